Context: an optimization exercise on an open-source flow, tuned for small area. The choices shown serve that exercise and are no tape-out recipe. At most, simulation tests tie the RTL to the original design; equivalence was not proved. Order is by start time. A run may have started before the one above it ended, and the first run may already hold edits. Not every run is shown, and edits may drop behaviour that the tests do not exercise. The RTL of run 7 was laid out without a check of its function. No activity file was given, so power comes from the tool's default toggle rates.

===== design/flow/design.v =====
module sync_debounce #(
	parameter int COUNTER_WIDTH = 15
) (
	input  logic Clk, 
	input  logic d, 
	output logic q
);
	logic ff1, ff2;
	logic [COUNTER_WIDTH : 0] counter;
	always_ff @(posedge Clk) begin
		ff1 <= d;  
		ff2 <= ff1;  
		if (~(ff1 ^ ff2)) begin  
		  if (~counter[COUNTER_WIDTH]) begin
		      counter <= counter + 1'b1;  
		  end else begin
		      q <= ff2;  
		  end
	    end else begin
	       counter <= '0;  
	    end
	end
endmodule
module reg_4 (
	input  logic 		  Clk, 
	input  logic 		  Reset, 
	input  logic 		  Shift_In, 
	input  logic 		  Load, 
	input  logic 		  Shift_En,
	input  logic [7:0]    D,
	output logic 		  Shift_Out,
	output logic [7:0] 	  Data_Out
);
	logic [7:0] Data_Out_d;
	always_comb
	begin
		if (Load) 
		begin
			Data_Out_d = D;
		end
		else if (Shift_En)
		begin
			Data_Out_d = { Shift_In, Data_Out[7:1] };
		end
		else
		begin
			Data_Out_d = Data_Out;  
		end
	end
	always_ff @(posedge Clk)
	begin
	 	 if (Reset)  
		 begin
			Data_Out <= 8'h0;
		 end
		 else 
		 begin
			Data_Out <= Data_Out_d;
		 end
	end
	assign Shift_Out = Data_Out[0];
endmodule
module register_unit (
	input  logic        Clk, 
	input  logic        Reset,
	input  logic        A_In,
	input  logic        B_In,
	input  logic        Ld_A,
	input  logic        Ld_B, 
	input  logic        Shift_En,
	input  logic [7:0]  D, 
	output logic        A_out, 
	output logic        B_out, 
	output logic [7:0]  A,
	output logic [7:0]  B
);
	reg_4 reg_A (
		.Clk            (Clk), 
		.Reset          (Reset),
		.Shift_In       (A_In), 
		.Load           (Ld_A), 
		.Shift_En       (Shift_En),
		.D              (D),
		.Shift_Out      (A_out),
		.Data_Out       (A)
	);
	reg_4 reg_B (
		.Clk            (Clk), 
		.Reset          (Reset),
		.Shift_In       (B_In), 
		.Load           (Ld_B), 
		.Shift_En       (Shift_En),
		.D              (D),
		.Shift_Out      (B_out),
		.Data_Out       (B)
	);
endmodule
module compute (
	input  logic [2:0]  F, 
	input  logic 		A_In, 
	input  logic 		B_In,
	output logic 		A_Out, 
	output logic 		B_Out, 
	output logic 		F_A_B
);
	always_comb
	begin
		case (F)  
			3'b000	: F_A_B = A_In & B_In ;
			3'b001	: F_A_B = A_In | B_In ;
			3'b010	: F_A_B = A_In ^ B_In ;
			3'b011	: F_A_B = 1'b1 ;
			3'b100	: F_A_B = ~(A_In & B_In);
			3'b101	: F_A_B = ~(A_In | B_In);
			3'b110	: F_A_B = ~(A_In ^ B_In);
			3'b111	: F_A_B = 1'b0 ;
		endcase
	end
	assign A_Out = A_In;
	assign B_Out = B_In;
endmodule
module router (
	input  logic [1:0]  R,
	input  logic 		A_In, 
	input  logic 		B_In, 
	input  logic 		F_A_B,
	output logic 		A_Out, 
	output logic 		B_Out
	);
	always_comb
	begin
		case (R)
			2'b00	: A_Out = A_In;
			2'b01	: A_Out = A_In;
			2'b10	: A_Out = F_A_B;
			2'b11	: A_Out = B_In;
		endcase
	end
	always_comb
	begin
		case (R)
			2'b00	: B_Out = B_In;
			2'b01	: B_Out = F_A_B;
			2'b10	: B_Out = B_In;
			2'b11	: B_Out = A_In;
		endcase
	end
endmodule
module control (
	input  logic Clk, 
	input  logic Reset,
	input  logic LoadA,
	input  logic LoadB,
	input  logic Execute,
	output logic Shift_En, 
	output logic Ld_A,
	output logic Ld_B
);
	enum logic [3:0] {
		s_start, 
		s_count0, 
		s_count1, 
		s_count2, 
		s_count3,
		s_count4,
		s_count5,
		s_count6,
		s_count7,
		s_done
	} curr_state, next_state; 
	always_comb
	begin
		case (curr_state) 
			s_start: 
			begin
				Ld_A = LoadA;
				Ld_B = LoadB;
				Shift_En = 1'b0;
			end
			s_done: 
			begin
				Ld_A = 1'b0;
				Ld_B = 1'b0;
				Shift_En = 1'b0;
			end
			default:   
			begin 
				Ld_A = 1'b0;
				Ld_B = 1'b0;
				Shift_En = 1'b1;
			end
		endcase
	end
	always_comb
	begin
		next_state  = curr_state;	 
		case (curr_state) 
			s_start :    
			begin
				if (Execute) 
				begin
					next_state = s_count0;
				end
			end
			s_count0 :    next_state = s_count1;
			s_count1 :    next_state = s_count2;
			s_count2 :    next_state = s_count3;
			s_count3 :    next_state = s_count4;
			s_count4 :    next_state = s_count5;
			s_count5 :    next_state = s_count6;
            s_count6 :    next_state = s_count7;
            s_count7 :    next_state = s_done;
			s_done :    
			begin
				if (~Execute) 
				begin
					next_state = s_start;
				end
			end
		endcase
	end
	always_ff @(posedge Clk)  
	begin
		if (Reset)
		begin
			curr_state <= s_start;
		end
		else 
		begin
			curr_state <= next_state;
		end
	end
endmodule
module HexDriver (
    input   logic           clk,
    input   logic           reset,
    input   logic   [15:0]  in,     
    output  logic   [7:0]   hex_seg,
    output  logic   [3:0]   hex_grid
);
    logic [7:0] hex [4];
    genvar i;
    generate
        for(i = 0; i < 4; i++) begin
            nibble_to_hex nibble_to_hex_(
                .nibble(in[15-4*i -: 4]),
                .hex(hex[i])
            );
        end
    endgenerate
    logic [16:0] counter;
    always_ff @( posedge clk ) begin
        if (reset) begin
            counter <= '0;
        end else begin
            counter <= counter + 1;
        end
    end
    always_comb begin
        if (reset) begin
            hex_grid = '1;
            hex_seg = '1;
        end else begin
            case (counter [16:15])
            2'b00: begin
                hex_seg = ~hex[0];
                hex_grid = 4'b1110;
            end
            2'b01: begin
                hex_seg = ~hex[1];
                hex_grid = 4'b1101;
            end
            2'b10: begin
                hex_seg = ~hex[2];
                hex_grid = 4'b1011;
            end
            2'b11: begin
                hex_seg = ~hex[3];
                hex_grid = 4'b0111;
            end
            endcase
        end
    end
endmodule
module nibble_to_hex(
    input   logic   [3:0]   nibble,
    output  logic   [7:0]   hex
);
    always_comb begin
    case(nibble)
        4'b0000 : hex = 8'b00111111;  
        4'b0001 : hex = 8'b00000110;  
        4'b0010 : hex = 8'b01011011;  
        4'b0011 : hex = 8'b01001111;  
        4'b0100 : hex = 8'b01100110;  
        4'b0101 : hex = 8'b01101101;  
        4'b0110 : hex = 8'b01111101;  
        4'b0111 : hex = 8'b00000111;  
        4'b1000 : hex = 8'b01111111;  
        4'b1001 : hex = 8'b01101111;  
        4'b1010 : hex = 8'b01110111;  
        4'b1011 : hex = 8'b01111100;  
        4'b1100 : hex = 8'b00111001;  
        4'b1101 : hex = 8'b01011110;  
        4'b1110 : hex = 8'b01111001;  
        4'b1111 : hex = 8'b01110001;  
    endcase
    end
endmodule
module Processor (
	input  logic        Clk,      
	input  logic        Reset,    
	input  logic        LoadA,    
	input  logic        LoadB,    
	input  logic        Execute,  
	input  logic [7:0]  Din,       
	input  logic [2:0]  F,        
	input  logic [1:0]  R,        
	output logic [3:0]  LED,      
	output logic [7:0]  Aval,     
	output logic [7:0]  Bval,     
	output logic [7:0]  hex_seg,  
	output logic [3:0]  hex_grid  
); 
	logic Reset_SH;
	logic LoadA_SH;
	logic LoadB_SH;
	logic Execute_SH;
	logic [2:0] F_S;
	logic [1:0] R_S;
	logic       Ld_A;
	logic       Ld_B;
	logic       newA;
	logic       newB;
	logic       bitA;
	logic       bitB;
	logic       Shift_En;
	logic       F_A_B;
	logic       opA;
	logic       opB;
	logic [7:0] A; 
	logic [7:0] B; 
	logic [7:0] Din_S;
	assign Aval = A;
	assign Bval = B;
	assign LED  = {Execute_SH, LoadA_SH, LoadB_SH, Reset_SH};  
	register_unit reg_unit (
		.Clk        (Clk),
		.Reset      (Reset_SH),
		.Ld_A       (Ld_A),
		.Ld_B       (Ld_B),
		.Shift_En   (Shift_En),
		.D          (Din_S),
		.A_In       (newA),
		.B_In       (newB),
		.A_out      (opA),
		.B_out      (opB),
		.A          (A),
		.B          (B) 
	);
	compute compute_unit (
		.F       (F_S),
		.A_In    (opA),
		.B_In    (opB),
		.A_Out   (bitA),
		.B_Out   (bitB),
		.F_A_B   (F_A_B) 
	);
	router router (
		.R       (R_S),
		.A_In    (bitA),
		.B_In    (bitB),
		.F_A_B   (F_A_B),
		.A_Out   (newA),
		.B_Out   (newB)
	);
	control control_unit (
		.Clk        (Clk),
		.Reset      (Reset_SH),
		.LoadA      (LoadA_SH),
		.LoadB      (LoadB_SH),
		.Execute    (Execute_SH),
		.Shift_En   (Shift_En),
		.Ld_A       (Ld_A),
		.Ld_B       (Ld_B) 
	);
	HexDriver HexA (
		.clk        (Clk),
		.reset      (Reset_SH),
		.in         ({B[7:4], B[3:0], A[7:4], A[3:0]}),
		.hex_seg    (hex_seg),
		.hex_grid   (hex_grid)
	);
	sync_debounce button_sync [3:0] (
		.Clk  (Clk),
		.d    ({Reset, LoadA, LoadB, Execute}),
		.q    ({Reset_SH, LoadA_SH, LoadB_SH, Execute_SH})
	);
	sync_debounce Din_sync [7:0] (
		.Clk  (Clk), 
		.d    (Din), 
		.q    (Din_S)
	);
	sync_debounce F_sync [2:0] (
		.Clk  (Clk), 
		.d    (F), 
		.q    (F_S)
	);
	sync_debounce R_sync [1:0] (
		.Clk  (Clk), 
		.d    (R), 
		.q    (R_S)
	);
endmodule

===== design/flow/run.sh =====
#!/bin/bash
# synth_recipe.tcl (not shown) runs the flow's synth.tcl, then flattens the netlist and writes it again
# the make line also repeats each setting of config.mk as NAME=value (left out here)
make -C /OpenROAD-flow-scripts/flow DESIGN_CONFIG=/design/flow/config.mk WORK_HOME=/design/flow/orfs CLKGATE_MAP_FILE= SYNTH_SCRIPT=/design/flow/synth_recipe.tcl finish

===== design/flow/config.mk =====
export PLATFORM = sky130hd
export DESIGN_NAME = Processor
export DESIGN_NICKNAME = Processor
export VERILOG_FILES = /design/flow/design.v
export SDC_FILE = /design/flow/constraint.sdc
export NUM_CORES = 4
export LEC_CHECK = 0
export CAP_MARGIN = 20
export CORE_MARGIN = 2
export CORE_UTILIZATION = 40
export SLEW_MARGIN = 20

===== design/flow/constraint.sdc =====
create_clock -name core_clock -period 5.0 [get_ports {Clk}]
set_input_delay 1.0000 -clock core_clock [delete_from_list [all_inputs] [get_ports {Clk}]]
set_output_delay 1.0000 -clock core_clock [all_outputs]
set_load 0.01 [all_outputs]

==> out/summary.json, run 1 <==
{
  "power": {
    "total_leakage_power_nw": 7.16,
    "power_per_cell_area_nw_per_um2": 351,
    "power_mw": 6.67,
    "max-vdd-ir-drop_mv": 0.244
  },
  "timing": {
    "setup_violations": 0,
    "max-slew-margin-rel_pct": 34.9,
    "clock.fmax_mhz": 262,
    "final.min_clock_period_ns": 3.82,
    "final_max_slew_viol_count": 0,
    "min_period_over_period_pct": 76.4,
    "finalHoldViolations": 0,
    "grt_setup_unrepaired": "false",
    "fin_worst_hold_slack_ns": 0.363,
    "fin_tns_setup_ns": 0,
    "worst-slew-pin-transition_ns": 0.973,
    "finalClockSkew_ns": 0.00890
  },
  "cts": {
    "post_cts_resized": 0,
    "cts-buffers-inserted": 44,
    "tritoncts_num_sinks": 388,
    "post_cts_buffers": 0,
    "ctsHoldBuffers": 0,
    "clock_latency_ns": 0.55,
    "root_buffer": "clkbuf_16",
    "cts.htree.levels": 2,
    "clk_transition_reported_paths_ns": 0.05,
    "clock_tree.buffer_depth": 3,
    "clock_tree_from_tritoncts": "built"
  },
  "setup_path": {
    "timing.setup.critical_path_class": "flop to output port",
    "r2r-start": "control_unit.curr_state[3]",
    "cp-startpoint": "button_sync[3].q",
    "worst-endpoint-arrival_ns": 2.82,
    "crit_path_max_fanout": 55,
    "regToRegSetupSlack_ns": 1.56,
    "timing.rr.end": "HexA.hex[1][1]",
    "ff2ff_path_depth": 9,
    "req_time_crit_path_ns": 4.00,
    "critPathCapture": "hex_seg[1]",
    "start_kind": "flop",
    "endpoint_kind": "output port"
  },
  "synth": {
    "synthesis.instances": 1818,
    "post_syn_area_um2": 16600,
    "netlist_top_cells_count": "371 x dfxtp_1, 306 x nor2_1, 181 x xor2_1",
    "yosys.cell_types.count": 66,
    "synth_nets": 1884,
    "synth.yosys.warnings": 8,
    "edff_count_synth": 17,
    "ys_top_cells_by_area": "dfxtp_1 45%, xor2_1 9.5%, nor2_1 6.9%",
    "synth_seq_area_share_pct": 47.8,
    "synth_flop_cell": "dfxtp_1",
    "yosys.cell_count.top_type": "dfxtp_1",
    "async_flop_share_pct": 0,
    "synth_top_area_share_pct": 44.7,
    "syn_area_per_cell_um2": 9.13,
    "postSynthRegisterBits": 388,
    "synth_top_cell_by_area": "dfxtp_1"
  },
  "global_route": {
    "globalRouteTotalUtil_pct": 14.5,
    "via_count_of_the_first_global_routing_pass": 11300,
    "antenna_found_initial": 0,
    "global_route.overflow_total": 0,
    "grt_pass1_wl_um": 53400,
    "grt_max_degree": 56
  },
  "placement": {
    "gp_congestion": 0.903,
    "dp_hpwl_um": 21600,
    "place.port_buffers": 48
  },
  "drt": {
    "route.detailed.vias_per_inst": 4.94,
    "detail_route.wl_per_cell_um": 12.8,
    "route.final.wire_length_um": 31200,
    "routed-via-count": 12000,
    "drt_iter0_drc": 657,
    "final_antenna_net_count": 0,
    "drc_errors": 0,
    "firstDrtPassIters": 7
  },
  "die": {
    "die_area_um2": 43200,
    "floorplan.core_area_um2": 40900,
    "initial_utilization_pct": 40.6,
    "die_width_um": 208,
    "die_h_um": 208,
    "rows": 74,
    "ios": 50
  },
  "cells_and_area": {
    "antenna-diode-count": 0,
    "num-nets-final": 1929,
    "drive_gt1_share_pct": 6.54,
    "area_delta_synth_final_pct": 14.6
  },
  "flow_run": {
    "maxCapViolCount": 0
  },
  "worst_hold_path": {
    "min_path_type": "flop to flop"
  },
  "outcome": {
    "status": "no timing/DRC/antenna violations"
  }
}
placed cells by master, fill, tap and decap left out, drive strengths merged, types with 46 or more instances in the layout:
cell type,Yosys,final
dfxtp,371,371
nor2,307,307
xor2,181,181
nand2,153,153
nand3,82,82
a21oi,70,70
clkbuf,41,68
inv,58,59
xnor2,56,56
ha,48,48
clkdlybuf4s50,0,48
o21ai,46,46
state kept, by name (all words and copies together) (netlist names), 4 cells and up:
| name | cells |
|---|---|
| Din_sync.counter | 128 |
| Din_sync.ff1 | 8 |
| Din_sync.ff2 | 8 |
| Din_sync.q | 8 |
| F_sync.counter | 48 |
| HexA.counter | 17 |
| HexA.hex | 28 |
| R_sync.counter | 32 |
| button_sync.counter | 64 |
| button_sync.ff1 | 4 |
| button_sync.ff2 | 4 |
| button_sync.q | 4 |
| control_unit.curr_state | 4 |
| reg_unit.reg_A.Data_Out | 8 |
| reg_unit.reg_B.Data_Out | 8 |
report_power, final:
| group | total (mW) | internal (mW) | switching [mW] |
|---|---|---|---|
| sequential | 3.28 | 3.20 | 0.0764 |
| clock | 3.13 | 1.90 | 1.23 |
| combinational | 0.260 | 0.115 | 0.144 |
critical path, cell delays in order (launching register included):
cell and delay [ns]:
edfxtp_1 0.32, buf_4 0.48, clkinv_1 0.68, nand2_1 0.23
clkdlybuf4s50_1 0.56
worst min-delay path by stage:
| stage | start | to | slack, ns | cells past startpoint |
|---|---|---|---|---|
| floorplan | Din_sync[0].ff1 | Din_sync[0].ff2 | 0.35 | 0 |
| global placement | button_sync[2].ff1 | button_sync[2].ff2 | 0.35 | 0 |
| CTS | R_sync[1].ff1 | R_sync[1].ff2 | 0.37 | 0 |
| finish | R_sync[1].ff1 | R_sync[1].ff2 | 0.36 | 0 |
| detailed placement | R_sync[1].ff1 | R_sync[1].ff2 | 0.36 | 0 |
| global route | R_sync[1].ff1 | R_sync[1].ff2 | 0.37 | 0 |
kinds of logic (layout without fill, tap and decap cells):
kind of cell	after synthesis	count (layout)	synth area share, %
XOR/XNOR	237	237	12.5
multiplexers	42	42	3.12
flip-flops	388	388	47.8
other	1	1	0.0226
AO/OA/AOI/OAI	178	178	6.57
adder cells (fa/ha/maj)	48	48	3.62
AND/OR/NAND/NOR	807	807	23.4
buffers and inverters	117	194	2.96
metrics by stage:
step                setup WS, ns  area [um2]  util (%)  std cells
finish                      1.18       19000      46.5       2427
global route               0.969       19000      46.5       2427
CTS                         1.15       19000      46.5       2427
detailed placement          1.63       17600      43.0       2349
global placement            1.80       17500      42.8       2347
floorplan                   2.24       16600         -       1818
final cells by class:
cell class | count | area, um2
clock buffers | 68 | 1310
clock inverters | 10 | 106
fillers | 3889 | 21900
inverters | 59 | 221
multi-input cells | 1313 | 8250
flip-flops and latches | 388 | 7940
well taps | 532 | 666
repair buffers | 57 | 548
per-layer routing:
| metal | track usage (%) | wire, um |
|---|---|---|
| met5 | 0 | 0 |
| met1 | 19.2 | 14900 |
| met4 | 4.70 | 732 |
| met3 | 3.84 | 1860 |
| met2 | 23.1 | 13700 |
==> inputs of run 2 (changes only) <==
--- a/design/flow/design.v
+++ b/design/flow/design.v
@@ -5,20 +5,24 @@
 	input  logic d, 
 	output logic q
 );
+	localparam logic [15:0] SEED = 16'h24bd;
+	localparam logic [15:0] TERM = 16'he485;
+	localparam logic [15:0] MASK = 16'h3d7f;
+	localparam logic [15:0] POL  = 16'haaaa;
 	logic ff1, ff2;
-	logic [COUNTER_WIDTH : 0] counter;
+	logic [15:0] m;         
+	logic [15:0] l, l_next;
+	logic stable, term;
+	assign l      = m ^ POL;
+	assign stable = ~(ff1 ^ ff2);
+	assign l_next = stable ? {l[14:0], l[15] ^ l[6]} : SEED;
+	assign term   = stable & ((l & MASK) == (TERM & MASK));
 	always_ff @(posedge Clk) begin
-		ff1 <= d;  
-		ff2 <= ff1;  
-		if (~(ff1 ^ ff2)) begin  
-		  if (~counter[COUNTER_WIDTH]) begin
-		      counter <= counter + 1'b1;  
-		  end else begin
-		      q <= ff2;  
-		  end
-	    end else begin
-	       counter <= '0;  
-	    end
+		ff1 <= d;
+		ff2 <= ff1;
+		m   <= l_next ^ POL;
+		if (term)
+			q <= ff2;
 	end
 endmodule
 module reg_4 (
@@ -31,32 +35,13 @@
 	output logic 		  Shift_Out,
 	output logic [7:0] 	  Data_Out
 );
-	logic [7:0] Data_Out_d;
-	always_comb
-	begin
-		if (Load) 
-		begin
-			Data_Out_d = D;
-		end
-		else if (Shift_En)
-		begin
-			Data_Out_d = { Shift_In, Data_Out[7:1] };
-		end
-		else
-		begin
-			Data_Out_d = Data_Out;  
-		end
-	end
-	always_ff @(posedge Clk)
-	begin
-	 	 if (Reset)  
-		 begin
+	always_ff @(posedge Clk) begin
+		if (Reset)
 			Data_Out <= 8'h0;
-		 end
-		 else 
-		 begin
-			Data_Out <= Data_Out_d;
-		 end
+		else if (Load)
+			Data_Out <= D;
+		else if (Shift_En)
+			Data_Out <= {Shift_In, Data_Out[7:1]};
 	end
 	assign Shift_Out = Data_Out[0];
 endmodule
@@ -156,78 +141,23 @@
 	output logic Ld_A,
 	output logic Ld_B
 );
-	enum logic [3:0] {
-		s_start, 
-		s_count0, 
-		s_count1, 
-		s_count2, 
-		s_count3,
-		s_count4,
-		s_count5,
-		s_count6,
-		s_count7,
-		s_done
-	} curr_state, next_state; 
-	always_comb
-	begin
-		case (curr_state) 
-			s_start: 
-			begin
-				Ld_A = LoadA;
-				Ld_B = LoadB;
-				Shift_En = 1'b0;
-			end
-			s_done: 
-			begin
-				Ld_A = 1'b0;
-				Ld_B = 1'b0;
-				Shift_En = 1'b0;
-			end
-			default:   
-			begin 
-				Ld_A = 1'b0;
-				Ld_B = 1'b0;
-				Shift_En = 1'b1;
-			end
-		endcase
-	end
-	always_comb
-	begin
-		next_state  = curr_state;	 
-		case (curr_state) 
-			s_start :    
-			begin
-				if (Execute) 
-				begin
-					next_state = s_count0;
-				end
-			end
-			s_count0 :    next_state = s_count1;
-			s_count1 :    next_state = s_count2;
-			s_count2 :    next_state = s_count3;
-			s_count3 :    next_state = s_count4;
-			s_count4 :    next_state = s_count5;
-			s_count5 :    next_state = s_count6;
-            s_count6 :    next_state = s_count7;
-            s_count7 :    next_state = s_done;
-			s_done :    
-			begin
-				if (~Execute) 
-				begin
-					next_state = s_start;
-				end
-			end
-		endcase
-	end
-	always_ff @(posedge Clk)  
-	begin
-		if (Reset)
-		begin
-			curr_state <= s_start;
-		end
-		else 
-		begin
-			curr_state <= next_state;
+	logic       busy;
+	logic [2:0] c;
+	logic       start;
+	assign start    = ~busy & ~c[0];
+	assign Shift_En = busy;
+	assign Ld_A     = start & LoadA;
+	assign Ld_B     = start & LoadB;
+	always_ff @(posedge Clk) begin
+		if (Reset) begin
+			busy <= 1'b0;
+			c    <= 3'b000;
+		end else if (busy) begin
+			busy <= ~&c;
+			c    <= c + {2'b00, ~&c};
+		end else begin
+			busy <= start & Execute;
+			c    <= {3{c[0] & Execute}};
 		end
 	end
 endmodule
@@ -238,47 +168,44 @@
     output  logic   [7:0]   hex_seg,
     output  logic   [3:0]   hex_grid
 );
-    logic [7:0] hex [4];
-    genvar i;
-    generate
-        for(i = 0; i < 4; i++) begin
-            nibble_to_hex nibble_to_hex_(
-                .nibble(in[15-4*i -: 4]),
-                .hex(hex[i])
-            );
-        end
-    endgenerate
-    logic [16:0] counter;
-    always_ff @( posedge clk ) begin
+    localparam logic [14:0] POL = 15'h2aaa;
+    logic [14:0] m;          
+    logic [14:0] p;
+    logic [1:0]  digit;
+    logic        low_zero, wrap;
+    logic [3:0]  nibble;
+    logic [7:0]  hex;
+    assign p        = m ^ POL;
+    assign low_zero = (p[13:0] == 14'd0);
+    assign wrap     = low_zero & ~p[14];
+    always_ff @(posedge clk) begin
         if (reset) begin
-            counter <= '0;
+            m     <= 15'd1 ^ POL;
+            digit <= 2'd0;
         end else begin
-            counter <= counter + 1;
+            m     <= {p[13:0], p[14] ^ p[13] ^ low_zero} ^ POL;
+            digit <= digit + {1'b0, wrap};
         end
     end
     always_comb begin
+        case (digit)
+        2'b00: nibble = in[15:12];
+        2'b01: nibble = in[11:8];
+        2'b10: nibble = in[7:4];
+        2'b11: nibble = in[3:0];
+        endcase
+    end
+    nibble_to_hex nibble_to_hex_ (
+        .nibble(nibble),
+        .hex(hex)
+    );
+    always_comb begin
         if (reset) begin
             hex_grid = '1;
-            hex_seg = '1;
+            hex_seg  = '1;
         end else begin
-            case (counter [16:15])
-            2'b00: begin
-                hex_seg = ~hex[0];
-                hex_grid = 4'b1110;
-            end
-            2'b01: begin
-                hex_seg = ~hex[1];
-                hex_grid = 4'b1101;
-            end
-            2'b10: begin
-                hex_seg = ~hex[2];
-                hex_grid = 4'b1011;
-            end
-            2'b11: begin
-                hex_seg = ~hex[3];
-                hex_grid = 4'b0111;
-            end
-            endcase
+            hex_seg  = ~hex;
+            hex_grid = ~(4'b0001 << digit);
         end
     end
 endmodule
==> run 2 against run 1 <==
Against the previous run: global-route usage fell by 1.7 points; register-to-register slack improved by 1.4 ns; maximum frequency fell by 9.9%; count of clock-buffer cells in the layout fell by 10; critical endpoint is now hex_seg[3].
==> out/summary.json, run 2 <==
{
  "outcome": {
    "status": {"value": "no timing/DRC/antenna violations", "change": "unchanged"}
  },
  "cells_and_area": {
    "top_flop_regs": {"value": "Din_sync.m x128, button_sync.m x64, F_sync.m x48", "change": "was Din_sync.counter x128, button_sync.counter x64, F_sync.counter x48"},
    "mostFrequentLayoutCells": {"value": "343 x dfxtp_1, 174 x nand2_1, 154 x nor2_1", "change": "was 371 x dfxtp_1, 306 x nor2_1, 172 x xor2_1"},
    "antenna-diode-count": {"value": 0, "change": "unchanged"},
    "largest_reg_flops": {"value": 128, "change": "unchanged"},
    "registers.top_by_ff_count": {"value": "Din_sync.m", "change": "was Din_sync.counter"},
    "layout.core_utilization": {"value": 48.9, "unit": "%", "change": "was 46.5%"},
    "layout.filler_cells": {"value": 2385, "change": "was 3889"},
    "most_common_cell_after_layout_fill_and_taps_aside": {"value": "dfxtp_1", "change": "unchanged"},
    "num-nets-final": {"value": 1034, "change": "was 1929"},
    "area_delta_synth_final": {"value": 20.2, "unit": "%", "change": "was 14.6%"},
    "drive_gt1_share": {"value": 7.35, "unit": "%", "change": "was 6.54%"}
  },
  "synth": {
    "edff_count_synth": {"value": 17, "change": "unchanged"},
    "postSynthRegisterBits": {"value": 360, "change": "was 388"},
    "netlist_top_cells_count": {"value": "343 x dfxtp_1, 174 x nand2_1, 154 x nor2_1", "change": "was 371 x dfxtp_1, 306 x nor2_1, 181 x xor2_1"},
    "synth_top_cell_by_area": {"value": "dfxtp_1", "change": "unchanged"},
    "yosys.cell_types.count": {"value": 50, "change": "was 66"},
    "synth_top_area_share": {"value": 65.0, "unit": "%", "change": "was 44.7%"},
    "synth_flop_cell": {"value": "dfxtp_1", "change": "unchanged"},
    "synth_nets": {"value": 964, "change": "was 1884"},
    "post_syn_area": {"value": 10600, "unit": "um2", "change": "was 16600 um2"},
    "ys_top_cells_by_area": {"value": "dfxtp_1 65%, nand2_1 6.2%, nor2_1 5.5%", "change": "was dfxtp_1 45%, xor2_1 9.5%, nor2_1 6.9%"},
    "synth_seq_area_share": {"value": 69.8, "unit": "%", "change": "was 47.8%"},
    "synthesis.instances": {"value": 935, "change": "was 1818"},
    "syn_area_per_cell": {"value": 11.3, "unit": "um2", "change": "was 9.13 um2"},
    "synth.yosys.warnings": {"value": 7, "change": "was 8"},
    "yosys.cell_count.top_type": {"value": "dfxtp_1", "change": "unchanged"},
    "async_flop_share": {"value": 0, "unit": "%", "change": "unchanged"}
  },
  "worst_hold_path": {
    "worstHoldStart": {"value": "Din_sync[4].m[9]", "change": "was R_sync[1].ff1"},
    "min_path_type": {"value": "flop to flop", "change": "unchanged"}
  },
  "power": {
    "power": {"value": 6.47, "unit": "mW", "change": "was 6.67 mW"},
    "p_switching": {"value": 1.34, "unit": "mW", "change": "was 1.45 mW"},
    "share_seq_of_total_power": {"value": 51.1, "unit": "%", "change": "was 49.2%"},
    "max-vdd-ir-drop": {"value": 0.311, "unit": "mV", "change": "was 0.244 mV"},
    "switch_share": {"value": 20.7, "unit": "%", "change": "was 21.8%"},
    "power_per_cell_area": {"value": 510, "unit": "nW/um2", "change": "was 351 nW/um2"},
    "clock_power_share": {"value": 45.1, "unit": "%", "change": "was 47.0%"},
    "total_leakage_power": {"value": 5.05, "unit": "nW", "change": "was 7.16 nW"},
    "pwr-share-comb": {"value": 3.7, "unit": "%", "change": "was 3.9%"},
    "internal_power": {"value": 5.13, "unit": "mW", "change": "was 5.22 mW"}
  },
  "timing": {
    "fin_tns_setup": {"value": 0, "unit": "ns", "change": "unchanged"},
    "finalHoldViolations": {"value": 0, "change": "unchanged"},
    "final.min_clock_period": {"value": 4.24, "unit": "ns", "change": "was 3.82 ns"},
    "setup_violations": {"value": 0, "change": "unchanged"},
    "clock.fmax": {"value": 236, "unit": "MHz", "change": "was 262 MHz"},
    "final_max_slew_viol_count": {"value": 0, "change": "unchanged"},
    "max-slew-margin-rel": {"value": 53.7, "unit": "%", "change": "was 34.9%"},
    "min_period_over_period": {"value": 84.8, "unit": "%", "change": "was 76.4%"},
    "finalClockSkew": {"value": 0.0138, "unit": "ns", "change": "was 0.00890 ns"},
    "layout_setup_ws": {"value": 0.759, "unit": "ns", "change": "was 1.18 ns"},
    "worst-slew-pin-transition": {"value": 0.687, "unit": "ns", "change": "was 0.973 ns"},
    "grt_setup_unrepaired": {"value": "false", "change": "unchanged"}
  },
  "cts": {
    "post_cts_buffers": {"value": 0, "change": "unchanged"},
    "root_buffer": {"value": "clkbuf_16", "change": "unchanged"},
    "clock_tree.buffer_depth": {"value": 3, "change": "unchanged"},
    "clk_transition_reported_paths": {"value": 0.06, "unit": "ns", "change": "was 0.05 ns"},
    "clock_latency": {"value": 0.51, "unit": "ns", "change": "was 0.55 ns"},
    "post_cts_resized": {"value": 0, "change": "unchanged"},
    "clock_tree_from_tritoncts": {"value": "built", "change": "unchanged"},
    "cts-buffers-inserted": {"value": 37, "change": "was 44"},
    "tritoncts_num_sinks": {"value": 360, "change": "was 388"},
    "ctsHoldBuffers": {"value": 0, "change": "unchanged"},
    "cts.htree.levels": {"value": 2, "change": "unchanged"}
  },
  "global_route": {
    "via_count_of_the_first_global_routing_pass": {"value": 6221, "change": "was 11300"},
    "antenna_found_initial": {"value": 0, "change": "unchanged"},
    "grt_pass1_wl": {"value": 30100, "unit": "um", "change": "was 53400 um"},
    "grt_max_degree": {"value": 38, "change": "was 56"},
    "global_route.overflow_total": {"value": 0, "change": "unchanged"},
    "globalRouteTotalUtil": {"value": 12.9, "unit": "%", "change": "was 14.5%"}
  },
  "drt": {
    "drc_errors": {"value": 0, "change": "unchanged"},
    "drt_iter0_drc": {"value": 392, "change": "was 657"},
    "detail_route.wl_per_cell": {"value": 12.8, "unit": "um", "change": "about the same"},
    "firstDrtPassIters": {"value": 4, "change": "was 7"},
    "route.detailed.vias_per_inst": {"value": 4.62, "change": "was 4.94"},
    "final_antenna_net_count": {"value": 0, "change": "unchanged"},
    "routed-via-count": {"value": 6319, "change": "was 12000"},
    "route.final.wire_length": {"value": 17500, "unit": "um", "change": "was 31200 um"}
  },
  "setup_path": {
    "start_kind": {"value": "flop", "change": "unchanged"},
    "crit_path_max_fanout": {"value": 9, "change": "was 55"},
    "cp-startpoint": {"value": "HexA.digit[0]", "change": "was button_sync[3].q"},
    "req_time_crit_path": {"value": 4.00, "unit": "ns", "change": "about the same"},
    "r2r-start": {"value": "control_unit.busy", "change": "was control_unit.curr_state[3]"},
    "max_stage_delay": {"value": 0.75, "unit": "ns", "change": "was 0.68 ns"},
    "timing.setup.critical_path_class": {"value": "flop to output port", "change": "unchanged"},
    "worst-endpoint-arrival": {"value": 3.24, "unit": "ns", "change": "was 2.82 ns"},
    "worst_path_max_delay_cell": {"value": "mux4_1", "change": "was clkinv_1"},
    "critical_path.cell_chain": {"value": "mux4_1, inv_1, ha_1, nor2b_1, a2111oi_4, a41oi_1, clkdlybuf4s50_1", "change": "was buf_4, clkinv_1, nand2_1, clkdlybuf4s50_1"},
    "endpoint_kind": {"value": "output port", "change": "unchanged"}
  },
  "die": {
    "rows": {"value": 59, "change": "was 74"},
    "ios": {"value": 50, "change": "unchanged"},
    "die_width": {"value": 167, "unit": "um", "change": "was 208 um"},
    "floorplan.core_area": {"value": 26000, "unit": "um2", "change": "was 40900 um2"},
    "initial_utilization": {"value": 40.7, "unit": "%", "change": "was 40.6%"},
    "die_h": {"value": 167, "unit": "um", "change": "was 208 um"},
    "die_area": {"value": 27700, "unit": "um2", "change": "was 43200 um2"}
  },
  "placement": {
    "dp_slack": {"value": 1.26, "unit": "ns", "change": "was 1.63 ns"},
    "gp_congestion": {"value": 0.769, "change": "was 0.903"},
    "dp_hpwl": {"value": 11800, "unit": "um", "change": "was 21600 um"},
    "place.port_buffers": {"value": 48, "change": "unchanged"}
  },
  "flow_run": {
    "maxCapViolCount": {"value": 0, "change": "unchanged"}
  }
}
[run 2: final timing paths]
| check | slack, ns | endpoint | cells past startpoint |
|---|---|---|---|
| worst min-delay path | 0.36 | Din_sync[4].m[10] | 1 |
| worst max-delay path | 0.76 | hex_seg[3] | 7 |
| worst min register to register | 0.36 | Din_sync[4].m[10] | 1 |
| worst max register to register | 3.00 | reg_unit.reg_B.Data_Out[7] | 5 |
[run 2: cell families (layout without fill, tap and decap cells)]
family	after synthesis	count (layout)	synth area share [%]
and+or+nand+nor	423	423	18.0
DFF	360	360	69.8
xor gates and xnor gates	54	54	4.48
AOI/OAI and AO/OA	49	49	3.28
buffers and inverters	25	124	1.36
muxes	12	12	1.72
adders and majority gates	11	11	1.30
other	1	1	0.0355
[run 2: per-stage QoR]
step,cells,hold slack (ns),instance area (um2)
6_report,1369,0.358,12700
2_1_floorplan,935,0.343,10600
5_1_grt,1369,0.364,12700
4_1_cts,1369,0.362,12700
3_5_place_dp,1301,0.348,11400
3_3_place_gp,1301,0.344,11400
[run 2: layer usage]
metal  global-route usage [%]  part of all wire (%)  vias to the layer above
li1                         -                     -                     3234
met4                     5.02                   2.3                        0
met3                     2.73                   4.0                       32
met2                     19.6                    44                      103
met5                        0                     0                        -
met1                     18.0                    50                     2950
[run 2: area by class of cell]
| class | instances | area [um2] | area share, % |
|---|---|---|---|
| sequential | 360 | 7380 | 58.1 |
| multi-input combinational | 550 | 3050 | 24.0 |
| clock buffer | 58 | 1160 | 9.12 |
| timing repair buffer | 50 | 495 | 3.90 |
| tap | 335 | 419 | 3.30 |
| clock inverter | 10 | 184 | 1.45 |
| inverter | 6 | 22.5 | 0.177 |
[run 2: power groups by stage]
stage	sequential, mW	clock [mW]	combinational, mW
final	3.31	2.92	0.241
after global routing	3.34	3.13	0.285
after CTS	3.31	3.00	0.247
after detailed placement	3.37	0	0.246
after global placement	3.37	0	0.238
after floorplan	3.33	0	0.187
[run 2: critical path: cells and delay by family (launching register included)]
kind,cells,cell delay (ns)
DFF,1,0.55
and+or+nand+nor,1,0.24
buffers and inverters,2,0.71
adders and majority gates,1,0.24
AOI/OAI and AO/OA,2,0.23
muxes,1,0.75
==> inputs of run 3 (changes only) <==
--- a/design/flow/config.mk
+++ b/design/flow/config.mk
@@ -5,6 +5,7 @@
 export SDC_FILE = /design/flow/constraint.sdc
 export NUM_CORES = 4
 export LEC_CHECK = 0
+export ABC_AREA = 1
 export CAP_MARGIN = 20
 export CORE_MARGIN = 2
 export CORE_UTILIZATION = 40
==> run 3 against run 2 <==
Against the previous run: critical path type unchanged; first-iteration DRC count shrank 12%; count of clock-buffer cells in the layout fell by 4; final area up 0.60%; global-route usage increased by 0.48 points; wire length is 4.2% higher; combinational power up 7%; via count up 6.2%.
==> out/summary.json, run 3 <==
{
  "cts": {
    "clock_latency": {"value": 0.52, "unit": "ns", "change": "was 0.51 ns"},
    "clock_tree.buffer_depth": {"value": 3, "change": "unchanged"},
    "clk_transition_reported_paths": {"value": 0.06, "unit": "ns", "change": "about the same"},
    "clock_tree_from_tritoncts": {"value": "built", "change": "unchanged"},
    "tritoncts_num_sinks": {"value": 360, "change": "unchanged"},
    "post_cts_buffers": {"value": 0, "change": "unchanged"},
    "root_buffer": {"value": "clkbuf_16", "change": "unchanged"},
    "cts-buffers-inserted": {"value": 37, "change": "unchanged"},
    "ctsHoldBuffers": {"value": 0, "change": "unchanged"},
    "post_cts_resized": {"value": 0, "change": "unchanged"},
    "cts.htree.levels": {"value": 2, "change": "unchanged"}
  },
  "die": {
    "rows": {"value": 60, "change": "was 59"},
    "die_width": {"value": 168, "unit": "um", "change": "was 167 um"},
    "initial_utilization": {"value": 40.4, "unit": "%", "change": "was 40.7%"},
    "die_h": {"value": 168, "unit": "um", "change": "was 167 um"},
    "floorplan.core_area": {"value": 26700, "unit": "um2", "change": "was 26000 um2"},
    "die_area": {"value": 28200, "unit": "um2", "change": "was 27700 um2"},
    "ios": {"value": 50, "change": "unchanged"}
  },
  "synth": {
    "yosys.cell_types.count": {"value": 39, "change": "was 50"},
    "edff_count_synth": {"value": 17, "change": "unchanged"},
    "synth_nets": {"value": 1092, "change": "was 964"},
    "async_flop_share": {"value": 0, "unit": "%", "change": "unchanged"},
    "synthesis.instances": {"value": 1063, "change": "was 935"},
    "yosys.cell_count.top_type": {"value": "dfxtp_1", "change": "unchanged"},
    "postSynthRegisterBits": {"value": 360, "change": "unchanged"},
    "synth_seq_area_share": {"value": 68.6, "unit": "%", "change": "was 69.8%"},
    "synth_top_cell_by_area": {"value": "dfxtp_1", "change": "unchanged"},
    "netlist_top_cells_count": {"value": "343 x dfxtp_1, 256 x nand2_1, 174 x nor2_1", "change": "was 343 x dfxtp_1, 174 x nand2_1, 154 x nor2_1"},
    "post_syn_area": {"value": 10800, "unit": "um2", "change": "was 10600 um2"},
    "ys_top_cells_by_area": {"value": "dfxtp_1 64%, nand2_1 8.9%, nor2_1 6.1%", "change": "was dfxtp_1 65%, nand2_1 6.2%, nor2_1 5.5%"},
    "synth.yosys.warnings": {"value": 7, "change": "unchanged"},
    "syn_area_per_cell": {"value": 10.1, "unit": "um2", "change": "was 11.3 um2"},
    "synth_flop_cell": {"value": "dfxtp_1", "change": "unchanged"},
    "synth_top_area_share": {"value": 63.8, "unit": "%", "change": "was 65.0%"}
  },
  "setup_path": {
    "crit_path_max_fanout": {"value": 6, "change": "was 9"},
    "worst-endpoint-arrival": {"value": 2.87, "unit": "ns", "change": "was 3.24 ns"},
    "regToRegSetupSlack": {"value": 3.27, "unit": "ns", "change": "was 3.00 ns"},
    "ff2ff_path_depth": {"value": 3, "change": "was 5"},
    "critPathCapture": {"value": "hex_seg[5]", "change": "was hex_seg[3]"},
    "critical_path_depth": {"value": 11, "change": "was 7"},
    "worst_path_max_delay_cell": {"value": "clkdlybuf4s50_1", "change": "was mux4_1"},
    "cp-startpoint": {"value": "HexA.digit[0]", "change": "unchanged"},
    "timing.setup.critical_path_class": {"value": "flop to output port", "change": "unchanged"},
    "timing.critical_path.max_delay_family": {"value": "buffers and inverters", "change": "was multiplexers"},
    "max_stage_delay": {"value": 0.53, "unit": "ns", "change": "was 0.75 ns"},
    "start_kind": {"value": "flop", "change": "unchanged"},
    "critical_path.cell_chain": {"value": "inv_2, o21ai_0, nand3_1, o21ai_1, inv_1, ha_1, inv_1, nor2_1, o21ai_1, nand3_1, clkdlybuf4s50_1", "change": "was mux4_1, inv_1, ha_1, nor2b_1, a2111oi_4, a41oi_1, clkdlybuf4s50_1"},
    "critical_path_buf_inv_count": {"value": 4, "change": "was 2"},
    "timing.rr.end": {"value": "F_sync[0].q", "change": "was reg_unit.reg_B.Data_Out[7]"},
    "r2r-start": {"value": "F_sync[0].ff2", "change": "was control_unit.busy"},
    "req_time_crit_path": {"value": 4.00, "unit": "ns", "change": "about the same"},
    "endpoint_kind": {"value": "output port", "change": "unchanged"}
  },
  "timing": {
    "grt_setup_unrepaired": {"value": "false", "change": "unchanged"},
    "layout_setup_ws": {"value": 1.13, "unit": "ns", "change": "was 0.759 ns"},
    "final.min_clock_period": {"value": 3.87, "unit": "ns", "change": "was 4.24 ns"},
    "min_period_over_period": {"value": 77.4, "unit": "%", "change": "was 84.8%"},
    "fin_tns_setup": {"value": 0, "unit": "ns", "change": "unchanged"},
    "worst-slew-pin-transition": {"value": 0.706, "unit": "ns", "change": "was 0.687 ns"},
    "max-slew-margin-rel": {"value": 52.6, "unit": "%", "change": "was 53.7%"},
    "finalHoldViolations": {"value": 0, "change": "unchanged"},
    "fin_worst_hold_slack": {"value": 0.343, "unit": "ns", "change": "was 0.358 ns"},
    "setup_violations": {"value": 0, "change": "unchanged"},
    "clock.fmax": {"value": 258, "unit": "MHz", "change": "was 236 MHz"},
    "finalClockSkew": {"value": 0.0292, "unit": "ns", "change": "was 0.0138 ns"},
    "final_max_slew_viol_count": {"value": 0, "change": "unchanged"}
  },
  "cells_and_area": {
    "layout.filler_cells": {"value": 2457, "change": "was 2385"},
    "antenna-diode-count": {"value": 0, "change": "unchanged"},
    "regArea": {"value": 7380, "unit": "um2", "change": "unchanged"},
    "drive_gt1_share": {"value": 7.38, "unit": "%", "change": "was 7.35%"},
    "top_flop_regs": {"value": "Din_sync.m x128, button_sync.m x64, F_sync.m x48", "change": "unchanged"},
    "post-route-cell-area": {"value": 12800, "unit": "um2", "change": "was 12700 um2"},
    "registers.top_by_ff_count": {"value": "Din_sync.m", "change": "unchanged"},
    "largest_reg_flops": {"value": 128, "change": "unchanged"},
    "num-nets-final": {"value": 1167, "change": "was 1034"},
    "mostFrequentLayoutCells": {"value": "343 x dfxtp_1, 256 x nand2_1, 174 x nor2_1", "change": "was 343 x dfxtp_1, 174 x nand2_1, 154 x nor2_1"},
    "most_common_cell_after_layout_fill_and_taps_aside": {"value": "dfxtp_1", "change": "unchanged"},
    "area_delta_synth_final": {"value": 18.8, "unit": "%", "change": "was 20.2%"},
    "area_occupied_by_multi_input_gates": {"value": 3030, "unit": "um2", "change": "was 3050 um2"}
  },
  "global_route": {
    "via_count_of_the_first_global_routing_pass": {"value": 6340, "change": "was 6221"},
    "grt_max_degree": {"value": 32, "change": "was 38"},
    "globalRouteTotalUtil": {"value": 13.3, "unit": "%", "change": "was 12.9%"},
    "global_route.overflow_total": {"value": 0, "change": "unchanged"},
    "antenna_found_initial": {"value": 0, "change": "unchanged"},
    "grt_pass1_wl": {"value": 30900, "unit": "um", "change": "was 30100 um"}
  },
  "drt": {
    "routed-via-count": {"value": 6709, "change": "was 6319"},
    "drt_iter0_drc": {"value": 345, "change": "was 392"},
    "firstDrtPassIters": {"value": 4, "change": "unchanged"},
    "final_antenna_net_count": {"value": 0, "change": "unchanged"},
    "drc_errors": {"value": 0, "change": "unchanged"},
    "detail_route.wl_per_cell": {"value": 12.1, "unit": "um", "change": "was 12.8 um"},
    "route.final.wire_length": {"value": 18300, "unit": "um", "change": "was 17500 um"},
    "route.detailed.vias_per_inst": {"value": 4.45, "change": "was 4.62"}
  },
  "placement": {
    "place.port_buffers": {"value": 48, "change": "unchanged"},
    "gp_congestion": {"value": 0.814, "change": "was 0.769"},
    "dp_hpwl": {"value": 12500, "unit": "um", "change": "was 11800 um"},
    "dpl-instance-area": {"value": 11600, "unit": "um2", "change": "was 11400 um2"},
    "dp_slack": {"value": 1.65, "unit": "ns", "change": "was 1.26 ns"}
  },
  "power": {
    "max-vdd-ir-drop": {"value": 0.273, "unit": "mV", "change": "was 0.311 mV"},
    "power_per_cell_area": {"value": 487, "unit": "nW/um2", "change": "was 510 nW/um2"},
    "total_leakage_power": {"value": 5.36, "unit": "nW", "change": "was 5.05 nW"},
    "power": {"value": 6.22, "unit": "mW", "change": "was 6.47 mW"}
  },
  "worst_hold_path": {
    "min_path_type": {"value": "flop to flop", "change": "unchanged"},
    "timing.hold.worst_path_depth": {"value": 1, "change": "unchanged"}
  },
  "outcome": {
    "status": {"value": "no timing/DRC/antenna violations", "change": "unchanged"}
  },
  "flow_run": {
    "maxCapViolCount": {"value": 0, "change": "unchanged"}
  }
}
==> run 3: cell count changes in the layout (fill, tap and decap cells not counted), sizes merged, moves of 13 or more <==
cell / delta
a31oi: +13
nor2: +24
nand2: +86
inv: +54
xor2: -18
a22oi: -13
nand3: +15
clkinv: +16
==> run 3: worst reg2reg max path: cells and delay by family, from the launching register on <==
kind / cells / cell delay (ns)
xor gates and xnor gates: 1 / 0.57
and+or+nand+nor: 2 / 0.52
DFF: 1 / 0.32
==> run 3: stage by stage <==
step	utilization [%]	instances
3_3_place_gp	43.5	1440
6_report	47.9	1506
4_1_cts	47.9	1506
3_5_place_dp	43.5	1440
2_1_floorplan	-	1063
5_1_grt	47.9	1506
==> run 3: area by class of cell <==
| type | instances | share of cell area (%) |
|---|---|---|
| clock buffers | 54 | 8.30 |
| clock inverters | 12 | 0.960 |
| inverters | 71 | 2.11 |
| multi-input cells | 619 | 23.7 |
| flip-flops and latches | 360 | 57.7 |
| well taps | 341 | 3.34 |
| repair buffers | 49 | 3.82 |
==> run 3: cells by family after synthesis <==
logic type      Yosys count  synth area share (%)
compound gates           40                  2.35
buf+inv                  84                  3.21
simple gates            531                  20.8
flops                   360                  68.6
other cells               1                0.0349
xor+xnor                 36                  3.77
fa+ha+maj                11                  1.28
==> run 3: per-layer routing <==
| layer | track usage (%) | part of all wire [%] |
|---|---|---|
| met5 | 0 | 0 |
| met4 | 4.99 | 2.4 |
| met3 | 3.62 | 5.3 |
| met2 | 20.4 | 43 |
| met1 | 18.1 | 49 |
==> run 3: how the worst min path moves through the flow <==
| stage | from | to | slack [ns] |
|---|---|---|---|
| after floorplan | Din_sync[5].ff1 | Din_sync[5].ff2 | 0.35 |
| after global placement | F_sync[0].m[14] | F_sync[0].m[15] | 0.35 |
| after detailed placement | Din_sync[6].m[9] | Din_sync[6].m[10] | 0.36 |
| after CTS | Din_sync[4].m[14] | Din_sync[4].m[15] | 0.34 |
| after global routing | Din_sync[4].m[14] | Din_sync[4].m[15] | 0.36 |
| final | Din_sync[4].m[14] | Din_sync[4].m[15] | 0.34 |
==> run 3: power breakdown <==
part           switching, mW  total (mW)  leakage [nW]  internal, mW
Sequential             0.141        3.31          3.01          3.17
Clock                   1.07        2.65         0.578          1.58
Combinational          0.146       0.258          1.77         0.112
==> inputs of run 4 (changes only) <==
--- a/design/flow/design.v
+++ b/design/flow/design.v
@@ -5,10 +5,10 @@
 	input  logic d, 
 	output logic q
 );
-	localparam logic [15:0] SEED = 16'h24bd;
-	localparam logic [15:0] TERM = 16'he485;
-	localparam logic [15:0] MASK = 16'h3d7f;
-	localparam logic [15:0] POL  = 16'haaaa;
+	localparam logic [15:0] SEED = 16'h7a64;
+	localparam logic [15:0] TERM = 16'ha8aa;
+	localparam logic [15:0] MASK = 16'hedfa;
+	localparam logic [15:0] POL  = 16'h5555;
 	logic ff1, ff2;
 	logic [15:0] m;         
 	logic [15:0] l, l_next;
@@ -27,22 +27,18 @@
 endmodule
 module reg_4 (
 	input  logic 		  Clk, 
-	input  logic 		  Reset, 
+	input  logic 		  Sel_Load, 
+	input  logic 		  Sel_Shift,
+	input  logic 		  Sel_Hold,
 	input  logic 		  Shift_In, 
-	input  logic 		  Load, 
-	input  logic 		  Shift_En,
 	input  logic [7:0]    D,
 	output logic 		  Shift_Out,
 	output logic [7:0] 	  Data_Out
 );
-	always_ff @(posedge Clk) begin
-		if (Reset)
-			Data_Out <= 8'h0;
-		else if (Load)
-			Data_Out <= D;
-		else if (Shift_En)
-			Data_Out <= {Shift_In, Data_Out[7:1]};
-	end
+	always_ff @(posedge Clk)
+		Data_Out <= ({8{Sel_Load}}  & D)
+		          | ({8{Sel_Shift}} & {Shift_In, Data_Out[7:1]})
+		          | ({8{Sel_Hold}}  & Data_Out);
 	assign Shift_Out = Data_Out[0];
 endmodule
 module register_unit (
@@ -59,22 +55,24 @@
 	output logic [7:0]  A,
 	output logic [7:0]  B
 );
+	logic sel_shift;
+	assign sel_shift = Shift_En & ~Reset;
 	reg_4 reg_A (
 		.Clk            (Clk), 
-		.Reset          (Reset),
+		.Sel_Load       (Ld_A & ~Reset),
+		.Sel_Shift      (sel_shift),
+		.Sel_Hold       (~Ld_A & ~Shift_En & ~Reset),
 		.Shift_In       (A_In), 
-		.Load           (Ld_A), 
-		.Shift_En       (Shift_En),
 		.D              (D),
 		.Shift_Out      (A_out),
 		.Data_Out       (A)
 	);
 	reg_4 reg_B (
 		.Clk            (Clk), 
-		.Reset          (Reset),
+		.Sel_Load       (Ld_B & ~Reset),
+		.Sel_Shift      (sel_shift),
+		.Sel_Hold       (~Ld_B & ~Shift_En & ~Reset),
 		.Shift_In       (B_In), 
-		.Load           (Ld_B), 
-		.Shift_En       (Shift_En),
 		.D              (D),
 		.Shift_Out      (B_out),
 		.Data_Out       (B)
@@ -144,20 +142,20 @@
 	logic       busy;
 	logic [2:0] c;
 	logic       start;
-	assign start    = ~busy & ~c[0];
+	assign start    = ~busy & c[0];
 	assign Shift_En = busy;
 	assign Ld_A     = start & LoadA;
 	assign Ld_B     = start & LoadB;
 	always_ff @(posedge Clk) begin
 		if (Reset) begin
 			busy <= 1'b0;
-			c    <= 3'b000;
+			c    <= 3'b111;
 		end else if (busy) begin
 			busy <= ~&c;
-			c    <= c + {2'b00, ~&c};
+			c    <= c + 3'd1;
 		end else begin
 			busy <= start & Execute;
-			c    <= {3{c[0] & Execute}};
+			c    <= {3{~Execute}};
 		end
 	end
 endmodule
@@ -187,14 +185,10 @@
             digit <= digit + {1'b0, wrap};
         end
     end
-    always_comb begin
-        case (digit)
-        2'b00: nibble = in[15:12];
-        2'b01: nibble = in[11:8];
-        2'b10: nibble = in[7:4];
-        2'b11: nibble = in[3:0];
-        endcase
-    end
+    logic [3:0]  sel;        
+    assign sel    = 4'b0001 << digit;
+    assign nibble = ({4{sel[0]}} & in[15:12]) | ({4{sel[1]}} & in[11:8])
+                  | ({4{sel[2]}} & in[7:4])   | ({4{sel[3]}} & in[3:0]);
     nibble_to_hex nibble_to_hex_ (
         .nibble(nibble),
         .hex(hex)
@@ -205,7 +199,7 @@
             hex_seg  = '1;
         end else begin
             hex_seg  = ~hex;
-            hex_grid = ~(4'b0001 << digit);
+            hex_grid = ~sel;
         end
     end
 endmodule
--- a/design/flow/config.mk
+++ b/design/flow/config.mk
@@ -5,8 +5,10 @@
 export SDC_FILE = /design/flow/constraint.sdc
 export NUM_CORES = 4
 export LEC_CHECK = 0
-export ABC_AREA = 1
 export CAP_MARGIN = 20
 export CORE_MARGIN = 2
-export CORE_UTILIZATION = 40
+export CORE_UTILIZATION = 55
+export CTS_BUF_LIST = sky130_fd_sc_hd__clkbuf_8
+export CTS_CLUSTER_DIAMETER = 45
+export CTS_CLUSTER_SIZE = 18
 export SLEW_MARGIN = 20
==> run 4 against run 3 <==
Against the previous run: still clean on timing, DRC and antenna; maximum frequency fell by 12%; worst setup slack got worse by 0.52 ns; power fell by 13%; area after synthesis fell by 3.8%; synthesized cell count fell by 15%; worst hold slack improved by 0.026 ns; utilization rose by 15 points; via count fell by 8.0%; wire length fell by 8.2%; critical endpoint is now hex_seg[3]; largest power group unchanged.
==> out/summary.json, run 4 <==
{
  "setup_path": {
    "req_time_crit_path": {"value": 4.00, "unit": "ns", "change": "about the same"},
    "regToRegSetupSlack": {"value": 2.78, "unit": "ns", "change": "was 3.27 ns"},
    "start_kind": {"value": "flop", "change": "unchanged"},
    "worst-endpoint-arrival": {"value": 3.39, "unit": "ns", "change": "was 2.87 ns"},
    "crit_path_max_fanout": {"value": 9, "change": "was 6"},
    "timing.setup.critical_path_class": {"value": "flop to output port", "change": "unchanged"},
    "endpoint_kind": {"value": "output port", "change": "unchanged"}
  },
  "global_route": {
    "antenna_found_initial": {"value": 0, "change": "unchanged"},
    "use_met1": {"value": 23.0, "unit": "%", "change": "was 18.1%"},
    "global_route.overflow_total": {"value": 0, "change": "unchanged"},
    "grt_max_degree": {"value": 22, "change": "was 32"},
    "use_met3": {"value": 2.92, "unit": "%", "change": "was 3.62%"},
    "globalRouteTotalUtil": {"value": 17.0, "unit": "%", "change": "was 13.3%"},
    "grt_pass1_wl": {"value": 28400, "unit": "um", "change": "was 30900 um"},
    "via_count_of_the_first_global_routing_pass": {"value": 6065, "change": "was 6340"},
    "globalRouteMet2Util": {"value": 28.2, "unit": "%", "change": "was 20.4%"},
    "global_route.peak_usage_layer": {"value": "met2", "change": "unchanged"}
  },
  "synth": {
    "synth_top_cell_by_area": {"value": "dfxtp_1", "change": "unchanged"},
    "postSynthRegisterBits": {"value": 360, "change": "unchanged"},
    "netlist_top_cells_count": {"value": "343 x dfxtp_1, 157 x nand2_1, 149 x nor2_1", "change": "was 343 x dfxtp_1, 256 x nand2_1, 174 x nor2_1"},
    "yosys.area_share.simple": {"value": 16.3, "unit": "%", "change": "was 20.8%"},
    "synth.yosys.warnings": {"value": 7, "change": "unchanged"},
    "edff_count_synth": {"value": 17, "change": "unchanged"},
    "async_flop_share": {"value": 0, "unit": "%", "change": "unchanged"},
    "synth-xor-area-share": {"value": 4.57, "unit": "%", "change": "was 3.77%"},
    "synth_top_area_share": {"value": 66.3, "unit": "%", "change": "was 63.8%"},
    "synth_seq_area_share": {"value": 71.3, "unit": "%", "change": "was 68.6%"},
    "yosys.cell_count.top_type": {"value": "dfxtp_1", "change": "unchanged"},
    "post_synth_fa_ha_maj_area_fraction": {"value": 1.33, "unit": "%", "change": "was 1.28%"},
    "synth_nets": {"value": 931, "change": "was 1092"},
    "synth_flop_cell": {"value": "dfxtp_1", "change": "unchanged"},
    "muxShareOfSynthArea": {"value": 1.68, "unit": "%", "change": "was 0%"},
    "post_syn_area": {"value": 10300, "unit": "um2", "change": "was 10800 um2"},
    "synthesis.instances": {"value": 902, "change": "was 1063"},
    "syn_area_per_cell": {"value": 11.5, "unit": "um2", "change": "was 10.1 um2"},
    "ys_top_cells_by_area": {"value": "dfxtp_1 66%, nand2_1 5.7%, nor2_1 5.4%", "change": "was dfxtp_1 64%, nand2_1 8.9%, nor2_1 6.1%"},
    "synth_top_family_by_area": {"value": "simple AND/OR/NAND/NOR gates", "change": "unchanged"},
    "yosys.cell_types.count": {"value": 41, "change": "was 39"},
    "post_synthesis_compound_gate_area_fraction": {"value": 3.05, "unit": "%", "change": "was 2.35%"}
  },
  "cts": {
    "clk_transition_reported_paths": {"value": 0.10, "unit": "ns", "change": "was 0.06 ns"},
    "cts-buffers-inserted": {"value": 30, "change": "was 37"},
    "post_cts_buffers": {"value": 0, "change": "unchanged"},
    "clock_latency": {"value": 0.59, "unit": "ns", "change": "was 0.52 ns"},
    "ctsHoldBuffers": {"value": 0, "change": "unchanged"},
    "clock_tree_from_tritoncts": {"value": "built", "change": "unchanged"},
    "clock_tree.buffer_depth": {"value": 3, "change": "unchanged"},
    "root_buffer": {"value": "clkbuf_8", "change": "was clkbuf_16"},
    "tritoncts_num_sinks": {"value": 360, "change": "unchanged"},
    "post_cts_resized": {"value": 0, "change": "unchanged"},
    "cts.htree.levels": {"value": 1, "change": "was 2"}
  },
  "timing": {
    "max-slew-margin-rel": {"value": 29.2, "unit": "%", "change": "was 52.6%"},
    "fin_tns_setup": {"value": 0, "unit": "ns", "change": "unchanged"},
    "min_period_over_period": {"value": 87.7, "unit": "%", "change": "was 77.4%"},
    "worst-slew-pin-transition": {"value": 1.05, "unit": "ns", "change": "was 0.706 ns"},
    "grt_setup_unrepaired": {"value": "false", "change": "unchanged"},
    "final.min_clock_period": {"value": 4.39, "unit": "ns", "change": "was 3.87 ns"},
    "finalClockSkew": {"value": 0.0218, "unit": "ns", "change": "was 0.0292 ns"},
    "final_max_slew_viol_count": {"value": 0, "change": "unchanged"},
    "clock.fmax": {"value": 228, "unit": "MHz", "change": "was 258 MHz"},
    "layout_setup_ws": {"value": 0.614, "unit": "ns", "change": "was 1.13 ns"},
    "finalHoldViolations": {"value": 0, "change": "unchanged"},
    "setup_violations": {"value": 0, "change": "unchanged"}
  },
  "cells_and_area": {
    "registers.top_by_ff_count": {"value": "Din_sync.m", "change": "unchanged"},
    "antenna-diode-count": {"value": 0, "change": "unchanged"},
    "drive_gt1_share": {"value": 6.17, "unit": "%", "change": "was 7.38%"},
    "most_common_cell_after_layout_fill_and_taps_aside": {"value": "dfxtp_1", "change": "unchanged"},
    "area_delta_synth_final": {"value": 13.5, "unit": "%", "change": "was 18.8%"},
    "top_flop_regs": {"value": "Din_sync.m x128, button_sync.m x64, F_sync.m x48", "change": "unchanged"},
    "layout.core_utilization": {"value": 63.2, "unit": "%", "change": "was 47.9%"},
    "largest_reg_flops": {"value": 128, "change": "unchanged"},
    "mostFrequentLayoutCells": {"value": "343 x dfxtp_1, 157 x nand2_1, 149 x nor2_1", "change": "was 343 x dfxtp_1, 256 x nand2_1, 174 x nor2_1"},
    "num-nets-final": {"value": 994, "change": "was 1167"}
  },
  "placement": {
    "gp_congestion": {"value": 0.829, "change": "was 0.814"},
    "dp_slack": {"value": 1.23, "unit": "ns", "change": "was 1.65 ns"},
    "place.port_buffers": {"value": 48, "change": "unchanged"},
    "dp_hpwl": {"value": 11800, "unit": "um", "change": "was 12500 um"}
  },
  "die": {
    "die_width": {"value": 141, "unit": "um", "change": "was 168 um"},
    "floorplan.core_area": {"value": 18600, "unit": "um2", "change": "was 26700 um2"},
    "rows": {"value": 50, "change": "was 60"},
    "initial_utilization": {"value": 55.7, "unit": "%", "change": "was 40.4%"},
    "die_area": {"value": 19900, "unit": "um2", "change": "was 28200 um2"},
    "die_h": {"value": 141, "unit": "um", "change": "was 168 um"},
    "ios": {"value": 50, "change": "unchanged"}
  },
  "drt": {
    "final_antenna_net_count": {"value": 0, "change": "unchanged"},
    "drc_errors": {"value": 0, "change": "unchanged"},
    "route.detailed.vias_per_inst": {"value": 5.05, "change": "was 4.45"},
    "route.final.wire_length": {"value": 16800, "unit": "um", "change": "was 18300 um"},
    "routed-via-count": {"value": 6175, "change": "was 6709"},
    "firstDrtPassIters": {"value": 5, "change": "was 4"},
    "detail_route.wl_per_cell": {"value": 13.7, "unit": "um", "change": "was 12.1 um"},
    "drt_iter0_drc": {"value": 381, "change": "was 345"}
  },
  "worst_hold_path": {
    "min_path_type": {"value": "flop to flop", "change": "unchanged"}
  },
  "flow_run": {
    "maxCapViolCount": {"value": 0, "change": "unchanged"}
  },
  "power": {
    "max-vdd-ir-drop": {"value": 0.302, "unit": "mV", "change": "was 0.273 mV"},
    "total_leakage_power": {"value": 4.77, "unit": "nW", "change": "was 5.36 nW"},
    "power": {"value": 5.42, "unit": "mW", "change": "was 6.22 mW"},
    "power_per_cell_area": {"value": 462, "unit": "nW/um2", "change": "was 487 nW/um2"}
  },
  "outcome": {
    "status": {"value": "no timing/DRC/antenna violations", "change": "unchanged"}
  }
}
[run 4: cell count changes after synthesis, sizes merged, moves of 16 or more]
cell,before,now
nor3,24,2
nor2,178,149
a222oi,0,16
nand2,260,157
xnor2,19,36
inv,59,18
nand4,21,37
[run 4: worst max-delay path, cell delays in order, from the launching register on]
cell and delay, ns:
dfxtp_1 0.56, mux4_1 0.74, inv_1 0.17, ha_1 0.27, nor2b_1 0.25, a2111oi_4 0.07, a41oi_1 0.19, clkdlybuf4s50_1 0.56
[run 4: per-stage QoR]
step,instances,instance area (um2),hold WS [ns]
3_3_place_gp,1167,11000,0.347
3_5_place_dp,1167,11000,0.347
2_1_floorplan,902,10300,0.343
5_1_grt,1222,11700,0.374
4_1_cts,1222,11700,0.371
6_report,1222,11700,0.369
[run 4: cell families after synthesis]
| logic type | Yosys count |
|---|---|
| compound gates | 34 |
| flops | 360 |
| mux | 11 |
| fa+ha+maj | 11 |
| xor+xnor | 54 |
| other cells | 1 |
| buf+inv | 36 |
| simple gates | 395 |
[run 4: final timing paths]
path	startpoint	to	cells after the start
setup / recovery	HexA.digit[0]	hex_seg[3]	7
hold / removal	F_sync[0].m[9]	F_sync[0].m[10]	1
setup reg to reg	button_sync[3].q	reg_unit.reg_A.Data_Out[7]	3
hold reg to reg	F_sync[0].m[9]	F_sync[0].m[10]	1
[run 4: layout make-up]
cell class	count	area, um2
clock buffers	31	427
repair buffers	48	480
clock inverters	24	305
fillers	1533	6840
well taps	234	293
flip-flops and latches	360	7380
multi-input cells	506	2790
inverters	19	71.3
[run 4: report_power, final]
group / switching, mW / leakage (nW) / total, mW / internal, mW
Combinational: 0.135 / 1.37 / 0.243 / 0.107
Clock: 0.979 / 0.388 / 1.87 / 0.888
Sequential: 0.142 / 3.01 / 3.31 / 3.17
[run 4: per-layer routing]
| metal | vias to the layer above | share of wire [%] |
|---|---|---|
| met5 | - | 0 |
| met1 | 2902 | 48 |
| met3 | 36 | 3.6 |
| li1 | 3128 | - |
| met4 | 0 | 2.8 |
| met2 | 109 | 46 |
==> inputs of run 5 (changes only) <==
==> design/flow/config.mk (replaced) <==
export PLATFORM = sky130hd
export DESIGN_NAME = Processor
export DESIGN_NICKNAME = Processor
export VERILOG_FILES = /design/flow/design.v
export SDC_FILE = /design/flow/constraint.sdc
export NUM_CORES = 4
export LEC_CHECK = 0
export CAP_MARGIN = 20
export CORE_MARGIN = 2
export CORE_UTILIZATION = 65
export CTS_BUF_LIST = sky130_fd_sc_hd__clkbuf_4
export CTS_CLUSTER_DIAMETER = 40
export CTS_CLUSTER_SIZE = 10
export SLEW_MARGIN = 20
==> run 5 against run 4 <==
Against the previous run: still clean on timing, DRC and antenna; count of clock-buffer cells in the layout increased by 27; sequential power about the same; clock power decreased by 21%; area after synthesis unchanged; highest routed layer unchanged.
==> out/summary.json, run 5 <==
{
  "synth": {
    "synthesis.instances": {"value": 902, "change": "unchanged"},
    "post_syn_area": {"value": 10300, "unit": "um2", "change": "unchanged"},
    "yosys.cell_types.count": {"value": 41, "change": "unchanged"},
    "edff_count_synth": {"value": 17, "change": "unchanged"},
    "async_flop_share": {"value": 0, "unit": "%", "change": "unchanged"},
    "yosys.cell_count.top_type": {"value": "dfxtp_1", "change": "unchanged"},
    "synth_nets": {"value": 931, "change": "unchanged"},
    "postSynthRegisterBits": {"value": 360, "change": "unchanged"},
    "synth_top_area_share": {"value": 66.3, "unit": "%", "change": "unchanged"},
    "netlist_top_cells_count": {"value": "343 x dfxtp_1, 157 x nand2_1, 149 x nor2_1", "change": "unchanged"},
    "ys_top_cells_by_area": {"value": "dfxtp_1 66%, nand2_1 5.7%, nor2_1 5.4%", "change": "unchanged"},
    "synth_seq_area_share": {"value": 71.3, "unit": "%", "change": "unchanged"},
    "syn_area_per_cell": {"value": 11.5, "unit": "um2", "change": "unchanged"},
    "synth_flop_cell": {"value": "dfxtp_1", "change": "unchanged"},
    "synth_top_cell_by_area": {"value": "dfxtp_1", "change": "unchanged"},
    "synth.yosys.warnings": {"value": 7, "change": "unchanged"}
  },
  "timing": {
    "final.min_clock_period": {"value": 4.51, "unit": "ns", "change": "was 4.39 ns"},
    "finalClockSkew": {"value": 0.0295, "unit": "ns", "change": "was 0.0218 ns"},
    "max-slew-margin-rel": {"value": 32.6, "unit": "%", "change": "was 29.2%"},
    "setup_violations": {"value": 0, "change": "unchanged"},
    "layout_setup_ws": {"value": 0.494, "unit": "ns", "change": "was 0.614 ns"},
    "finalHoldViolations": {"value": 0, "change": "unchanged"},
    "grt_setup_unrepaired": {"value": "false", "change": "unchanged"},
    "clock.fmax": {"value": 222, "unit": "MHz", "change": "was 228 MHz"},
    "min_period_over_period": {"value": 90.1, "unit": "%", "change": "was 87.7%"},
    "worst-slew-pin-transition": {"value": 1.00, "unit": "ns", "change": "was 1.05 ns"},
    "fin_tns_setup": {"value": 0, "unit": "ns", "change": "unchanged"},
    "final_max_slew_viol_count": {"value": 0, "change": "unchanged"}
  },
  "global_route": {
    "use_met1": {"value": 26.9, "unit": "%", "change": "was 23.0%"},
    "via_count_of_the_first_global_routing_pass": {"value": 6297, "change": "was 6065"},
    "global_route.overflow_total": {"value": 0, "change": "unchanged"},
    "grt_pass1_wl": {"value": 28700, "unit": "um", "change": "was 28400 um"},
    "globalRouteMet2Util": {"value": 34.8, "unit": "%", "change": "was 28.2%"},
    "globalRouteTotalUtil": {"value": 21.1, "unit": "%", "change": "was 17.0%"},
    "global_route.peak_usage_layer": {"value": "met2", "change": "unchanged"},
    "antenna_found_initial": {"value": 0, "change": "unchanged"},
    "grt_max_degree": {"value": 22, "change": "unchanged"},
    "use_met3": {"value": 4.92, "unit": "%", "change": "was 2.92%"}
  },
  "setup_path": {
    "timing.rr.end": {"value": "reg_unit.reg_B.Data_Out[7]", "change": "was reg_unit.reg_A.Data_Out[7]"},
    "crit_path_max_fanout": {"value": 9, "change": "unchanged"},
    "worst-endpoint-arrival": {"value": 3.51, "unit": "ns", "change": "was 3.39 ns"},
    "start_kind": {"value": "flop", "change": "unchanged"},
    "worst_path_max_delay_cell": {"value": "mux4_1", "change": "unchanged"},
    "r2r-start": {"value": "button_sync[3].q", "change": "unchanged"},
    "ff2ff_path_depth": {"value": 3, "change": "unchanged"},
    "timing.critical_path.max_delay_family": {"value": "multiplexers", "change": "unchanged"},
    "req_time_crit_path": {"value": 4.00, "unit": "ns", "change": "about the same"},
    "critical_path.cell_chain": {"value": "mux4_1, inv_1, ha_1, nor2b_1, a2111oi_4, a41oi_1, clkdlybuf4s50_1", "change": "unchanged"},
    "critical_path_buf_inv_count": {"value": 2, "change": "unchanged"},
    "regToRegSetupSlack": {"value": 2.85, "unit": "ns", "change": "was 2.78 ns"},
    "max_stage_delay": {"value": 0.73, "unit": "ns", "change": "was 0.74 ns"},
    "endpoint_kind": {"value": "output port", "change": "unchanged"},
    "timing.setup.critical_path_class": {"value": "flop to output port", "change": "unchanged"}
  },
  "cells_and_area": {
    "most_common_cell_after_layout_fill_and_taps_aside": {"value": "dfxtp_1", "change": "unchanged"},
    "largest_reg_flops": {"value": 128, "change": "unchanged"},
    "top_flop_regs": {"value": "Din_sync.m x128, button_sync.m x64, F_sync.m x48", "change": "unchanged"},
    "mostFrequentLayoutCells": {"value": "343 x dfxtp_1, 157 x nand2_1, 149 x nor2_1", "change": "unchanged"},
    "area_delta_synth_final": {"value": 11.0, "unit": "%", "change": "was 13.5%"},
    "stdcell_count": {"value": 1216, "change": "was 1222"},
    "registers.top_by_ff_count": {"value": "Din_sync.m", "change": "unchanged"},
    "num-nets-final": {"value": 1007, "change": "was 994"},
    "drive_gt1_share": {"value": 7.30, "unit": "%", "change": "was 6.17%"},
    "antenna-diode-count": {"value": 0, "change": "unchanged"}
  },
  "cts": {
    "root_buffer": {"value": "clkbuf_4", "change": "was clkbuf_8"},
    "cts.htree.levels": {"value": 2, "change": "was 1"},
    "tritoncts_num_sinks": {"value": 360, "change": "unchanged"},
    "cts-buffers-inserted": {"value": 43, "change": "was 30"},
    "post_cts_resized": {"value": 0, "change": "unchanged"},
    "clock_tree.buffer_depth": {"value": 3, "change": "unchanged"},
    "clk_transition_reported_paths": {"value": 0.11, "unit": "ns", "change": "was 0.10 ns"},
    "clock_tree_from_tritoncts": {"value": "built", "change": "unchanged"},
    "ctsHoldBuffers": {"value": 0, "change": "unchanged"},
    "clock_latency": {"value": 0.67, "unit": "ns", "change": "was 0.59 ns"},
    "post_cts_buffers": {"value": 0, "change": "unchanged"}
  },
  "placement": {
    "place.port_buffers": {"value": 48, "change": "unchanged"},
    "gp_congestion": {"value": 0.931, "change": "was 0.829"},
    "dp_hpwl": {"value": 12000, "unit": "um", "change": "was 11800 um"},
    "dpl.cell_count": {"value": 1149, "change": "was 1167"},
    "dp_slack": {"value": 1.20, "unit": "ns", "change": "was 1.23 ns"}
  },
  "drt": {
    "drt_iter0_drc": {"value": 370, "change": "was 381"},
    "final_antenna_net_count": {"value": 0, "change": "unchanged"},
    "route.final.wire_length": {"value": 17300, "unit": "um", "change": "was 16800 um"},
    "firstDrtPassIters": {"value": 5, "change": "unchanged"},
    "routed-via-count": {"value": 6289, "change": "was 6175"},
    "detail_route.wl_per_cell": {"value": 14.2, "unit": "um", "change": "was 13.7 um"},
    "drc_errors": {"value": 0, "change": "unchanged"},
    "route.detailed.vias_per_inst": {"value": 5.17, "change": "was 5.05"}
  },
  "power": {
    "share_seq_of_total_power": {"value": 66.0, "unit": "%", "change": "was 61.1%"},
    "pwr-share-comb": {"value": 4.8, "unit": "%", "change": "was 4.5%"},
    "internal_power": {"value": 3.87, "unit": "mW", "change": "was 4.17 mW"},
    "power": {"value": 5.03, "unit": "mW", "change": "was 5.42 mW"},
    "max-vdd-ir-drop": {"value": 0.316, "unit": "mV", "change": "was 0.302 mV"},
    "p_switching": {"value": 1.16, "unit": "mW", "change": "was 1.26 mW"},
    "power_per_cell_area": {"value": 438, "unit": "nW/um2", "change": "was 462 nW/um2"},
    "clock_power_share": {"value": 29.2, "unit": "%", "change": "was 34.4%"},
    "switch_share": {"value": 23.1, "unit": "%", "change": "was 23.2%"},
    "total_leakage_power": {"value": 4.69, "unit": "nW", "change": "was 4.77 nW"}
  },
  "worst_hold_path": {
    "timing.hold.worst_path_depth": {"value": 1, "change": "unchanged"},
    "min_path_type": {"value": "flop to flop", "change": "unchanged"},
    "hold_end": {"value": "Din_sync[6].m[13]", "change": "was F_sync[0].m[10]"},
    "worstHoldStart": {"value": "Din_sync[6].m[12]", "change": "was F_sync[0].m[9]"}
  },
  "outcome": {
    "status": {"value": "no timing/DRC/antenna violations", "change": "unchanged"}
  },
  "die": {
    "die_area": {"value": 16900, "unit": "um2", "change": "was 19900 um2"},
    "die_width": {"value": 130, "unit": "um", "change": "was 141 um"},
    "die_h": {"value": 130, "unit": "um", "change": "was 141 um"},
    "floorplan.core_area": {"value": 15700, "unit": "um2", "change": "was 18600 um2"},
    "initial_utilization": {"value": 65.9, "unit": "%", "change": "was 55.7%"},
    "rows": {"value": 46, "change": "was 50"},
    "ios": {"value": 50, "change": "unchanged"}
  },
  "flow_run": {
    "maxCapViolCount": {"value": 0, "change": "unchanged"}
  }
}
run 5: cell counts after synthesis:
Identical to the previous run, type by type.
run 5: logic make-up (layout without fill, tap and decap cells):
logic type / Yosys count / in the layout / synth area share (%)
buffers and inverters: 36 / 134 / 1.80
adders and majority gates: 11 / 11 / 1.33
other: 1 / 1 / 0.0362
xor gates and xnor gates: 54 / 54 / 4.57
AOI/OAI and AO/OA: 34 / 34 / 3.05
and+or+nand+nor: 395 / 395 / 16.3
muxes: 11 / 11 / 1.68
DFF: 360 / 360 / 71.3
run 5: through the flow:
| step | area (um2) | util [%] | hold slack [ns] |
|---|---|---|---|
| detailed placement | 11000 | 69.9 | 0.348 |
| global route | 11500 | 73.1 | 0.376 |
| finish | 11500 | 73.1 | 0.359 |
| global placement | 11000 | 69.9 | 0.346 |
| floorplan | 10300 | - | 0.343 |
| CTS | 11500 | 73.1 | 0.364 |
run 5: worst max-delay path by stage:
stage             startpoint    endpoint  cells after the start
3_5_place_dp   HexA.digit[0]  hex_seg[3]                      7
4_1_cts        HexA.digit[0]  hex_seg[3]                      7
6_report       HexA.digit[0]  hex_seg[3]                      7
5_1_grt        HexA.digit[0]  hex_seg[3]                      7
3_3_place_gp   HexA.digit[0]  hex_seg[3]                      7
2_1_floorplan  HexA.digit[0]  hex_seg[3]                      7
run 5: power groups by stage:
stage	logic (mW)	registers, mW	clock network [mW]
6_report	0.244	3.32	1.47
5_1_grt	0.283	3.35	1.63
4_1_cts	0.249	3.32	1.52
3_5_place_dp	0.248	3.38	0
3_3_place_gp	0.232	3.37	0
2_1_floorplan	0.187	3.34	0
run 5: cell type report:
type	instances	area, um2
clock buffers	58	435
clock inverters	9	65.1
fillers	1112	4220
inverters	19	71.3
multi-input cells	506	2790
flip-flops and latches	360	7380
well taps	216	270
repair buffers	48	480
run 5: layer usage:
| metal | vias to the layer above | wire [um] |
|---|---|---|
| li1 | 3161 | - |
| met1 | 2951 | 7870 |
| met4 | 0 | 470 |
| met2 | 139 | 8120 |
| met3 | 38 | 829 |
| met5 | - | 0 |
==> inputs of run 6 (changes only) <==
==> design/flow/flow/run.sh (new file) <==
#!/bin/bash
export BUFFER_PORTS_ARGS="-buffer_cell sky130_fd_sc_hd__buf_1"
export CTS_ARGS="-sink_clustering_enable -repair_clock_nets -sink_clustering_size 10 -sink_clustering_max_diameter 40 -buf_list sky130_fd_sc_hd__clkbuf_4 -dont_use_dummy_load"
bash standard.sh > standard.log 2>&1
==> design/flow/standard.sh (new file) <==
#!/bin/bash
# synth_recipe.tcl (not shown) runs the flow's synth.tcl, then flattens the netlist and writes it again
# the make line also repeats each setting of config.mk as NAME=value (left out here)
make -C /OpenROAD-flow-scripts/flow DESIGN_CONFIG=/design/flow/config.mk WORK_HOME=/design/flow/orfs CLKGATE_MAP_FILE= SYNTH_SCRIPT=/design/flow/synth_recipe.tcl "${@:-finish}"
--- a/design/flow/config.mk
+++ b/design/flow/config.mk
@@ -8,7 +8,4 @@
 export CAP_MARGIN = 20
 export CORE_MARGIN = 2
 export CORE_UTILIZATION = 65
-export CTS_BUF_LIST = sky130_fd_sc_hd__clkbuf_4
-export CTS_CLUSTER_DIAMETER = 40
-export CTS_CLUSTER_SIZE = 10
 export SLEW_MARGIN = 20
removed: design/flow/run.sh
==> run 6 against run 5 <==
Against the previous run: still clean on timing, DRC and antenna; sequential power about the same; global-route usage decreased by 0.90 points; cell count decreased by 1.9%; synthesized cell count unchanged; sequential share of layout area increased by 2.8 points; clock skew increased by 0.017 ns; count of clock-buffer cells in the layout decreased by 15; via count increased by 0.35%; die area unchanged; combinational power decreased by 5%; critical path type unchanged; critical endpoint unchanged; largest power group unchanged.
==> out/summary.json, run 6 <==
{
  "global_route": {
    "antenna_found_initial": {"value": 1, "change": "was 0"},
    "global_route.overflow_total": {"value": 0, "change": "unchanged"},
    "globalRouteTotalUtil": {"value": 20.2, "unit": "%", "change": "was 21.1%"},
    "grt_pass1_wl": {"value": 27400, "unit": "um", "change": "was 28700 um"},
    "via_count_of_the_first_global_routing_pass": {"value": 6122, "change": "was 6297"},
    "grt_max_degree": {"value": 22, "change": "unchanged"}
  },
  "timing": {
    "final_max_slew_viol_count": {"value": 0, "change": "unchanged"},
    "grt_setup_unrepaired": {"value": "false", "change": "unchanged"},
    "finalHoldViolations": {"value": 0, "change": "unchanged"},
    "fin_worst_hold_slack": {"value": 0.367, "unit": "ns", "change": "was 0.359 ns"},
    "setup_violations": {"value": 0, "change": "unchanged"},
    "max-slew-margin-rel": {"value": 29.9, "unit": "%", "change": "was 32.6%"},
    "clock.fmax": {"value": 250, "unit": "MHz", "change": "was 222 MHz"},
    "final.min_clock_period": {"value": 3.99, "unit": "ns", "change": "was 4.51 ns"},
    "worst-slew-pin-transition": {"value": 1.04, "unit": "ns", "change": "was 1.00 ns"},
    "min_period_over_period": {"value": 79.9, "unit": "%", "change": "was 90.1%"},
    "finalClockSkew": {"value": 0.0466, "unit": "ns", "change": "was 0.0295 ns"},
    "fin_tns_setup": {"value": 0, "unit": "ns", "change": "unchanged"}
  },
  "placement": {
    "dp_hpwl": {"value": 11600, "unit": "um", "change": "was 12000 um"},
    "gp_congestion": {"value": 0.876, "change": "was 0.931"},
    "dpl.cell_count": {"value": 1149, "change": "unchanged"},
    "place.port_buffers": {"value": 48, "change": "unchanged"}
  },
  "power": {
    "share_seq_of_total_power": {"value": 69.7, "unit": "%", "change": "was 66.0%"},
    "clock_power_share": {"value": 25.4, "unit": "%", "change": "was 29.2%"},
    "max-vdd-ir-drop": {"value": 0.366, "unit": "mV", "change": "was 0.316 mV"},
    "p_switching": {"value": 1.09, "unit": "mW", "change": "was 1.16 mW"},
    "power_per_cell_area": {"value": 432, "unit": "nW/um2", "change": "was 438 nW/um2"},
    "total_leakage_power": {"value": 4.45, "unit": "nW", "change": "was 4.69 nW"},
    "switch_share": {"value": 22.9, "unit": "%", "change": "was 23.1%"},
    "pwr-share-comb": {"value": 4.9, "unit": "%", "change": "was 4.8%"},
    "internal_power": {"value": 3.67, "unit": "mW", "change": "was 3.87 mW"}
  },
  "synth": {
    "edff_count_synth": {"value": 17, "change": "unchanged"},
    "synth_top_cell_by_area": {"value": "dfxtp_1", "change": "unchanged"},
    "synth_top_area_share": {"value": 66.3, "unit": "%", "change": "unchanged"},
    "syn_area_per_cell": {"value": 11.5, "unit": "um2", "change": "unchanged"},
    "yosys.cell_types.count": {"value": 41, "change": "unchanged"},
    "post_syn_area": {"value": 10300, "unit": "um2", "change": "unchanged"},
    "synth_nets": {"value": 931, "change": "unchanged"},
    "netlist_top_cells_count": {"value": "343 x dfxtp_1, 157 x nand2_1, 149 x nor2_1", "change": "unchanged"},
    "synth_seq_area_share": {"value": 71.3, "unit": "%", "change": "unchanged"},
    "ys_top_cells_by_area": {"value": "dfxtp_1 66%, nand2_1 5.7%, nor2_1 5.4%", "change": "unchanged"},
    "async_flop_share": {"value": 0, "unit": "%", "change": "unchanged"},
    "yosys.cell_count.top_type": {"value": "dfxtp_1", "change": "unchanged"},
    "synth_flop_cell": {"value": "dfxtp_1", "change": "unchanged"},
    "synthesis.instances": {"value": 902, "change": "unchanged"},
    "synth.yosys.warnings": {"value": 7, "change": "unchanged"},
    "postSynthRegisterBits": {"value": 360, "change": "unchanged"}
  },
  "drt": {
    "drc_errors": {"value": 0, "change": "unchanged"},
    "detail_route.wl_per_cell": {"value": 13.9, "unit": "um", "change": "was 14.2 um"},
    "final_antenna_net_count": {"value": 0, "change": "unchanged"},
    "met3RoutedLength": {"value": 833, "unit": "um", "change": "was 829 um"},
    "routed-via-count": {"value": 6311, "change": "was 6289"},
    "top_layer_used": {"value": "met4", "change": "unchanged"},
    "drt_iter0_drc": {"value": 316, "change": "was 370"},
    "route.detailed.vias_per_inst": {"value": 5.29, "change": "was 5.17"},
    "routed_wire_length_on_met2": {"value": 7750, "unit": "um", "change": "was 8120 um"},
    "route.final.wire_length": {"value": 16600, "unit": "um", "change": "was 17300 um"},
    "firstDrtPassIters": {"value": 8, "change": "was 5"},
    "drt-met1-wl": {"value": 7540, "unit": "um", "change": "was 7870 um"}
  },
  "worst_hold_path": {
    "hold_end": {"value": "Din_sync[5].m[10]", "change": "was Din_sync[6].m[13]"},
    "worstHoldStart": {"value": "Din_sync[5].m[9]", "change": "was Din_sync[6].m[12]"},
    "timing.hold.worst_path_depth": {"value": 1, "change": "unchanged"},
    "min_path_type": {"value": "flop to flop", "change": "unchanged"}
  },
  "setup_path": {
    "timing.setup.critical_path_class": {"value": "flop to output port", "change": "unchanged"},
    "start_kind": {"value": "flop", "change": "unchanged"},
    "timing.critical_path.max_delay_family": {"value": "multiplexers", "change": "unchanged"},
    "endpoint_kind": {"value": "output port", "change": "unchanged"},
    "timing.rr.end": {"value": "reg_unit.reg_B.Data_Out[7]", "change": "unchanged"},
    "ff2ff_path_depth": {"value": 3, "change": "unchanged"},
    "crit_path_max_fanout": {"value": 9, "change": "unchanged"},
    "r2r-start": {"value": "button_sync[3].q", "change": "unchanged"},
    "critical_path_buf_inv_count": {"value": 2, "change": "unchanged"},
    "worst-endpoint-arrival": {"value": 2.99, "unit": "ns", "change": "was 3.51 ns"},
    "max_stage_delay": {"value": 0.71, "unit": "ns", "change": "was 0.73 ns"},
    "worst_path_max_delay_cell": {"value": "mux4_1", "change": "unchanged"},
    "regToRegSetupSlack": {"value": 2.84, "unit": "ns", "change": "was 2.85 ns"},
    "req_time_crit_path": {"value": 4.00, "unit": "ns", "change": "about the same"},
    "critical_path.cell_chain": {"value": "mux4_1, inv_1, ha_1, nor2b_1, a2111oi_4, a41oi_1, buf_1", "change": "was mux4_1, inv_1, ha_1, nor2b_1, a2111oi_4, a41oi_1, clkdlybuf4s50_1"}
  },
  "cells_and_area": {
    "mostFrequentLayoutCells": {"value": "343 x dfxtp_1, 157 x nand2_1, 149 x nor2_1", "change": "unchanged"},
    "stdcell_count": {"value": 1193, "change": "was 1216"},
    "area_occupied_by_multi_input_gates": {"value": 2790, "unit": "um2", "change": "unchanged"},
    "most_common_cell_after_layout_fill_and_taps_aside": {"value": "dfxtp_1", "change": "unchanged"},
    "area_delta_synth_final": {"value": 6.41, "unit": "%", "change": "was 11.0%"},
    "drive_gt1_share": {"value": 5.33, "unit": "%", "change": "was 7.30%"},
    "regArea": {"value": 7380, "unit": "um2", "change": "unchanged"},
    "largest_reg_flops": {"value": 128, "change": "unchanged"},
    "layout.filler_cells": {"value": 1203, "change": "was 1112"},
    "num-nets-final": {"value": 1007, "change": "unchanged"},
    "top_flop_regs": {"value": "Din_sync.m x128, button_sync.m x64, F_sync.m x48", "change": "unchanged"},
    "registers.top_by_ff_count": {"value": "Din_sync.m", "change": "unchanged"}
  },
  "cts": {
    "cts.htree.levels": {"value": 2, "change": "unchanged"},
    "post_cts_resized": {"value": 0, "change": "unchanged"},
    "clk_transition_reported_paths": {"value": 0.10, "unit": "ns", "change": "was 0.11 ns"},
    "tritoncts_num_sinks": {"value": 360, "change": "unchanged"},
    "cts-buffers-inserted": {"value": 43, "change": "unchanged"},
    "post_cts_buffers": {"value": 0, "change": "unchanged"},
    "root_buffer": {"value": "clkbuf_4", "change": "unchanged"},
    "clock_tree.buffer_depth": {"value": 3, "change": "unchanged"},
    "clock_latency": {"value": 0.64, "unit": "ns", "change": "was 0.67 ns"},
    "ctsHoldBuffers": {"value": 0, "change": "unchanged"},
    "clock_tree_from_tritoncts": {"value": "built", "change": "unchanged"}
  },
  "die": {
    "rows": {"value": 46, "change": "unchanged"},
    "floorplan.core_area": {"value": 15700, "unit": "um2", "change": "unchanged"},
    "die_h": {"value": 130, "unit": "um", "change": "unchanged"},
    "die_width": {"value": 130, "unit": "um", "change": "unchanged"},
    "ios": {"value": 50, "change": "unchanged"},
    "initial_utilization": {"value": 65.9, "unit": "%", "change": "unchanged"},
    "die_area": {"value": 16900, "unit": "um2", "change": "unchanged"}
  },
  "flow_run": {
    "maxCapViolCount": {"value": 0, "change": "unchanged"}
  },
  "outcome": {
    "status": {"value": "no timing/DRC/antenna violations", "change": "unchanged"}
  }
}
-- run 6: cell type report --
class                           count  area share, %
Sequential cell                   360           67.0
Clock buffer                       43           2.93
Inverter                           19          0.648
Tap cell                          216           2.45
Multi-Input combinational cell    506           25.3
Timing Repair Buffer               48           1.64
Antenna cell                        1         0.0227
-- run 6: stage by stage --
step / worst slack [ns] / cell area [um2] / util [%] / total power, mW
finish: 1.01 / 11000 / 70.1 / 4.75
floorplan: 2.03 / 10300 / - / 3.52
global route: 0.777 / 11000 / 70.1 / 4.98
detailed placement: 1.66 / 10700 / 68.0 / 3.62
CTS: 0.950 / 11000 / 70.1 / 4.81
global placement: 1.74 / 10700 / 68.0 / 3.59
-- run 6: power by group through the flow --
stage	combinational (mW)	clock (mW)	sequential [mW]
CTS	0.238	1.26	3.32
detailed placement	0.239	0	3.38
floorplan	0.187	0	3.34
finish	0.233	1.21	3.31
global placement	0.223	0	3.37
global route	0.273	1.36	3.35
-- run 6: layer usage --
| metal | up-vias | global-route usage [%] |
|---|---|---|
| met2 | 132 | 33.4 |
| li1 | 3150 | - |
| met4 | 0 | 9.49 |
| met3 | 42 | 4.55 |
| met1 | 2987 | 25.3 |
| met5 | - | 0 |
-- run 6: cells by family (layout without fill, tap and decap cells) --
kind of cell	count (synthesis)	after routing	synth area share [%]
other	1	2	0.0362
buffers and inverters	36	110	1.80
AOI/OAI and AO/OA	34	34	3.05
adders and majority gates	11	11	1.33
DFF	360	360	71.3
muxes	11	11	1.68
and+or+nand+nor	395	395	16.3
xor gates and xnor gates	54	54	4.57
-- run 6: how the worst max path moves through the flow --
stage	startpoint	to	cells past startpoint
final	HexA.digit[0]	hex_seg[3]	7
after global routing	HexA.digit[0]	hex_seg[3]	7
after global placement	HexA.digit[0]	hex_seg[3]	7
after detailed placement	HexA.digit[0]	hex_seg[3]	7
after floorplan	HexA.digit[0]	hex_seg[3]	7
after CTS	HexA.digit[0]	hex_seg[3]	7
-- run 6: worst register-to-register path: stages, from the launching register on --
cell and delay [ns]:
edfxtp_1 0.69, a211oi_1 0.96, a222oi_1 0.27, o311ai_0 0.14
==> inputs of run 7 (changes only) <==
--- a/design/flow/design.v
+++ b/design/flow/design.v
@@ -187,8 +187,13 @@
     end
     logic [3:0]  sel;        
     assign sel    = 4'b0001 << digit;
-    assign nibble = ({4{sel[0]}} & in[15:12]) | ({4{sel[1]}} & in[11:8])
-                  | ({4{sel[2]}} & in[7:4])   | ({4{sel[3]}} & in[3:0]);
+    always_comb
+        case (digit)
+        2'b00: nibble = in[15:12];
+        2'b01: nibble = in[11:8];
+        2'b10: nibble = in[7:4];
+        2'b11: nibble = in[3:0];
+        endcase
     nibble_to_hex nibble_to_hex_ (
         .nibble(nibble),
         .hex(hex)
==> design/flow/flow/run.sh (replaced) <==
#!/bin/bash
# The standard layout with three changes:
#  - synthesis is the standard synthesis script, except that ABC maps the
#    logic with flow/abc_map.script (area-relaxed mapping, no gate sizing or
#    buffering; the resizer later fixes what timing and slew need);
#  - ports are buffered with the smallest buffer;
#  - CTS builds the tree from clkbuf_4 in small clusters, without dummy loads.
# Each tool's full output stays in this folder: standard.log and the ORFS logs
# under orfs/logs.
set -euo pipefail
W=$PWD
sed "s#^\([[:space:]]*\)log_cmd abc {\*}\$abc_args#\1log_cmd abc -script $W/flow/abc_map.script {*}[lrange \$abc_args 2 end]#" \
  "$FLOW_HOME/scripts/synth.tcl" > synth_core.tcl
grep -q "abc_map.script" synth_core.tcl
sed "s#\$::env(SCRIPTS_DIR)/synth.tcl#$W/synth_core.tcl#" synth_recipe.tcl > my_synth.tcl
grep -q "synth_core.tcl" my_synth.tcl
sed "s#SYNTH_SCRIPT=[^ ]*#SYNTH_SCRIPT=$W/my_synth.tcl#" standard.sh > my_standard.sh
grep -q "my_synth.tcl" my_standard.sh
export BUFFER_PORTS_ARGS="-buffer_cell sky130_fd_sc_hd__buf_1"
export CTS_ARGS="-sink_clustering_enable -repair_clock_nets -sink_clustering_size 10 -sink_clustering_max_diameter 40 -buf_list sky130_fd_sc_hd__clkbuf_4 -dont_use_dummy_load"
bash my_standard.sh > standard.log 2>&1
==> design/flow/flow/abc_map.script (new file) <==
&get -n
&st
&dch
&nf -R 1000 -p
&st
&syn2
&if -g -K 6
&synch2
&nf -R 1000 -p
&st
&syn2
&if -g -K 6
&synch2
&nf -R 1000 -p
&st
&syn2
&if -g -K 6
&synch2
&nf -R 1000 -p
&st
&syn2
&if -g -K 6
&synch2
&nf -R 1000 -p
&st
&syn2
&if -g -K 6
&synch2
&nf -R 1000 -p
&put
topo
stime -c
==> run 7 against run 6 <==
Against the previous run: worst setup slack worse by 0.043 ns; critical path depth down 1; largest cell class unchanged; sequential share of layout area about the same; clock power about the same; global-route usage up 0.25 points.
==> out/summary.json, run 7 <==
{
  "outcome": {
    "status": {"value": "no timing/DRC/antenna violations", "change": "unchanged"}
  },
  "setup_path": {
    "r2r-start": {"value": "button_sync[3].q", "change": "unchanged"},
    "timing.setup.critical_path_class": {"value": "flop to output port", "change": "unchanged"},
    "timing.critical_path.max_delay_family": {"value": "multiplexers", "change": "unchanged"},
    "worst-endpoint-arrival": {"value": 3.04, "unit": "ns", "change": "was 2.99 ns"},
    "crit_path_max_fanout": {"value": 9, "change": "unchanged"},
    "critical_path_depth": {"value": 6, "change": "was 7"},
    "endpoint_kind": {"value": "output port", "change": "unchanged"},
    "ff2ff_path_depth": {"value": 3, "change": "unchanged"},
    "req_time_crit_path": {"value": 4.00, "unit": "ns", "change": "about the same"},
    "cp-startpoint": {"value": "HexA.digit[1]", "change": "was HexA.digit[0]"},
    "start_kind": {"value": "flop", "change": "unchanged"},
    "max_stage_delay": {"value": 0.65, "unit": "ns", "change": "was 0.71 ns"},
    "worst_path_max_delay_cell": {"value": "mux4_2", "change": "was mux4_1"},
    "critical_path.cell_chain": {"value": "mux4_2, ha_1, nor2b_1, a2111oi_0, a31oi_1, buf_1", "change": "was mux4_1, inv_1, ha_1, nor2b_1, a2111oi_4, a41oi_1, buf_1"},
    "critical_path_buf_inv_count": {"value": 1, "change": "was 2"}
  },
  "drt": {
    "drt-met1-wl": {"value": 7800, "unit": "um", "change": "was 7540 um"},
    "top_layer_used": {"value": "met4", "change": "unchanged"},
    "firstDrtPassIters": {"value": 5, "change": "was 8"},
    "routed_wire_length_on_met2": {"value": 7600, "unit": "um", "change": "was 7750 um"},
    "met3RoutedLength": {"value": 702, "unit": "um", "change": "was 833 um"},
    "drc_errors": {"value": 0, "change": "unchanged"},
    "route.final.wire_length": {"value": 16400, "unit": "um", "change": "was 16600 um"},
    "routed-via-count": {"value": 6166, "change": "was 6311"},
    "drt_iter0_drc": {"value": 331, "change": "was 316"},
    "detail_route.wl_per_cell": {"value": 13.7, "unit": "um", "change": "was 13.9 um"},
    "route.detailed.vias_per_inst": {"value": 5.17, "change": "was 5.29"},
    "final_antenna_net_count": {"value": 0, "change": "unchanged"}
  },
  "die": {
    "die_width": {"value": 130, "unit": "um", "change": "about the same"},
    "initial_utilization": {"value": 67.2, "unit": "%", "change": "was 65.9%"},
    "ios": {"value": 50, "change": "unchanged"},
    "die_area": {"value": 16900, "unit": "um2", "change": "about the same"},
    "floorplan.core_area": {"value": 15300, "unit": "um2", "change": "was 15700 um2"},
    "die_h": {"value": 130, "unit": "um", "change": "about the same"},
    "rows": {"value": 45, "change": "was 46"}
  },
  "global_route": {
    "via_count_of_the_first_global_routing_pass": {"value": 6180, "change": "was 6122"},
    "antenna_found_initial": {"value": 1, "change": "unchanged"},
    "grt_max_degree": {"value": 37, "change": "was 22"},
    "grt_pass1_wl": {"value": 27900, "unit": "um", "change": "was 27400 um"},
    "global_route.overflow_total": {"value": 0, "change": "unchanged"},
    "globalRouteTotalUtil": {"value": 20.4, "unit": "%", "change": "was 20.2%"}
  },
  "power": {
    "total_leakage_power": {"value": 4.38, "unit": "nW", "change": "was 4.45 nW"},
    "power_per_cell_area": {"value": 430, "unit": "nW/um2", "change": "was 432 nW/um2"},
    "max-vdd-ir-drop": {"value": 0.292, "unit": "mV", "change": "was 0.366 mV"}
  },
  "worst_hold_path": {
    "min_path_type": {"value": "flop to flop", "change": "unchanged"},
    "worstHoldStart": {"value": "Din_sync[2].m[12]", "change": "was Din_sync[5].m[9]"},
    "timing.hold.worst_path_depth": {"value": 1, "change": "unchanged"}
  },
  "synth": {
    "netlist_top_cells_count": {"value": "343 x dfxtp_1, 151 x nand2_1, 151 x nor2_1", "change": "was 343 x dfxtp_1, 157 x nand2_1, 149 x nor2_1"},
    "async_flop_share": {"value": 0, "unit": "%", "change": "unchanged"},
    "syn_area_per_cell": {"value": 11.5, "unit": "um2", "change": "about the same"},
    "ys_top_cells_by_area": {"value": "dfxtp_1 67%, nand2_1 5.5%, nor2_1 5.5%", "change": "was dfxtp_1 66%, nand2_1 5.7%, nor2_1 5.4%"},
    "yosys.cell_types.count": {"value": 36, "change": "was 41"},
    "synth_seq_area_share": {"value": 71.7, "unit": "%", "change": "was 71.3%"},
    "yosys.cell_count.top_type": {"value": "dfxtp_1", "change": "unchanged"},
    "synth_top_cell_by_area": {"value": "dfxtp_1", "change": "unchanged"},
    "postSynthRegisterBits": {"value": 360, "change": "unchanged"},
    "synthesis.instances": {"value": 897, "change": "was 902"},
    "edff_count_synth": {"value": 17, "change": "unchanged"},
    "post_syn_area": {"value": 10300, "unit": "um2", "change": "about the same"},
    "synth_top_area_share": {"value": 66.7, "unit": "%", "change": "was 66.3%"},
    "synth_flop_cell": {"value": "dfxtp_1", "change": "unchanged"},
    "synth_nets": {"value": 926, "change": "was 931"},
    "synth.yosys.warnings": {"value": 7, "change": "unchanged"}
  },
  "cts": {
    "post_cts_buffers": {"value": 0, "change": "unchanged"},
    "clock_latency": {"value": 0.63, "unit": "ns", "change": "was 0.64 ns"},
    "root_buffer": {"value": "clkbuf_4", "change": "unchanged"},
    "cts.htree.levels": {"value": 2, "change": "unchanged"},
    "clock_tree.buffer_depth": {"value": 3, "change": "unchanged"},
    "tritoncts_num_sinks": {"value": 360, "change": "unchanged"},
    "post_cts_resized": {"value": 0, "change": "unchanged"},
    "clk_transition_reported_paths": {"value": 0.10, "unit": "ns", "change": "about the same"},
    "clock_tree_from_tritoncts": {"value": "built", "change": "unchanged"},
    "ctsHoldBuffers": {"value": 0, "change": "unchanged"},
    "cts-buffers-inserted": {"value": 42, "change": "was 43"}
  },
  "timing": {
    "clock.fmax": {"value": 248, "unit": "MHz", "change": "was 250 MHz"},
    "final.min_clock_period": {"value": 4.04, "unit": "ns", "change": "was 3.99 ns"},
    "fin_tns_setup": {"value": 0, "unit": "ns", "change": "unchanged"},
    "final_max_slew_viol_count": {"value": 0, "change": "unchanged"},
    "grt_setup_unrepaired": {"value": "false", "change": "unchanged"},
    "min_period_over_period": {"value": 80.7, "unit": "%", "change": "was 79.9%"},
    "worst-slew-pin-transition": {"value": 1.03, "unit": "ns", "change": "was 1.04 ns"},
    "max-slew-margin-rel": {"value": 30.8, "unit": "%", "change": "was 29.9%"},
    "finalHoldViolations": {"value": 0, "change": "unchanged"},
    "finalClockSkew": {"value": 0.0437, "unit": "ns", "change": "was 0.0466 ns"},
    "setup_violations": {"value": 0, "change": "unchanged"}
  },
  "cells_and_area": {
    "area_occupied_by_multi_input_gates": {"value": 2800, "unit": "um2", "change": "was 2790 um2"},
    "registers.top_by_ff_count": {"value": "Din_sync.m", "change": "unchanged"},
    "largest_reg_flops": {"value": 128, "change": "unchanged"},
    "stdcell_count": {"value": 1192, "change": "was 1193"},
    "drive_gt1_share": {"value": 4.90, "unit": "%", "change": "was 5.33%"},
    "top_flop_regs": {"value": "Din_sync.m x128, button_sync.m x64, F_sync.m x48", "change": "unchanged"},
    "num-nets-final": {"value": 1011, "change": "was 1007"},
    "mostFrequentLayoutCells": {"value": "343 x dfxtp_1, 151 x nor2_1, 151 x nand2_1", "change": "was 343 x dfxtp_1, 157 x nand2_1, 149 x nor2_1"},
    "layout.core_utilization": {"value": 71.9, "unit": "%", "change": "was 70.1%"},
    "layout.filler_cells": {"value": 1127, "change": "was 1203"},
    "regArea": {"value": 7380, "unit": "um2", "change": "unchanged"},
    "area_delta_synth_final": {"value": 6.97, "unit": "%", "change": "was 6.41%"},
    "most_common_cell_after_layout_fill_and_taps_aside": {"value": "dfxtp_1", "change": "unchanged"}
  },
  "placement": {
    "place.port_buffers": {"value": 48, "change": "unchanged"},
    "gp_congestion": {"value": 0.798, "change": "was 0.876"},
    "dp_hpwl": {"value": 11400, "unit": "um", "change": "was 11600 um"},
    "dpl.cell_count": {"value": 1149, "change": "unchanged"}
  },
  "flow_run": {
    "maxCapViolCount": {"value": 0, "change": "unchanged"}
  }
}
[run 7: cell types whose count changed in the layout (fill, tap and decap cells not counted), sizes merged, moves of 3 or more]
cell	before	now
clkinv	1	19
inv	18	0
nand2	157	151
nand2b	2	8
o311ai	3	0
[run 7: path summary, 6_finish.rpt]
kind,end,slack (ns)
max,hex_seg[3],0.96
max reg2reg,reg_unit.reg_B.Data_Out[7],2.86
min,Din_sync[2].m[13],0.36
min reg2reg,Din_sync[2].m[13],0.36
[run 7: layout make-up]
class	instances	area share [%]
antenna	1	0.0227
clock buffer	42	2.86
inverter	19	0.648
multi-input combinational	511	25.4
sequential	360	67.0
tap	211	2.40
timing repair buffer	48	1.64
[run 7: cells by family after synthesis]
family,synth area share [%]
xor+xnor,4.60
mux,1.70
fa+ha+maj,1.34
other cells,0.0364
buf+inv,1.20
simple gates,16.7
compound gates,2.74
flops,71.7
[run 7: power breakdown]
group          leakage (nW)  internal (mW)  switching, mW  total (mW)
sequential             3.01           3.17          0.142        3.31
combinational          1.17         0.0988          0.135       0.234
clock                 0.193          0.389          0.800        1.19
total                  4.38           3.66           1.08        4.74
[run 7: metal layers]
metal,track usage (%),up-vias
li1,-,3144
met1,26.7,2897
met2,33.3,104
met3,5.00,21
met4,7.59,0
met5,0,-
[run 7: stage by stage]
step / setup slack [ns] / hold slack, ns / total power, mW / area, um2
2_1_floorplan: 2.03 / 0.343 / 3.52 / 10300
3_3_place_gp: 1.87 / 0.344 / 3.59 / 10700
3_5_place_dp: 1.60 / 0.348 / 3.62 / 10700
4_1_cts: 0.920 / 0.370 / 4.80 / 11000
5_1_grt: 0.533 / 0.380 / 4.98 / 11000
6_report: 0.963 / 0.364 / 4.74 / 11000
==> inputs of run 8 (changes only) <==
==> design/flow/design.v (replaced) <==
module sync_debounce #(
	parameter int COUNTER_WIDTH = 15,
	parameter int N = 1
) (
	input  logic         Clk, 
	input  logic [N-1:0] d, 
	output logic [N-1:0] q
);
	genvar i;
	generate
	for (i = 0; i < N; i++) begin : bit_
	localparam logic [15:0] SEED = 16'h7a64;
	localparam logic [15:0] TERM = 16'ha8aa;
	localparam logic [15:0] MASK = 16'hedfa;
	localparam logic [15:0] POL  = 16'h5555;
	logic ff1, ff2;
	logic [15:0] m;         
	logic [15:0] l, l_next;
	logic stable, term;
	assign l      = m ^ POL;
	assign stable = ~(ff1 ^ ff2);
	assign l_next = stable ? {l[14:0], l[15] ^ l[6]} : SEED;
	assign term   = stable & ((l & MASK) == (TERM & MASK));
	always_ff @(posedge Clk) begin
		ff1 <= d[i];
		ff2 <= ff1;
		m   <= l_next ^ POL;
		if (term)
			q[i] <= ff2;
	end
	end
	endgenerate
endmodule
module reg_4 (
	input  logic 		  Clk, 
	input  logic 		  Sel_Load, 
	input  logic 		  Sel_Shift,
	input  logic 		  Sel_Hold,
	input  logic 		  Shift_In, 
	input  logic [7:0]    D,
	output logic [7:0] 	  Data_Out
);
	always_ff @(posedge Clk)
		Data_Out <= ({8{Sel_Load}}  & D)
		          | ({8{Sel_Shift}} & {Shift_In, Data_Out[7:1]})
		          | ({8{Sel_Hold}}  & Data_Out);
endmodule
module register_unit (
	input  logic        Clk, 
	input  logic [3:0]  Buttons,    
	input  logic        A_In,
	input  logic        B_In,
	input  logic        Ld_A,
	input  logic        Ld_B, 
	input  logic        Shift_En,
	input  logic [7:0]  D, 
	output logic [7:0]  A,
	output logic [7:0]  B
);
	logic sel_shift;
	assign sel_shift = Shift_En & ~Buttons[0];
	reg_4 reg_A (
		.Clk            (Clk), 
		.Sel_Load       (Ld_A & ~Buttons[0]),
		.Sel_Shift      (sel_shift),
		.Sel_Hold       (~Ld_A & ~Shift_En & ~Buttons[0]),
		.Shift_In       (A_In), 
		.D              (D),
		.Data_Out       (A)
	);
	reg_4 reg_B (
		.Clk            (Clk), 
		.Sel_Load       (Ld_B & ~Buttons[0]),
		.Sel_Shift      (sel_shift),
		.Sel_Hold       (~Ld_B & ~Shift_En & ~Buttons[0]),
		.Shift_In       (B_In), 
		.D              (D),
		.Data_Out       (B)
	);
endmodule
module compute (
	input  logic [2:0]  F, 
	input  logic [7:0]  A,      
	input  logic [7:0]  B,
	output logic 		F_A_B
);
	logic [3:0] tt;    
	always_comb
	begin
		case (F)
			3'b000	: tt = 4'b1000;    
			3'b001	: tt = 4'b1110;    
			3'b010	: tt = 4'b0110;    
			3'b011	: tt = 4'b1111;    
			3'b100	: tt = 4'b0111;    
			3'b101	: tt = 4'b0001;    
			3'b110	: tt = 4'b1001;    
			3'b111	: tt = 4'b0000;    
		endcase
	end
	assign F_A_B = tt[{A[0], B[0]}];
endmodule
module router (
	input  logic [1:0]  R,
	input  logic [7:0]  A,      
	input  logic [7:0]  B,
	input  logic 		F_A_B,
	output logic 		A_Out, 
	output logic 		B_Out
	);
	always_comb
	begin
		case (R)
			2'b00	: A_Out = A[0];
			2'b01	: A_Out = A[0];
			2'b10	: A_Out = F_A_B;
			2'b11	: A_Out = B[0];
		endcase
	end
	always_comb
	begin
		case (R)
			2'b00	: B_Out = B[0];
			2'b01	: B_Out = F_A_B;
			2'b10	: B_Out = B[0];
			2'b11	: B_Out = A[0];
		endcase
	end
endmodule
module control (
	input  logic       Clk, 
	input  logic [3:0] Buttons,    
	output logic Shift_En, 
	output logic Ld_A,
	output logic Ld_B
);
	logic       busy;
	logic [2:0] c;
	logic       start;
	assign start    = ~busy & c[0];
	assign Shift_En = busy;
	assign Ld_A     = start & Buttons[2];
	assign Ld_B     = start & Buttons[1];
	always_ff @(posedge Clk) begin
		if (Buttons[0]) begin
			busy <= 1'b0;
			c    <= 3'b111;
		end else if (busy) begin
			busy <= ~&c;
			c    <= c + 3'd1;
		end else begin
			busy <= start & Buttons[3];
			c    <= {3{~Buttons[3]}};
		end
	end
endmodule
module HexDriver (
    input   logic           clk,
    input   logic   [3:0]   buttons,    
    input   logic   [15:0]  in,     
    output  logic   [7:0]   hex_seg,
    output  logic   [3:0]   hex_grid
);
    localparam logic [14:0] POL = 15'h2aaa;
    logic [14:0] m;          
    logic [14:0] p;
    logic [1:0]  digit;
    logic        low_zero, wrap;
    logic [3:0]  nibble;
    logic [7:0]  hex;
    assign p        = m ^ POL;
    assign low_zero = (p[13:0] == 14'd0);
    assign wrap     = low_zero & ~p[14];
    always_ff @(posedge clk) begin
        if (buttons[0]) begin
            m     <= 15'd1 ^ POL;
            digit <= 2'd0;
        end else begin
            m     <= {p[13:0], p[14] ^ p[13] ^ low_zero} ^ POL;
            digit <= digit + {1'b0, wrap};
        end
    end
    logic [3:0]  sel;        
    assign sel    = 4'b0001 << digit;
    always_comb
        case (digit)
        2'b00: nibble = in[15:12];
        2'b01: nibble = in[11:8];
        2'b10: nibble = in[7:4];
        2'b11: nibble = in[3:0];
        endcase
    nibble_to_hex nibble_to_hex_ (
        .nibble(nibble),
        .hex(hex)
    );
    always_comb begin
        if (buttons[0]) begin
            hex_grid = '1;
            hex_seg  = '1;
        end else begin
            hex_seg  = ~hex;
            hex_grid = ~sel;
        end
    end
endmodule
module nibble_to_hex(
    input   logic   [3:0]   nibble,
    output  logic   [7:0]   hex
);
    always_comb begin
    case(nibble)
        4'b0000 : hex = 8'b00111111;  
        4'b0001 : hex = 8'b00000110;  
        4'b0010 : hex = 8'b01011011;  
        4'b0011 : hex = 8'b01001111;  
        4'b0100 : hex = 8'b01100110;  
        4'b0101 : hex = 8'b01101101;  
        4'b0110 : hex = 8'b01111101;  
        4'b0111 : hex = 8'b00000111;  
        4'b1000 : hex = 8'b01111111;  
        4'b1001 : hex = 8'b01101111;  
        4'b1010 : hex = 8'b01110111;  
        4'b1011 : hex = 8'b01111100;  
        4'b1100 : hex = 8'b00111001;  
        4'b1101 : hex = 8'b01011110;  
        4'b1110 : hex = 8'b01111001;  
        4'b1111 : hex = 8'b01110001;  
    endcase
    end
endmodule
module Processor (
	input  logic        Clk,      
	input  logic        Reset,    
	input  logic        LoadA,    
	input  logic        LoadB,    
	input  logic        Execute,  
	input  logic [7:0]  Din,       
	input  logic [2:0]  F,        
	input  logic [1:0]  R,        
	output logic [3:0]  LED,      
	output logic [7:0]  Aval,     
	output logic [7:0]  Bval,     
	output logic [7:0]  hex_seg,  
	output logic [3:0]  hex_grid  
); 
	logic [2:0] F_S;
	logic [1:0] R_S;
	logic [7:0] Din_S;
	logic       Ld_A;
	logic       Ld_B;
	logic       Shift_En;
	logic       newA;
	logic       newB;
	logic       F_A_B;
	register_unit reg_unit (
		.Clk        (Clk),
		.Buttons    (LED),
		.Ld_A       (Ld_A),
		.Ld_B       (Ld_B),
		.Shift_En   (Shift_En),
		.D          (Din_S),
		.A_In       (newA),
		.B_In       (newB),
		.A          (Aval),
		.B          (Bval) 
	);
	compute compute_unit (
		.F       (F_S),
		.A       (Aval),
		.B       (Bval),
		.F_A_B   (F_A_B) 
	);
	router router (
		.R       (R_S),
		.A       (Aval),
		.B       (Bval),
		.F_A_B   (F_A_B),
		.A_Out   (newA),
		.B_Out   (newB)
	);
	control control_unit (
		.Clk        (Clk),
		.Buttons    (LED),
		.Shift_En   (Shift_En),
		.Ld_A       (Ld_A),
		.Ld_B       (Ld_B) 
	);
	HexDriver HexA (
		.clk        (Clk),
		.buttons    (LED),
		.in         ({Bval[7:4], Bval[3:0], Aval[7:4], Aval[3:0]}),
		.hex_seg    (hex_seg),
		.hex_grid   (hex_grid)
	);
	sync_debounce #(.N(4)) button_sync (
		.Clk  (Clk),
		.d    ({Execute, LoadA, LoadB, Reset}),
		.q    (LED)
	);
	sync_debounce #(.N(8)) Din_sync (
		.Clk  (Clk), 
		.d    (Din), 
		.q    (Din_S)
	);
	sync_debounce #(.N(3)) F_sync (
		.Clk  (Clk), 
		.d    (F), 
		.q    (F_S)
	);
	sync_debounce #(.N(2)) R_sync (
		.Clk  (Clk), 
		.d    (R), 
		.q    (R_S)
	);
endmodule
==> design/flow/flow/run.sh (replaced) <==
#!/bin/bash
# The standard layout with these changes:
#  - synthesis is the standard synthesis script, except that ABC maps the
#    logic with flow/abc_map.script (area-relaxed mapping, no gate sizing or
#    buffering; the resizer later fixes what timing and slew need) and that
#    Yosys does not pre-extract half/full adders (ADDER_MAP_FILE empty), so
#    ABC maps all combinational logic. Registers are mapped exactly as in the
#    standard synthesis (dfflibmap before ABC; ABC does not touch them);
#  - ports are buffered with the smallest buffer;
#  - CTS builds the tree from clkbuf_4 in small clusters, without dummy loads.
# Each tool's full output stays in this folder: standard.log and the ORFS logs
# under orfs/logs.
set -euo pipefail
W=$PWD
sed "s#^\([[:space:]]*\)log_cmd abc {\*}\$abc_args#\1log_cmd abc -script $W/flow/abc_map.script {*}[lrange \$abc_args 2 end]#" \
  "$FLOW_HOME/scripts/synth.tcl" > synth_core.tcl
grep -q "abc_map.script" synth_core.tcl
sed "s#\$::env(SCRIPTS_DIR)/synth.tcl#$W/synth_core.tcl#" synth_recipe.tcl > my_synth.tcl
grep -q "synth_core.tcl" my_synth.tcl
sed "s#SYNTH_SCRIPT=[^ ]*#SYNTH_SCRIPT=$W/my_synth.tcl ADDER_MAP_FILE=#" standard.sh > my_standard.sh
grep -q "my_synth.tcl" my_standard.sh
export BUFFER_PORTS_ARGS="-buffer_cell sky130_fd_sc_hd__buf_1"
export CTS_ARGS="-sink_clustering_enable -repair_clock_nets -sink_clustering_size 10 -sink_clustering_max_diameter 40 -buf_list sky130_fd_sc_hd__clkbuf_4 -dont_use_dummy_load"
bash my_standard.sh > standard.log 2>&1
==> run 8 against run 7 <==
Against the previous run: register-to-register slack gained 0.09 ns; utilization decreased by 0.13 points; worst hold slack worse by 0.029 ns; non-clock buffer count grew 1; critical path depth did not move; worst setup slack better by 0.34 ns; clock power is essentially flat; count of clock-buffer cells in the layout up 1; cell count down 2.1%; sequential power is essentially flat; critical path type unchanged; critical endpoint unchanged.
==> out/summary.json, run 8 <==
{
  "die": {
    "die_h": {"value": 129, "unit": "um", "change": "was 130 um"},
    "die_width": {"value": 129, "unit": "um", "change": "was 130 um"},
    "floorplan.core_area": {"value": 15200, "unit": "um2", "change": "was 15300 um2"},
    "ios": {"value": 50, "change": "unchanged"},
    "die_area": {"value": 16600, "unit": "um2", "change": "was 16900 um2"},
    "rows": {"value": 45, "change": "unchanged"},
    "initial_utilization": {"value": 66.7, "unit": "%", "change": "was 67.2%"}
  },
  "power": {
    "max-vdd-ir-drop": {"value": 0.334, "unit": "mV", "change": "was 0.292 mV"},
    "pwr-share-comb": {"value": 4.9, "unit": "%", "change": "about the same"},
    "power_per_cell_area": {"value": 436, "unit": "nW/um2", "change": "was 430 nW/um2"},
    "clock_power_share": {"value": 25.5, "unit": "%", "change": "was 25.1%"},
    "share_seq_of_total_power": {"value": 69.6, "unit": "%", "change": "was 69.9%"},
    "internal_power": {"value": 3.67, "unit": "mW", "change": "was 3.66 mW"},
    "power": {"value": 4.76, "unit": "mW", "change": "was 4.74 mW"},
    "total_leakage_power": {"value": 4.32, "unit": "nW", "change": "was 4.38 nW"},
    "p_switching": {"value": 1.09, "unit": "mW", "change": "was 1.08 mW"},
    "switch_share": {"value": 22.9, "unit": "%", "change": "was 22.8%"}
  },
  "timing": {
    "fin_tns_setup": {"value": 0, "unit": "ns", "change": "unchanged"},
    "min_period_over_period": {"value": 74.0, "unit": "%", "change": "was 80.7%"},
    "finalClockSkew": {"value": 0.0603, "unit": "ns", "change": "was 0.0437 ns"},
    "setup_violations": {"value": 0, "change": "unchanged"},
    "final.min_clock_period": {"value": 3.70, "unit": "ns", "change": "was 4.04 ns"},
    "clock.fmax": {"value": 270, "unit": "MHz", "change": "was 248 MHz"},
    "worst-slew-pin-transition": {"value": 0.987, "unit": "ns", "change": "was 1.03 ns"},
    "grt_setup_unrepaired": {"value": "false", "change": "unchanged"},
    "max-slew-margin-rel": {"value": 33.8, "unit": "%", "change": "was 30.8%"},
    "final_max_slew_viol_count": {"value": 0, "change": "unchanged"},
    "finalHoldViolations": {"value": 0, "change": "unchanged"}
  },
  "cts": {
    "tritoncts_num_sinks": {"value": 360, "change": "unchanged"},
    "cts.htree.levels": {"value": 2, "change": "unchanged"},
    "clk_transition_reported_paths": {"value": 0.10, "unit": "ns", "change": "about the same"},
    "clock_tree.buffer_depth": {"value": 3, "change": "unchanged"},
    "post_cts_buffers": {"value": 0, "change": "unchanged"},
    "root_buffer": {"value": "clkbuf_4", "change": "unchanged"},
    "ctsHoldBuffers": {"value": 0, "change": "unchanged"},
    "cts-buffers-inserted": {"value": 43, "change": "was 42"},
    "clock_tree_from_tritoncts": {"value": "built", "change": "unchanged"},
    "clock_latency": {"value": 0.65, "unit": "ns", "change": "was 0.63 ns"},
    "post_cts_resized": {"value": 0, "change": "unchanged"}
  },
  "global_route": {
    "grt_max_degree": {"value": 39, "change": "was 37"},
    "antenna_found_initial": {"value": 1, "change": "unchanged"},
    "globalRouteTotalUtil": {"value": 19.7, "unit": "%", "change": "was 20.4%"},
    "global_route.overflow_total": {"value": 0, "change": "unchanged"},
    "grt_pass1_wl": {"value": 26800, "unit": "um", "change": "was 27900 um"},
    "via_count_of_the_first_global_routing_pass": {"value": 6035, "change": "was 6180"}
  },
  "placement": {
    "dpl-instance-area": {"value": 10600, "unit": "um2", "change": "was 10700 um2"},
    "gp_congestion": {"value": 0.824, "change": "was 0.798"},
    "dp_hpwl": {"value": 11000, "unit": "um", "change": "was 11400 um"},
    "place.port_buffers": {"value": 48, "change": "unchanged"}
  },
  "synth": {
    "synth_top_cell_by_area": {"value": "dfxtp_1", "change": "unchanged"},
    "ys_top_cells_by_area": {"value": "dfxtp_1 68%, nor2_1 5.7%, nand2_1 5.6%", "change": "was dfxtp_1 67%, nand2_1 5.5%, nor2_1 5.5%"},
    "postSynthRegisterBits": {"value": 360, "change": "unchanged"},
    "synth_seq_area_share": {"value": 72.7, "unit": "%", "change": "was 71.7%"},
    "synth.yosys.warnings": {"value": 10, "change": "was 7"},
    "yosys.cell_count.top_type": {"value": "dfxtp_1", "change": "unchanged"},
    "synthesis.instances": {"value": 887, "change": "was 897"},
    "yosys.cell_types.count": {"value": 40, "change": "was 36"},
    "synth_nets": {"value": 905, "change": "was 926"},
    "edff_count_synth": {"value": 17, "change": "unchanged"},
    "async_flop_share": {"value": 0, "unit": "%", "change": "unchanged"},
    "post_syn_area": {"value": 10100, "unit": "um2", "change": "was 10300 um2"},
    "netlist_top_cells_count": {"value": "343 x dfxtp_1, 153 x nor2_1, 150 x nand2_1", "change": "was 343 x dfxtp_1, 151 x nand2_1, 151 x nor2_1"},
    "synth_flop_cell": {"value": "dfxtp_1", "change": "unchanged"},
    "syn_area_per_cell": {"value": 11.4, "unit": "um2", "change": "was 11.5 um2"},
    "synth_top_area_share": {"value": 67.7, "unit": "%", "change": "was 66.7%"}
  },
  "setup_path": {
    "worst-endpoint-arrival": {"value": 2.70, "unit": "ns", "change": "was 3.04 ns"},
    "endpoint_kind": {"value": "output port", "change": "unchanged"},
    "r2r-start": {"value": "button_sync.q[0]", "change": "was button_sync[3].q"},
    "crit_path_max_fanout": {"value": 10, "change": "was 9"},
    "cp-startpoint": {"value": "HexA.digit[1]", "change": "unchanged"},
    "start_kind": {"value": "flop", "change": "unchanged"},
    "timing.setup.critical_path_class": {"value": "flop to output port", "change": "unchanged"},
    "req_time_crit_path": {"value": 4.00, "unit": "ns", "change": "about the same"}
  },
  "drt": {
    "final_antenna_net_count": {"value": 0, "change": "unchanged"},
    "route.final.wire_length": {"value": 15900, "unit": "um", "change": "was 16400 um"},
    "route.detailed.vias_per_inst": {"value": 5.28, "change": "was 5.17"},
    "drc_errors": {"value": 0, "change": "unchanged"},
    "firstDrtPassIters": {"value": 9, "change": "was 5"},
    "drt_iter0_drc": {"value": 331, "change": "unchanged"},
    "detail_route.wl_per_cell": {"value": 13.6, "unit": "um", "change": "was 13.7 um"},
    "routed-via-count": {"value": 6164, "change": "was 6166"}
  },
  "cells_and_area": {
    "top_flop_regs": {"value": "Din_sync.bit_.m x128, button_sync.bit_.m x64, F_sync.bit_.m x48", "change": "was Din_sync.m x128, button_sync.m x64, F_sync.m x48"},
    "largest_reg_flops": {"value": 128, "change": "unchanged"},
    "area_delta_synth_final": {"value": 7.52, "unit": "%", "change": "was 6.97%"},
    "most_common_cell_after_layout_fill_and_taps_aside": {"value": "dfxtp_1", "change": "unchanged"},
    "num-nets-final": {"value": 998, "change": "was 1011"},
    "regArea": {"value": 7380, "unit": "um2", "change": "unchanged"},
    "drive_gt1_share": {"value": 5.01, "unit": "%", "change": "was 4.90%"},
    "area_occupied_by_multi_input_gates": {"value": 2710, "unit": "um2", "change": "was 2800 um2"},
    "registers.top_by_ff_count": {"value": "Din_sync.bit_.m", "change": "was Din_sync.m"},
    "post-route-cell-area": {"value": 10900, "unit": "um2", "change": "was 11000 um2"},
    "layout.filler_cells": {"value": 1123, "change": "was 1127"},
    "mostFrequentLayoutCells": {"value": "343 x dfxtp_1, 153 x nor2_1, 150 x nand2_1", "change": "was 343 x dfxtp_1, 151 x nor2_1, 151 x nand2_1"}
  },
  "flow_run": {
    "maxCapViolCount": {"value": 0, "change": "unchanged"}
  },
  "worst_hold_path": {
    "worstHoldStart": {"value": "Din_sync.bit_[4].m[12]", "change": "was Din_sync[2].m[12]"},
    "min_path_type": {"value": "flop to flop", "change": "unchanged"}
  },
  "outcome": {
    "status": {"value": "no timing/DRC/antenna violations", "change": "unchanged"}
  }
}
[run 8: power groups by stage]
stage | clock, mW | combinational [mW] | sequential (mW)
6_report | 1.21 | 0.233 | 3.31
5_1_grt | 1.37 | 0.275 | 3.35
4_1_cts | 1.25 | 0.237 | 3.31
3_5_place_dp | 0 | 0.237 | 3.38
3_3_place_gp | 0 | 0.224 | 3.37
2_1_floorplan | 0 | 0.187 | 3.34
[run 8: worst max-delay path, cell delays in order (launching register included)]
cell and delay, ns:
dfxtp_1 0.55, mux4_2 0.66, nor2b_1 0.20, nand3b_1 0.11, o21ai_0 0.08, a2111o_1 0.37
buf_1 0.14
[run 8: area by class of cell]
| cell class | instances | area share (%) |
|---|---|---|
| diodes | 1 | 0.0229 |
| well taps | 188 | 2.16 |
| repair buffers | 49 | 1.90 |
| flip-flops and latches | 360 | 67.6 |
| multi-input cells | 512 | 24.8 |
| inverters | 14 | 0.482 |
| clock buffers | 43 | 2.96 |
[run 8: metrics by stage]
| step | std cells | setup slack, ns | util (%) | hold slack (ns) |
|---|---|---|---|---|
| detailed placement | 1122 | 1.95 | 69.4 | 0.347 |
| finish | 1167 | 1.30 | 71.8 | 0.335 |
| global route | 1167 | 1.15 | 71.8 | 0.352 |
| global placement | 1122 | 2.05 | 69.4 | 0.346 |
| CTS | 1165 | 1.26 | 71.5 | 0.327 |
| floorplan | 887 | 2.19 | - | 0.343 |
[run 8: worst paths after layout]
| check | to | slack [ns] | cells past startpoint |
|---|---|---|---|
| worst min-delay path | Din_sync.bit_[4].m[13] | 0.34 | 1 |
| worst max-delay path | hex_seg[3] | 1.30 | 6 |
| worst min register to register | Din_sync.bit_[4].m[13] | 0.34 | 1 |
| worst max register to register | reg_unit.reg_B.Data_Out[7] | 2.95 | 4 |
[run 8: metal layers]
layer	track usage, %	up-vias	wire, um
met5	0	-	0
li1	-	3138	-
met3	5.82	29	1000
met2	30.7	129	7150
met4	8.12	0	303
met1	26.1	2868	7470
[run 8: kinds of logic after synthesis]
| group | share of synthesized area (%) |
|---|---|
| and+or+nand+nor | 17.5 |
| DFF | 72.7 |
| xor gates and xnor gates | 4.83 |
| AOI/OAI and AO/OA | 3.16 |
| buffers and inverters | 0.592 |
| muxes | 1.09 |
| adders and majority gates | 0.0987 |
| other | 0.0370 |
==> inputs of run 9 (changes only) <==
--- a/design/flow/flow/run.sh
+++ b/design/flow/flow/run.sh
@@ -20,5 +20,5 @@
 sed "s#SYNTH_SCRIPT=[^ ]*#SYNTH_SCRIPT=$W/my_synth.tcl ADDER_MAP_FILE=#" standard.sh > my_standard.sh
 grep -q "my_synth.tcl" my_standard.sh
 export BUFFER_PORTS_ARGS="-buffer_cell sky130_fd_sc_hd__buf_1"
-export CTS_ARGS="-sink_clustering_enable -repair_clock_nets -sink_clustering_size 10 -sink_clustering_max_diameter 40 -buf_list sky130_fd_sc_hd__clkbuf_4 -dont_use_dummy_load"
+export CTS_ARGS="-sink_clustering_enable -repair_clock_nets -sink_clustering_size 22 -sink_clustering_max_diameter 50 -buf_list sky130_fd_sc_hd__clkbuf_8 -dont_use_dummy_load"
 bash my_standard.sh > standard.log 2>&1
==> design/flow/flow/abc_map.script (replaced) <==
strash
&get -n
&st
&dch -f
&nf -R 1000 -p
&put
topo
stime -c
==> run 9 against run 8 <==
Against the previous run: worst setup slack lost 0.20 ns; combinational power is essentially flat; first-iteration DRC count grew 35%; power is essentially flat; wire length grew 1.6%; register-to-register slack lost 0.28 ns; clock skew shrank 0.0057 ns; worst hold slack gained 0.011 ns; still clean; via count grew 0.28%.
==> out/summary.json, run 9 <==
{
  "outcome": {
    "status": {"value": "no timing/DRC/antenna violations", "change": "unchanged"}
  },
  "global_route": {
    "antenna_found_initial": {"value": 0, "change": "was 1"},
    "grt_max_degree": {"value": 23, "change": "was 39"},
    "globalRouteTotalUtil": {"value": 20.2, "unit": "%", "change": "was 19.7%"},
    "global_route.overflow_total": {"value": 0, "change": "unchanged"},
    "via_count_of_the_first_global_routing_pass": {"value": 6029, "change": "was 6035"},
    "grt_pass1_wl": {"value": 27500, "unit": "um", "change": "was 26800 um"}
  },
  "flow_run": {
    "maxCapViolCount": {"value": 0, "change": "unchanged"}
  },
  "drt": {
    "route.detailed.vias_per_inst": {"value": 5.37, "change": "was 5.28"},
    "firstDrtPassIters": {"value": 5, "change": "was 9"},
    "detail_route.wl_per_cell": {"value": 14.0, "unit": "um", "change": "was 13.6 um"},
    "route.final.wire_length": {"value": 16200, "unit": "um", "change": "was 15900 um"},
    "final_antenna_net_count": {"value": 0, "change": "unchanged"},
    "drc_errors": {"value": 0, "change": "unchanged"},
    "drt_iter0_drc": {"value": 447, "change": "was 331"},
    "routed-via-count": {"value": 6181, "change": "was 6164"}
  },
  "timing": {
    "clock.fmax": {"value": 257, "unit": "MHz", "change": "was 270 MHz"},
    "worst-slew-pin-transition": {"value": 1.03, "unit": "ns", "change": "was 0.987 ns"},
    "max-slew-margin-rel": {"value": 31.0, "unit": "%", "change": "was 33.8%"},
    "fin_tns_setup": {"value": 0, "unit": "ns", "change": "unchanged"},
    "finalHoldViolations": {"value": 0, "change": "unchanged"},
    "layout_setup_ws": {"value": 1.10, "unit": "ns", "change": "was 1.30 ns"},
    "min_period_over_period": {"value": 78.0, "unit": "%", "change": "was 74.0%"},
    "grt_setup_unrepaired": {"value": "false", "change": "unchanged"},
    "finalClockSkew": {"value": 0.0546, "unit": "ns", "change": "was 0.0603 ns"},
    "final_max_slew_viol_count": {"value": 0, "change": "unchanged"},
    "setup_violations": {"value": 0, "change": "unchanged"},
    "final.min_clock_period": {"value": 3.90, "unit": "ns", "change": "was 3.70 ns"}
  },
  "cts": {
    "ctsHoldBuffers": {"value": 0, "change": "unchanged"},
    "cts.htree.levels": {"value": 1, "change": "was 2"},
    "tritoncts_num_sinks": {"value": 360, "change": "unchanged"},
    "post_cts_resized": {"value": 0, "change": "unchanged"},
    "clock_latency": {"value": 0.55, "unit": "ns", "change": "was 0.65 ns"},
    "root_buffer": {"value": "clkbuf_8", "change": "was clkbuf_4"},
    "clk_transition_reported_paths": {"value": 0.12, "unit": "ns", "change": "was 0.10 ns"},
    "clock_tree.buffer_depth": {"value": 3, "change": "unchanged"},
    "post_cts_buffers": {"value": 0, "change": "unchanged"},
    "clock_tree_from_tritoncts": {"value": "built", "change": "unchanged"},
    "cts-buffers-inserted": {"value": 24, "change": "was 43"}
  },
  "die": {
    "rows": {"value": 45, "change": "unchanged"},
    "initial_utilization": {"value": 66.5, "unit": "%", "change": "was 66.7%"},
    "floorplan.core_area": {"value": 15100, "unit": "um2", "change": "was 15200 um2"},
    "die_width": {"value": 128, "unit": "um", "change": "was 129 um"},
    "die_h": {"value": 128, "unit": "um", "change": "was 129 um"},
    "ios": {"value": 50, "change": "unchanged"},
    "die_area": {"value": 16500, "unit": "um2", "change": "was 16600 um2"}
  },
  "synth": {
    "synth_flop_cell": {"value": "dfxtp_1", "change": "unchanged"},
    "ys_top_cells_by_area": {"value": "dfxtp_1 68%, nand2_1 5.9%, nor2_1 5.6%", "change": "was dfxtp_1 68%, nor2_1 5.7%, nand2_1 5.6%"},
    "synth.yosys.warnings": {"value": 10, "change": "unchanged"},
    "netlist_top_cells_count": {"value": "343 x dfxtp_1, 159 x nand2_1, 151 x nor2_1", "change": "was 343 x dfxtp_1, 153 x nor2_1, 150 x nand2_1"},
    "syn_area_per_cell": {"value": 11.3, "unit": "um2", "change": "was 11.4 um2"},
    "yosys.cell_types.count": {"value": 38, "change": "was 40"},
    "synth_top_area_share": {"value": 68.2, "unit": "%", "change": "was 67.7%"},
    "synth_nets": {"value": 911, "change": "was 905"},
    "edff_count_synth": {"value": 17, "change": "unchanged"},
    "synth_top_cell_by_area": {"value": "dfxtp_1", "change": "unchanged"},
    "post_syn_area": {"value": 10100, "unit": "um2", "change": "about the same"},
    "synthesis.instances": {"value": 893, "change": "was 887"},
    "async_flop_share": {"value": 0, "unit": "%", "change": "unchanged"},
    "postSynthRegisterBits": {"value": 360, "change": "unchanged"},
    "yosys.cell_count.top_type": {"value": "dfxtp_1", "change": "unchanged"},
    "synth_seq_area_share": {"value": 73.2, "unit": "%", "change": "was 72.7%"}
  },
  "setup_path": {
    "critical_path_buf_inv_count": {"value": 2, "change": "was 1"},
    "start_kind": {"value": "flop", "change": "unchanged"},
    "critical_path.cell_chain": {"value": "nor2b_1, a222oi_1, mux2i_1, clkinv_1, nor2_1, o21ai_0, a21oi_1, a311o_1, buf_1", "change": "was mux4_2, nor2b_1, nand3b_1, o21ai_0, a2111o_1, buf_1"},
    "timing.critical_path.max_delay_family": {"value": "compound AO/OA/AOI/OAI gates", "change": "was multiplexers"},
    "req_time_crit_path": {"value": 4.00, "unit": "ns", "change": "about the same"},
    "max_stage_delay": {"value": 0.55, "unit": "ns", "change": "was 0.66 ns"},
    "timing.setup.critical_path_class": {"value": "flop to output port", "change": "unchanged"},
    "endpoint_kind": {"value": "output port", "change": "unchanged"},
    "worst-endpoint-arrival": {"value": 2.90, "unit": "ns", "change": "was 2.70 ns"},
    "crit_path_max_fanout": {"value": 9, "change": "was 10"},
    "worst_path_max_delay_cell": {"value": "mux2i_1", "change": "was mux4_2"}
  },
  "placement": {
    "dp_slack": {"value": 1.69, "unit": "ns", "change": "was 1.95 ns"},
    "dpl-instance-area": {"value": 10500, "unit": "um2", "change": "was 10600 um2"},
    "place.port_buffers": {"value": 48, "change": "unchanged"},
    "dp_hpwl": {"value": 11500, "unit": "um", "change": "was 11000 um"},
    "gp_congestion": {"value": 0.824, "change": "about the same"}
  },
  "power": {
    "internal_power": {"value": 3.70, "unit": "mW", "change": "was 3.67 mW"},
    "share_seq_of_total_power": {"value": 69.7, "unit": "%", "change": "was 69.6%"},
    "total_leakage_power": {"value": 4.28, "unit": "nW", "change": "was 4.32 nW"},
    "clock_power_share": {"value": 25.4, "unit": "%", "change": "was 25.5%"},
    "power_per_cell_area": {"value": 440, "unit": "nW/um2", "change": "was 436 nW/um2"},
    "switch_share": {"value": 22.2, "unit": "%", "change": "was 22.9%"},
    "power": {"value": 4.76, "unit": "mW", "change": "about the same"},
    "max-vdd-ir-drop": {"value": 0.333, "unit": "mV", "change": "was 0.334 mV"},
    "pwr-share-comb": {"value": 4.9, "unit": "%", "change": "about the same"},
    "p_switching": {"value": 1.05, "unit": "mW", "change": "was 1.09 mW"}
  },
  "cells_and_area": {
    "area_occupied_by_multi_input_gates": {"value": 2620, "unit": "um2", "change": "was 2710 um2"},
    "mostFrequentLayoutCells": {"value": "343 x dfxtp_1, 159 x nand2_1, 151 x nor2_1", "change": "was 343 x dfxtp_1, 153 x nor2_1, 150 x nand2_1"},
    "regArea": {"value": 7380, "unit": "um2", "change": "unchanged"},
    "top_flop_regs": {"value": "Din_sync.bit_.m x128, button_sync.bit_.m x64, F_sync.bit_.m x48", "change": "unchanged"},
    "area_delta_synth_final": {"value": 7.33, "unit": "%", "change": "was 7.52%"},
    "layout.filler_cells": {"value": 1098, "change": "was 1123"},
    "most_common_cell_after_layout_fill_and_taps_aside": {"value": "dfxtp_1", "change": "unchanged"},
    "layout.core_utilization": {"value": 71.4, "unit": "%", "change": "was 71.8%"},
    "drive_gt1_share": {"value": 2.49, "unit": "%", "change": "was 5.01%"},
    "post-route-cell-area": {"value": 10800, "unit": "um2", "change": "was 10900 um2"},
    "antenna-diode-count": {"value": 0, "change": "was 1"},
    "num-nets-final": {"value": 984, "change": "was 998"},
    "largest_reg_flops": {"value": 128, "change": "unchanged"},
    "registers.top_by_ff_count": {"value": "Din_sync.bit_.m", "change": "unchanged"}
  },
  "worst_hold_path": {
    "min_path_type": {"value": "flop to flop", "change": "unchanged"}
  }
}
-- run 9: changes by cell type after synthesis, moves of 3 or more --
cell | previous run | this run
a21oi_1 | 3 | 8
and3_1 | 1 | 4
clkinv_1 | 14 | 19
mux4_2 | 4 | 0
nand2_1 | 150 | 159
nand2b_1 | 11 | 0
o211ai_1 | 1 | 5
xnor2_1 | 37 | 34
-- run 9: path summary, 6_finish.rpt --
| kind | slack, ns | to | from | cells past startpoint |
|---|---|---|---|---|
| setup / recovery | 1.10 | hex_seg[0] | HexA.digit[0] | 9 |
| hold / removal | 0.35 | Din_sync.bit_[6].m[11] | Din_sync.bit_[6].m[10] | 1 |
| setup reg to reg | 2.67 | reg_unit.reg_B.Data_Out[0] | button_sync.q[0] | 4 |
| hold reg to reg | 0.35 | Din_sync.bit_[6].m[11] | Din_sync.bit_[6].m[10] | 1 |
-- run 9: metrics by stage --
stage          instances  hold WS [ns]
6_report            1152         0.347
3_5_place_dp        1128         0.347
3_3_place_gp        1128         0.345
2_1_floorplan        893         0.343
4_1_cts             1152         0.350
5_1_grt             1152         0.358
-- run 9: area by class of cell --
class | count | area share (%)
multi-input combinational | 513 | 24.2
clock buffer | 24 | 3.05
inverter | 19 | 0.660
tap | 188 | 2.18
timing repair buffer | 48 | 1.67
sequential | 360 | 68.2
-- run 9: logic make-up (layout without fill, tap and decap cells) --
group	Yosys count	in the layout	synth area share, %
buf+inv	20	91	0.782
simple gates	400	400	16.9
fa+ha+maj	1	1	0.0994
xor+xnor	54	54	4.69
other cells	1	1	0.0372
flops	360	360	73.2
compound gates	56	56	4.19
mux	1	1	0.0994
-- run 9: power by group through the flow --
stage | Combinational [mW] | Sequential [mW] | Clock, mW
2_1_floorplan | 0.186 | 3.34 | 0
3_3_place_gp | 0.224 | 3.37 | 0
3_5_place_dp | 0.238 | 3.38 | 0
4_1_cts | 0.239 | 3.31 | 1.25
5_1_grt | 0.276 | 3.34 | 1.36
6_report | 0.235 | 3.31 | 1.21
-- run 9: routing by layer --
layer / up-vias / routed length (um) / part of all wire [%] / track usage (%)
met2: 151 / 7380 / 46 / 33.1
met3: 33 / 782 / 4.8 / 3.95
met5: - / 0 / 0 / 0
met1: 2886 / 7620 / 47 / 27.6
li1: 3111 / - / - / -
met4: 0 / 396 / 2.4 / 6.07
-- run 9: worst register-to-register path: cells and delay by family (launching register included) --
family                 cells  cell delay [ns]
AND/OR/NAND/NOR            1             0.43
AO/OA/AOI/OAI              1             0.35
buffers and inverters      2             0.68
flip-flops                 1             0.75
==> inputs of run 10 (changes only) <==
--- a/design/flow/flow/run.sh
+++ b/design/flow/flow/run.sh
@@ -20,5 +20,5 @@
 sed "s#SYNTH_SCRIPT=[^ ]*#SYNTH_SCRIPT=$W/my_synth.tcl ADDER_MAP_FILE=#" standard.sh > my_standard.sh
 grep -q "my_synth.tcl" my_standard.sh
 export BUFFER_PORTS_ARGS="-buffer_cell sky130_fd_sc_hd__buf_1"
-export CTS_ARGS="-sink_clustering_enable -repair_clock_nets -sink_clustering_size 22 -sink_clustering_max_diameter 50 -buf_list sky130_fd_sc_hd__clkbuf_8 -dont_use_dummy_load"
+export CTS_ARGS="-sink_clustering_enable -repair_clock_nets -sink_clustering_size 12 -sink_clustering_max_diameter 45 -buf_list sky130_fd_sc_hd__clkbuf_4 -dont_use_dummy_load"
 bash my_standard.sh > standard.log 2>&1
==> run 10 against run 9 <==
Against the previous run: still clean; utilization fell by 0.38 points; wire length barely moved; die area did not move; synthesized cell count did not move; register-to-register slack barely moved; first-iteration DRC count rose by 0.22%.
==> out/summary.json, run 10 <==
{
  "setup_path": {
    "critPathCapture": {"value": "hex_seg[0]", "change": "unchanged"},
    "critical_path_depth": {"value": 9, "change": "unchanged"},
    "timing.rr.end": {"value": "reg_unit.reg_B.Data_Out[0]", "change": "unchanged"},
    "timing.setup.critical_path_class": {"value": "flop to output port", "change": "unchanged"},
    "critical_path.cell_chain": {"value": "nor2b_1, a222oi_1, mux2i_1, clkinv_1, nor2_1, o21ai_0, a21oi_1, a311o_1, buf_1", "change": "unchanged"},
    "critical_path_buf_inv_count": {"value": 2, "change": "unchanged"},
    "worst-endpoint-arrival": {"value": 2.97, "unit": "ns", "change": "was 2.90 ns"},
    "r2r-start": {"value": "button_sync.q[0]", "change": "unchanged"},
    "cp-startpoint": {"value": "HexA.digit[1]", "change": "was HexA.digit[0]"},
    "crit_path_max_fanout": {"value": 9, "change": "unchanged"},
    "worst_path_max_delay_cell": {"value": "mux2i_1", "change": "unchanged"},
    "start_kind": {"value": "flop", "change": "unchanged"},
    "regToRegSetupSlack": {"value": 2.67, "unit": "ns", "change": "about the same"},
    "timing.critical_path.max_delay_family": {"value": "compound AO/OA/AOI/OAI gates", "change": "unchanged"},
    "endpoint_kind": {"value": "output port", "change": "unchanged"},
    "max_stage_delay": {"value": 0.55, "unit": "ns", "change": "about the same"},
    "ff2ff_path_depth": {"value": 4, "change": "unchanged"},
    "req_time_crit_path": {"value": 4.00, "unit": "ns", "change": "about the same"}
  },
  "global_route": {
    "grt_max_degree": {"value": 21, "change": "was 23"},
    "grt_pass1_wl": {"value": 27400, "unit": "um", "change": "was 27500 um"},
    "via_count_of_the_first_global_routing_pass": {"value": 6119, "change": "was 6029"},
    "global_route.overflow_total": {"value": 0, "change": "unchanged"},
    "globalRouteTotalUtil": {"value": 20.5, "unit": "%", "change": "was 20.2%"},
    "antenna_found_initial": {"value": 1, "change": "was 0"}
  },
  "placement": {
    "dpl-instance-area": {"value": 10500, "unit": "um2", "change": "unchanged"},
    "dp_hpwl": {"value": 11500, "unit": "um", "change": "unchanged"},
    "place.port_buffers": {"value": 48, "change": "unchanged"},
    "gp_congestion": {"value": 0.824, "change": "unchanged"}
  },
  "synth": {
    "netlist_top_cells_count": {"value": "343 x dfxtp_1, 159 x nand2_1, 151 x nor2_1", "change": "unchanged"},
    "async_flop_share": {"value": 0, "unit": "%", "change": "unchanged"},
    "synth_top_cell_by_area": {"value": "dfxtp_1", "change": "unchanged"},
    "post_synthesis_compound_gate_area_fraction": {"value": 4.19, "unit": "%", "change": "unchanged"},
    "synth.yosys.warnings": {"value": 10, "change": "unchanged"},
    "synth-xor-area-share": {"value": 4.69, "unit": "%", "change": "unchanged"},
    "postSynthRegisterBits": {"value": 360, "change": "unchanged"},
    "yosys.cell_count.top_type": {"value": "dfxtp_1", "change": "unchanged"},
    "yosys.cell_types.count": {"value": 38, "change": "unchanged"},
    "muxShareOfSynthArea": {"value": 0.0994, "unit": "%", "change": "unchanged"},
    "ys_top_cells_by_area": {"value": "dfxtp_1 68%, nand2_1 5.9%, nor2_1 5.6%", "change": "unchanged"},
    "synth_nets": {"value": 911, "change": "unchanged"},
    "yosys.area_share.simple": {"value": 16.9, "unit": "%", "change": "unchanged"},
    "edff_count_synth": {"value": 17, "change": "unchanged"},
    "syn_area_per_cell": {"value": 11.3, "unit": "um2", "change": "unchanged"},
    "post_syn_area": {"value": 10100, "unit": "um2", "change": "unchanged"},
    "post_synth_fa_ha_maj_area_fraction": {"value": 0.0994, "unit": "%", "change": "unchanged"},
    "synth_flop_cell": {"value": "dfxtp_1", "change": "unchanged"},
    "synth_top_area_share": {"value": 68.2, "unit": "%", "change": "unchanged"},
    "synth_seq_area_share": {"value": 73.2, "unit": "%", "change": "unchanged"},
    "synthesis.instances": {"value": 893, "change": "unchanged"},
    "synth_top_family_by_area": {"value": "simple AND/OR/NAND/NOR gates", "change": "unchanged"}
  },
  "cells_and_area": {
    "mostFrequentLayoutCells": {"value": "343 x dfxtp_1, 159 x nand2_1, 151 x nor2_1", "change": "unchanged"},
    "area_delta_synth_final": {"value": 6.76, "unit": "%", "change": "was 7.33%"},
    "drive_gt1_share": {"value": 3.69, "unit": "%", "change": "was 2.49%"},
    "top_flop_regs": {"value": "Din_sync.bit_.m x128, button_sync.bit_.m x64, F_sync.bit_.m x48", "change": "unchanged"},
    "post-route-cell-area": {"value": 10800, "unit": "um2", "change": "about the same"},
    "largest_reg_flops": {"value": 128, "change": "unchanged"},
    "layout.filler_cells": {"value": 1111, "change": "was 1098"},
    "most_common_cell_after_layout_fill_and_taps_aside": {"value": "dfxtp_1", "change": "unchanged"},
    "num-nets-final": {"value": 996, "change": "was 984"},
    "registers.top_by_ff_count": {"value": "Din_sync.bit_.m", "change": "unchanged"}
  },
  "cts": {
    "cts-buffers-inserted": {"value": 36, "change": "was 24"},
    "clock_tree.buffer_depth": {"value": 3, "change": "unchanged"},
    "ctsHoldBuffers": {"value": 0, "change": "unchanged"},
    "clk_transition_reported_paths": {"value": 0.11, "unit": "ns", "change": "was 0.12 ns"},
    "cts.htree.levels": {"value": 2, "change": "was 1"},
    "root_buffer": {"value": "clkbuf_4", "change": "was clkbuf_8"},
    "post_cts_resized": {"value": 0, "change": "unchanged"},
    "tritoncts_num_sinks": {"value": 360, "change": "unchanged"},
    "clock_tree_from_tritoncts": {"value": "built", "change": "unchanged"},
    "clock_latency": {"value": 0.62, "unit": "ns", "change": "was 0.55 ns"},
    "post_cts_buffers": {"value": 0, "change": "unchanged"}
  },
  "timing": {
    "fin_tns_setup": {"value": 0, "unit": "ns", "change": "unchanged"},
    "fin_worst_hold_slack": {"value": 0.333, "unit": "ns", "change": "was 0.347 ns"},
    "final_max_slew_viol_count": {"value": 0, "change": "unchanged"},
    "grt_setup_unrepaired": {"value": "false", "change": "unchanged"},
    "setup_violations": {"value": 0, "change": "unchanged"},
    "min_period_over_period": {"value": 79.4, "unit": "%", "change": "was 78.0%"},
    "max-slew-margin-rel": {"value": 28.6, "unit": "%", "change": "was 31.0%"},
    "final.min_clock_period": {"value": 3.97, "unit": "ns", "change": "was 3.90 ns"},
    "finalHoldViolations": {"value": 0, "change": "unchanged"},
    "finalClockSkew": {"value": 0.0398, "unit": "ns", "change": "was 0.0546 ns"},
    "clock.fmax": {"value": 252, "unit": "MHz", "change": "was 257 MHz"},
    "worst-slew-pin-transition": {"value": 1.06, "unit": "ns", "change": "was 1.03 ns"}
  },
  "worst_hold_path": {
    "min_path_type": {"value": "flop to flop", "change": "unchanged"},
    "timing.hold.worst_path_depth": {"value": 1, "change": "unchanged"},
    "worstHoldStart": {"value": "button_sync.bit_[1].m[12]", "change": "was Din_sync.bit_[6].m[10]"}
  },
  "drt": {
    "drc_errors": {"value": 0, "change": "unchanged"},
    "detail_route.wl_per_cell": {"value": 13.9, "unit": "um", "change": "was 14.0 um"},
    "routed-via-count": {"value": 6248, "change": "was 6181"},
    "drt_iter0_drc": {"value": 448, "change": "was 447"},
    "firstDrtPassIters": {"value": 6, "change": "was 5"},
    "route.final.wire_length": {"value": 16200, "unit": "um", "change": "about the same"},
    "route.detailed.vias_per_inst": {"value": 5.36, "change": "was 5.37"},
    "final_antenna_net_count": {"value": 0, "change": "unchanged"}
  },
  "die": {
    "ios": {"value": 50, "change": "unchanged"},
    "initial_utilization": {"value": 66.5, "unit": "%", "change": "unchanged"},
    "rows": {"value": 45, "change": "unchanged"},
    "die_area": {"value": 16500, "unit": "um2", "change": "unchanged"},
    "floorplan.core_area": {"value": 15100, "unit": "um2", "change": "unchanged"},
    "die_h": {"value": 128, "unit": "um", "change": "unchanged"},
    "die_width": {"value": 128, "unit": "um", "change": "unchanged"}
  },
  "power": {
    "total_leakage_power": {"value": 4.27, "unit": "nW", "change": "was 4.28 nW"},
    "power_per_cell_area": {"value": 433, "unit": "nW/um2", "change": "was 440 nW/um2"},
    "max-vdd-ir-drop": {"value": 0.300, "unit": "mV", "change": "was 0.333 mV"}
  },
  "outcome": {
    "status": {"value": "no timing/DRC/antenna violations", "change": "unchanged"}
  },
  "flow_run": {
    "maxCapViolCount": {"value": 0, "change": "unchanged"}
  }
}
==> run 10: layer usage <==
layer	vias to the layer above	GRT usage [%]	routed length [um]
met5	-	0	0
met4	0	8.50	389
met3	31	4.86	795
met2	125	33.0	7410
met1	2942	26.8	7590
li1	3150	-	-
==> run 10: layout make-up <==
type                       instances  area (um2)  area share, %
sequential                       360        7380           68.6
multi-input combinational        513        2620           24.3
clock buffer                      36         270           2.51
tap                              188         235           2.19
timing repair buffer              48         180           1.68
inverter                          19        71.3          0.663
antenna                            1        2.50         0.0233
==> run 10: worst min-delay path by stage <==
stage | end | slack (ns)
after floorplan | Din_sync.bit_[0].m[10] | 0.34
after global placement | F_sync.bit_[2].m[13] | 0.34
after CTS | button_sync.bit_[1].m[13] | 0.32
after detailed placement | F_sync.bit_[2].m[13] | 0.35
final | button_sync.bit_[1].m[13] | 0.33
after global routing | button_sync.bit_[1].m[13] | 0.34
==> run 10: cell families (layout without fill, tap and decap cells) <==
kind of cell | count (synthesis) | count (layout)
compound gates | 56 | 56
xor+xnor | 54 | 54
fa+ha+maj | 1 | 1
buf+inv | 20 | 103
flops | 360 | 360
mux | 1 | 1
other cells | 1 | 2
simple gates | 400 | 400
==> run 10: stage by stage <==
stage          power, mW  cells  utilization [%]  setup WS, ns
2_1_floorplan       3.52    893                -          2.12
3_3_place_gp        3.59   1128             69.2          1.89
3_5_place_dp        3.61   1128             69.2          1.69
4_1_cts             4.71   1164             71.0          1.02
5_1_grt             4.89   1165             71.0         0.739
6_report            4.66   1165             71.0          1.03
==> run 10: where the power goes <==
part	switching (mW)	internal, mW
registers	0.140	3.17
clock network	0.779	0.335
logic	0.136	0.0981
==> inputs of run 11 (changes only) <==
--- a/design/flow/flow/run.sh
+++ b/design/flow/flow/run.sh
@@ -20,5 +20,5 @@
 sed "s#SYNTH_SCRIPT=[^ ]*#SYNTH_SCRIPT=$W/my_synth.tcl ADDER_MAP_FILE=#" standard.sh > my_standard.sh
 grep -q "my_synth.tcl" my_standard.sh
 export BUFFER_PORTS_ARGS="-buffer_cell sky130_fd_sc_hd__buf_1"
-export CTS_ARGS="-sink_clustering_enable -repair_clock_nets -sink_clustering_size 12 -sink_clustering_max_diameter 45 -buf_list sky130_fd_sc_hd__clkbuf_4 -dont_use_dummy_load"
+export CTS_ARGS="-sink_clustering_enable -repair_clock_nets -sink_clustering_size 13 -sink_clustering_max_diameter 35 -buf_list sky130_fd_sc_hd__clkbuf_4 -dont_use_dummy_load"
 bash my_standard.sh > standard.log 2>&1
--- a/design/flow/config.mk
+++ b/design/flow/config.mk
@@ -7,5 +7,5 @@
 export LEC_CHECK = 0
 export CAP_MARGIN = 20
 export CORE_MARGIN = 2
-export CORE_UTILIZATION = 65
+export CORE_UTILIZATION = 75
 export SLEW_MARGIN = 20
==> run 11 against run 10 <==
Against the previous run: cell count fell by 0.77%; sequential share of layout area is essentially flat; worst setup slack lost 0.019 ns; synthesized cell count is the same; global-route usage is 4.2 points higher; worst hold slack gained 0.014 ns; flip-flop and latch count is the same; first-iteration DRC count decreased by 4.9%; area after synthesis did not move; utilization increased by 11 points; final area hardly changed; register-to-register slack lost 0.05 ns; critical endpoint is now hex_seg[3]; largest cell class unchanged; largest power group unchanged.
==> out/summary.json, run 11 <==
{
  "synth": {
    "synth_top_cell_by_area": {"value": "dfxtp_1", "change": "unchanged"},
    "synth_seq_area_share": {"value": 73.2, "unit": "%", "change": "unchanged"},
    "synthesis.instances": {"value": 893, "change": "unchanged"},
    "async_flop_share": {"value": 0, "unit": "%", "change": "unchanged"},
    "post_syn_area": {"value": 10100, "unit": "um2", "change": "unchanged"},
    "yosys.cell_count.top_type": {"value": "dfxtp_1", "change": "unchanged"},
    "synth_flop_cell": {"value": "dfxtp_1", "change": "unchanged"},
    "yosys.cell_types.count": {"value": 38, "change": "unchanged"},
    "ys_top_cells_by_area": {"value": "dfxtp_1 68%, nand2_1 5.9%, nor2_1 5.6%", "change": "unchanged"},
    "netlist_top_cells_count": {"value": "343 x dfxtp_1, 159 x nand2_1, 151 x nor2_1", "change": "unchanged"},
    "edff_count_synth": {"value": 17, "change": "unchanged"},
    "synth_nets": {"value": 911, "change": "unchanged"},
    "syn_area_per_cell": {"value": 11.3, "unit": "um2", "change": "unchanged"},
    "synth.yosys.warnings": {"value": 10, "change": "unchanged"},
    "postSynthRegisterBits": {"value": 360, "change": "unchanged"},
    "synth_top_area_share": {"value": 68.2, "unit": "%", "change": "unchanged"}
  },
  "setup_path": {
    "r2r-start": {"value": "button_sync.q[0]", "change": "unchanged"},
    "start_kind": {"value": "flop", "change": "unchanged"},
    "timing.setup.critical_path_class": {"value": "flop to output port", "change": "unchanged"},
    "worst-endpoint-arrival": {"value": 2.99, "unit": "ns", "change": "was 2.97 ns"},
    "cp-startpoint": {"value": "HexA.digit[0]", "change": "was HexA.digit[1]"},
    "req_time_crit_path": {"value": 4.00, "unit": "ns", "change": "about the same"},
    "endpoint_kind": {"value": "output port", "change": "unchanged"},
    "crit_path_max_fanout": {"value": 9, "change": "unchanged"}
  },
  "cts": {
    "tritoncts_num_sinks": {"value": 360, "change": "unchanged"},
    "post_cts_buffers": {"value": 0, "change": "unchanged"},
    "cts-buffers-inserted": {"value": 39, "change": "was 36"},
    "clock_tree.buffer_depth": {"value": 3, "change": "unchanged"},
    "ctsHoldBuffers": {"value": 0, "change": "unchanged"},
    "root_buffer": {"value": "clkbuf_4", "change": "unchanged"},
    "clock_latency": {"value": 0.65, "unit": "ns", "change": "was 0.62 ns"},
    "clock_tree_from_tritoncts": {"value": "built", "change": "unchanged"},
    "post_cts_resized": {"value": 0, "change": "unchanged"},
    "clk_transition_reported_paths": {"value": 0.12, "unit": "ns", "change": "was 0.11 ns"},
    "cts.htree.levels": {"value": 2, "change": "unchanged"}
  },
  "flow_run": {
    "maxCapViolCount": {"value": 0, "change": "unchanged"}
  },
  "timing": {
    "final.min_clock_period": {"value": 3.99, "unit": "ns", "change": "was 3.97 ns"},
    "finalClockSkew": {"value": 0.0564, "unit": "ns", "change": "was 0.0398 ns"},
    "min_period_over_period": {"value": 79.8, "unit": "%", "change": "was 79.4%"},
    "finalHoldViolations": {"value": 0, "change": "unchanged"},
    "fin_worst_hold_slack": {"value": 0.347, "unit": "ns", "change": "was 0.333 ns"},
    "max-slew-margin-rel": {"value": 32.6, "unit": "%", "change": "was 28.6%"},
    "grt_setup_unrepaired": {"value": "false", "change": "unchanged"},
    "final_max_slew_viol_count": {"value": 0, "change": "unchanged"},
    "worst-slew-pin-transition": {"value": 1.01, "unit": "ns", "change": "was 1.06 ns"},
    "fin_tns_setup": {"value": 0, "unit": "ns", "change": "unchanged"},
    "clock.fmax": {"value": 251, "unit": "MHz", "change": "was 252 MHz"},
    "setup_violations": {"value": 0, "change": "unchanged"}
  },
  "die": {
    "ios": {"value": 50, "change": "unchanged"},
    "initial_utilization": {"value": 76.4, "unit": "%", "change": "was 66.5%"},
    "die_area": {"value": 14400, "unit": "um2", "change": "was 16500 um2"},
    "rows": {"value": 42, "change": "was 45"},
    "die_width": {"value": 120, "unit": "um", "change": "was 128 um"},
    "die_h": {"value": 120, "unit": "um", "change": "was 128 um"},
    "floorplan.core_area": {"value": 13200, "unit": "um2", "change": "was 15100 um2"}
  },
  "drt": {
    "final_antenna_net_count": {"value": 0, "change": "unchanged"},
    "drt_iter0_drc": {"value": 426, "change": "was 448"},
    "detail_route.wl_per_cell": {"value": 14.7, "unit": "um", "change": "was 13.9 um"},
    "route.final.wire_length": {"value": 17000, "unit": "um", "change": "was 16200 um"},
    "route.detailed.vias_per_inst": {"value": 5.52, "change": "was 5.36"},
    "routed-via-count": {"value": 6384, "change": "was 6248"},
    "drc_errors": {"value": 0, "change": "unchanged"},
    "firstDrtPassIters": {"value": 6, "change": "unchanged"}
  },
  "power": {
    "max-vdd-ir-drop": {"value": 0.285, "unit": "mV", "change": "was 0.300 mV"},
    "p_switching": {"value": 1.07, "unit": "mW", "change": "was 1.06 mW"},
    "share_seq_of_total_power": {"value": 70.5, "unit": "%", "change": "was 71.1%"},
    "total_leakage_power": {"value": 4.28, "unit": "nW", "change": "was 4.27 nW"},
    "clock_power_share": {"value": 24.4, "unit": "%", "change": "was 23.9%"},
    "power": {"value": 4.70, "unit": "mW", "change": "was 4.66 mW"},
    "power_per_cell_area": {"value": 437, "unit": "nW/um2", "change": "was 433 nW/um2"},
    "internal_power": {"value": 3.63, "unit": "mW", "change": "was 3.61 mW"},
    "pwr-share-comb": {"value": 5.1, "unit": "%", "change": "was 5.0%"},
    "switch_share": {"value": 22.8, "unit": "%", "change": "was 22.6%"}
  },
  "worst_hold_path": {
    "worstHoldStart": {"value": "button_sync.bit_[1].m[12]", "change": "unchanged"},
    "min_path_type": {"value": "flop to flop", "change": "unchanged"}
  },
  "placement": {
    "dpl.cell_count": {"value": 1116, "change": "was 1128"},
    "gp_congestion": {"value": 0.877, "change": "was 0.824"},
    "place.port_buffers": {"value": 48, "change": "unchanged"},
    "dp_hpwl": {"value": 12100, "unit": "um", "change": "was 11500 um"}
  },
  "cells_and_area": {
    "top_flop_regs": {"value": "Din_sync.bit_.m x128, button_sync.bit_.m x64, F_sync.bit_.m x48", "change": "unchanged"},
    "area_occupied_by_multi_input_gates": {"value": 2620, "unit": "um2", "change": "unchanged"},
    "mostFrequentLayoutCells": {"value": "343 x dfxtp_1, 159 x nand2_1, 151 x nor2_1", "change": "unchanged"},
    "layout.filler_cells": {"value": 818, "change": "was 1111"},
    "drive_gt1_share": {"value": 3.98, "unit": "%", "change": "was 3.69%"},
    "stdcell_count": {"value": 1156, "change": "was 1165"},
    "registers.top_by_ff_count": {"value": "Din_sync.bit_.m", "change": "unchanged"},
    "num-nets-final": {"value": 999, "change": "was 996"},
    "most_common_cell_after_layout_fill_and_taps_aside": {"value": "dfxtp_1", "change": "unchanged"},
    "largest_reg_flops": {"value": 128, "change": "unchanged"},
    "area_delta_synth_final": {"value": 6.83, "unit": "%", "change": "was 6.76%"},
    "regArea": {"value": 7380, "unit": "um2", "change": "unchanged"}
  },
  "outcome": {
    "status": {"value": "no timing/DRC/antenna violations", "change": "unchanged"}
  },
  "global_route": {
    "grt_max_degree": {"value": 21, "change": "unchanged"},
    "antenna_found_initial": {"value": 1, "change": "unchanged"},
    "grt_pass1_wl": {"value": 28600, "unit": "um", "change": "was 27400 um"},
    "globalRouteTotalUtil": {"value": 24.6, "unit": "%", "change": "was 20.5%"},
    "via_count_of_the_first_global_routing_pass": {"value": 6275, "change": "was 6119"},
    "global_route.overflow_total": {"value": 0, "change": "unchanged"}
  }
}
==> run 11: layout make-up <==
type / instances / share of cell area [%]
diodes: 1 / 0.0233
clock buffers: 39 / 2.72
inverters: 19 / 0.663
multi-input cells: 513 / 24.3
flip-flops and latches: 360 / 68.5
well taps: 176 / 2.05
repair buffers: 48 / 1.67
==> run 11: metal layers <==
layer / routed length, um / track usage [%] / vias to the layer above
met5: 0 / 0 / -
met4: 397 / 8.75 / 0
met3: 961 / 6.08 / 41
met2: 8250 / 41.1 / 181
met1: 7400 / 31.4 / 2999
li1: - / - / 3163
==> run 11: power groups by stage <==
stage	Sequential (mW)	Clock, mW	Combinational, mW
floorplan	3.34	0	0.186
global placement	3.37	0	0.222
detailed placement	3.38	0	0.242
CTS	3.32	1.19	0.243
global route	3.35	1.30	0.279
finish	3.32	1.15	0.239
==> run 11: logic make-up (layout without fill, tap and decap cells) <==
family	Yosys count	in the layout	synth area share, %
flops	360	360	73.2
fa+ha+maj	1	1	0.0994
buf+inv	20	106	0.782
xor+xnor	54	54	4.69
compound gates	56	56	4.19
mux	1	1	0.0994
simple gates	400	400	16.9
other cells	1	2	0.0372
==> run 11: critical path: stages, from the launching register on <==
cell,delay [ns]
dfxtp_1,0.45
nor2b_1,0.32
a222oi_1,0.14
mux2i_1,0.53
nor2_1,0.19
nand2_1,0.13
a21oi_1,0.09
or3_1,0.37
buf_1,0.14
==> run 11: through the flow <==
step / cell area (um2) / setup slack [ns] / utilization [%]
3_5_place_dp: 10500 / 1.70 / 79.4
5_1_grt: 10800 / 0.716 / 81.6
4_1_cts: 10800 / 1.03 / 81.6
3_3_place_gp: 10500 / 1.90 / 79.4
2_1_floorplan: 10100 / 2.12 / -
6_report: 10800 / 1.01 / 81.6
==> run 11: worst paths after layout <==
kind | slack (ns) | cells past startpoint | to
worst max-delay path | 1.01 | 8 | hex_seg[3]
worst max register to register | 2.62 | 4 | reg_unit.reg_B.Data_Out[2]
worst min-delay path | 0.35 | 1 | button_sync.bit_[1].m[13]
worst min register to register | 0.35 | 1 | button_sync.bit_[1].m[13]
==> inputs of run 12 (changes only) <==
==> design/flow/flow/run.sh (replaced) <==
#!/bin/bash
# The standard layout with these changes:
#  - synthesis is the standard synthesis script, except that ABC maps the
#    logic with flow/abc_map.script (area-relaxed mapping, no gate sizing or
#    buffering; the resizer later fixes what timing and slew need) and that
#    Yosys does not pre-extract half/full adders (ADDER_MAP_FILE empty), so
#    ABC maps all combinational logic, and inserts no buffers for
#    pass-through wires (SYNTH_INSBUF=0; the constant output is then driven
#    by its tie cell directly). Registers are mapped exactly as in the
#    standard synthesis (dfflibmap before ABC; ABC does not touch them);
#  - ports are buffered with the smallest buffer;
#  - CTS builds the tree from clkbuf_4 in small clusters, without dummy loads.
# Each tool's full output stays in this folder: standard.log and the ORFS logs
# under orfs/logs.
set -euo pipefail
W=$PWD
sed "s#^\([[:space:]]*\)log_cmd abc {\*}\$abc_args#\1log_cmd abc -script $W/flow/abc_map.script {*}[lrange \$abc_args 2 end]#" \
  "$FLOW_HOME/scripts/synth.tcl" > synth_core.tcl
grep -q "abc_map.script" synth_core.tcl
sed "s#\$::env(SCRIPTS_DIR)/synth.tcl#$W/synth_core.tcl#" synth_recipe.tcl > my_synth.tcl
grep -q "synth_core.tcl" my_synth.tcl
sed "s#SYNTH_SCRIPT=[^ ]*#SYNTH_SCRIPT=$W/my_synth.tcl ADDER_MAP_FILE= SYNTH_INSBUF=0#" standard.sh > my_standard.sh
grep -q "my_synth.tcl" my_standard.sh
export BUFFER_PORTS_ARGS="-buffer_cell sky130_fd_sc_hd__buf_1"
export CTS_ARGS="-sink_clustering_enable -repair_clock_nets -sink_clustering_size 12 -sink_clustering_max_diameter 45 -buf_list sky130_fd_sc_hd__clkbuf_4 -dont_use_dummy_load"
bash my_standard.sh > standard.log 2>&1
--- a/design/flow/config.mk
+++ b/design/flow/config.mk
@@ -7,5 +7,5 @@
 export LEC_CHECK = 0
 export CAP_MARGIN = 20
 export CORE_MARGIN = 2
-export CORE_UTILIZATION = 75
+export CORE_UTILIZATION = 65
 export SLEW_MARGIN = 20
==> run 12 against run 11 <==
Against the previous run: die area increased by 15%; first-iteration DRC count decreased by 31%; sequential share of layout area about the same; synthesized cell count decreased by 0.11%; cell count increased by 0.78%; critical path type unchanged; largest cell class unchanged; largest power group unchanged.
==> out/summary.json, run 12 <==
{
  "outcome": {
    "status": {"value": "no timing/DRC/antenna violations", "change": "unchanged"}
  },
  "global_route": {
    "grt_pass1_wl": {"value": 27800, "unit": "um", "change": "was 28600 um"},
    "globalRouteTotalUtil": {"value": 20.5, "unit": "%", "change": "was 24.6%"},
    "global_route.overflow_total": {"value": 0, "change": "unchanged"},
    "grt_max_degree": {"value": 21, "change": "unchanged"},
    "antenna_found_initial": {"value": 1, "change": "unchanged"},
    "via_count_of_the_first_global_routing_pass": {"value": 6171, "change": "was 6275"}
  },
  "synth": {
    "yosys.cell_count.top_type": {"value": "dfxtp_1", "change": "unchanged"},
    "synth_top_cell_by_area": {"value": "dfxtp_1", "change": "unchanged"},
    "synth_seq_area_share": {"value": 73.3, "unit": "%", "change": "was 73.2%"},
    "ys_top_cells_by_area": {"value": "dfxtp_1 68%, nand2_1 5.9%, nor2_1 5.6%", "change": "unchanged"},
    "yosys.cell_types.count": {"value": 37, "change": "was 38"},
    "post_syn_area": {"value": 10100, "unit": "um2", "change": "about the same"},
    "synthesis.instances": {"value": 892, "change": "was 893"},
    "syn_area_per_cell": {"value": 11.3, "unit": "um2", "change": "about the same"},
    "synth_nets": {"value": 910, "change": "was 911"},
    "synth_flop_cell": {"value": "dfxtp_1", "change": "unchanged"},
    "async_flop_share": {"value": 0, "unit": "%", "change": "unchanged"},
    "postSynthRegisterBits": {"value": 360, "change": "unchanged"},
    "synth.yosys.warnings": {"value": 10, "change": "unchanged"},
    "edff_count_synth": {"value": 17, "change": "unchanged"},
    "netlist_top_cells_count": {"value": "343 x dfxtp_1, 159 x nand2_1, 151 x nor2_1", "change": "unchanged"},
    "synth_top_area_share": {"value": 68.2, "unit": "%", "change": "about the same"}
  },
  "die": {
    "floorplan.core_area": {"value": 15100, "unit": "um2", "change": "was 13200 um2"},
    "initial_utilization": {"value": 66.5, "unit": "%", "change": "was 76.4%"},
    "ios": {"value": 50, "change": "unchanged"},
    "rows": {"value": 45, "change": "was 42"},
    "die_area": {"value": 16500, "unit": "um2", "change": "was 14400 um2"},
    "die_h": {"value": 128, "unit": "um", "change": "was 120 um"},
    "die_width": {"value": 128, "unit": "um", "change": "was 120 um"}
  },
  "drt": {
    "route.detailed.vias_per_inst": {"value": 5.36, "change": "was 5.52"},
    "route.final.wire_length": {"value": 16300, "unit": "um", "change": "was 17000 um"},
    "firstDrtPassIters": {"value": 7, "change": "was 6"},
    "final_antenna_net_count": {"value": 0, "change": "unchanged"},
    "detail_route.wl_per_cell": {"value": 14.0, "unit": "um", "change": "was 14.7 um"},
    "routed-via-count": {"value": 6240, "change": "was 6384"},
    "drt_iter0_drc": {"value": 292, "change": "was 426"},
    "drc_errors": {"value": 0, "change": "unchanged"}
  },
  "worst_hold_path": {
    "min_path_type": {"value": "flop to flop", "change": "unchanged"},
    "worstHoldStart": {"value": "Din_sync.bit_[0].m[12]", "change": "was button_sync.bit_[1].m[12]"},
    "timing.hold.worst_path_depth": {"value": 1, "change": "unchanged"},
    "hold_end": {"value": "Din_sync.bit_[0].m[13]", "change": "was button_sync.bit_[1].m[13]"}
  },
  "setup_path": {
    "max_stage_delay": {"value": 0.54, "unit": "ns", "change": "was 0.53 ns"},
    "timing.setup.critical_path_class": {"value": "flop to output port", "change": "unchanged"},
    "r2r-start": {"value": "button_sync.q[0]", "change": "unchanged"},
    "crit_path_max_fanout": {"value": 9, "change": "unchanged"},
    "endpoint_kind": {"value": "output port", "change": "unchanged"},
    "regToRegSetupSlack": {"value": 2.62, "unit": "ns", "change": "about the same"},
    "worst-endpoint-arrival": {"value": 3.08, "unit": "ns", "change": "was 2.99 ns"},
    "cp-startpoint": {"value": "HexA.digit[0]", "change": "unchanged"},
    "req_time_crit_path": {"value": 4.00, "unit": "ns", "change": "about the same"},
    "timing.rr.end": {"value": "reg_unit.reg_B.Data_Out[0]", "change": "was reg_unit.reg_B.Data_Out[2]"},
    "critical_path.cell_chain": {"value": "nor2b_1, a222oi_1, mux2i_1, clkinv_1, nor2_1, o21ai_0, a21oi_1, a311o_1, buf_1", "change": "was nor2b_1, a222oi_1, mux2i_1, nor2_1, nand2_1, a21oi_1, or3_1, buf_1"},
    "ff2ff_path_depth": {"value": 4, "change": "unchanged"},
    "worst_path_max_delay_cell": {"value": "mux2i_1", "change": "unchanged"},
    "start_kind": {"value": "flop", "change": "unchanged"}
  },
  "timing": {
    "finalHoldViolations": {"value": 0, "change": "unchanged"},
    "min_period_over_period": {"value": 81.5, "unit": "%", "change": "was 79.8%"},
    "grt_setup_unrepaired": {"value": "false", "change": "unchanged"},
    "final.min_clock_period": {"value": 4.08, "unit": "ns", "change": "was 3.99 ns"},
    "max-slew-margin-rel": {"value": 27.8, "unit": "%", "change": "was 32.6%"},
    "setup_violations": {"value": 0, "change": "unchanged"},
    "final_max_slew_viol_count": {"value": 0, "change": "unchanged"},
    "fin_tns_setup": {"value": 0, "unit": "ns", "change": "unchanged"},
    "finalClockSkew": {"value": 0.0373, "unit": "ns", "change": "was 0.0564 ns"},
    "clock.fmax": {"value": 245, "unit": "MHz", "change": "was 251 MHz"},
    "worst-slew-pin-transition": {"value": 1.08, "unit": "ns", "change": "was 1.01 ns"}
  },
  "cells_and_area": {
    "top_flop_regs": {"value": "Din_sync.bit_.m x128, button_sync.bit_.m x64, F_sync.bit_.m x48", "change": "unchanged"},
    "num-nets-final": {"value": 996, "change": "was 999"},
    "most_common_cell_after_layout_fill_and_taps_aside": {"value": "dfxtp_1", "change": "unchanged"},
    "area_delta_synth_final": {"value": 6.84, "unit": "%", "change": "was 6.83%"},
    "mostFrequentLayoutCells": {"value": "343 x dfxtp_1, 159 x nand2_1, 151 x nor2_1", "change": "unchanged"},
    "layout.core_utilization": {"value": 71.0, "unit": "%", "change": "was 81.6%"},
    "registers.top_by_ff_count": {"value": "Din_sync.bit_.m", "change": "unchanged"},
    "largest_reg_flops": {"value": 128, "change": "unchanged"},
    "drive_gt1_share": {"value": 3.69, "unit": "%", "change": "was 3.98%"}
  },
  "cts": {
    "ctsHoldBuffers": {"value": 0, "change": "unchanged"},
    "post_cts_buffers": {"value": 0, "change": "unchanged"},
    "root_buffer": {"value": "clkbuf_4", "change": "unchanged"},
    "clock_tree_from_tritoncts": {"value": "built", "change": "unchanged"},
    "clock_latency": {"value": 0.62, "unit": "ns", "change": "was 0.65 ns"},
    "cts-buffers-inserted": {"value": 36, "change": "was 39"},
    "cts.htree.levels": {"value": 2, "change": "unchanged"},
    "post_cts_resized": {"value": 0, "change": "unchanged"},
    "clock_tree.buffer_depth": {"value": 3, "change": "unchanged"},
    "clk_transition_reported_paths": {"value": 0.12, "unit": "ns", "change": "about the same"},
    "tritoncts_num_sinks": {"value": 360, "change": "unchanged"}
  },
  "placement": {
    "place.port_buffers": {"value": 48, "change": "unchanged"},
    "dp_hpwl": {"value": 11500, "unit": "um", "change": "was 12100 um"},
    "gp_congestion": {"value": 0.830, "change": "was 0.877"}
  },
  "power": {
    "total_leakage_power": {"value": 4.27, "unit": "nW", "change": "was 4.28 nW"},
    "max-vdd-ir-drop": {"value": 0.245, "unit": "mV", "change": "was 0.285 mV"},
    "power_per_cell_area": {"value": 434, "unit": "nW/um2", "change": "was 437 nW/um2"}
  },
  "flow_run": {
    "maxCapViolCount": {"value": 0, "change": "unchanged"}
  }
}
run 12: metrics by stage:
step | instances | setup slack (ns) | power (mW) | instance area, um2 | hold WS, ns
2_1_floorplan | 892 | 2.12 | 3.52 | 10100 | 0.343
3_3_place_gp | 1128 | 1.90 | 3.59 | 10500 | 0.345
3_5_place_dp | 1128 | 1.63 | 3.61 | 10500 | 0.347
4_1_cts | 1164 | 0.953 | 4.72 | 10800 | 0.366
5_1_grt | 1165 | 0.587 | 4.89 | 10800 | 0.369
6_report | 1165 | 0.924 | 4.66 | 10800 | 0.366
run 12: cell type report:
cell class / count / area [um2]
sequential: 360 / 7380
fill: 1127 / 4390
multi-input combinational: 513 / 2620
clock buffer: 36 / 270
tap: 188 / 235
timing repair buffer: 48 / 180
inverter: 19 / 71.3
antenna: 1 / 2.50
run 12: worst max path at each step:
stage | end | slack [ns] | cells past startpoint
6_report | hex_seg[0] | 0.92 | 9
2_1_floorplan | hex_seg[3] | 2.12 | 7
4_1_cts | hex_seg[0] | 0.95 | 9
5_1_grt | hex_seg[3] | 0.59 | 9
3_3_place_gp | hex_seg[3] | 1.90 | 8
3_5_place_dp | hex_seg[0] | 1.63 | 9
run 12: logic make-up after synthesis:
group	share of synthesized area, %
multiplexers	0.0994
XOR/XNOR	4.70
AO/OA/AOI/OAI	4.19
AND/OR/NAND/NOR	16.9
other	0.0372
flip-flops	73.3
buffers and inverters	0.708
adder cells (fa/ha/maj)	0.0994
run 12: power by group:
part | total (mW) | internal (mW) | switching (mW) | leakage (nW)
registers | 3.31 | 3.17 | 0.138 | 3.01
logic | 0.235 | 0.0981 | 0.137 | 1.09
clock network | 1.12 | 0.336 | 0.782 | 0.166
total | 4.66 | 3.61 | 1.06 | 4.27
run 12: worst max-delay path: cells and delay by family, from the launching register on:
kind | cells | cell delay (ns)
buffers and inverters | 2 | 0.32
AOI/OAI and AO/OA | 4 | 0.64
DFF | 1 | 0.47
and+or+nand+nor | 2 | 0.49
muxes | 1 | 0.54
run 12: per-layer routing:
metal  track usage, %  up-vias  part of all wire (%)
li1                 -     3147                     -
met1             27.6     2935                    47
met2             34.0      129                    46
met3             3.91       29                   4.7
met4             6.72        0                   1.9
met5                0        -                     0
==> inputs of run 13 (changes only) <==
--- a/design/flow/flow/run.sh
+++ b/design/flow/flow/run.sh
@@ -22,5 +22,5 @@
 sed "s#SYNTH_SCRIPT=[^ ]*#SYNTH_SCRIPT=$W/my_synth.tcl ADDER_MAP_FILE= SYNTH_INSBUF=0#" standard.sh > my_standard.sh
 grep -q "my_synth.tcl" my_standard.sh
 export BUFFER_PORTS_ARGS="-buffer_cell sky130_fd_sc_hd__buf_1"
-export CTS_ARGS="-sink_clustering_enable -repair_clock_nets -sink_clustering_size 12 -sink_clustering_max_diameter 45 -buf_list sky130_fd_sc_hd__clkbuf_4 -dont_use_dummy_load"
+export CTS_ARGS="-sink_clustering_enable -repair_clock_nets -sink_clustering_size 12 -sink_clustering_max_diameter 45 -buf_list sky130_fd_sc_hd__clkbuf_4 -dont_use_dummy_load -sink_clustering_levels 0"
 bash my_standard.sh > standard.log 2>&1
==> run 13 against run 12 <==
Against the previous run: combinational power about the same; flip-flop and latch count did not move; synthesized cell count stayed put; area after synthesis unchanged; die area did not move; clock power hardly changed; utilization unchanged; via count is the same; final area did not move; count of clock-buffer cells in the layout is the same; clock skew stayed put.
==> out/summary.json, run 13 <==
{
  "outcome": {
    "status": {"value": "no timing/DRC/antenna violations", "change": "unchanged"}
  },
  "die": {
    "die_width": {"value": 128, "unit": "um", "change": "unchanged"},
    "initial_utilization": {"value": 66.5, "unit": "%", "change": "unchanged"},
    "floorplan.core_area": {"value": 15100, "unit": "um2", "change": "unchanged"},
    "die_area": {"value": 16500, "unit": "um2", "change": "unchanged"},
    "die_h": {"value": 128, "unit": "um", "change": "unchanged"},
    "rows": {"value": 45, "change": "unchanged"},
    "ios": {"value": 50, "change": "unchanged"}
  },
  "setup_path": {
    "worst_path_max_delay_cell": {"value": "mux2i_1", "change": "unchanged"},
    "endpoint_kind": {"value": "output port", "change": "unchanged"},
    "crit_path_max_fanout": {"value": 9, "change": "unchanged"},
    "max_stage_delay": {"value": 0.54, "unit": "ns", "change": "about the same"},
    "regToRegSetupSlack": {"value": 2.62, "unit": "ns", "change": "about the same"},
    "timing.rr.end": {"value": "reg_unit.reg_B.Data_Out[0]", "change": "unchanged"},
    "timing.setup.critical_path_class": {"value": "flop to output port", "change": "unchanged"},
    "req_time_crit_path": {"value": 4.00, "unit": "ns", "change": "about the same"},
    "critical_path.cell_chain": {"value": "nor2b_1, a222oi_1, mux2i_1, clkinv_1, nor2_1, o21ai_0, a21oi_1, a311o_1, buf_1", "change": "unchanged"},
    "ff2ff_path_depth": {"value": 4, "change": "unchanged"},
    "r2r-start": {"value": "button_sync.q[0]", "change": "unchanged"},
    "worst-endpoint-arrival": {"value": 3.08, "unit": "ns", "change": "about the same"},
    "start_kind": {"value": "flop", "change": "unchanged"}
  },
  "global_route": {
    "grt_max_degree": {"value": 21, "change": "unchanged"},
    "grt_pass1_wl": {"value": 27800, "unit": "um", "change": "unchanged"},
    "antenna_found_initial": {"value": 1, "change": "unchanged"},
    "global_route.peak_usage_layer": {"value": "met2", "change": "unchanged"},
    "global_route.overflow_total": {"value": 0, "change": "unchanged"},
    "via_count_of_the_first_global_routing_pass": {"value": 6171, "change": "unchanged"},
    "globalRouteMet2Util": {"value": 34.0, "unit": "%", "change": "unchanged"},
    "use_met3": {"value": 3.91, "unit": "%", "change": "unchanged"},
    "globalRouteTotalUtil": {"value": 20.5, "unit": "%", "change": "unchanged"},
    "use_met1": {"value": 27.6, "unit": "%", "change": "unchanged"}
  },
  "timing": {
    "fin_tns_setup": {"value": 0, "unit": "ns", "change": "unchanged"},
    "finalClockSkew": {"value": 0.0373, "unit": "ns", "change": "unchanged"},
    "final_max_slew_viol_count": {"value": 0, "change": "unchanged"},
    "finalHoldViolations": {"value": 0, "change": "unchanged"},
    "max-slew-margin-rel": {"value": 27.8, "unit": "%", "change": "unchanged"},
    "grt_setup_unrepaired": {"value": "false", "change": "unchanged"},
    "setup_violations": {"value": 0, "change": "unchanged"},
    "fin_worst_hold_slack": {"value": 0.366, "unit": "ns", "change": "unchanged"},
    "min_period_over_period": {"value": 81.5, "unit": "%", "change": "unchanged"},
    "final.min_clock_period": {"value": 4.08, "unit": "ns", "change": "unchanged"},
    "worst-slew-pin-transition": {"value": 1.08, "unit": "ns", "change": "unchanged"},
    "clock.fmax": {"value": 245, "unit": "MHz", "change": "unchanged"},
    "layout_setup_ws": {"value": 0.924, "unit": "ns", "change": "unchanged"}
  },
  "flow_run": {
    "maxCapViolCount": {"value": 0, "change": "unchanged"}
  },
  "synth": {
    "synthesis.instances": {"value": 892, "change": "unchanged"},
    "synth_flop_cell": {"value": "dfxtp_1", "change": "unchanged"},
    "synth_top_cell_by_area": {"value": "dfxtp_1", "change": "unchanged"},
    "netlist_top_cells_count": {"value": "343 x dfxtp_1, 159 x nand2_1, 151 x nor2_1", "change": "unchanged"},
    "postSynthRegisterBits": {"value": 360, "change": "unchanged"},
    "synth_nets": {"value": 910, "change": "unchanged"},
    "yosys.cell_types.count": {"value": 37, "change": "unchanged"},
    "ys_top_cells_by_area": {"value": "dfxtp_1 68%, nand2_1 5.9%, nor2_1 5.6%", "change": "unchanged"},
    "synth_top_area_share": {"value": 68.2, "unit": "%", "change": "unchanged"},
    "async_flop_share": {"value": 0, "unit": "%", "change": "unchanged"},
    "synth_seq_area_share": {"value": 73.3, "unit": "%", "change": "unchanged"},
    "edff_count_synth": {"value": 17, "change": "unchanged"},
    "syn_area_per_cell": {"value": 11.3, "unit": "um2", "change": "unchanged"},
    "synth.yosys.warnings": {"value": 10, "change": "unchanged"},
    "post_syn_area": {"value": 10100, "unit": "um2", "change": "unchanged"},
    "yosys.cell_count.top_type": {"value": "dfxtp_1", "change": "unchanged"}
  },
  "drt": {
    "routed-via-count": {"value": 6240, "change": "unchanged"},
    "route.detailed.vias_per_inst": {"value": 5.36, "change": "unchanged"},
    "final_antenna_net_count": {"value": 0, "change": "unchanged"},
    "route.final.wire_length": {"value": 16300, "unit": "um", "change": "unchanged"},
    "detail_route.wl_per_cell": {"value": 14.0, "unit": "um", "change": "unchanged"},
    "firstDrtPassIters": {"value": 7, "change": "unchanged"},
    "drc_errors": {"value": 0, "change": "unchanged"},
    "drt_iter0_drc": {"value": 292, "change": "unchanged"}
  },
  "cells_and_area": {
    "drive_gt1_share": {"value": 3.69, "unit": "%", "change": "unchanged"},
    "area_delta_synth_final": {"value": 6.84, "unit": "%", "change": "unchanged"},
    "top_flop_regs": {"value": "Din_sync.bit_.m x128, button_sync.bit_.m x64, F_sync.bit_.m x48", "change": "unchanged"},
    "num-nets-final": {"value": 996, "change": "unchanged"},
    "registers.top_by_ff_count": {"value": "Din_sync.bit_.m", "change": "unchanged"},
    "most_common_cell_after_layout_fill_and_taps_aside": {"value": "dfxtp_1", "change": "unchanged"},
    "mostFrequentLayoutCells": {"value": "343 x dfxtp_1, 159 x nand2_1, 151 x nor2_1", "change": "unchanged"},
    "stdcell_count": {"value": 1165, "change": "unchanged"},
    "largest_reg_flops": {"value": 128, "change": "unchanged"}
  },
  "power": {
    "power_per_cell_area": {"value": 434, "unit": "nW/um2", "change": "unchanged"},
    "max-vdd-ir-drop": {"value": 0.245, "unit": "mV", "change": "unchanged"},
    "total_leakage_power": {"value": 4.27, "unit": "nW", "change": "unchanged"}
  },
  "cts": {
    "cts-buffers-inserted": {"value": 36, "change": "unchanged"},
    "tritoncts_num_sinks": {"value": 360, "change": "unchanged"},
    "post_cts_buffers": {"value": 0, "change": "unchanged"},
    "ctsHoldBuffers": {"value": 0, "change": "unchanged"},
    "clock_tree.buffer_depth": {"value": 3, "change": "unchanged"},
    "post_cts_resized": {"value": 0, "change": "unchanged"},
    "clock_latency": {"value": 0.62, "unit": "ns", "change": "about the same"},
    "root_buffer": {"value": "clkbuf_4", "change": "unchanged"},
    "cts.htree.levels": {"value": 2, "change": "unchanged"},
    "clk_transition_reported_paths": {"value": 0.12, "unit": "ns", "change": "about the same"},
    "clock_tree_from_tritoncts": {"value": "built", "change": "unchanged"}
  },
  "worst_hold_path": {
    "min_path_type": {"value": "flop to flop", "change": "unchanged"},
    "hold_end": {"value": "Din_sync.bit_[0].m[13]", "change": "unchanged"},
    "worstHoldStart": {"value": "Din_sync.bit_[0].m[12]", "change": "unchanged"},
    "timing.hold.worst_path_depth": {"value": 1, "change": "unchanged"}
  },
  "placement": {
    "dp_hpwl": {"value": 11500, "unit": "um", "change": "unchanged"},
    "dp_slack": {"value": 1.63, "unit": "ns", "change": "unchanged"},
    "gp_congestion": {"value": 0.830, "change": "unchanged"},
    "dpl.cell_count": {"value": 1128, "change": "unchanged"},
    "place.port_buffers": {"value": 48, "change": "unchanged"}
  }
}
## run 13: cell counts after synthesis
Identical to the previous run, type by type.
## run 13: layout make-up
type / count / area, um2
Timing Repair Buffer: 48 / 180
Fill cell: 1127 / 4390
Tap cell: 188 / 235
Multi-Input combinational cell: 513 / 2620
Sequential cell: 360 / 7380
Inverter: 19 / 71.3
Antenna cell: 1 / 2.50
Clock buffer: 36 / 270
## run 13: kinds of logic after synthesis
group | count (synthesis) | share of synthesized area, %
multiplexers | 1 | 0.0994
XOR/XNOR | 54 | 4.70
other | 1 | 0.0372
flip-flops | 360 | 73.3
AND/OR/NAND/NOR | 400 | 16.9
AO/OA/AOI/OAI | 56 | 4.19
buffers and inverters | 19 | 0.708
adder cells (fa/ha/maj) | 1 | 0.0994
## run 13: per-stage QoR
step / total power [mW] / instance area, um2 / util [%]
floorplan: 3.52 / 10100 / -
global placement: 3.59 / 10500 / 69.2
detailed placement: 3.61 / 10500 / 69.2
CTS: 4.72 / 10800 / 71.0
global route: 4.89 / 10800 / 71.0
finish: 4.66 / 10800 / 71.0
## run 13: worst max path at each step
| stage | to | cells after the start | slack (ns) | from |
|---|---|---|---|---|
| final | hex_seg[0] | 9 | 0.92 | HexA.digit[0] |
| after global routing | hex_seg[3] | 9 | 0.59 | HexA.digit[0] |
| after CTS | hex_seg[0] | 9 | 0.95 | HexA.digit[0] |
| after detailed placement | hex_seg[0] | 9 | 1.63 | HexA.digit[0] |
| after global placement | hex_seg[3] | 8 | 1.90 | HexA.digit[0] |
| after floorplan | hex_seg[3] | 7 | 2.12 | HexA.digit[0] |
## run 13: critical path: cells and delay by family (launching register included)
kind	cells	cell delay (ns)
flip-flops	1	0.47
buffers and inverters	2	0.32
multiplexers	1	0.54
AND/OR/NAND/NOR	2	0.49
AO/OA/AOI/OAI	4	0.64
## run 13: where the power goes
group / switching [mW] / leakage [nW] / internal (mW)
clock: 0.782 / 0.166 / 0.336
combinational: 0.137 / 1.09 / 0.0981
sequential: 0.138 / 3.01 / 3.17
total: 1.06 / 4.27 / 3.61
## run 13: per-layer routing
layer,share of wire [%],wire length (um)
met1,47,7750
met2,46,7510
met3,4.7,776
met4,1.9,305
met5,0,0
==> inputs of run 14 (changes only) <==
--- a/design/flow/flow/run.sh
+++ b/design/flow/flow/run.sh
@@ -22,5 +22,5 @@
 sed "s#SYNTH_SCRIPT=[^ ]*#SYNTH_SCRIPT=$W/my_synth.tcl ADDER_MAP_FILE= SYNTH_INSBUF=0#" standard.sh > my_standard.sh
 grep -q "my_synth.tcl" my_standard.sh
 export BUFFER_PORTS_ARGS="-buffer_cell sky130_fd_sc_hd__buf_1"
-export CTS_ARGS="-sink_clustering_enable -repair_clock_nets -sink_clustering_size 12 -sink_clustering_max_diameter 45 -buf_list sky130_fd_sc_hd__clkbuf_4 -dont_use_dummy_load -sink_clustering_levels 0"
+export CTS_ARGS="-sink_clustering_enable -repair_clock_nets -sink_clustering_size 12 -sink_clustering_max_diameter 70 -buf_list sky130_fd_sc_hd__clkbuf_4 -dont_use_dummy_load"
 bash my_standard.sh > standard.log 2>&1
==> run 14 against run 13 <==
Against the previous run: register-to-register slack gained 0.03 ns; final area about the same; first-iteration DRC count rose by 12%; global-route usage is 0.10 points higher; utilization barely moved; cell count barely moved; via count about the same; non-clock buffer count unchanged.
==> out/summary.json, run 14 <==
{
  "setup_path": {
    "crit_path_max_fanout": {"value": 9, "change": "unchanged"},
    "critical_path.cell_chain": {"value": "nor2b_1, a222oi_1, mux2i_1, clkinv_1, nor2_1, o21ai_0, a21oi_1, a311o_1, buf_1", "change": "unchanged"},
    "endpoint_kind": {"value": "output port", "change": "unchanged"},
    "max_stage_delay": {"value": 0.54, "unit": "ns", "change": "about the same"},
    "timing.setup.critical_path_class": {"value": "flop to output port", "change": "unchanged"},
    "critical_path_buf_inv_count": {"value": 2, "change": "unchanged"},
    "req_time_crit_path": {"value": 4.00, "unit": "ns", "change": "about the same"},
    "start_kind": {"value": "flop", "change": "unchanged"},
    "timing.critical_path.max_delay_family": {"value": "compound AO/OA/AOI/OAI gates", "change": "unchanged"},
    "worst_path_max_delay_cell": {"value": "mux2i_1", "change": "unchanged"},
    "worst-endpoint-arrival": {"value": 3.08, "unit": "ns", "change": "about the same"}
  },
  "synth": {
    "synth_top_cell_by_area": {"value": "dfxtp_1", "change": "unchanged"},
    "async_flop_share": {"value": 0, "unit": "%", "change": "unchanged"},
    "netlist_top_cells_count": {"value": "343 x dfxtp_1, 159 x nand2_1, 151 x nor2_1", "change": "unchanged"},
    "synth.yosys.warnings": {"value": 10, "change": "unchanged"},
    "synth_flop_cell": {"value": "dfxtp_1", "change": "unchanged"},
    "post_syn_area": {"value": 10100, "unit": "um2", "change": "unchanged"},
    "edff_count_synth": {"value": 17, "change": "unchanged"},
    "synth_seq_area_share": {"value": 73.3, "unit": "%", "change": "unchanged"},
    "syn_area_per_cell": {"value": 11.3, "unit": "um2", "change": "unchanged"},
    "yosys.cell_types.count": {"value": 37, "change": "unchanged"},
    "postSynthRegisterBits": {"value": 360, "change": "unchanged"},
    "synthesis.instances": {"value": 892, "change": "unchanged"},
    "yosys.cell_count.top_type": {"value": "dfxtp_1", "change": "unchanged"},
    "synth_top_area_share": {"value": 68.2, "unit": "%", "change": "unchanged"},
    "synth_nets": {"value": 910, "change": "unchanged"},
    "ys_top_cells_by_area": {"value": "dfxtp_1 68%, nand2_1 5.9%, nor2_1 5.6%", "change": "unchanged"}
  },
  "power": {
    "pwr-share-comb": {"value": 5.1, "unit": "%", "change": "was 5.0%"},
    "internal_power": {"value": 3.60, "unit": "mW", "change": "was 3.61 mW"},
    "power": {"value": 4.66, "unit": "mW", "change": "about the same"},
    "power_per_cell_area": {"value": 433, "unit": "nW/um2", "change": "was 434 nW/um2"},
    "share_seq_of_total_power": {"value": 71.1, "unit": "%", "change": "was 71.0%"},
    "clock_power_share": {"value": 23.9, "unit": "%", "change": "was 24.0%"},
    "switch_share": {"value": 22.8, "unit": "%", "change": "was 22.7%"},
    "p_switching": {"value": 1.06, "unit": "mW", "change": "about the same"},
    "total_leakage_power": {"value": 4.26, "unit": "nW", "change": "was 4.27 nW"},
    "max-vdd-ir-drop": {"value": 0.308, "unit": "mV", "change": "was 0.245 mV"}
  },
  "timing": {
    "finalClockSkew": {"value": 0.0198, "unit": "ns", "change": "was 0.0373 ns"},
    "worst-slew-pin-transition": {"value": 1.11, "unit": "ns", "change": "was 1.08 ns"},
    "fin_tns_setup": {"value": 0, "unit": "ns", "change": "unchanged"},
    "setup_violations": {"value": 0, "change": "unchanged"},
    "final_max_slew_viol_count": {"value": 0, "change": "unchanged"},
    "finalHoldViolations": {"value": 0, "change": "unchanged"},
    "grt_setup_unrepaired": {"value": "false", "change": "unchanged"},
    "final.min_clock_period": {"value": 4.08, "unit": "ns", "change": "about the same"},
    "max-slew-margin-rel": {"value": 25.7, "unit": "%", "change": "was 27.8%"},
    "clock.fmax": {"value": 245, "unit": "MHz", "change": "about the same"},
    "min_period_over_period": {"value": 81.7, "unit": "%", "change": "was 81.5%"}
  },
  "die": {
    "initial_utilization": {"value": 66.5, "unit": "%", "change": "unchanged"},
    "floorplan.core_area": {"value": 15100, "unit": "um2", "change": "unchanged"},
    "die_h": {"value": 128, "unit": "um", "change": "unchanged"},
    "die_width": {"value": 128, "unit": "um", "change": "unchanged"},
    "die_area": {"value": 16500, "unit": "um2", "change": "unchanged"},
    "ios": {"value": 50, "change": "unchanged"},
    "rows": {"value": 45, "change": "unchanged"}
  },
  "cts": {
    "clock_latency": {"value": 0.61, "unit": "ns", "change": "was 0.62 ns"},
    "post_cts_resized": {"value": 0, "change": "unchanged"},
    "tritoncts_num_sinks": {"value": 360, "change": "unchanged"},
    "clock_tree_from_tritoncts": {"value": "built", "change": "unchanged"},
    "cts.htree.levels": {"value": 2, "change": "unchanged"},
    "post_cts_buffers": {"value": 0, "change": "unchanged"},
    "ctsHoldBuffers": {"value": 0, "change": "unchanged"},
    "root_buffer": {"value": "clkbuf_4", "change": "unchanged"},
    "clock_tree.buffer_depth": {"value": 3, "change": "unchanged"},
    "cts-buffers-inserted": {"value": 35, "change": "was 36"},
    "clk_transition_reported_paths": {"value": 0.12, "unit": "ns", "change": "about the same"}
  },
  "flow_run": {
    "maxCapViolCount": {"value": 0, "change": "unchanged"}
  },
  "cells_and_area": {
    "most_common_cell_after_layout_fill_and_taps_aside": {"value": "dfxtp_1", "change": "unchanged"},
    "mostFrequentLayoutCells": {"value": "343 x dfxtp_1, 159 x nand2_1, 151 x nor2_1", "change": "unchanged"},
    "registers.top_by_ff_count": {"value": "Din_sync.bit_.m", "change": "unchanged"},
    "drive_gt1_share": {"value": 3.59, "unit": "%", "change": "was 3.69%"},
    "num-nets-final": {"value": 995, "change": "was 996"},
    "largest_reg_flops": {"value": 128, "change": "unchanged"},
    "top_flop_regs": {"value": "Din_sync.bit_.m x128, button_sync.bit_.m x64, F_sync.bit_.m x48", "change": "unchanged"},
    "area_delta_synth_final": {"value": 6.76, "unit": "%", "change": "was 6.84%"}
  },
  "drt": {
    "firstDrtPassIters": {"value": 8, "change": "was 7"},
    "drt_iter0_drc": {"value": 326, "change": "was 292"},
    "final_antenna_net_count": {"value": 0, "change": "unchanged"},
    "detail_route.wl_per_cell": {"value": 14.1, "unit": "um", "change": "was 14.0 um"},
    "routed-via-count": {"value": 6236, "change": "was 6240"},
    "route.final.wire_length": {"value": 16500, "unit": "um", "change": "was 16300 um"},
    "drc_errors": {"value": 0, "change": "unchanged"},
    "route.detailed.vias_per_inst": {"value": 5.36, "change": "about the same"}
  },
  "global_route": {
    "antenna_found_initial": {"value": 1, "change": "unchanged"},
    "global_route.overflow_total": {"value": 0, "change": "unchanged"},
    "globalRouteTotalUtil": {"value": 20.7, "unit": "%", "change": "was 20.5%"},
    "via_count_of_the_first_global_routing_pass": {"value": 6187, "change": "was 6171"},
    "grt_max_degree": {"value": 21, "change": "unchanged"},
    "grt_pass1_wl": {"value": 28000, "unit": "um", "change": "was 27800 um"}
  },
  "worst_hold_path": {
    "min_path_type": {"value": "flop to flop", "change": "unchanged"}
  },
  "outcome": {
    "status": {"value": "no timing/DRC/antenna violations", "change": "unchanged"}
  },
  "placement": {
    "gp_congestion": {"value": 0.830, "change": "unchanged"},
    "dp_hpwl": {"value": 11500, "unit": "um", "change": "unchanged"},
    "place.port_buffers": {"value": 48, "change": "unchanged"}
  }
}
-- run 14: kinds of logic after synthesis --
| group | synth area share [%] |
|---|---|
| buffers and inverters | 0.708 |
| muxes | 0.0994 |
| xor gates and xnor gates | 4.70 |
| other | 0.0372 |
| and+or+nand+nor | 16.9 |
| adders and majority gates | 0.0994 |
| DFF | 73.3 |
| AOI/OAI and AO/OA | 4.19 |
-- run 14: area by class of cell --
type	count	area [um2]
antenna	1	2.50
timing repair buffer	48	180
clock buffer	35	263
sequential	360	7380
tap	188	235
inverter	19	71.3
multi-input combinational	513	2620
fill	1119	4400
-- run 14: through the flow --
stage	area (um2)	cells	util, %	setup slack (ns)	hold WS [ns]
floorplan	10100	892	-	2.12	0.343
detailed placement	10500	1128	69.2	1.63	0.347
global placement	10500	1128	69.2	1.90	0.345
CTS	10700	1163	70.9	0.948	0.374
finish	10700	1164	71.0	0.915	0.362
global route	10700	1164	71.0	0.579	0.379
-- run 14: worst paths after layout --
check	from	end	slack [ns]	cells past startpoint
worst max-delay path	HexA.digit[0]	hex_seg[0]	0.92	9
worst max register to register	button_sync.q[0]	reg_unit.reg_B.Data_Out[4]	2.65	4
worst min register to register	Din_sync.bit_[0].m[12]	Din_sync.bit_[0].m[13]	0.36	1
worst min-delay path	Din_sync.bit_[0].m[12]	Din_sync.bit_[0].m[13]	0.36	1
-- run 14: layer usage --
metal / share of wire (%) / global-route usage, % / vias to the layer above / wire, um
li1: - / - / 3140 / -
met1: 47 / 27.7 / 2930 / 7760
met2: 46 / 34.1 / 139 / 7610
met3: 5.0 / 4.24 / 27 / 822
met4: 1.6 / 6.46 / 0 / 260
met5: 0 / 0 / - / 0
-- run 14: power groups by stage --
stage,Sequential [mW],Combinational (mW),Clock [mW]
detailed placement,3.37,0.240,0
CTS,3.31,0.240,1.16
floorplan,3.34,0.185,0
global placement,3.37,0.225,0
global route,3.34,0.276,1.27
finish,3.31,0.236,1.11

[static timing again, ports no longer ideal]
Ports are ideal in the flow. The routed layouts listed here were re-timed in OpenROAD.
Step 1: set_driving_cell puts a clkbuf_16 on Clk and a buf_2 on each other input, an assumption about the parent block.
Step 2, shift: input delay + t, output delay - t, t = (earliest + latest rising clock arrival at the registers) / 2. This alone moves slack from input paths to output paths.
Three values: ideal ports, drivers, drivers and shift; two values: the first two.
| run | shift t [ns] | setup WS [ns] | worst data-port slew with drivers (ns) |
|---|---|---|---|
| run 1 | 0.597 | 1.178 / 1.125 / 1.563 | 0.03 |
| run 2 | 0.546 | 0.759 / 0.717 / 1.263 | 0.04 |
| run 3 | 0.550 | 1.130 / 1.084 / 1.634 | 0.04 |
| run 4 | 0.617 | 0.614 / 0.576 / 1.193 | 0.04 |
| run 5 | 0.691 | 0.494 / 0.458 / 1.149 | 0.04 |
| run 6 | 0.664 | 1.005 / 0.966 / 1.630 | 0.03 |
| run 7 | 0.653 | 0.963 / 0.927 / 1.580 | 0.03 |
| run 8 | 0.651 | 1.300 / 1.261 / 1.913 | 0.04 |
| run 9 | 0.562 | 1.102 / 1.066 / 1.628 | 0.03 |
| run 10 | 0.638 | 1.029 / 0.993 / 1.631 | 0.03 |
| run 11 | 0.658 | 1.010 / 0.972 / 1.630 | 0.05 |
| run 12 | 0.633 | 0.924 / 0.888 / 1.521 | 0.03 |
| run 13 | 0.633 | 0.924 / 0.888 / 1.521 | 0.03 |
| run 14 | 0.639 | 0.915 / 0.881 / 1.520 | 0.03 |
After both steps every run listed still meets setup and hold.
